Context: an optimization exercise on an open-source flow, tuned for small area and a short achievable clock period. The choices shown serve that exercise and are no tape-out recipe. Where RTL was checked, it was by simulation tests only, not by an equivalence proof against the original. Runs are listed by start time; runs that overlapped did not see each other's results, and the first one shown may already differ from the original design. The series may have gaps, and a smaller design here may also do less where the tests do not look. For runs 1, 2 and 5, only the layout was checked, not whether the RTL still works.

File: flow/design.v
module div_steps #(parameter int JHI = 15, parameter int JLO = 0) (
	input  logic [15:0]      r_in,
	input  logic [JHI:JLO]   a,
	input  logic [15:0]      b,
	output logic [15:0]      r_out,
	output logic [JHI:JLO]   q
);
	logic [15:0] rr [JLO:JHI+1];
	assign rr[JHI+1] = r_in;
	for (genvar j = JHI; j >= JLO; j--) begin : st
		localparam int W = 16 - j;
		logic [W-1:0] t, d;
		logic         bo, hz;
		if (W == 1) begin : w1
			assign t = a[j];
		end else begin : wn
			assign t = {rr[j+1][W-2:0], a[j]};
		end
		assign {bo, d} = {1'b0, t} - {1'b0, b[W-1:0]};
		if (W == 16) begin : hz16
			assign hz = 1'b1;
		end else begin : hzn
			assign hz = ~|b[15:W];
		end
		assign q[j] = hz & ~bo;
		if (W == 16) begin : o16
			assign rr[j] = q[j] ? d : t;
		end else begin : on
			assign rr[j] = {{(16-W){1'b0}}, q[j] ? d : t};
		end
	end
	assign r_out = rr[JLO];
endmodule
module pr2_cpu(
	input  logic        clk,
	input  logic        rst,
	output logic [5:0]  pc,
	input  logic [17:0] instr,
	output logic [4:0]  dmem_addr,
	output logic [15:0] dmem_wdata,
	output logic        dmem_we,
	input  logic [15:0] dmem_rdata,
	input  logic        init_en,
	input  logic [3:0]  init_addr,
	input  logic [3:0]  init_data,
	input  logic [3:0]  dbg_addr,
	output logic [15:0] dbg_data
	);
	localparam int DK = 6;    
	logic [5:0] op;
	logic [3:0] rs, rt, rd;
	assign op = instr[17:12];
	assign rs = instr[11:8];
	assign rt = instr[7:4];
	assign rd = instr[3:0];
	logic cJ, cB1, cB2, cM, cI, cR, jump;
	assign cJ  = (op[5:1] == 5'b00000);    
	assign cB1 = (op[5:1] == 5'b00001);    
	assign cB2 = (op[5:2] == 4'b0001);     
	assign cM  = (op[5:3] == 3'b001);      
	assign cI  = (op[5:4] == 2'b01);       
	assign cR  = op[5];                    
	assign jump = cJ | (op[5:2] == 4'b1000);
	logic [15:0] regs [16];
	logic [15:0] RD1, RD2, WD;
	logic [3:0]  WA;
	assign RD1 = regs[rs];
	assign RD2 = regs[rt];
	assign dbg_data = regs[dbg_addr];
	for (genvar k = 0; k < 16; k++) begin : rf
		always_ff @(posedge clk)
			if (WA == k) regs[k] <= WD;
	end
	logic [15:0] SignImm, ZeroImm, CompImm, opb;
	assign SignImm = {{12{rd[3]}}, rd};
	assign ZeroImm = {12'b0, rd};
	assign CompImm = op[1] ? (op[0] ? {~rd, 12'hFFF} : {8'b0, rd, 4'b0}) : {4'b0, rd, 8'b0};
	assign opb = cR ? RD2 : ((op[2] & cI) ? ((op[3] | (op[0] & op[1])) ? CompImm : ZeroImm) : SignImm);
	logic [3:0]  F;
	logic [15:0] g, sum, lg, alu_out;
	logic        cout, ovs, slt;
	assign F = (op[3] & op[2]) ? 4'b0101 : op[3:0];
	assign g = F[1] ? ~opb : opb;
	assign {cout, sum} = {1'b0, RD1} + {1'b0, g} + {16'b0, F[1]};
	assign ovs = (sum[15] ^ RD1[15]) & ~(RD1[15] ^ g[15]);
	assign slt = F[0] ? ~cout : (ovs ? cout : sum[15]);
	always_comb
		case (F[1:0])
			2'b00: lg = RD1 & opb;
			2'b01: lg = RD1 | opb;
			2'b10: lg = RD1 ^ opb;
			default: lg = ~(RD1 | opb);
		endcase
	assign alu_out = F[2] ? lg : (F[3] ? {15'b0, slt} : sum);
	logic [15:0] sh_out;
	always_comb
		case (op[1:0])
			2'b00: sh_out = RD2 << RD1[3:0];
			2'b01: sh_out = RD2 >> RD1[3:0];
			default: sh_out = $signed(RD2) >>> RD1[3:0];
		endcase
	localparam logic [1:0] MD_RES = 2'd0, MD_MUL = 2'd1, MD_DIV = 2'd2;
	logic [1:0]  mode;
	logic [15:0] hr, lr, xr;
	logic [15:0] fH, fL, mH, mL, dR, dQl;
	logic [31:0] prod;
	assign prod = hr * lr;
	div_steps #(.JHI(15-DK), .JLO(0)) div2 (
		.r_in(hr), .a(lr[15:DK]), .b(xr), .r_out(dR), .q(dQl[15-DK:0]));
	assign dQl[15:16-DK] = lr[DK-1:0];
	always_comb
		case (mode)
			MD_MUL: begin fH = prod[31:16]; fL = prod[15:0]; end
			MD_DIV: begin fH = dR; fL = dQl; end
			default: begin fH = hr; fL = lr; end
		endcase
	logic [15:0] d1R;
	logic [15:16-DK] d1Q;
	div_steps #(.JHI(15), .JLO(16-DK)) div1 (
		.r_in(16'b0), .a(RD1[15:16-DK]), .b(RD2), .r_out(d1R), .q(d1Q));
	always_ff @(posedge clk) begin
		if (op[2]) begin
			if (op[0]) begin
				mode <= MD_RES; hr <= RD1; lr <= RD1;
			end else if (op[1]) begin
				mode <= MD_DIV; hr <= d1R; lr <= {RD1[15-DK:0], d1Q}; xr <= RD2;
			end else begin
				mode <= MD_MUL; hr <= RD1; lr <= RD2;
			end
		end else if (op[0]) begin
			mode <= MD_RES;
			if (op[1]) begin hr <= fH; lr <= RD1; end
			else       begin hr <= RD1; lr <= fL; end
		end
	end
	logic [15:0] mul_out;
	assign mul_out = op[1] ? fL : fH;
	logic [15:0] R_out;
	always_comb
		if (cI | (cR & op[4]))       R_out = alu_out;
		else if (cR & ~op[3])        R_out = sh_out;
		else if (cR)                 R_out = mul_out;
		else                         R_out = 16'b0;
	logic [5:0]  addr6;
	logic [15:0] MOut, ld, bsel;
	assign addr6 = RD1[5:0] + SignImm[5:0];
	assign MOut = dmem_rdata;
	assign dmem_addr = addr6[5:1];
	assign dmem_we = op[2] & cM;
	assign dmem_wdata = op[0] ? RD2 : (addr6[0] ? {RD2[7:0], MOut[15:8]} : {MOut[15:8], RD2[7:0]});
	assign bsel = addr6[0] ? {8'b0, MOut[15:8]} : {8'b0, MOut[7:0]};
	assign ld = op[0] ? MOut : {{8{bsel[7] & ~op[1]}}, bsel[7:0]};
	logic [5:0] pc1, pc_next;
	logic       taken, eq, lez;
	assign pc1 = pc + 6'd1;
	assign eq  = (RD1 == RD2);
	assign lez = RD1[15] | (RD1 == 16'b0);
	assign taken = (cB1 & (op[0] ^ RD1[15])) |
	               (cB2 & (op[0] ^ (op[1] ? lez : eq)));
	assign pc_next = taken ? (pc1 + SignImm[5:0]) : (jump ? (cR ? RD1[5:0] : instr[5:0]) : pc1);
	always_ff @(posedge clk)
		if (rst) pc <= 6'd0;
		else if (!init_en) pc <= pc_next;
	always_comb begin
		if (init_en) begin
			WA = init_addr;
			WD = {12'b0, init_data};
		end else begin
			WA = jump ? 4'd15 : (cR ? rd : rt);
			WD = cM ? ld : ((jump & op[0]) ? {10'b0, pc1} : R_out);
		end
	end
endmodule
File: flow/run.sh
#!/bin/bash
# synth_recipe.tcl (not shown) runs the flow's synth.tcl, then flattens the netlist and writes it again
# the make line also repeats each setting of config.mk as NAME=value (left out here)
make -C /OpenROAD-flow-scripts/flow DESIGN_CONFIG=/design/flow/config.mk WORK_HOME=/design/flow/orfs CLKGATE_MAP_FILE= SYNTH_SCRIPT=/design/flow/synth_recipe.tcl finish
File: flow/config.mk
export PLATFORM = sky130hd
export DESIGN_NAME = pr2_cpu
export DESIGN_NICKNAME = pr2_cpu
export VERILOG_FILES = /design/flow/design.v
export SDC_FILE = /design/flow/constraint.sdc
export NUM_CORES = 4
export LEC_CHECK = 0
export CAP_MARGIN = 20
export CORE_MARGIN = 2
export CORE_UTILIZATION = 40
export SLEW_MARGIN = 20
File: flow/constraint.sdc
create_clock -name core_clock -period 42.0 [get_ports {clk}]
set_input_delay 8.4000 -clock core_clock [delete_from_list [all_inputs] [get_ports {clk}]]
set_output_delay 8.4000 -clock core_clock [all_outputs]
set_load 0.01 [all_outputs]
==> impl_metrics.tcl, run 1 <==
set metrics [dict create \
    ant_nets 0 \
    cts_buffers 36 \
    synth_edf_count 306 \
    synthAdderAreaFrac 0.1991 \
    min_to "pc[5]" \
    htree_levels 2 \
    period_share 0.6200 \
    cts-resized-gates 0 \
    min_from "pc[5]" \
    worstSkewPairLatency_ns 0.58 \
    worstRegToRegCells 78 \
    hpwlAfterDp_um 123700 \
    synth_warnings 6 \
    hold_depth 2 \
    grt_overflow 0 \
    yosysSeqAreaShare 0.2317 \
    io_buffers 92 \
    finClkSkew_ns 0.04977 \
    async_reset_ff_frac 0 \
    die_w_um 320.9 \
    holdBufCountCts 0 \
    cp_max_fo 20 \
    area_delta_synth_final_pct 9.322 \
    vias 39890 \
    hold_violations 0 \
    worstPathArrival_ns 26.24 \
    nNetsFinal 5187 \
    tns_ns 0 \
    r2r_start "xr[1]" \
    maxCapViolations 0 \
    post-route-min-period_ns 26.04 \
    gp_congestion 1.025 \
    crit_path_end_kind "register" \
    rows 116 \
    worstPathRequired_ns 42.20 \
    wl_per_cell_um 29.53 \
    die_area_um2 103000 \
    synth_top_family_by_area "compound AO/OA/AOI/OAI gates" \
    drv_slew 0 \
    post_cts_buffers 0 \
    tightestPinTransition_ns 1.336 \
    die_h_um 320.9 \
    cpMostUsedCell "ha_1" \
    initial_core_util 0.4023 \
    final-setup-viol-count 0 \
    synth_nets 5199 \
    grt_pass1_wl_um 254800 \
    core_area_um2 99860 \
    synth_compound_area_frac 0.2499 \
    viasPerCell 6.702 \
    synthDistinctLibCells 117 \
    rsz0062_at_grt "no" \
    fmax_ghz 0.03840 \
    start_kind "register" \
    ys.flop_type "edfxtp_1" \
    synthMuxAreaShare 0.04544 \
    layout-drive-gt1-share 0.08276 \
    cts_root_buf "clkbuf_16" \
    hp-class "register to register" \
    drc_errors 0 \
    final_area_um2 43920 \
    antenna_found_initial 4 \
    clk_pin_slew_ns 0.07 \
    cts_tree "done" \
    worst-setup-path-type "register to register" \
    outcome "finished clean" \
    synthCells 4638 \
    synth-simple-area-share 0.1708 \
    wl_um 175700 \
    track_usage 0.3314 \
    cts_sinks 312 \
    syn_area_per_cell_um2 8.662 \
    syn_area_um2 40170 \
    place_area_um2 42650 \
    num_io_pins 93 \
    cp_slowest_cell "a221oi_2" \
    grt_max_degree 67 \
    synth_seq_cells 312 \
    timing.rr.end "regs[3][5]" \
    drt-initial-drc-count 5592 \
    dr.pass1.iters 9 \
    grt_pass1_vias 37750 \
    cts_buffer_depth 3 \
    cpPeakStageDelay_ns 0.89 \
    synth_xor_area_frac 0.03336 \
    reg2reg_slack_ns 15.96 \
    maxSlewHeadroom 0.1078 \
]
state kept, by name, summed over array words and instances (netlist names):
signal	cells
lr	16
regs	256
xr	16
hr	16
mode	2
pc	6
cells in the mapped netlist, drive strengths merged (50+ instances only):
cell type | n | share of area
nor2 | 319 | 0.030
nor3 | 97 | 0.012
buf | 96 | 0.015
xor2 | 61 | 0.013
xnor2 | 92 | 0.020
mux2i | 104 | 0.026
a22oi | 139 | 0.026
o21a | 58 | 0.011
inv | 395 | 0.037
a21oi | 263 | 0.033
edfxtp | 306 | 0.23
ha | 300 | 0.093
o22ai | 56 | 0.0087
fa | 212 | 0.11
mux2 | 65 | 0.018
a21o | 76 | 0.014
a31oi | 72 | 0.013
clkbuf | 186 | 0.017
nand2b | 50 | 0.0078
a221oi | 59 | 0.013
nand2 | 423 | 0.040
nor2b | 67 | 0.010
o21ai | 224 | 0.028
nand3 | 104 | 0.013
a211oi | 59 | 0.011
and2 | 96 | 0.015
per-stage QoR:
step,instances,util,hold WS (ns),worst slack [ns]
after global placement,5884,0.4269,0.5103,17.03
final,5952,0.4398,0.5248,15.96
after detailed placement,5886,0.4271,0.5154,16.52
after global routing,5950,0.4398,0.5499,14.04
after floorplan,4638,-,0.5225,21.06
after CTS,5950,0.4396,0.5274,16.30
cell type report:
| class | count | area, um^2 |
|---|---|---|
| repair buffers | 232 | 1919 |
| diodes | 2 | 5.005 |
| clock inverters | 22 | 305.3 |
| inverters | 403 | 1513 |
| multi-input cells | 3641 | 28300 |
| flip-flops and latches | 312 | 9309 |
| clock buffers | 42 | 944.7 |
| well taps | 1298 | 1624 |
| fillers | 9800 | 55940 |
worst max-delay path by stage:
stage | startpoint | to | slack, ns | depth (start not counted)
6_report | xr[1] | regs[3][5] | 15.96 | 78
5_1_grt | xr[1] | regs[0][5] | 14.04 | 78
4_1_cts | xr[1] | regs[0][5] | 16.30 | 78
3_5_place_dp | xr[1] | regs[0][5] | 16.52 | 78
3_3_place_gp | xr[1] | regs[1][5] | 17.03 | 78
2_1_floorplan | xr[1] | regs[0][5] | 21.06 | 84
critical path: cells and delay by family (launching register included):
family	cells	cell delay [ns]
DFF	1	0.60
adders and majority gates	10	3.11
and+or+nand+nor	17	4.99
buffers and inverters	5	0.98
AOI/OAI and AO/OA	43	14.78
muxes	3	1.17
logic make-up (layout without fill, tap and decap cells):
kind of cell / Yosys count / in the layout
compound gates: 1421 / 1421
simple gates: 1384 / 1384
buf+inv: 685 / 699
fa+ha+maj: 512 / 512
flops: 312 / 312
mux: 171 / 171
xor+xnor: 153 / 153
other cells: 0 / 2
metal layers:
layer | wire length (um) | vias up | global-route usage | share of wire
li1 | - | 17100 | - | -
met1 | 68740 | 19290 | 0.4377 | 0.39
met2 | 74620 | 2807 | 0.5008 | 0.42
met3 | 20770 | 691 | 0.07826 | 0.12
met4 | 11610 | 0 | 0.1790 | 0.066
met5 | 0 | - | 0 | 0
layout by cell type, fill, tap and decap left out, types with 76 or more instances in the layout:
cell type | netlist | final
nand3_1 | 103 | 103
buf_4 | 9 | 141
a22oi_1 | 138 | 138
edfxtp_1 | 306 | 306
xnor2_1 | 92 | 92
and2_1 | 93 | 93
nand2_1 | 423 | 423
ha_1 | 300 | 300
o21ai_0 | 216 | 215
a21o_1 | 76 | 76
nor3_1 | 95 | 88
fa_1 | 212 | 212
a21oi_1 | 261 | 260
mux2i_1 | 104 | 104
clkdlybuf4s50_1 | 0 | 79
nor2_1 | 317 | 301
inv_1 | 395 | 395
Power of run 1 is not shown: the default activity estimate is doubtful for this run.
==> run 2, diff against run 1 <==
--- a/flow/config.mk
+++ b/flow/config.mk
@@ -5,6 +5,7 @@
 export SDC_FILE = /design/flow/constraint.sdc
 export NUM_CORES = 4
 export LEC_CHECK = 0
+export ABC_AREA = 1
 export CAP_MARGIN = 20
 export CORE_MARGIN = 2
 export CORE_UTILIZATION = 40
==> run 2 against run 1 <==
  * Worst setup slack better by 3.0 ns
  * Count of clock-buffer cells in the layout down 1
  * Critical path type unchanged
  * Cell count up 12%
  * Register-to-register slack better by 3.0 ns
  * Sequential share of layout area up 0.78 points
  * Critical path depth up 31
==> impl_metrics.tcl, run 2 <==
set metrics [dict create \
    use_met1 0.4729 \
    period_share 0.5490 \
    worstRegToRegCells 109 \
    track_usage 0.3341 \
    initial_core_util 0.4034 \
    syn_area_per_cell_um2 7.242 \
    hold_depth 4 \
    cpMostUsedCell "nand2_1" \
    maxSlewHeadroom 0.1301 \
    tns_ns 0 \
    nNetsFinal 5910 \
    post-route-min-period_ns 23.06 \
    core_area_um2 95010 \
    hpwlAfterDp_um 123600 \
    yosysSeqAreaShare 0.2429 \
    worstPathArrival_ns 23.33 \
    async_reset_ff_frac 0 \
    synth_nets 5853 \
    grt_overflow 0 \
    clk_pin_slew_ns 0.07 \
    crit_cells 109 \
    final-setup-viol-count 0 \
    drc_errors 0 \
    cts_root_buf "clkbuf_16" \
    die_w_um 313.5 \
    cts_buffers 38 \
    yosysTopAreaCell "edfxtp_1" \
    cts_tree "done" \
    holdBufCountCts 0 \
    outcome "finished clean" \
    worst-setup-path-type "register to register" \
    cts-resized-gates 0 \
    synthCells 5292 \
    hold_violations 0 \
    postLayoutCoreUtil 0.4458 \
    die_h_um 313.5 \
    dr.pass1.iters 10 \
    drv_slew 0 \
    cpPeakStageDelay_ns 0.71 \
    gp_congestion 1.075 \
    cp_slowest_cell "nor2_1" \
    wl_um 167800 \
    io_buffers 92 \
    viasPerCell 6.011 \
    drt-initial-drc-count 5829 \
    crit_family "simple AND/OR/NAND/NOR gates" \
    yosysTopAreaCellShare 0.2397 \
    synth_area_leaders "edfxtp_1 24%, nand2_1 13%, fa_1 11%" \
    ys.flop_type "edfxtp_1" \
    hp-class "register to register" \
    crit_path_end_kind "register" \
    finClkSkew_ns 0.02444 \
    grt_pass1_wl_um 246400 \
    worstPathRequired_ns 42.27 \
    maxCapViolations 0 \
    rows 113 \
    cp_max_fo 22 \
    num_io_pins 93 \
    syn_area_um2 38330 \
    synth_edf_count 306 \
    rsz0062_at_grt "no" \
    synth_seq_cells 312 \
    fmax_ghz 0.04337 \
    antenna_found_initial 5 \
    yosysMostFrequentCell "nand2_1" \
    layout_commonest_cell "nand2_1" \
    synth_warnings 6 \
    largest_register_ffs 256 \
    layout-drive-gt1-share 0.06193 \
    wl_per_cell_um 25.24 \
    cts_buffer_depth 3 \
    busiest_layer "met2" \
    post_cts_buffers 0 \
    tightestPinTransition_ns 1.295 \
    htree_levels 2 \
    yosys-top-cells-count "1,352 x nand2_1, 866 x inv_1, 317 x o21ai_0, 306 x edfxtp_1, 302 x a21oi_1" \
    vias 39960 \
    use_met3 0.08675 \
    final_cell_mix "1,352 x nand2_1, 866 x inv_1, 315 x o21ai_0" \
    die_area_um2 98310 \
    cts_sinks 312 \
    grt_max_degree 48 \
    ant_nets 0 \
    area_delta_synth_final_pct 10.51 \
    crit_buf_inv 14 \
    worstSkewPairLatency_ns 0.59 \
    synthDistinctLibCells 66 \
    use_met2 0.4810 \
    regMostFlops "regs" \
    start_kind "register" \
    grt_pass1_vias 37720 \
]
run 2: worst min-delay path, cell delays in order, from the launching register on:
cell and delay [ns]:
dfxtp_1 0.31, inv_1 0.08, a21oi_1 0.06, nand2_1 0.06, inv_1 0.03
run 2: area by class of cell:
| type | instances | area (um^2) |
|---|---|---|
| clock buffers | 41 | 962.2 |
| fillers | 9825 | 52660 |
| inverters | 916 | 3446 |
| repair buffers | 207 | 1784 |
| well taps | 1265 | 1583 |
| flip-flops and latches | 312 | 9309 |
| multi-input cells | 3874 | 24870 |
| diodes | 5 | 12.51 |
| clock inverters | 27 | 386.6 |
run 2: per-layer routing:
metal / wire, um / up-vias
met5: 13 / -
li1: - / 17800
met1: 69970 / 18820
met4: 8603 / 2
met3: 21300 / 593
met2: 67900 / 2735
run 2: cell families after synthesis:
logic type                 synth area share
buffers and inverters                0.1107
adders and majority gates            0.2087
DFF                                  0.2429
xor gates and xnor gates            0.02559
AOI/OAI and AO/OA                    0.1812
and+or+nand+nor                      0.2309
run 2: per-stage QoR:
stage	cell area, um^2	std cells	worst slack [ns]	hold WS [ns]
floorplan	38330	5292	22.32	0.5781
global placement	40980	6574	19.77	0.5752
detailed placement	40990	6574	19.30	0.5801
CTS	42330	6642	19.23	0.5933
global route	42340	6642	16.65	0.6333
finish	42350	6647	18.94	0.5793
run 2: path summary, 6_finish.rpt:
check                           slack [ns]  start         end
worst min-delay path                  0.58  pc[5]       pc[5]
worst max register to register       18.94  xr[1]  regs[2][1]
worst max-delay path                 18.94  xr[1]  regs[2][1]
worst min register to register        0.58  pc[5]       pc[5]
Power of run 2 is not shown: the default activity estimate is doubtful for this run.
==> run 3, diff against run 2 <==
--- a/flow/design.v
+++ b/flow/design.v
@@ -31,6 +31,37 @@
 	end
 	assign r_out = rr[JLO];
 endmodule
+module mul16 (
+	input  logic [15:0] a, b,
+	output logic [31:0] p
+);
+	logic [16:0] s [0:15];
+	logic [15:0] c [0:15];
+	assign s[0] = {1'b0, a & {16{b[0]}}};
+	assign c[0] = 16'b0;
+	assign p[0] = s[0][0];
+	for (genvar i = 1; i < 16; i++) begin : row
+		for (genvar j = 0; j < 16; j++) begin : col
+			logic x, y, z;
+			assign x = a[j] & b[i];
+			assign y = s[i-1][j+1];
+			assign z = c[i-1][j];
+			assign s[i][j] = x ^ y ^ z;
+			assign c[i][j] = (x & y) | (x & z) | (y & z);
+		end
+		assign s[i][16] = 1'b0;
+		assign p[i] = s[i][0];
+	end
+	logic [16:0] fc;
+	assign fc[0] = 1'b0;
+	for (genvar j = 0; j < 16; j++) begin : fin
+		logic x, y;
+		assign x = s[15][j+1];
+		assign y = c[15][j];
+		assign p[16+j] = x ^ y ^ fc[j];
+		assign fc[j+1] = (x & y) | (x & fc[j]) | (y & fc[j]);
+	end
+endmodule
 module pr2_cpu(
 	input  logic        clk,
 	input  logic        rst,
@@ -46,7 +77,7 @@
 	input  logic [3:0]  dbg_addr,
 	output logic [15:0] dbg_data
 	);
-	localparam int DK = 6;    
+	localparam int DK = 7;    
 	logic [5:0] op;
 	logic [3:0] rs, rt, rd;
 	assign op = instr[17:12];
@@ -104,7 +135,7 @@
 	logic [15:0] hr, lr, xr;
 	logic [15:0] fH, fL, mH, mL, dR, dQl;
 	logic [31:0] prod;
-	assign prod = hr * lr;
+	mul16 mul (.a(hr), .b(lr), .p(prod));
 	div_steps #(.JHI(15-DK), .JLO(0)) div2 (
 		.r_in(hr), .a(lr[15:DK]), .b(xr), .r_out(dR), .q(dQl[15-DK:0]));
 	assign dQl[15:16-DK] = lr[DK-1:0];
==> flow/flow/run.sh (new file) <==
#!/bin/bash
# Standard layout, with timing repair asked to leave extra setup slack so that
# the resizer keeps improving paths beyond what the 42 ns clock requires.
set -euo pipefail
bash standard.sh SETUP_SLACK_MARGIN=20 finish > orfs_flow.log 2>&1
==> flow/standard.sh (new file) <==
#!/bin/bash
# synth_recipe.tcl (not shown) runs the flow's synth.tcl, then flattens the netlist and writes it again
# the make line also repeats each setting of config.mk as NAME=value (left out here)
make -C /OpenROAD-flow-scripts/flow DESIGN_CONFIG=/design/flow/config.mk WORK_HOME=/design/flow/orfs CLKGATE_MAP_FILE= SYNTH_SCRIPT=/design/flow/synth_recipe.tcl "${@:-finish}"
removed: flow/run.sh
==> run 3 against run 2 <==
  * Still clean on timing, DRC and antenna
  * Core utilization is 0.35 points lower
  * Die area shrank 3.8%
  * Synthesized area is 3.8% lower
  * Synthesized cell count down 3.6%
  * Via count decreased by 6.0%
  * Flip-flop and latch count did not move
  * Count of clock-buffer cells in the layout increased by 5
  * Non-clock buffer count is 27 lower
  * Critical path type is now input pin to output port
==> impl_metrics.tcl, run 3 <==
set metrics [dict create \
    outcome "finished clean" \
    post-route-min-period_ns 21.78 \
    syn_area_um2 36860 \
    timing.rr.end "regs[14][0]" \
    die_area_um2 94600 \
    cp_slowest_cell "clkdlybuf4s50_1" \
    maxSlewHeadroom 0.1467 \
    synthDistinctLibCells 63 \
    die_w_um 307.6 \
    yosys-top-cells-count "1,421 x nand2_1, 867 x inv_1, 315 x nor2_1, 306 x edfxtp_1, 281 x o21ai_0" \
    grt_overflow 0 \
    tns_ns 0 \
    hold_violations 0 \
    synth_area_leaders "edfxtp_1 25%, nand2_1 14%, fa_1 13%" \
    yosysSeqAreaShare 0.2525 \
    clk_pin_slew_ns 0.05 \
    nNetsFinal 5645 \
    yosysMostFrequentCell "nand2_1" \
    fin_ws_ns 20.22 \
    layout_commonest_cell "nand2_1" \
    num_io_pins 93 \
    crit_path_end_kind "output port" \
    cts_root_buf "clkbuf_16" \
    core_area_um2 91520 \
    synth_edf_count 306 \
    cts_buffers 36 \
    io_buffers 92 \
    grt_pass1_wl_um 243100 \
    grt_pass1_vias 35920 \
    initial_core_util 0.4028 \
    min_to "pc[2]" \
    worstPathRequired_ns 33.60 \
    wl_um 168000 \
    start_kind "input pin" \
    reg2reg_slack_ns 22.22 \
    fmax_ghz 0.04592 \
    hpwlAfterDp_um 125400 \
    synth_seq_cells 312 \
    dr.pass1.iters 8 \
    gp_congestion 1.021 \
    ys.flop_type "edfxtp_1" \
    synth_nets 5605 \
    track_usage 0.3496 \
    worstPathArrival_ns 13.38 \
    finClkSkew_ns 0.02933 \
    antenna_found_initial 4 \
    worstRegToRegCells 98 \
    cts_buffer_depth 3 \
    cts_sinks 312 \
    crit_path_cell_trace "clkdlybuf4s50_1, nand2_1, nor2_2, inv_1, o22ai_1, nor2_1, nand4_1, o21ai_2, buf_4, inv_2, ha_1, a21oi_1, inv_1, a31oi_1, nor2_1, o21ai_0, nand2_1, xor2_1, xnor2_1, inv_1, clkdlybuf4s50_1" \
    drt-initial-drc-count 4933 \
    cpMostUsedCell "inv_1" \
    ant_nets 0 \
    synth_warnings 9 \
    regMostFlops "regs" \
    dp_slack_ns 20.04 \
    holdBufCountCts 0 \
    worst-setup-path-type "input pin to output port" \
    cp_max_fo 35 \
    wl_per_cell_um 26.45 \
    final-setup-viol-count 0 \
    area_delta_synth_final_pct 9.816 \
    rsz0062_at_grt "no" \
    viasPerCell 5.915 \
    final_cells 6351 \
    period_share 0.5185 \
    cpPeakStageDelay_ns 0.55 \
    hold_depth 2 \
    synthCells 5102 \
    largest_register_ffs 256 \
    maxCapViolations 0 \
    syn_area_per_cell_um2 7.225 \
    min_from "pc[2]" \
    vias 37570 \
    htree_levels 2 \
    drv_slew 0 \
    final.hold.worst_slack_ns 0.6349 \
    r2r_start "hr[0]" \
    async_reset_ff_frac 0 \
    drc_errors 0 \
    layout-drive-gt1-share 0.05383 \
    tightestPinTransition_ns 1.279 \
    yosysTopAreaCell "edfxtp_1" \
    yosysTopAreaCellShare 0.2493 \
    grt_max_degree 36 \
    worstSkewPairLatency_ns 0.58 \
    hp-class "register to register" \
    dp_cells 6288 \
    cts_tree "done" \
    rows 111 \
    die_h_um 307.6 \
    final_cell_mix "1,418 x nand2_1, 866 x inv_1, 306 x edfxtp_1" \
]
[run 3: cells by family (layout without fill, tap and decap cells)]
group / count (synthesis) / in the layout / synth area share
AND/OR/NAND/NOR: 2120 / 2120 / 0.2347
buffers and inverters: 1085 / 1147 / 0.1130
AO/OA/AOI/OAI: 1012 / 1012 / 0.1681
adder cells (fa/ha/maj): 454 / 454 / 0.2034
flip-flops: 312 / 312 / 0.2525
XOR/XNOR: 118 / 118 / 0.02804
multiplexers: 1 / 1 / 0.0002715
other: 0 / 1 / 0
[run 3: worst max-delay path, delay by kind of cell]
family / cells / cell delay (ns)
buffers and inverters: 7 / 2.40
and+or+nand+nor: 6 / 0.97
AOI/OAI and AO/OA: 5 / 0.86
adders and majority gates: 1 / 0.36
xor gates and xnor gates: 2 / 0.30
[run 3: worst max-delay path by stage]
| stage | startpoint | endpoint | slack (ns) |
|---|---|---|---|
| CTS | instr[8] | dmem_wdata[1] | 20.02 |
| global route | hr[0] | regs[0][3] | 20.00 |
| finish | instr[11] | dmem_addr[4] | 20.22 |
| global placement | instr[8] | dmem_wdata[1] | 20.19 |
| floorplan | instr[8] | dmem_addr[4] | 22.54 |
| detailed placement | instr[8] | dmem_wdata[1] | 20.04 |
[run 3: layout make-up]
cell class	count	area, um^2
Clock inverter	14	147.6
Fill cell	9444	51040
Multi-Input combinational cell	3705	23570
Sequential cell	312	9309
Timing Repair Buffer	180	1582
Antenna cell	1	2.502
Inverter	907	3405
Clock buffer	46	980.9
Tap cell	1186	1484
[run 3: timing repair]
item,CTS,global route
setup buffers,0,0
endpoints found under the setup margin,0,261
gates resized for setup,0,10
[run 3: metal layers]
metal,wire length [um],up-vias,share of wire,track usage
li1,-,16850,-,-
met2,70910,2313,0.42,0.5256
met5,24,-,0.00014,0
met3,18460,559,0.11,0.07673
met4,10080,4,0.060,0.1706
met1,68530,17840,0.41,0.4753
[run 3: metrics by stage]
stage,area [um^2],util
after global routing,40480,0.4423
after CTS,40440,0.4418
after floorplan,36860,-
final,40480,0.4423
after detailed placement,39310,0.4295
after global placement,39310,0.4295
Power of run 3 is not shown: the default activity estimate is doubtful for this run.
==> run 4, diff against run 3 <==
==> flow/run.sh (new file) <==
#!/bin/bash
# synth_recipe.tcl (not shown) runs the flow's synth.tcl, then flattens the netlist and writes it again
# the make line also repeats each setting of config.mk as NAME=value (left out here)
make -C /OpenROAD-flow-scripts/flow DESIGN_CONFIG=/design/flow/config.mk WORK_HOME=/design/flow/orfs CLKGATE_MAP_FILE= SYNTH_SCRIPT=/design/flow/synth_recipe.tcl finish
removed: flow/flow/run.sh
removed: flow/standard.sh
==> run 4 against run 3 <==
  * Still clean on timing, DRC and antenna
  * Fmax fell by 1.4%
  * Worst setup slack got worse by 0.31 ns
  * Synthesized area did not move
  * Count of clock-buffer cells in the layout did not move
  * Worst hold slack got worse by 0.027 ns
  * First-iteration DRC count rose by 1.8%
  * Sequential share of layout area barely moved
  * Cell count barely moved
  * Global-route usage did not move
  * Flip-flop and latch count did not move
==> impl_metrics.tcl, run 4 <==
set metrics [dict create \
    async_reset_ff_frac 0 \
    drv_slew 0 \
    synth_nets 5605 \
    cts_tree "done" \
    vias 37610 \
    grt_pass1_wl_um 243100 \
    grt_pass1_vias 35920 \
    layout-drive-gt1-share 0.05287 \
    die_area_um2 94600 \
    wl_met3_um 18510 \
    hold_depth 2 \
    cp_max_fo 23 \
    holdBufCountCts 0 \
    cts_buffers 36 \
    hpwlAfterDp_um 125400 \
    synth_seq_cells 312 \
    dr_wl_met2_um 71230 \
    rows 111 \
    die_w_um 307.6 \
    gp_congestion 1.021 \
    post_cts_buffers 0 \
    synth_area_leaders "edfxtp_1 25%, nand2_1 14%, fa_1 13%" \
    syn_area_per_cell_um2 7.225 \
    num_io_pins 93 \
    final-setup-viol-count 0 \
    viasPerCell 5.921 \
    io_buffers 92 \
    cts_sinks 312 \
    dr.pass1.iters 8 \
    maxCapViolations 0 \
    clk_pin_slew_ns 0.05 \
    fmax_ghz 0.04526 \
    period_share 0.5260 \
    grt_max_degree 36 \
    grt_overflow 0 \
    ys.flop_type "edfxtp_1" \
    tns_ns 0 \
    wl_um 167900 \
    post-route-min-period_ns 22.09 \
    worstPathRequired_ns 33.60 \
    synthCells 5102 \
    worstSkewPairLatency_ns 0.58 \
    rsz0062_at_grt "no" \
    synthDistinctLibCells 63 \
    topRoutingLayerUsed "met5" \
    yosysMostFrequentCell "nand2_1" \
    core_area_um2 91520 \
    worst-setup-path-type "input pin to output port" \
    worstRegToRegCells 100 \
    synth_edf_count 306 \
    worstPathArrival_ns 13.69 \
    yosysSeqAreaShare 0.2525 \
    final_cell_mix "1,421 x nand2_1, 866 x inv_1, 306 x edfxtp_1" \
    hold_violations 0 \
    outcome "finished clean" \
    area_delta_synth_final_pct 9.755 \
    htree_levels 2 \
    syn_area_um2 36860 \
    cts-resized-gates 0 \
    yosysTopAreaCellShare 0.2493 \
    nNetsFinal 5645 \
    wl_per_cell_um 26.44 \
    drc_errors 0 \
    track_usage 0.3496 \
    cts_buffer_depth 3 \
    maxSlewHeadroom 0.1291 \
    cts_root_buf "clkbuf_16" \
    finClkSkew_ns 0.02558 \
    wl_met1_um 68490 \
    largest_register_ffs 256 \
    yosysTopAreaCell "edfxtp_1" \
    hp-class "register to register" \
    drt-initial-drc-count 5024 \
    synth_warnings 9 \
    initial_core_util 0.4028 \
    start_kind "input pin" \
    yosys-top-cells-count "1,421 x nand2_1, 867 x inv_1, 315 x nor2_1, 306 x edfxtp_1, 281 x o21ai_0" \
    die_h_um 307.6 \
    antenna_found_initial 5 \
    crit_path_end_kind "output port" \
    regMostFlops "regs" \
    tightestPinTransition_ns 1.302 \
    layout_commonest_cell "nand2_1" \
    ant_nets 0 \
]
run 4: layout make-up:
class	instances	area, um^2
clock buffer	46	980.9
antenna	2	5.005
sequential	312	9309
timing repair buffer	180	1582
inverter	907	3405
clock inverter	14	147.6
multi-input combinational	3705	23550
fill	9443	51070
tap	1186	1484
run 4: per-stage QoR:
stage | worst slack [ns] | instances | area (um^2) | hold slack (ns) | util
2_1_floorplan | 22.54 | 5102 | 36860 | 0.5798 | -
3_3_place_gp | 20.19 | 6288 | 39310 | 0.5663 | 0.4295
3_5_place_dp | 20.04 | 6288 | 39310 | 0.5844 | 0.4295
4_1_cts | 20.02 | 6348 | 40440 | 0.6008 | 0.4418
5_1_grt | 19.14 | 6350 | 40450 | 0.6099 | 0.4420
6_report | 19.91 | 6352 | 40460 | 0.6082 | 0.4421
run 4: layer usage:
layer,vias up,global-route usage
met5,-,0
met4,4,0.1706
met3,530,0.07673
met2,2337,0.5256
met1,17890,0.4753
li1,16850,-
run 4: path summary, 6_finish.rpt:
kind / startpoint / end / slack, ns
setup reg to reg: hr[0] / regs[0][1] / 21.28
hold / removal: pc[5] / pc[5] / 0.61
setup / recovery: instr[9] / dmem_wdata[1] / 19.91
hold reg to reg: pc[5] / pc[5] / 0.61
run 4: cells by family (layout without fill, tap and decap cells):
group,Yosys count,after routing,share of synthesized area
AND/OR/NAND/NOR,2120,2120,0.2347
buffers and inverters,1085,1147,0.1130
AO/OA/AOI/OAI,1012,1012,0.1681
adder cells (fa/ha/maj),454,454,0.2034
flip-flops,312,312,0.2525
XOR/XNOR,118,118,0.02804
multiplexers,1,1,0.0002715
other,0,2,0
run 4: worst max-delay path, stage by stage:
cell             delay (ns)
clkdlybuf4s50_1        0.51
nand2_1                0.21
inv_1                  0.09
nand2_1                0.58
inv_1                  0.40
nand2_1                0.15
nand2_1                0.05
nor2_1                 0.11
nand4_1                0.09
nand2_1                0.07
buf_4                  0.31
inv_2                  0.29
ha_1                   0.39
clkinv_1               0.34
nor2_1                 0.77
nand2_1                0.14
o21ai_0                0.15
clkdlybuf4s50_1        0.58
Power of run 4 is not shown: the default activity estimate is doubtful for this run.
==> run 5, diff against run 4 <==
--- a/flow/design.v
+++ b/flow/design.v
@@ -1,3 +1,1056 @@
+module mul16 (
+	input  logic [15:0] a, b,
+	output logic [31:0] p
+);
+	logic one0, two0, neg0;
+	logic e1;
+	logic e2;
+	logic e3;
+	logic e4;
+	logic e5;
+	logic e6;
+	logic e7;
+	logic e8;
+	logic e9;
+	logic e10;
+	logic e11;
+	logic e12;
+	logic e13;
+	logic e14;
+	logic e15;
+	logic e16;
+	logic e17;
+	logic ns18;
+	logic one1, two1, neg1;
+	logic e19;
+	logic e20;
+	logic e21;
+	logic e22;
+	logic e23;
+	logic e24;
+	logic e25;
+	logic e26;
+	logic e27;
+	logic e28;
+	logic e29;
+	logic e30;
+	logic e31;
+	logic e32;
+	logic e33;
+	logic e34;
+	logic e35;
+	logic ns36;
+	logic one2, two2, neg2;
+	logic e37;
+	logic e38;
+	logic e39;
+	logic e40;
+	logic e41;
+	logic e42;
+	logic e43;
+	logic e44;
+	logic e45;
+	logic e46;
+	logic e47;
+	logic e48;
+	logic e49;
+	logic e50;
+	logic e51;
+	logic e52;
+	logic e53;
+	logic ns54;
+	logic one3, two3, neg3;
+	logic e55;
+	logic e56;
+	logic e57;
+	logic e58;
+	logic e59;
+	logic e60;
+	logic e61;
+	logic e62;
+	logic e63;
+	logic e64;
+	logic e65;
+	logic e66;
+	logic e67;
+	logic e68;
+	logic e69;
+	logic e70;
+	logic e71;
+	logic ns72;
+	logic one4, two4, neg4;
+	logic e73;
+	logic e74;
+	logic e75;
+	logic e76;
+	logic e77;
+	logic e78;
+	logic e79;
+	logic e80;
+	logic e81;
+	logic e82;
+	logic e83;
+	logic e84;
+	logic e85;
+	logic e86;
+	logic e87;
+	logic e88;
+	logic e89;
+	logic ns90;
+	logic one5, two5, neg5;
+	logic e91;
+	logic e92;
+	logic e93;
+	logic e94;
+	logic e95;
+	logic e96;
+	logic e97;
+	logic e98;
+	logic e99;
+	logic e100;
+	logic e101;
+	logic e102;
+	logic e103;
+	logic e104;
+	logic e105;
+	logic e106;
+	logic e107;
+	logic ns108;
+	logic one6, two6, neg6;
+	logic e109;
+	logic e110;
+	logic e111;
+	logic e112;
+	logic e113;
+	logic e114;
+	logic e115;
+	logic e116;
+	logic e117;
+	logic e118;
+	logic e119;
+	logic e120;
+	logic e121;
+	logic e122;
+	logic e123;
+	logic e124;
+	logic e125;
+	logic ns126;
+	logic one7, two7, neg7;
+	logic e127;
+	logic e128;
+	logic e129;
+	logic e130;
+	logic e131;
+	logic e132;
+	logic e133;
+	logic e134;
+	logic e135;
+	logic e136;
+	logic e137;
+	logic e138;
+	logic e139;
+	logic e140;
+	logic e141;
+	logic e142;
+	logic e143;
+	logic ns144;
+	logic e145;
+	logic e146;
+	logic e147;
+	logic e148;
+	logic e149;
+	logic e150;
+	logic e151;
+	logic e152;
+	logic e153;
+	logic e154;
+	logic e155;
+	logic e156;
+	logic e157;
+	logic e158;
+	logic e159;
+	logic e160;
+	logic s161;
+	logic c162;
+	logic s163;
+	logic c164;
+	logic s165;
+	logic c166;
+	logic s167;
+	logic c168;
+	logic s169;
+	logic c170;
+	logic s171;
+	logic c172;
+	logic s173;
+	logic c174;
+	logic s175;
+	logic c176;
+	logic s177;
+	logic c178;
+	logic s179;
+	logic c180;
+	logic s181;
+	logic c182;
+	logic s183;
+	logic c184;
+	logic s185;
+	logic c186;
+	logic s187;
+	logic c188;
+	logic s189;
+	logic c190;
+	logic s191;
+	logic c192;
+	logic s193;
+	logic c194;
+	logic s195;
+	logic c196;
+	logic s197;
+	logic c198;
+	logic s199;
+	logic c200;
+	logic s201;
+	logic c202;
+	logic s203;
+	logic c204;
+	logic s205;
+	logic c206;
+	logic s207;
+	logic c208;
+	logic s209;
+	logic c210;
+	logic s211;
+	logic c212;
+	logic s213;
+	logic c214;
+	logic s215;
+	logic c216;
+	logic s217;
+	logic c218;
+	logic s219;
+	logic c220;
+	logic s221;
+	logic c222;
+	logic s223;
+	logic c224;
+	logic s225;
+	logic c226;
+	logic s227;
+	logic c228;
+	logic s229;
+	logic c230;
+	logic s231;
+	logic c232;
+	logic s233;
+	logic c234;
+	logic s235;
+	logic c236;
+	logic s237;
+	logic c238;
+	logic s239;
+	logic c240;
+	logic s241;
+	logic c242;
+	logic s243;
+	logic c244;
+	logic s245;
+	logic c246;
+	logic s247;
+	logic c248;
+	logic s249;
+	logic c250;
+	logic s251;
+	logic c252;
+	logic s253;
+	logic c254;
+	logic s255;
+	logic c256;
+	logic s257;
+	logic c258;
+	logic s259;
+	logic c260;
+	logic s261;
+	logic c262;
+	logic s263;
+	logic c264;
+	logic s265;
+	logic c266;
+	logic s267;
+	logic c268;
+	logic s269;
+	logic c270;
+	logic s271;
+	logic c272;
+	logic s273;
+	logic c274;
+	logic s275;
+	logic c276;
+	logic s277;
+	logic c278;
+	logic s279;
+	logic c280;
+	logic s281;
+	logic c282;
+	logic s283;
+	logic c284;
+	logic s285;
+	logic c286;
+	logic s287;
+	logic c288;
+	logic s289;
+	logic c290;
+	logic s291;
+	logic c292;
+	logic s293;
+	logic c294;
+	logic s295;
+	logic c296;
+	logic s297;
+	logic c298;
+	logic s299;
+	logic c300;
+	logic s301;
+	logic c302;
+	logic s303;
+	logic c304;
+	logic s305;
+	logic c306;
+	logic s307;
+	logic c308;
+	logic s309;
+	logic c310;
+	logic s311;
+	logic c312;
+	logic s313;
+	logic c314;
+	logic s315;
+	logic c316;
+	logic s317;
+	logic c318;
+	logic s319;
+	logic c320;
+	logic s321;
+	logic c322;
+	logic s323;
+	logic c324;
+	logic s325;
+	logic c326;
+	logic s327;
+	logic c328;
+	logic s329;
+	logic c330;
+	logic s331;
+	logic c332;
+	logic s333;
+	logic c334;
+	logic s335;
+	logic c336;
+	logic s337;
+	logic c338;
+	logic s339;
+	logic c340;
+	logic s341;
+	logic c342;
+	logic s343;
+	logic c344;
+	logic s345;
+	logic c346;
+	logic s347;
+	logic c348;
+	logic s349;
+	logic c350;
+	logic s351;
+	logic c352;
+	logic s353;
+	logic c354;
+	logic s355;
+	logic c356;
+	logic s357;
+	logic c358;
+	logic s359;
+	logic c360;
+	logic s361;
+	logic c362;
+	logic s363;
+	logic c364;
+	logic s365;
+	logic c366;
+	logic s367;
+	logic c368;
+	logic s369;
+	logic c370;
+	logic s371;
+	logic c372;
+	logic s373;
+	logic c374;
+	logic s375;
+	logic c376;
+	logic s377;
+	logic c378;
+	logic s379;
+	logic c380;
+	logic s381;
+	logic c382;
+	logic s383;
+	logic c384;
+	logic s385;
+	logic c386;
+	logic s387;
+	logic c388;
+	logic s389;
+	logic c390;
+	logic s391;
+	logic c392;
+	logic s393;
+	logic c394;
+	logic s395;
+	logic c396;
+	logic s397;
+	logic c398;
+	logic s399;
+	logic c400;
+	logic s401;
+	logic c402;
+	logic s403;
+	logic c404;
+	logic s405;
+	logic c406;
+	logic s407;
+	logic c408;
+	logic s409;
+	logic c410;
+	logic s411;
+	logic c412;
+	logic s413;
+	logic c414;
+	logic s415;
+	logic c416;
+	logic s417;
+	logic c418;
+	logic s419;
+	logic c420;
+	logic s421;
+	logic c422;
+	logic s423;
+	logic c424;
+	logic s425;
+	logic c426;
+	logic s427;
+	logic c428;
+	logic s429;
+	logic c430;
+	logic s431;
+	logic c432;
+	logic s433;
+	logic c434;
+	logic s435;
+	logic c436;
+	logic s437;
+	logic c438;
+	logic s439;
+	logic c440;
+	logic s441;
+	logic c442;
+	logic s443;
+	logic c444;
+	logic s445;
+	logic c446;
+	logic s447;
+	logic c448;
+	logic s449;
+	logic c450;
+	logic s451;
+	logic c452;
+	logic s453;
+	logic c454;
+	logic s455;
+	logic c456;
+	logic s457;
+	logic c458;
+	logic s459;
+	logic c460;
+	logic s461;
+	logic c462;
+	logic s463;
+	logic c464;
+	logic s465;
+	logic c466;
+	logic s467;
+	logic c468;
+	logic s469;
+	logic c470;
+	logic s471;
+	logic c472;
+	logic s473;
+	logic c474;
+	logic s475;
+	logic c476;
+	logic s477;
+	logic c478;
+	logic s479;
+	logic c480;
+	logic s481;
+	logic c482;
+	logic s483;
+	logic c484;
+	logic s485;
+	logic c486;
+	logic s487;
+	logic c488;
+	logic s489;
+	logic c490;
+	logic s491;
+	logic c492;
+	assign one0 = b[0] ^ 1'b0;
+	assign two0 = (b[1] & ~b[0] & ~1'b0) | (~b[1] & b[0] & 1'b0);
+	assign neg0 = b[1];
+	assign e1 = ((one0 & a[0])) ^ neg0;
+	assign e2 = ((one0 & a[1]) | (two0 & a[0])) ^ neg0;
+	assign e3 = ((one0 & a[2]) | (two0 & a[1])) ^ neg0;
+	assign e4 = ((one0 & a[3]) | (two0 & a[2])) ^ neg0;
+	assign e5 = ((one0 & a[4]) | (two0 & a[3])) ^ neg0;
+	assign e6 = ((one0 & a[5]) | (two0 & a[4])) ^ neg0;
+	assign e7 = ((one0 & a[6]) | (two0 & a[5])) ^ neg0;
+	assign e8 = ((one0 & a[7]) | (two0 & a[6])) ^ neg0;
+	assign e9 = ((one0 & a[8]) | (two0 & a[7])) ^ neg0;
+	assign e10 = ((one0 & a[9]) | (two0 & a[8])) ^ neg0;
+	assign e11 = ((one0 & a[10]) | (two0 & a[9])) ^ neg0;
+	assign e12 = ((one0 & a[11]) | (two0 & a[10])) ^ neg0;
+	assign e13 = ((one0 & a[12]) | (two0 & a[11])) ^ neg0;
+	assign e14 = ((one0 & a[13]) | (two0 & a[12])) ^ neg0;
+	assign e15 = ((one0 & a[14]) | (two0 & a[13])) ^ neg0;
+	assign e16 = ((one0 & a[15]) | (two0 & a[14])) ^ neg0;
+	assign e17 = ((two0 & a[15])) ^ neg0;
+	assign ns18 = ~neg0;
+	assign one1 = b[2] ^ b[1];
+	assign two1 = (b[3] & ~b[2] & ~b[1]) | (~b[3] & b[2] & b[1]);
+	assign neg1 = b[3];
+	assign e19 = ((one1 & a[0])) ^ neg1;
+	assign e20 = ((one1 & a[1]) | (two1 & a[0])) ^ neg1;
+	assign e21 = ((one1 & a[2]) | (two1 & a[1])) ^ neg1;
+	assign e22 = ((one1 & a[3]) | (two1 & a[2])) ^ neg1;
+	assign e23 = ((one1 & a[4]) | (two1 & a[3])) ^ neg1;
+	assign e24 = ((one1 & a[5]) | (two1 & a[4])) ^ neg1;
+	assign e25 = ((one1 & a[6]) | (two1 & a[5])) ^ neg1;
+	assign e26 = ((one1 & a[7]) | (two1 & a[6])) ^ neg1;
+	assign e27 = ((one1 & a[8]) | (two1 & a[7])) ^ neg1;
+	assign e28 = ((one1 & a[9]) | (two1 & a[8])) ^ neg1;
+	assign e29 = ((one1 & a[10]) | (two1 & a[9])) ^ neg1;
+	assign e30 = ((one1 & a[11]) | (two1 & a[10])) ^ neg1;
+	assign e31 = ((one1 & a[12]) | (two1 & a[11])) ^ neg1;
+	assign e32 = ((one1 & a[13]) | (two1 & a[12])) ^ neg1;
+	assign e33 = ((one1 & a[14]) | (two1 & a[13])) ^ neg1;
+	assign e34 = ((one1 & a[15]) | (two1 & a[14])) ^ neg1;
+	assign e35 = ((two1 & a[15])) ^ neg1;
+	assign ns36 = ~neg1;
+	assign one2 = b[4] ^ b[3];
+	assign two2 = (b[5] & ~b[4] & ~b[3]) | (~b[5] & b[4] & b[3]);
+	assign neg2 = b[5];
+	assign e37 = ((one2 & a[0])) ^ neg2;
+	assign e38 = ((one2 & a[1]) | (two2 & a[0])) ^ neg2;
+	assign e39 = ((one2 & a[2]) | (two2 & a[1])) ^ neg2;
+	assign e40 = ((one2 & a[3]) | (two2 & a[2])) ^ neg2;
+	assign e41 = ((one2 & a[4]) | (two2 & a[3])) ^ neg2;
+	assign e42 = ((one2 & a[5]) | (two2 & a[4])) ^ neg2;
+	assign e43 = ((one2 & a[6]) | (two2 & a[5])) ^ neg2;
+	assign e44 = ((one2 & a[7]) | (two2 & a[6])) ^ neg2;
+	assign e45 = ((one2 & a[8]) | (two2 & a[7])) ^ neg2;
+	assign e46 = ((one2 & a[9]) | (two2 & a[8])) ^ neg2;
+	assign e47 = ((one2 & a[10]) | (two2 & a[9])) ^ neg2;
+	assign e48 = ((one2 & a[11]) | (two2 & a[10])) ^ neg2;
+	assign e49 = ((one2 & a[12]) | (two2 & a[11])) ^ neg2;
+	assign e50 = ((one2 & a[13]) | (two2 & a[12])) ^ neg2;
+	assign e51 = ((one2 & a[14]) | (two2 & a[13])) ^ neg2;
+	assign e52 = ((one2 & a[15]) | (two2 & a[14])) ^ neg2;
+	assign e53 = ((two2 & a[15])) ^ neg2;
+	assign ns54 = ~neg2;
+	assign one3 = b[6] ^ b[5];
+	assign two3 = (b[7] & ~b[6] & ~b[5]) | (~b[7] & b[6] & b[5]);
+	assign neg3 = b[7];
+	assign e55 = ((one3 & a[0])) ^ neg3;
+	assign e56 = ((one3 & a[1]) | (two3 & a[0])) ^ neg3;
+	assign e57 = ((one3 & a[2]) | (two3 & a[1])) ^ neg3;
+	assign e58 = ((one3 & a[3]) | (two3 & a[2])) ^ neg3;
+	assign e59 = ((one3 & a[4]) | (two3 & a[3])) ^ neg3;
+	assign e60 = ((one3 & a[5]) | (two3 & a[4])) ^ neg3;
+	assign e61 = ((one3 & a[6]) | (two3 & a[5])) ^ neg3;
+	assign e62 = ((one3 & a[7]) | (two3 & a[6])) ^ neg3;
+	assign e63 = ((one3 & a[8]) | (two3 & a[7])) ^ neg3;
+	assign e64 = ((one3 & a[9]) | (two3 & a[8])) ^ neg3;
+	assign e65 = ((one3 & a[10]) | (two3 & a[9])) ^ neg3;
+	assign e66 = ((one3 & a[11]) | (two3 & a[10])) ^ neg3;
+	assign e67 = ((one3 & a[12]) | (two3 & a[11])) ^ neg3;
+	assign e68 = ((one3 & a[13]) | (two3 & a[12])) ^ neg3;
+	assign e69 = ((one3 & a[14]) | (two3 & a[13])) ^ neg3;
+	assign e70 = ((one3 & a[15]) | (two3 & a[14])) ^ neg3;
+	assign e71 = ((two3 & a[15])) ^ neg3;
+	assign ns72 = ~neg3;
+	assign one4 = b[8] ^ b[7];
+	assign two4 = (b[9] & ~b[8] & ~b[7]) | (~b[9] & b[8] & b[7]);
+	assign neg4 = b[9];
+	assign e73 = ((one4 & a[0])) ^ neg4;
+	assign e74 = ((one4 & a[1]) | (two4 & a[0])) ^ neg4;
+	assign e75 = ((one4 & a[2]) | (two4 & a[1])) ^ neg4;
+	assign e76 = ((one4 & a[3]) | (two4 & a[2])) ^ neg4;
+	assign e77 = ((one4 & a[4]) | (two4 & a[3])) ^ neg4;
+	assign e78 = ((one4 & a[5]) | (two4 & a[4])) ^ neg4;
+	assign e79 = ((one4 & a[6]) | (two4 & a[5])) ^ neg4;
+	assign e80 = ((one4 & a[7]) | (two4 & a[6])) ^ neg4;
+	assign e81 = ((one4 & a[8]) | (two4 & a[7])) ^ neg4;
+	assign e82 = ((one4 & a[9]) | (two4 & a[8])) ^ neg4;
+	assign e83 = ((one4 & a[10]) | (two4 & a[9])) ^ neg4;
+	assign e84 = ((one4 & a[11]) | (two4 & a[10])) ^ neg4;
+	assign e85 = ((one4 & a[12]) | (two4 & a[11])) ^ neg4;
+	assign e86 = ((one4 & a[13]) | (two4 & a[12])) ^ neg4;
+	assign e87 = ((one4 & a[14]) | (two4 & a[13])) ^ neg4;
+	assign e88 = ((one4 & a[15]) | (two4 & a[14])) ^ neg4;
+	assign e89 = ((two4 & a[15])) ^ neg4;
+	assign ns90 = ~neg4;
+	assign one5 = b[10] ^ b[9];
+	assign two5 = (b[11] & ~b[10] & ~b[9]) | (~b[11] & b[10] & b[9]);
+	assign neg5 = b[11];
+	assign e91 = ((one5 & a[0])) ^ neg5;
+	assign e92 = ((one5 & a[1]) | (two5 & a[0])) ^ neg5;
+	assign e93 = ((one5 & a[2]) | (two5 & a[1])) ^ neg5;
+	assign e94 = ((one5 & a[3]) | (two5 & a[2])) ^ neg5;
+	assign e95 = ((one5 & a[4]) | (two5 & a[3])) ^ neg5;
+	assign e96 = ((one5 & a[5]) | (two5 & a[4])) ^ neg5;
+	assign e97 = ((one5 & a[6]) | (two5 & a[5])) ^ neg5;
+	assign e98 = ((one5 & a[7]) | (two5 & a[6])) ^ neg5;
+	assign e99 = ((one5 & a[8]) | (two5 & a[7])) ^ neg5;
+	assign e100 = ((one5 & a[9]) | (two5 & a[8])) ^ neg5;
+	assign e101 = ((one5 & a[10]) | (two5 & a[9])) ^ neg5;
+	assign e102 = ((one5 & a[11]) | (two5 & a[10])) ^ neg5;
+	assign e103 = ((one5 & a[12]) | (two5 & a[11])) ^ neg5;
+	assign e104 = ((one5 & a[13]) | (two5 & a[12])) ^ neg5;
+	assign e105 = ((one5 & a[14]) | (two5 & a[13])) ^ neg5;
+	assign e106 = ((one5 & a[15]) | (two5 & a[14])) ^ neg5;
+	assign e107 = ((two5 & a[15])) ^ neg5;
+	assign ns108 = ~neg5;
+	assign one6 = b[12] ^ b[11];
+	assign two6 = (b[13] & ~b[12] & ~b[11]) | (~b[13] & b[12] & b[11]);
+	assign neg6 = b[13];
+	assign e109 = ((one6 & a[0])) ^ neg6;
+	assign e110 = ((one6 & a[1]) | (two6 & a[0])) ^ neg6;
+	assign e111 = ((one6 & a[2]) | (two6 & a[1])) ^ neg6;
+	assign e112 = ((one6 & a[3]) | (two6 & a[2])) ^ neg6;
+	assign e113 = ((one6 & a[4]) | (two6 & a[3])) ^ neg6;
+	assign e114 = ((one6 & a[5]) | (two6 & a[4])) ^ neg6;
+	assign e115 = ((one6 & a[6]) | (two6 & a[5])) ^ neg6;
+	assign e116 = ((one6 & a[7]) | (two6 & a[6])) ^ neg6;
+	assign e117 = ((one6 & a[8]) | (two6 & a[7])) ^ neg6;
+	assign e118 = ((one6 & a[9]) | (two6 & a[8])) ^ neg6;
+	assign e119 = ((one6 & a[10]) | (two6 & a[9])) ^ neg6;
+	assign e120 = ((one6 & a[11]) | (two6 & a[10])) ^ neg6;
+	assign e121 = ((one6 & a[12]) | (two6 & a[11])) ^ neg6;
+	assign e122 = ((one6 & a[13]) | (two6 & a[12])) ^ neg6;
+	assign e123 = ((one6 & a[14]) | (two6 & a[13])) ^ neg6;
+	assign e124 = ((one6 & a[15]) | (two6 & a[14])) ^ neg6;
+	assign e125 = ((two6 & a[15])) ^ neg6;
+	assign ns126 = ~neg6;
+	assign one7 = b[14] ^ b[13];
+	assign two7 = (b[15] & ~b[14] & ~b[13]) | (~b[15] & b[14] & b[13]);
+	assign neg7 = b[15];
+	assign e127 = ((one7 & a[0])) ^ neg7;
+	assign e128 = ((one7 & a[1]) | (two7 & a[0])) ^ neg7;
+	assign e129 = ((one7 & a[2]) | (two7 & a[1])) ^ neg7;
+	assign e130 = ((one7 & a[3]) | (two7 & a[2])) ^ neg7;
+	assign e131 = ((one7 & a[4]) | (two7 & a[3])) ^ neg7;
+	assign e132 = ((one7 & a[5]) | (two7 & a[4])) ^ neg7;
+	assign e133 = ((one7 & a[6]) | (two7 & a[5])) ^ neg7;
+	assign e134 = ((one7 & a[7]) | (two7 & a[6])) ^ neg7;
+	assign e135 = ((one7 & a[8]) | (two7 & a[7])) ^ neg7;
+	assign e136 = ((one7 & a[9]) | (two7 & a[8])) ^ neg7;
+	assign e137 = ((one7 & a[10]) | (two7 & a[9])) ^ neg7;
+	assign e138 = ((one7 & a[11]) | (two7 & a[10])) ^ neg7;
+	assign e139 = ((one7 & a[12]) | (two7 & a[11])) ^ neg7;
+	assign e140 = ((one7 & a[13]) | (two7 & a[12])) ^ neg7;
+	assign e141 = ((one7 & a[14]) | (two7 & a[13])) ^ neg7;
+	assign e142 = ((one7 & a[15]) | (two7 & a[14])) ^ neg7;
+	assign e143 = ((two7 & a[15])) ^ neg7;
+	assign ns144 = ~neg7;
+	assign e145 = a[0] & b[15];
+	assign e146 = a[1] & b[15];
+	assign e147 = a[2] & b[15];
+	assign e148 = a[3] & b[15];
+	assign e149 = a[4] & b[15];
+	assign e150 = a[5] & b[15];
+	assign e151 = a[6] & b[15];
+	assign e152 = a[7] & b[15];
+	assign e153 = a[8] & b[15];
+	assign e154 = a[9] & b[15];
+	assign e155 = a[10] & b[15];
+	assign e156 = a[11] & b[15];
+	assign e157 = a[12] & b[15];
+	assign e158 = a[13] & b[15];
+	assign e159 = a[14] & b[15];
+	assign e160 = a[15] & b[15];
+	assign s161 = ns18 ^ e34;
+	assign c162 = ns18 & e34;
+	assign s163 = e35 ^ e51;
+	assign c164 = e35 & e51;
+	assign s165 = e11 ^ e27;
+	assign c166 = e11 & e27;
+	assign s167 = e12 ^ e28;
+	assign c168 = e12 & e28;
+	assign s169 = e13 ^ e29 ^ e45;
+	assign c170 = (e13 & e29) | (e13 & e45) | (e29 & e45);
+	assign s171 = e61 ^ e77;
+	assign c172 = e61 & e77;
+	assign s173 = e14 ^ e30 ^ e46;
+	assign c174 = (e14 & e30) | (e14 & e46) | (e30 & e46);
+	assign s175 = e62 ^ e78;
+	assign c176 = e62 & e78;
+	assign s177 = e15 ^ e31 ^ e47;
+	assign c178 = (e15 & e31) | (e15 & e47) | (e31 & e47);
+	assign s179 = e63 ^ e79 ^ e95;
+	assign c180 = (e63 & e79) | (e63 & e95) | (e79 & e95);
+	assign s181 = e111 ^ e127;
+	assign c182 = e111 & e127;
+	assign s183 = e16 ^ e32 ^ e48;
+	assign c184 = (e16 & e32) | (e16 & e48) | (e32 & e48);
+	assign s185 = e64 ^ e80 ^ e96;
+	assign c186 = (e64 & e80) | (e64 & e96) | (e80 & e96);
+	assign s187 = e112 ^ e128;
+	assign c188 = e112 & e128;
+	assign s189 = e17 ^ e33 ^ e49;
+	assign c190 = (e17 & e33) | (e17 & e49) | (e33 & e49);
+	assign s191 = e65 ^ e81 ^ e97;
+	assign c192 = (e65 & e81) | (e65 & e97) | (e81 & e97);
+	assign s193 = e113 ^ e129 ^ e145;
+	assign c194 = (e113 & e129) | (e113 & e145) | (e129 & e145);
+	assign s195 = s161 ^ e50 ^ e66;
+	assign c196 = (s161 & e50) | (s161 & e66) | (e50 & e66);
+	assign s197 = e82 ^ e98 ^ e114;
+	assign c198 = (e82 & e98) | (e82 & e114) | (e98 & e114);
+	assign s199 = e130 ^ e146 ^ 1'b1;
+	assign c200 = (e130 & e146) | (e130 & 1'b1) | (e146 & 1'b1);
+	assign s201 = c162 ^ s163 ^ e67;
+	assign c202 = (c162 & s163) | (c162 & e67) | (s163 & e67);
+	assign s203 = e83 ^ e99 ^ e115;
+	assign c204 = (e83 & e99) | (e83 & e115) | (e99 & e115);
+	assign s205 = e131 ^ e147 ^ 1'b1;
+	assign c206 = (e131 & e147) | (e131 & 1'b1) | (e147 & 1'b1);
+	assign s207 = c164 ^ ns36 ^ e52;
+	assign c208 = (c164 & ns36) | (c164 & e52) | (ns36 & e52);
+	assign s209 = e68 ^ e84 ^ e100;
+	assign c210 = (e68 & e84) | (e68 & e100) | (e84 & e100);
+	assign s211 = e116 ^ e132 ^ e148;
+	assign c212 = (e116 & e132) | (e116 & e148) | (e132 & e148);
+	assign s213 = e53 ^ e69 ^ e85;
+	assign c214 = (e53 & e69) | (e53 & e85) | (e69 & e85);
+	assign s215 = e101 ^ e117 ^ e133;
+	assign c216 = (e101 & e117) | (e101 & e133) | (e117 & e133);
+	assign s217 = e149 ^ 1'b1;
+	assign c218 = e149 & 1'b1;
+	assign s219 = ns54 ^ e70 ^ e86;
+	assign c220 = (ns54 & e70) | (ns54 & e86) | (e70 & e86);
+	assign s221 = e102 ^ e118 ^ e134;
+	assign c222 = (e102 & e118) | (e102 & e134) | (e118 & e134);
+	assign s223 = e71 ^ e87 ^ e103;
+	assign c224 = (e71 & e87) | (e71 & e103) | (e87 & e103);
+	assign s225 = e119 ^ e135;
+	assign c226 = e119 & e135;
+	assign s227 = ns72 ^ e88 ^ e104;
+	assign c228 = (ns72 & e88) | (ns72 & e104) | (e88 & e104);
+	assign s229 = e89 ^ e105;
+	assign c230 = e89 & e105;
+	assign s231 = e7 ^ e23;
+	assign c232 = e7 & e23;
+	assign s233 = e8 ^ e24;
+	assign c234 = e8 & e24;
+	assign s235 = e9 ^ e25 ^ e41;
+	assign c236 = (e9 & e25) | (e9 & e41) | (e25 & e41);
+	assign s237 = e57 ^ e73;
+	assign c238 = e57 & e73;
+	assign s239 = e10 ^ e26 ^ e42;
+	assign c240 = (e10 & e26) | (e10 & e42) | (e26 & e42);
+	assign s241 = e58 ^ e74;
+	assign c242 = e58 & e74;
+	assign s243 = s165 ^ e43 ^ e59;
+	assign c244 = (s165 & e43) | (s165 & e59) | (e43 & e59);
+	assign s245 = e75 ^ e91 ^ neg5;
+	assign c246 = (e75 & e91) | (e75 & neg5) | (e91 & neg5);
+	assign s247 = c166 ^ s167 ^ e44;
+	assign c248 = (c166 & s167) | (c166 & e44) | (s167 & e44);
+	assign s249 = e60 ^ e76 ^ e92;
+	assign c250 = (e60 & e76) | (e60 & e92) | (e76 & e92);
+	assign s251 = c168 ^ s169 ^ s171;
+	assign c252 = (c168 & s169) | (c168 & s171) | (s169 & s171);
+	assign s253 = e93 ^ e109 ^ neg6;
+	assign c254 = (e93 & e109) | (e93 & neg6) | (e109 & neg6);
+	assign s255 = c170 ^ c172 ^ s173;
+	assign c256 = (c170 & c172) | (c170 & s173) | (c172 & s173);
+	assign s257 = s175 ^ e94 ^ e110;
+	assign c258 = (s175 & e94) | (s175 & e110) | (e94 & e110);
+	assign s259 = c174 ^ c176 ^ s177;
+	assign c260 = (c174 & c176) | (c174 & s177) | (c176 & s177);
+	assign s261 = s179 ^ s181 ^ neg7;
+	assign c262 = (s179 & s181) | (s179 & neg7) | (s181 & neg7);
+	assign s263 = c178 ^ c180 ^ c182;
+	assign c264 = (c178 & c180) | (c178 & c182) | (c180 & c182);
+	assign s265 = s183 ^ s185 ^ s187;
+	assign c266 = (s183 & s185) | (s183 & s187) | (s185 & s187);
+	assign s267 = c184 ^ c186 ^ c188;
+	assign c268 = (c184 & c186) | (c184 & c188) | (c186 & c188);
+	assign s269 = s189 ^ s191 ^ s193;
+	assign c270 = (s189 & s191) | (s189 & s193) | (s191 & s193);
+	assign s271 = c190 ^ c192 ^ c194;
+	assign c272 = (c190 & c192) | (c190 & c194) | (c192 & c194);
+	assign s273 = s195 ^ s197 ^ s199;
+	assign c274 = (s195 & s197) | (s195 & s199) | (s197 & s199);
+	assign s275 = c196 ^ c198 ^ c200;
+	assign c276 = (c196 & c198) | (c196 & c200) | (c198 & c200);
+	assign s277 = s201 ^ s203 ^ s205;
+	assign c278 = (s201 & s203) | (s201 & s205) | (s203 & s205);
+	assign s279 = c202 ^ c204 ^ c206;
+	assign c280 = (c202 & c204) | (c202 & c206) | (c204 & c206);
+	assign s281 = s207 ^ s209 ^ s211;
+	assign c282 = (s207 & s209) | (s207 & s211) | (s209 & s211);
+	assign s283 = c208 ^ c210 ^ c212;
+	assign c284 = (c208 & c210) | (c208 & c212) | (c210 & c212);
+	assign s285 = s213 ^ s215 ^ s217;
+	assign c286 = (s213 & s215) | (s213 & s217) | (s215 & s217);
+	assign s287 = c214 ^ c216 ^ c218;
+	assign c288 = (c214 & c216) | (c214 & c218) | (c216 & c218);
+	assign s289 = s219 ^ s221 ^ e150;
+	assign c290 = (s219 & s221) | (s219 & e150) | (s221 & e150);
+	assign s291 = c220 ^ c222 ^ s223;
+	assign c292 = (c220 & c222) | (c220 & s223) | (c222 & s223);
+	assign s293 = s225 ^ e151 ^ 1'b1;
+	assign c294 = (s225 & e151) | (s225 & 1'b1) | (e151 & 1'b1);
+	assign s295 = c224 ^ c226 ^ s227;
+	assign c296 = (c224 & c226) | (c224 & s227) | (c226 & s227);
+	assign s297 = e120 ^ e136 ^ e152;
+	assign c298 = (e120 & e136) | (e120 & e152) | (e136 & e152);
+	assign s299 = c228 ^ s229 ^ e121;
+	assign c300 = (c228 & s229) | (c228 & e121) | (s229 & e121);
+	assign s301 = e137 ^ e153 ^ 1'b1;
+	assign c302 = (e137 & e153) | (e137 & 1'b1) | (e153 & 1'b1);
+	assign s303 = c230 ^ ns90 ^ e106;
+	assign c304 = (c230 & ns90) | (c230 & e106) | (ns90 & e106);
+	assign s305 = e122 ^ e138 ^ e154;
+	assign c306 = (e122 & e138) | (e122 & e154) | (e138 & e154);
+	assign s307 = e107 ^ e123 ^ e139;
+	assign c308 = (e107 & e123) | (e107 & e139) | (e123 & e139);
+	assign s309 = e155 ^ 1'b1;
+	assign c310 = e155 & 1'b1;
+	assign s311 = ns108 ^ e124 ^ e140;
+	assign c312 = (ns108 & e124) | (ns108 & e140) | (e124 & e140);
+	assign s313 = e125 ^ e141;
+	assign c314 = e125 & e141;
+	assign s315 = e5 ^ e21;
+	assign c316 = e5 & e21;
+	assign s317 = e6 ^ e22;
+	assign c318 = e6 & e22;
+	assign s319 = s231 ^ e39 ^ e55;
+	assign c320 = (s231 & e39) | (s231 & e55) | (e39 & e55);
+	assign s321 = c232 ^ s233 ^ e40;
+	assign c322 = (c232 & s233) | (c232 & e40) | (s233 & e40);
+	assign s323 = c234 ^ s235 ^ s237;
+	assign c324 = (c234 & s235) | (c234 & s237) | (s235 & s237);
+	assign s325 = c236 ^ c238 ^ s239;
+	assign c326 = (c236 & c238) | (c236 & s239) | (c238 & s239);
+	assign s327 = c240 ^ c242 ^ s243;
+	assign c328 = (c240 & c242) | (c240 & s243) | (c242 & s243);
+	assign s329 = c244 ^ c246 ^ s247;
+	assign c330 = (c244 & c246) | (c244 & s247) | (c246 & s247);
+	assign s331 = c248 ^ c250 ^ s251;
+	assign c332 = (c248 & c250) | (c248 & s251) | (c250 & s251);
+	assign s333 = c252 ^ c254 ^ s255;
+	assign c334 = (c252 & c254) | (c252 & s255) | (c254 & s255);
+	assign s335 = c256 ^ c258 ^ s259;
+	assign c336 = (c256 & c258) | (c256 & s259) | (c258 & s259);
+	assign s337 = c260 ^ c262 ^ s263;
+	assign c338 = (c260 & c262) | (c260 & s263) | (c262 & s263);
+	assign s339 = c264 ^ c266 ^ s267;
+	assign c340 = (c264 & c266) | (c264 & s267) | (c266 & s267);
+	assign s341 = c268 ^ c270 ^ s271;
+	assign c342 = (c268 & c270) | (c268 & s271) | (c270 & s271);
+	assign s343 = c272 ^ c274 ^ s275;
+	assign c344 = (c272 & c274) | (c272 & s275) | (c274 & s275);
+	assign s345 = c276 ^ c278 ^ s279;
+	assign c346 = (c276 & c278) | (c276 & s279) | (c278 & s279);
+	assign s347 = c280 ^ c282 ^ s283;
+	assign c348 = (c280 & c282) | (c280 & s283) | (c282 & s283);
+	assign s349 = c284 ^ c286 ^ s287;
+	assign c350 = (c284 & c286) | (c284 & s287) | (c286 & s287);
+	assign s351 = c288 ^ c290 ^ s291;
+	assign c352 = (c288 & c290) | (c288 & s291) | (c290 & s291);
+	assign s353 = c292 ^ c294 ^ s295;
+	assign c354 = (c292 & c294) | (c292 & s295) | (c294 & s295);
+	assign s355 = c296 ^ c298 ^ s299;
+	assign c356 = (c296 & c298) | (c296 & s299) | (c298 & s299);
+	assign s357 = c300 ^ c302 ^ s303;
+	assign c358 = (c300 & c302) | (c300 & s303) | (c302 & s303);
+	assign s359 = c304 ^ c306 ^ s307;
+	assign c360 = (c304 & c306) | (c304 & s307) | (c306 & s307);
+	assign s361 = c308 ^ c310 ^ s311;
+	assign c362 = (c308 & c310) | (c308 & s311) | (c310 & s311);
+	assign s363 = c312 ^ s313 ^ e157;
+	assign c364 = (c312 & s313) | (c312 & e157) | (s313 & e157);
+	assign s365 = c314 ^ ns126 ^ e142;
+	assign c366 = (c314 & ns126) | (c314 & e142) | (ns126 & e142);
+	assign s367 = e143 ^ e159;
+	assign c368 = e143 & e159;
+	assign s369 = e3 ^ e19;
+	assign c370 = e3 & e19;
+	assign s371 = e4 ^ e20;
+	assign c372 = e4 & e20;
+	assign s373 = s315 ^ e37 ^ neg2;
+	assign c374 = (s315 & e37) | (s315 & neg2) | (e37 & neg2);
+	assign s375 = c316 ^ s317 ^ e38;
+	assign c376 = (c316 & s317) | (c316 & e38) | (s317 & e38);
+	assign s377 = c318 ^ s319 ^ neg3;
+	assign c378 = (c318 & s319) | (c318 & neg3) | (s319 & neg3);
+	assign s379 = c320 ^ s321 ^ e56;
+	assign c380 = (c320 & s321) | (c320 & e56) | (s321 & e56);
+	assign s381 = c322 ^ s323 ^ neg4;
+	assign c382 = (c322 & s323) | (c322 & neg4) | (s323 & neg4);
+	assign s383 = c324 ^ s325 ^ s241;
+	assign c384 = (c324 & s325) | (c324 & s241) | (s325 & s241);
+	assign s385 = c326 ^ s327 ^ s245;
+	assign c386 = (c326 & s327) | (c326 & s245) | (s327 & s245);
+	assign s387 = c328 ^ s329 ^ s249;
+	assign c388 = (c328 & s329) | (c328 & s249) | (s329 & s249);
+	assign s389 = c330 ^ s331 ^ s253;
+	assign c390 = (c330 & s331) | (c330 & s253) | (s331 & s253);
+	assign s391 = c332 ^ s333 ^ s257;
+	assign c392 = (c332 & s333) | (c332 & s257) | (s333 & s257);
+	assign s393 = c334 ^ s335 ^ s261;
+	assign c394 = (c334 & s335) | (c334 & s261) | (s335 & s261);
+	assign s395 = c336 ^ s337 ^ s265;
+	assign c396 = (c336 & s337) | (c336 & s265) | (s337 & s265);
+	assign s397 = c338 ^ s339 ^ s269;
+	assign c398 = (c338 & s339) | (c338 & s269) | (s339 & s269);
+	assign s399 = c340 ^ s341 ^ s273;
+	assign c400 = (c340 & s341) | (c340 & s273) | (s341 & s273);
+	assign s401 = c342 ^ s343 ^ s277;
+	assign c402 = (c342 & s343) | (c342 & s277) | (s343 & s277);
+	assign s403 = c344 ^ s345 ^ s281;
+	assign c404 = (c344 & s345) | (c344 & s281) | (s345 & s281);
+	assign s405 = c346 ^ s347 ^ s285;
+	assign c406 = (c346 & s347) | (c346 & s285) | (s347 & s285);
+	assign s407 = c348 ^ s349 ^ s289;
+	assign c408 = (c348 & s349) | (c348 & s289) | (s349 & s289);
+	assign s409 = c350 ^ s351 ^ s293;
+	assign c410 = (c350 & s351) | (c350 & s293) | (s351 & s293);
+	assign s411 = c352 ^ s353 ^ s297;
+	assign c412 = (c352 & s353) | (c352 & s297) | (s353 & s297);
+	assign s413 = c354 ^ s355 ^ s301;
+	assign c414 = (c354 & s355) | (c354 & s301) | (s355 & s301);
+	assign s415 = c356 ^ s357 ^ s305;
+	assign c416 = (c356 & s357) | (c356 & s305) | (s357 & s305);
+	assign s417 = c358 ^ s359 ^ s309;
+	assign c418 = (c358 & s359) | (c358 & s309) | (s359 & s309);
+	assign s419 = c360 ^ s361 ^ e156;
+	assign c420 = (c360 & s361) | (c360 & e156) | (s361 & e156);
+	assign s421 = c362 ^ s363 ^ 1'b1;
+	assign c422 = (c362 & s363) | (c362 & 1'b1) | (s363 & 1'b1);
+	assign s423 = c364 ^ s365 ^ e158;
+	assign c424 = (c364 & s365) | (c364 & e158) | (s365 & e158);
+	assign s425 = c366 ^ s367 ^ 1'b1;
+	assign c426 = (c366 & s367) | (c366 & 1'b1) | (s367 & 1'b1);
+	assign s427 = c368 ^ ns144 ^ e160;
+	assign c428 = (c368 & ns144) | (c368 & e160) | (ns144 & e160);
+	assign s429 = e1 ^ neg0;
+	assign c430 = e1 & neg0;
+	assign s431 = e2 ^ c430;
+	assign c432 = e2 & c430;
+	assign s433 = s369 ^ neg1 ^ c432;
+	assign c434 = (s369 & neg1) | (s369 & c432) | (neg1 & c432);
+	assign s435 = c370 ^ s371 ^ c434;
+	assign c436 = (c370 & s371) | (c370 & c434) | (s371 & c434);
+	assign s437 = c372 ^ s373 ^ c436;
+	assign c438 = (c372 & s373) | (c372 & c436) | (s373 & c436);
+	assign s439 = c374 ^ s375 ^ c438;
+	assign c440 = (c374 & s375) | (c374 & c438) | (s375 & c438);
+	assign s441 = c376 ^ s377 ^ c440;
+	assign c442 = (c376 & s377) | (c376 & c440) | (s377 & c440);
+	assign s443 = c378 ^ s379 ^ c442;
+	assign c444 = (c378 & s379) | (c378 & c442) | (s379 & c442);
+	assign s445 = c380 ^ s381 ^ c444;
+	assign c446 = (c380 & s381) | (c380 & c444) | (s381 & c444);
+	assign s447 = c382 ^ s383 ^ c446;
+	assign c448 = (c382 & s383) | (c382 & c446) | (s383 & c446);
+	assign s449 = c384 ^ s385 ^ c448;
+	assign c450 = (c384 & s385) | (c384 & c448) | (s385 & c448);
+	assign s451 = c386 ^ s387 ^ c450;
+	assign c452 = (c386 & s387) | (c386 & c450) | (s387 & c450);
+	assign s453 = c388 ^ s389 ^ c452;
+	assign c454 = (c388 & s389) | (c388 & c452) | (s389 & c452);
+	assign s455 = c390 ^ s391 ^ c454;
+	assign c456 = (c390 & s391) | (c390 & c454) | (s391 & c454);
+	assign s457 = c392 ^ s393 ^ c456;
+	assign c458 = (c392 & s393) | (c392 & c456) | (s393 & c456);
+	assign s459 = c394 ^ s395 ^ c458;
+	assign c460 = (c394 & s395) | (c394 & c458) | (s395 & c458);
+	assign s461 = c396 ^ s397 ^ c460;
+	assign c462 = (c396 & s397) | (c396 & c460) | (s397 & c460);
+	assign s463 = c398 ^ s399 ^ c462;
+	assign c464 = (c398 & s399) | (c398 & c462) | (s399 & c462);
+	assign s465 = c400 ^ s401 ^ c464;
+	assign c466 = (c400 & s401) | (c400 & c464) | (s401 & c464);
+	assign s467 = c402 ^ s403 ^ c466;
+	assign c468 = (c402 & s403) | (c402 & c466) | (s403 & c466);
+	assign s469 = c404 ^ s405 ^ c468;
+	assign c470 = (c404 & s405) | (c404 & c468) | (s405 & c468);
+	assign s471 = c406 ^ s407 ^ c470;
+	assign c472 = (c406 & s407) | (c406 & c470) | (s407 & c470);
+	assign s473 = c408 ^ s409 ^ c472;
+	assign c474 = (c408 & s409) | (c408 & c472) | (s409 & c472);
+	assign s475 = c410 ^ s411 ^ c474;
+	assign c476 = (c410 & s411) | (c410 & c474) | (s411 & c474);
+	assign s477 = c412 ^ s413 ^ c476;
+	assign c478 = (c412 & s413) | (c412 & c476) | (s413 & c476);
+	assign s479 = c414 ^ s415 ^ c478;
+	assign c480 = (c414 & s415) | (c414 & c478) | (s415 & c478);
+	assign s481 = c416 ^ s417 ^ c480;
+	assign c482 = (c416 & s417) | (c416 & c480) | (s417 & c480);
+	assign s483 = c418 ^ s419 ^ c482;
+	assign c484 = (c418 & s419) | (c418 & c482) | (s419 & c482);
+	assign s485 = c420 ^ s421 ^ c484;
+	assign c486 = (c420 & s421) | (c420 & c484) | (s421 & c484);
+	assign s487 = c422 ^ s423 ^ c486;
+	assign c488 = (c422 & s423) | (c422 & c486) | (s423 & c486);
+	assign s489 = c424 ^ s425 ^ c488;
+	assign c490 = (c424 & s425) | (c424 & c488) | (s425 & c488);
+	assign s491 = c426 ^ s427 ^ c490;
+	assign c492 = (c426 & s427) | (c426 & c490) | (s427 & c490);
+	assign p[0] = s429;
+	assign p[1] = s431;
+	assign p[2] = s433;
+	assign p[3] = s435;
+	assign p[4] = s437;
+	assign p[5] = s439;
+	assign p[6] = s441;
+	assign p[7] = s443;
+	assign p[8] = s445;
+	assign p[9] = s447;
+	assign p[10] = s449;
+	assign p[11] = s451;
+	assign p[12] = s453;
+	assign p[13] = s455;
+	assign p[14] = s457;
+	assign p[15] = s459;
+	assign p[16] = s461;
+	assign p[17] = s463;
+	assign p[18] = s465;
+	assign p[19] = s467;
+	assign p[20] = s469;
+	assign p[21] = s471;
+	assign p[22] = s473;
+	assign p[23] = s475;
+	assign p[24] = s477;
+	assign p[25] = s479;
+	assign p[26] = s481;
+	assign p[27] = s483;
+	assign p[28] = s485;
+	assign p[29] = s487;
+	assign p[30] = s489;
+	assign p[31] = s491;
+endmodule
 module div_steps #(parameter int JHI = 15, parameter int JLO = 0) (
 	input  logic [15:0]      r_in,
 	input  logic [JHI:JLO]   a,
@@ -31,37 +1084,6 @@
 	end
 	assign r_out = rr[JLO];
 endmodule
-module mul16 (
-	input  logic [15:0] a, b,
-	output logic [31:0] p
-);
-	logic [16:0] s [0:15];
-	logic [15:0] c [0:15];
-	assign s[0] = {1'b0, a & {16{b[0]}}};
-	assign c[0] = 16'b0;
-	assign p[0] = s[0][0];
-	for (genvar i = 1; i < 16; i++) begin : row
-		for (genvar j = 0; j < 16; j++) begin : col
-			logic x, y, z;
-			assign x = a[j] & b[i];
-			assign y = s[i-1][j+1];
-			assign z = c[i-1][j];
-			assign s[i][j] = x ^ y ^ z;
-			assign c[i][j] = (x & y) | (x & z) | (y & z);
-		end
-		assign s[i][16] = 1'b0;
-		assign p[i] = s[i][0];
-	end
-	logic [16:0] fc;
-	assign fc[0] = 1'b0;
-	for (genvar j = 0; j < 16; j++) begin : fin
-		logic x, y;
-		assign x = s[15][j+1];
-		assign y = c[15][j];
-		assign p[16+j] = x ^ y ^ fc[j];
-		assign fc[j+1] = (x & y) | (x & fc[j]) | (y & fc[j]);
-	end
-endmodule
 module pr2_cpu(
 	input  logic        clk,
 	input  logic        rst,
==> flow/flow/run.sh (new file) <==
#!/bin/bash
# Standard layout with two changes to how the layout is optimised (the clock,
# constraints and synthesis are the standard flow's own):
#  - timing repair is asked to leave extra setup slack, so the resizer keeps
#    improving paths beyond what the 42 ns clock requires;
#  - the input/output port buffers are buf_4 instead of the default choice.
set -euo pipefail
bash standard.sh SETUP_SLACK_MARGIN=24 "BUFFER_PORTS_ARGS=-buffer_cell sky130_fd_sc_hd__buf_4" finish > orfs_flow.log 2>&1
==> flow/standard.sh (new file) <==
#!/bin/bash
# synth_recipe.tcl (not shown) runs the flow's synth.tcl, then flattens the netlist and writes it again
# the make line also repeats each setting of config.mk as NAME=value (left out here)
make -C /OpenROAD-flow-scripts/flow DESIGN_CONFIG=/design/flow/config.mk WORK_HOME=/design/flow/orfs CLKGATE_MAP_FILE= SYNTH_SCRIPT=/design/flow/synth_recipe.tcl "${@:-finish}"
removed: flow/run.sh
==> run 5 against run 4 <==
  * Die area decreased by 2.6%
  * Fmax increased by 13%
  * Wire length increased by 6.3%
  * Core utilization increased by 5.8 points
  * Critical endpoint is now dmem_addr[4]
  * Worst hold slack got worse by 0.0068 ns
  * Cell count increased by 2.1%
  * Via count increased by 8.1%
  * Synthesized area decreased by 2.6%
  * Worst setup slack improved by 2.5 ns
  * Synthesized cell count decreased by 2.2%
  * Highest routed layer unchanged
  * Critical path type unchanged
==> impl_metrics.tcl, run 5 <==
set metrics [dict create \
    outcome "finished clean" \
    final-setup-viol-count 0 \
    hold_violations 0 \
    worstSkewPairLatency_ns 0.58 \
    vias 40650 \
    crit_path_cell_trace "buf_6, nand2_4, inv_4, nand2_8, buf_4, o22ai_1, a211oi_1, nand2_2, nor2_1, nor2_1, buf_4, ha_1, a21oi_1, xor2_1, xor2_1, inv_1, buf_6" \
    cp_slowest_cell "buf_4" \
    cpPeakStageDelay_ns 0.32 \
    regMostFlops "regs" \
    layout-drive-gt1-share 0.1692 \
    tightestPinTransition_ns 1.128 \
    gp_congestion 1.038 \
    synthCells 4989 \
    yosys-top-cells-count "1,226 x nand2_1, 704 x inv_1, 338 x nor2_1, 312 x o21ai_0, 306 x edfxtp_1" \
    yosysTopAreaCellShare 0.2559 \
    dp_cells 6158 \
    syn_area_um2 35910 \
    htree_levels 2 \
    grt_pass1_vias 37580 \
    synth_seq_cells 312 \
    worstPathArrival_ns 11.22 \
    dr.pass1.iters 9 \
    grt_overflow 0 \
    ys.flop_type "edfxtp_1" \
    track_usage 0.3676 \
    die_w_um 303.6 \
    yosysTopAreaCell "edfxtp_1" \
    die_area_um2 92180 \
    synth_edf_count 306 \
    crit_path_end_kind "output port" \
    initial_core_util 0.4051 \
    core_area_um2 88650 \
    wl_per_cell_um 27.53 \
    grt_max_degree 36 \
    synth_area_leaders "edfxtp_1 26%, nand2_1 13%, fa_1 8.1%" \
    syn_area_per_cell_um2 7.197 \
    maxSlewHeadroom 0.2473 \
    cts_buffers 34 \
    cts_sinks 312 \
    drv_slew 0 \
    hp-class "register to register" \
    fmax_ghz 0.05098 \
    cts_buffer_depth 3 \
    layout_commonest_cell "nand2_1" \
    rows 109 \
    finClkSkew_ns 0.03829 \
    nNetsFinal 5707 \
    start_kind "input pin" \
    drc_errors 0 \
    final_cell_mix "1,154 x nand2_1, 654 x inv_1, 320 x buf_4" \
    yosysSeqAreaShare 0.2593 \
    synth_warnings 6 \
    largest_register_ffs 256 \
    drt-initial-drc-count 6243 \
    holdBufCountCts 0 \
    worst-setup-path-type "input pin to output port" \
    maxCapViolations 0 \
    post-route-min-period_ns 19.62 \
    ant_nets 0 \
    area_delta_synth_final_pct 23.48 \
    num_io_pins 93 \
    viasPerCell 6.270 \
    yosysMostFrequentCell "nand2_1" \
    tns_ns 0 \
    worstPathRequired_ns 33.60 \
    antenna_found_initial 5 \
    cts_tree "done" \
    period_share 0.4671 \
    io_buffers 92 \
    clk_pin_slew_ns 0.06 \
    die_h_um 303.6 \
    wl_um 178500 \
    final_cells 6483 \
    grt_pass1_wl_um 252200 \
    cts_root_buf "clkbuf_16" \
    cp_max_fo 10 \
    rsz0062_at_grt "yes" \
    synth_nets 5407 \
    hpwlAfterDp_um 121600 \
    synthDistinctLibCells 58 \
    async_reset_ff_frac 0 \
]
[run 5: per-layer routing]
metal | wire length (um) | GRT usage | up-vias
met5 | 46 | 0 | -
met2 | 72920 | 0.5417 | 3143
li1 | - | - | 17550
met1 | 68130 | 0.4878 | 19130
met4 | 13200 | 0.2059 | 6
met3 | 24190 | 0.09778 | 822
[run 5: final timing paths]
path	depth (start not counted)	end	slack, ns	from
worst max-delay path	17	dmem_addr[4]	22.38	instr[9]
worst min-delay path	2	pc[5]	0.60	pc[5]
worst max register to register	52	regs[13][15]	25.12	lr[0]
worst min register to register	2	pc[5]	0.60	pc[5]
[run 5: through the flow]
step / utilization / setup WS (ns) / hold slack (ns) / area [um^2]
global route: 0.5000 / 22.29 / 0.6485 / 44330
detailed placement: 0.4330 / 21.11 / 0.5834 / 38380
CTS: 0.4810 / 22.50 / 0.5935 / 42640
global placement: 0.4330 / 21.09 / 0.5618 / 38380
floorplan: - / 22.98 / 0.5798 / 36210
finish: 0.5002 / 22.38 / 0.6014 / 44340
[run 5: timing repair]
item,CTS,global route
pin swaps,87,97
cloned,9,1
endpoints found under the setup margin,310,310
resized for setup,343,254
setup buffers,175,75
[run 5: area by class of cell]
| class | count | area [um^2] |
|---|---|---|
| Timing Repair Buffer | 433 | 4198 |
| Antenna cell | 4 | 10.01 |
| Fill cell | 8618 | 44310 |
| Sequential cell | 312 | 9309 |
| Tap cell | 1165 | 1458 |
| Timing Repair inverter | 1 | 5.005 |
| Clock buffer | 37 | 883.3 |
| Inverter | 753 | 3065 |
| Clock inverter | 24 | 244.0 |
| Multi-Input combinational cell | 3754 | 25170 |
[run 5: cell families (layout without fill, tap and decap cells)]
logic type / Yosys count / after routing / synth area share
compound gates: 1177 / 1177 / 0.2000
xor+xnor: 244 / 244 / 0.05952
fa+ha+maj: 370 / 370 / 0.1594
buf+inv: 926 / 1248 / 0.09833
flops: 312 / 312 / 0.2593
other cells: 0 / 4 / 0
simple gates: 1960 / 1963 / 0.2235
[run 5: critical path, delay by kind of cell]
kind	cells	cell delay [ns]
AO/OA/AOI/OAI	3	0.63
XOR/XNOR	2	0.36
adder cells (fa/ha/maj)	1	0.32
buffers and inverters	6	0.92
AND/OR/NAND/NOR	5	0.57
Power of run 5 is not shown: the default activity estimate is doubtful for this run.
==> run 6, diff against run 5 <==
--- a/flow/design.v
+++ b/flow/design.v
@@ -1145,13 +1145,18 @@
 			default: lg = ~(RD1 | opb);
 		endcase
 	assign alu_out = F[2] ? lg : (F[3] ? {15'b0, slt} : sum);
-	logic [15:0] sh_out;
-	always_comb
-		case (op[1:0])
-			2'b00: sh_out = RD2 << RD1[3:0];
-			2'b01: sh_out = RD2 >> RD1[3:0];
-			default: sh_out = $signed(RD2) >>> RD1[3:0];
-		endcase
+	logic [15:0] sh_in, sh_r, sh_out, sh_s0, sh_s1, sh_s2;
+	logic        sh_left, sh_fill;
+	assign sh_left = (op[1:0] == 2'b00);
+	assign sh_fill = op[1] & RD2[15];
+	for (genvar i = 0; i < 16; i++) begin : rv
+		assign sh_in[i] = sh_left ? RD2[15-i] : RD2[i];
+		assign sh_out[i] = sh_left ? sh_r[15-i] : sh_r[i];
+	end
+	assign sh_s0 = RD1[0] ? {sh_fill, sh_in[15:1]} : sh_in;
+	assign sh_s1 = RD1[1] ? {{2{sh_fill}}, sh_s0[15:2]} : sh_s0;
+	assign sh_s2 = RD1[2] ? {{4{sh_fill}}, sh_s1[15:4]} : sh_s1;
+	assign sh_r  = RD1[3] ? {{8{sh_fill}}, sh_s2[15:8]} : sh_s2;
 	localparam logic [1:0] MD_RES = 2'd0, MD_MUL = 2'd1, MD_DIV = 2'd2;
 	logic [1:0]  mode;
 	logic [15:0] hr, lr, xr;
==> flow/run.sh (new file) <==
#!/bin/bash
# synth_recipe.tcl (not shown) runs the flow's synth.tcl, then flattens the netlist and writes it again
# the make line also repeats each setting of config.mk as NAME=value (left out here)
make -C /OpenROAD-flow-scripts/flow DESIGN_CONFIG=/design/flow/config.mk WORK_HOME=/design/flow/orfs CLKGATE_MAP_FILE= SYNTH_SCRIPT=/design/flow/synth_recipe.tcl finish
removed: flow/flow/run.sh
removed: flow/standard.sh
==> run 6 against run 5 <==
  * Via count shrank 11%
  * Worst hold slack improved by 0.014 ns
  * Count of clock-buffer cells in the layout down 1
  * Flip-flop and latch count unchanged
  * Still clean on timing, DRC and antenna
  * Register-to-register slack lost 3.7 ns
  * Clock skew up 0.012 ns
  * Synthesized cell count decreased by 5.3%
  * Worst setup slack worse by 2.6 ns
  * Largest cell class unchanged
  * Core utilization down 5.4 points
==> impl_metrics.tcl, run 6 <==
set metrics [dict create \
    antenna_found_initial 2 \
    synthMuxAreaShare 0 \
    outcome "finished clean" \
    die_area_um2 89790 \
    viasPerCell 6.078 \
    ant_nets 0 \
    maxCapViolations 0 \
    hp-class "register to register" \
    largest_register_ffs 256 \
    num_io_pins 93 \
    synthCells 4723 \
    final_cell_mix "1,086 x nand2_1, 645 x inv_1, 306 x edfxtp_1" \
    io_buffers 92 \
    clk_pin_slew_ns 0.06 \
    start_kind "input pin" \
    synthDistinctLibCells 55 \
    grt_pass1_vias 34270 \
    use_met2 0.5029 \
    grt_pass1_wl_um 225300 \
    cts_buffers 35 \
    cts_sinks 312 \
    worst-setup-path-type "input pin to output port" \
    area_delta_synth_final_pct 10.64 \
    finClkSkew_ns 0.05032 \
    drc_errors 0 \
    hold_violations 0 \
    die_w_um 299.7 \
    tightestPinTransition_ns 1.181 \
    syn_area_um2 34960 \
    dr.pass1.iters 8 \
    synth_seq_cells 312 \
    holdBufCountCts 0 \
    cts_buffer_depth 3 \
    synth_xor_area_frac 0.06638 \
    yosysMostFrequentCell "nand2_1" \
    cts-resized-gates 0 \
    wl_um 154500 \
    initial_core_util 0.4030 \
    rsz0062_at_grt "no" \
    worstPathArrival_ns 13.82 \
    synth_area_leaders "edfxtp_1 26%, nand2_1 12%, fa_1 8.4%" \
    drv_slew 0 \
    fin_ws_ns 19.78 \
    period_share 0.5291 \
    cp_max_fo 23 \
    yosysTopAreaCellShare 0.2628 \
    gp_congestion 1.023 \
    track_usage 0.3353 \
    final.hold.worst_slack_ns 0.6156 \
    layout_commonest_cell "nand2_1" \
    use_met1 0.4670 \
    post-route-min-period_ns 22.22 \
    syn_area_per_cell_um2 7.403 \
    cts_root_buf "clkbuf_16" \
    yosysSeqAreaShare 0.2662 \
    layout-drive-gt1-share 0.05500 \
    rows 108 \
    yosys-top-cells-count "1,086 x nand2_1, 645 x inv_1, 306 x edfxtp_1, 299 x o21ai_0, 284 x nand3_1" \
    synth-simple-area-share 0.2141 \
    final-setup-viol-count 0 \
    synth_warnings 6 \
    synthAdderAreaFrac 0.1633 \
    worstSkewPairLatency_ns 0.58 \
    crit_path_end_kind "output port" \
    regMostFlops "regs" \
    grt_max_degree 41 \
    drt-initial-drc-count 4650 \
    post_cts_buffers 0 \
    cts_tree "done" \
    wl_per_cell_um 25.86 \
    fmax_ghz 0.04500 \
    core_area_um2 86750 \
    nNetsFinal 5210 \
    grt_overflow 0 \
    use_met3 0.06320 \
    die_h_um 299.7 \
    htree_levels 2 \
    busiest_layer "met2" \
    yosysTopAreaCell "edfxtp_1" \
    worstPathRequired_ns 33.60 \
    tns_ns 0 \
    ys.flop_type "edfxtp_1" \
    synth_compound_area_frac 0.1951 \
    async_reset_ff_frac 0 \
    synth_top_family_by_area "simple AND/OR/NAND/NOR gates" \
    hpwlAfterDp_um 118000 \
    synth_edf_count 306 \
    synth_nets 5140 \
    vias 36310 \
    dp_slack_ns 19.90 \
    fill_cells 8988 \
    maxSlewHeadroom 0.1924 \
]
[run 6: cell types whose count changed after synthesis, sizes merged, moves of 18 or more]
cell and change:
nand2 -136, nor2 -79, inv -58, nand3 +45, a21oi -38, a221oi +29
o211ai -29, o22ai -28, nor4 +18
[run 6: area by class of cell]
| type | count | area [um^2] | share of cell area |
|---|---|---|---|
| antenna | 1 | 2.502 | 0.00006469 |
| clock buffer | 36 | 879.6 | 0.02274 |
| clock inverter | 26 | 292.8 | 0.007569 |
| inverter | 699 | 2624 | 0.06783 |
| multi-input combinational | 3542 | 22380 | 0.5785 |
| sequential | 312 | 9309 | 0.2406 |
| tap | 1155 | 1445 | 0.03736 |
| timing repair buffer | 203 | 1754 | 0.04535 |
[run 6: per-layer routing]
metal  share of wire  up-vias
li1                -    16350
met1            0.42    17350
met2            0.42     2187
met3            0.10      430
met4           0.054        4
met5         0.00017        -
[run 6: worst paths after layout]
check / start / end / slack, ns / depth (start not counted)
max: instr[8] / dmem_wdata[3] / 19.78 / 16
min: pc[5] / pc[5] / 0.62 / 4
max reg2reg: lr[15] / regs[6][1] / 21.44 / 101
min reg2reg: pc[5] / pc[5] / 0.62 / 4
[run 6: through the flow]
stage / cell area [um^2] / utilization / std cells
floorplan: 34960 / - / 4723
global placement: 37500 / 0.4322 / 5910
detailed placement: 37510 / 0.4324 / 5911
CTS: 38680 / 0.4459 / 5973
global route: 38680 / 0.4459 / 5973
finish: 38680 / 0.4459 / 5974
[run 6: critical path: stages]
cell and delay, ns:
clkdlybuf4s50_1 0.60, nand2_1 0.17, nor2_1 0.45, inv_1 0.42, o22ai_1 0.27, nor2_1 0.07, nand4_1 0.10, nand2_1 0.16
buf_4 0.28, inv_1 0.61, ha_1 0.26, clkinv_1 0.33, nor2_1 0.79, nand2_1 0.14, o21ai_0 0.14, clkdlybuf4s50_1 0.59
[run 6: logic make-up (layout without fill, tap and decap cells)]
| kind of cell | count (synthesis) | in the layout |
|---|---|---|
| xor+xnor | 265 | 265 |
| simple gates | 1794 | 1794 |
| fa+ha+maj | 369 | 369 |
| flops | 312 | 312 |
| other cells | 0 | 1 |
| compound gates | 1114 | 1114 |
| buf+inv | 869 | 964 |
Power of run 6 is not shown: default switching activity piles up to over one toggle a cycle in this logic, so the estimate is an artifact.
==> run 7, diff against run 6 <==
==> flow/flow/run.sh (new file) <==
#!/bin/bash
# Standard layout (the standard flow's synthesis, clock and constraints) with two changes
# to how the layout is optimised:
#  - timing repair is asked to leave extra setup slack, so the resizer keeps
#    improving paths beyond what the 42 ns clock requires;
#  - the input/output port buffers are buf_2 instead of the default choice.
set -euo pipefail
bash standard.sh SETUP_SLACK_MARGIN=20 "BUFFER_PORTS_ARGS=-buffer_cell sky130_fd_sc_hd__buf_2" finish > orfs_flow.log 2>&1
==> flow/standard.sh (new file) <==
#!/bin/bash
# synth_recipe.tcl (not shown) runs the flow's synth.tcl, then flattens the netlist and writes it again
# the make line also repeats each setting of config.mk as NAME=value (left out here)
make -C /OpenROAD-flow-scripts/flow DESIGN_CONFIG=/design/flow/config.mk WORK_HOME=/design/flow/orfs CLKGATE_MAP_FILE= SYNTH_SCRIPT=/design/flow/synth_recipe.tcl "${@:-finish}"
--- a/flow/config.mk
+++ b/flow/config.mk
@@ -9,4 +9,5 @@
 export CAP_MARGIN = 20
 export CORE_MARGIN = 2
 export CORE_UTILIZATION = 40
+export CTS_BUF_LIST = sky130_fd_sc_hd__clkbuf_8
 export SLEW_MARGIN = 20
removed: flow/run.sh
==> run 7 against run 6 <==
  * Still clean
  * Synthesized area unchanged
  * Non-clock buffer count increased by 4
  * First-iteration DRC count increased by 8.8%
  * Flip-flop and latch count unchanged
  * Via count decreased by 0.14%
  * Global-route usage increased by 0.086 points
  * Synthesized cell count unchanged
  * Worst setup slack improved by 0.76 ns
  * Die area unchanged
  * Sequential share of layout area increased by 0.29 points
==> impl_metrics.tcl, run 7 <==
set metrics [dict create \
    drt-initial-drc-count 5057 \
    cts_buffer_depth 3 \
    largest_register_ffs 256 \
    outcome "finished clean" \
    layout-drive-gt1-share 0.08049 \
    synthMuxAreaShare 0 \
    layout_commonest_cell "nand2_1" \
    synthCells 4723 \
    worstPathArrival_ns 13.07 \
    crit_path_end_kind "output port" \
    area_delta_synth_final_pct 9.304 \
    cts_tree "done" \
    crit_family "simple AND/OR/NAND/NOR gates" \
    synth_compound_area_frac 0.1951 \
    core_area_um2 86750 \
    tns_ns 0 \
    ys.flop_type "edfxtp_1" \
    synth_area_leaders "edfxtp_1 26%, nand2_1 12%, fa_1 8.4%" \
    grt_pass1_wl_um 226300 \
    yosysTopAreaCellShare 0.2628 \
    multi_input_area_um2 22400 \
    synthAdderAreaFrac 0.1633 \
    die_w_um 299.7 \
    reg2reg_slack_ns 21.77 \
    crit_buf_inv 6 \
    cp_max_fo 23 \
    yosysTopAreaCell "edfxtp_1" \
    gp_congestion 0.9963 \
    ant_nets 0 \
    yosysMostFrequentCell "nand2_1" \
    dp_slack_ns 20.44 \
    hpwlAfterDp_um 117800 \
    fill_cells 9073 \
    regArea_um2 9309 \
    grt_overflow 0 \
    nNetsFinal 5231 \
    maxSlewHeadroom 0.2207 \
    worst-setup-path-type "input pin to output port" \
    drc_errors 0 \
    post-route-min-period_ns 21.47 \
    synth_nets 5140 \
    regMostFlops "regs" \
    final_cell_mix "1,078 x nand2_1, 653 x inv_1, 306 x edfxtp_1" \
    wl_um 154600 \
    final-setup-viol-count 0 \
    start_kind "input pin" \
    wl_per_cell_um 25.71 \
    worstPathRequired_ns 33.60 \
    hp-class "register to register" \
    track_usage 0.3361 \
    drv_slew 0 \
    rsz0062_at_grt "no" \
    cts_root_buf "clkbuf_8" \
    syn_area_per_cell_um2 7.403 \
    yosys-top-cells-count "1,086 x nand2_1, 645 x inv_1, 306 x edfxtp_1, 299 x o21ai_0, 284 x nand3_1" \
    crit_path_cell_trace "buf_2, nor2_1, inv_1, nor2_1, a221oi_1, nand4_1, nand2_1, buf_4, inv_1, ha_1, clkinv_1, nor2_1, nand2_1, o21ai_0, buf_2" \
    synth_top_family_by_area "simple AND/OR/NAND/NOR gates" \
    grt_max_degree 41 \
    dr.pass1.iters 8 \
    fmax_ghz 0.04658 \
    worstSkewPairLatency_ns 0.71 \
    synthDistinctLibCells 55 \
    synth-simple-area-share 0.2141 \
    cpPeakStageDelay_ns 0.82 \
    cp_slowest_cell "nor2_1" \
    period_share 0.5111 \
    initial_core_util 0.4030 \
    num_io_pins 93 \
    synth_edf_count 306 \
    grt_pass1_vias 34210 \
    antenna_cells 0 \
    async_reset_ff_frac 0 \
    io_buffers 92 \
    viasPerCell 6.031 \
    antenna_found_initial 6 \
    cts_buffers 52 \
    fin_ws_ns 20.53 \
    syn_area_um2 34960 \
    maxCapViolations 0 \
    synth_seq_cells 312 \
    holdBufCountCts 0 \
    die_area_um2 89790 \
    cts_sinks 312 \
    rows 108 \
    tightestPinTransition_ns 1.140 \
    hold_violations 0 \
    synth_xor_area_frac 0.06638 \
    htree_levels 2 \
    cpMostUsedCell "nor2_1" \
    synth_warnings 6 \
    yosysSeqAreaShare 0.2662 \
    finClkSkew_ns 0.08385 \
    clk_pin_slew_ns 0.07 \
    vias 36260 \
    die_h_um 299.7 \
]
## run 7: final timing paths
kind              cells after the start             to  startpoint
setup reg to reg                     98     regs[0][0]       xr[1]
setup / recovery                     15  dmem_wdata[3]    instr[9]
hold reg to reg                       2          pc[2]       pc[2]
hold / removal                        2          pc[2]       pc[2]
## run 7: repair_timing
action	in CTS	in global routing
endpoints found under the setup margin	0	271
resized for setup	0	11
setup buffers	0	5
## run 7: layout make-up
cell class                 count  share of cell area
multi-input combinational   3542              0.5861
sequential                   312              0.2436
inverter                     699             0.06875
tap                         1155             0.03781
timing repair buffer         207             0.03464
clock buffer                  52             0.01873
clock inverter                46             0.01041
## run 7: metrics by stage
stage,hold WS [ns],cells,instance area (um^2),utilization
finish,0.6228,6013,38220,0.4405
global route,0.6341,6013,38220,0.4405
CTS,0.6139,6008,38140,0.4397
detailed placement,0.6022,5910,37030,0.4268
global placement,0.5830,5910,37030,0.4268
floorplan,0.5841,4723,34960,-
## run 7: tightest hold or removal path: cells and delay by family (launching register included)
kind	cells	cell delay [ns]
AND/OR/NAND/NOR	1	0.04
AO/OA/AOI/OAI	1	0.16
flip-flops	1	0.38
## run 7: cells by family after synthesis
family | count (synthesis)
AOI/OAI and AO/OA | 1114
buffers and inverters | 869
xor gates and xnor gates | 265
and+or+nand+nor | 1794
DFF | 312
adders and majority gates | 369
## run 7: routing by layer
layer  vias up  routed length, um  track usage
met5         -                 36            0
met4         6               7345       0.1445
met3       376              15760      0.05392
met2      2201              66680       0.5119
met1     17300              64760       0.4716
li1      16380                  -            -
Power of run 7 is not shown: the default activity estimate is doubtful for this run.
==> run 8, diff against run 7 <==
--- a/flow/flow/run.sh
+++ b/flow/flow/run.sh
@@ -5,4 +5,4 @@
 #    improving paths beyond what the 42 ns clock requires;
 #  - the input/output port buffers are buf_2 instead of the default choice.
 set -euo pipefail
-bash standard.sh SETUP_SLACK_MARGIN=20 "BUFFER_PORTS_ARGS=-buffer_cell sky130_fd_sc_hd__buf_2" finish > orfs_flow.log 2>&1
+bash standard.sh SETUP_SLACK_MARGIN=22 "BUFFER_PORTS_ARGS=-buffer_cell sky130_fd_sc_hd__buf_2" finish > orfs_flow.log 2>&1
==> run 8 against run 7 <==
  * Flip-flop and latch count did not move
  * Clock skew is 0.011 ns higher
  * Still clean on timing, DRC and antenna
  * Worst setup slack better by 1.5 ns
  * Largest cell class unchanged
  * Synthesized cell count unchanged
  * First-iteration DRC count down 3.2%
  * Sequential share of layout area shrank 0.62 points
  * Register-to-register slack improved by 1.7 ns
  * Wire length is 0.74% higher
  * Fmax grew 7.5%
==> impl_metrics.tcl, run 8 <==
set metrics [dict create \
    holdBufCountCts 0 \
    grt_overflow 0 \
    vias 36660 \
    maxSlewHeadroom 0.2292 \
    use_met2 0.5164 \
    synth_xor_area_frac 0.06638 \
    async_reset_ff_frac 0 \
    grt_max_degree 41 \
    clk_pin_slew_ns 0.07 \
    use_met1 0.4717 \
    fmax_ghz 0.05007 \
    hpwlAfterDp_um 117800 \
    ant_nets 0 \
    synthMuxAreaShare 0 \
    synth-simple-area-share 0.2141 \
    layout_commonest_cell "nand2_1" \
    nNetsFinal 5284 \
    cts_tree "done" \
    synth_area_leaders "edfxtp_1 26%, nand2_1 12%, fa_1 8.4%" \
    cp_max_fo 10 \
    worstPathArrival_ns 11.57 \
    gp_congestion 0.9963 \
    finClkSkew_ns 0.09441 \
    cts_buffer_depth 3 \
    yosys-top-cells-count "1,086 x nand2_1, 645 x inv_1, 306 x edfxtp_1, 299 x o21ai_0, 284 x nand3_1" \
    cts_buffers 52 \
    crit_path_end_kind "output port" \
    start_kind "input pin" \
    synthAdderAreaFrac 0.1633 \
    period_share 0.4755 \
    maxCapViolations 0 \
    viasPerCell 6.044 \
    die_w_um 299.7 \
    yosysMostFrequentCell "nand2_1" \
    wl_um 155700 \
    synth_compound_area_frac 0.1951 \
    grt_pass1_vias 34470 \
    synth_warnings 6 \
    synth_nets 5140 \
    rsz0062_at_grt "no" \
    worstPathRequired_ns 33.60 \
    ys.flop_type "edfxtp_1" \
    yosysTopAreaCell "edfxtp_1" \
    drt-initial-drc-count 4893 \
    tns_ns 0 \
    use_met3 0.05516 \
    synth_edf_count 306 \
    io_buffers 92 \
    core_area_um2 86750 \
    yosysTopAreaCellShare 0.2628 \
    htree_levels 2 \
    fill_cells 9034 \
    cts_root_buf "clkbuf_8" \
    syn_area_per_cell_um2 7.403 \
    grt_pass1_wl_um 227500 \
    initial_core_util 0.4030 \
    worst-setup-path-type "input pin to output port" \
    area_delta_synth_final_pct 12.15 \
    syn_area_um2 34960 \
    synth_seq_cells 312 \
    tightestPinTransition_ns 1.127 \
    worstSkewPairLatency_ns 0.72 \
    hp-class "register to register" \
    yosysSeqAreaShare 0.2662 \
    num_io_pins 93 \
    die_h_um 299.7 \
    track_usage 0.3377 \
    regMostFlops "regs" \
    drc_errors 0 \
    dr.pass1.iters 8 \
    hold_violations 0 \
    die_area_um2 89790 \
    synthCells 4723 \
    cts_sinks 312 \
    drv_slew 0 \
    final_cell_mix "1,056 x nand2_1, 641 x inv_1, 306 x edfxtp_1" \
    synth_top_family_by_area "simple AND/OR/NAND/NOR gates" \
    wl_per_cell_um 25.67 \
    antenna_found_initial 4 \
    synthDistinctLibCells 55 \
    busiest_layer "met2" \
    rows 108 \
    post-route-min-period_ns 19.97 \
    antenna_cells 0 \
    final-setup-viol-count 0 \
    layout-drive-gt1-share 0.1041 \
    largest_register_ffs 256 \
    outcome "finished clean" \
]
[run 8: changes by cell type in the layout (fill, tap and decap cells not counted), sizes merged]
cell,previous run,this run
bufbuf,0,1
clkbuf,52,54
inv,683,678
clkinv,52,49
buf,207,255
nor2,268,269
clkinvlp,4,13
[run 8: stage by stage]
step | hold WS, ns | instances | util | setup WS, ns | cell area [um^2]
CTS | 0.6139 | 6033 | 0.4451 | 21.98 | 38610
detailed placement | 0.6022 | 5910 | 0.4268 | 20.44 | 37030
floorplan | 0.5841 | 4723 | - | 22.51 | 34960
finish | 0.6269 | 6066 | 0.4520 | 22.03 | 39210
global placement | 0.5830 | 5910 | 0.4268 | 20.45 | 37030
global route | 0.6341 | 6066 | 0.4520 | 22.01 | 39210
[run 8: metal layers]
metal,routed length [um],vias to the layer above
met2,66890,2288
li1,-,16490
met5,13,-
met1,64720,17470
met3,16340,410
met4,7770,2
[run 8: path summary, 6_finish.rpt]
path                            depth (start not counted)  slack (ns)         from      endpoint
worst max register to register                        103       23.50       lr[15]    regs[0][0]
worst max-delay path                                    9       22.03  dbg_addr[3]  dbg_data[14]
worst min-delay path                                    2        0.63        pc[2]         pc[2]
worst min register to register                          2        0.63        pc[2]         pc[2]
[run 8: critical path: stages]
cell and delay (ns):
buf_2 0.14, nor2_1 0.59, inv_1 0.16, nor2_1 0.73
clkinvlp_4 0.57, o221ai_1 0.31, a2111oi_0 0.09, o211ai_1 0.32
buf_2 0.25
[run 8: cells by family (layout without fill, tap and decap cells)]
family	Yosys count	after routing
compound gates	1114	1114
simple gates	1794	1795
fa+ha+maj	369	369
buf+inv	869	1056
flops	312	312
xor+xnor	265	265
[run 8: cell type report]
cell class	instances	area [um^2]	area share
flip-flops and latches	312	9309	0.2374
clock buffers	52	715.7	0.01825
multi-input cells	3543	22820	0.5821
repair buffers	258	1831	0.04668
clock inverters	46	397.9	0.01015
well taps	1155	1445	0.03686
inverters	699	2684	0.06844
repair inverters	1	5.005	0.0001276
[run 8: repair_timing]
item                                    in CTS  in global routing
buffers inserted                            23                 32
endpoints found under the setup margin     290                287
gates cloned                                 2                  1
endpoints found under the hold margin        0                  0
gates resized for setup                     66                 90
pin swaps                                   10                 15
Power of run 8 is not shown: the default activity estimate is doubtful for this run.
==> run 9, diff against run 8 <==
--- a/flow/flow/run.sh
+++ b/flow/flow/run.sh
@@ -5,4 +5,4 @@
 #    improving paths beyond what the 42 ns clock requires;
 #  - the input/output port buffers are buf_2 instead of the default choice.
 set -euo pipefail
-bash standard.sh SETUP_SLACK_MARGIN=22 "BUFFER_PORTS_ARGS=-buffer_cell sky130_fd_sc_hd__buf_2" finish > orfs_flow.log 2>&1
+bash standard.sh SETUP_SLACK_MARGIN=23 "BUFFER_PORTS_ARGS=-buffer_cell sky130_fd_sc_hd__buf_2" finish > orfs_flow.log 2>&1
--- a/flow/config.mk
+++ b/flow/config.mk
@@ -11,3 +11,4 @@
 export CORE_UTILIZATION = 40
 export CTS_BUF_LIST = sky130_fd_sc_hd__clkbuf_8
 export SLEW_MARGIN = 20
+export TNS_END_PERCENT = 20
==> run 9 against run 8 <==
  * Critical path depth unchanged
  * Worst hold slack got worse by 0.037 ns
  * Flip-flop and latch count unchanged
  * Fmax increased by 1.8%
  * Critical endpoint unchanged
  * Worst setup slack improved by 0.36 ns
==> impl_metrics.tcl, run 9 <==
set metrics [dict create \
    post-route-min-period_ns 19.61 \
    synth_top_family_by_area "simple AND/OR/NAND/NOR gates" \
    synthMuxAreaShare 0 \
    core_area_um2 86750 \
    vias 37300 \
    finClkSkew_ns 0.1093 \
    hold_violations 0 \
    synth_warnings 6 \
    worstPathArrival_ns 11.21 \
    synthCells 4723 \
    rsz0062_at_grt "yes" \
    syn_area_per_cell_um2 7.403 \
    ys.flop_type "edfxtp_1" \
    largest_register_ffs 256 \
    synth_nets 5140 \
    ant_nets 0 \
    hp-class "register to register" \
    synth_edf_count 306 \
    drt-initial-drc-count 5188 \
    die_h_um 299.7 \
    grt_max_degree 41 \
    syn_area_um2 34960 \
    antenna_found_initial 4 \
    cts_tree "done" \
    holdBufCountCts 0 \
    synth_area_leaders "edfxtp_1 26%, nand2_1 12%, fa_1 8.4%" \
    outcome "finished clean" \
    grt_overflow 0 \
    async_reset_ff_frac 0 \
    track_usage 0.3368 \
    synth_seq_cells 312 \
    start_kind "input pin" \
    yosysTopAreaCell "edfxtp_1" \
    crit_path_cell_trace "buf_2, nor2_1, inv_1, nor2_2, clkinv_1, o221ai_1, a2111oi_0, o211ai_1, buf_2" \
    final.hold.worst_slack_ns 0.5895 \
    reg2reg_slack_ns 24.38 \
    tightestPinTransition_ns 1.088 \
    io_buffers 92 \
    gp_congestion 1.036 \
    final_cell_mix "1,048 x nand2_1, 634 x inv_1, 306 x edfxtp_1" \
    worst-setup-path-type "input pin to output port" \
    synth_xor_area_frac 0.06638 \
    grt_pass1_vias 35100 \
    synthDistinctLibCells 55 \
    worstRegToRegCells 104 \
    synth_compound_area_frac 0.1951 \
    period_share 0.4669 \
    layout_commonest_cell "nand2_1" \
    yosysSeqAreaShare 0.2662 \
    cts_root_buf "clkbuf_8" \
    synthAdderAreaFrac 0.1633 \
    hpwlAfterDp_um 112800 \
    viasPerCell 6.122 \
    maxSlewHeadroom 0.2703 \
    layout-drive-gt1-share 0.1161 \
    yosysTopAreaCellShare 0.2628 \
    nNetsFinal 5313 \
    htree_levels 2 \
    wl_um 155100 \
    hold_depth 4 \
    tns_ns 0 \
    die_area_um2 89790 \
    yosysMostFrequentCell "nand2_1" \
    cpMostUsedCell "buf_2" \
    cpPeakStageDelay_ns 0.56 \
    wl_per_cell_um 25.45 \
    drv_slew 0 \
    clk_pin_slew_ns 0.05 \
    yosys-top-cells-count "1,086 x nand2_1, 645 x inv_1, 306 x edfxtp_1, 299 x o21ai_0, 284 x nand3_1" \
    fmax_ghz 0.05100 \
    worstPathRequired_ns 33.60 \
    grt_pass1_wl_um 226700 \
    rows 108 \
    cts_buffer_depth 3 \
    initial_core_util 0.4030 \
    num_io_pins 93 \
    maxCapViolations 0 \
    area_delta_synth_final_pct 13.77 \
    dr.pass1.iters 6 \
    worstSkewPairLatency_ns 0.70 \
    regMostFlops "regs" \
    cp_slowest_cell "nor2_1" \
    cts_sinks 312 \
    cp_max_fo 10 \
    die_w_um 299.7 \
    cts_buffers 51 \
    final-setup-viol-count 0 \
    synth-simple-area-share 0.2141 \
    crit_path_end_kind "output port" \
    drc_errors 0 \
]
## run 9: per-stage QoR
stage | util | instances | area (um^2) | setup WS (ns)
CTS | 0.4544 | 6077 | 39420 | 22.59
global placement | 0.4276 | 5900 | 37090 | 19.87
detailed placement | 0.4277 | 5900 | 37110 | 20.37
global route | 0.4585 | 6091 | 39780 | 22.37
floorplan | - | 4723 | 35170 | 22.90
finish | 0.4586 | 6093 | 39780 | 22.39
## run 9: worst paths after layout
path	from	endpoint
max reg2reg	lr[15]	regs[5][8]
max	dbg_addr[3]	dbg_data[14]
min reg2reg	pc[3]	pc[3]
min	pc[3]	pc[3]
## run 9: layout make-up
| class | count | area [um^2] |
|---|---|---|
| Fill cell | 8886 | 46970 |
| Multi-Input combinational cell | 3543 | 23120 |
| Sequential cell | 312 | 9309 |
| Inverter | 699 | 2751 |
| Timing Repair Buffer | 287 | 2102 |
| Tap cell | 1155 | 1445 |
| Clock buffer | 51 | 701.9 |
| Clock inverter | 41 | 334.1 |
| Timing Repair inverter | 2 | 8.758 |
| Antenna cell | 3 | 7.507 |
## run 9: repair_timing
| action | CTS | global route |
|---|---|---|
| resized for setup | 146 | 63 |
| gates cloned | 5 | 0 |
| setup endpoints to repair | 308 | 310 |
| pin swaps | 30 | 6 |
| buffers inserted | 80 | 13 |
| endpoints found under the hold margin | 0 | 0 |
## run 9: cell families (layout without fill, tap and decap cells)
kind of cell,after synthesis,count (layout)
AND/OR/NAND/NOR,1794,1794
AO/OA/AOI/OAI,1114,1115
XOR/XNOR,265,265
buffers and inverters,869,1080
other,0,3
flip-flops,312,312
adder cells (fa/ha/maj),369,369
## run 9: critical path: cells and delay by family
family / cells / cell delay (ns)
buf+inv: 4 / 1.04
simple gates: 2 / 0.95
compound gates: 3 / 0.81
## run 9: per-layer routing
layer  track usage  share of wire  up-vias
li1              -              -    16550
met1        0.4635           0.41    17610
met2        0.4955           0.41     2613
met3       0.07197           0.12      532
met4        0.1762          0.063        0
met5             0              0        -
Power of run 9 is left out: the tool's default activity adds up to more than one toggle a clock period on the data nets, which glitch-free logic cannot reach.
==> run 10, diff against run 9 <==
--- a/flow/flow/run.sh
+++ b/flow/flow/run.sh
@@ -5,4 +5,4 @@
 #    improving paths beyond what the 42 ns clock requires;
 #  - the input/output port buffers are buf_2 instead of the default choice.
 set -euo pipefail
-bash standard.sh SETUP_SLACK_MARGIN=23 "BUFFER_PORTS_ARGS=-buffer_cell sky130_fd_sc_hd__buf_2" finish > orfs_flow.log 2>&1
+bash standard.sh SETUP_SLACK_MARGIN=24 "BUFFER_PORTS_ARGS=-buffer_cell sky130_fd_sc_hd__buf_2" finish > orfs_flow.log 2>&1
--- a/flow/config.mk
+++ b/flow/config.mk
@@ -10,5 +10,6 @@
 export CORE_MARGIN = 2
 export CORE_UTILIZATION = 40
 export CTS_BUF_LIST = sky130_fd_sc_hd__clkbuf_8
+export CTS_CLUSTER_SIZE = 30
 export SLEW_MARGIN = 20
-export TNS_END_PERCENT = 20
+export TNS_END_PERCENT = 10
==> run 10 against run 9 <==
  * Non-clock buffer count rose by 54
  * Cell area grew 2.7%
  * Register-to-register slack improved by 0.34 ns
  * Count of clock-buffer cells in the layout shrank 1
  * Cell count increased by 0.79%
  * First-iteration DRC count down 6.1%
  * Critical path depth up 1
  * Critical endpoint unchanged
==> impl_metrics.tcl, run 10 <==
set metrics [dict create \
    outcome "finished clean" \
    crit_path_cell_trace "buf_2, nor2_1, buf_4, inv_1, nor2_1, clkinv_1, o221ai_1, a2111oi_0, o211ai_1, buf_2" \
    synthMuxAreaShare 0 \
    synth_warnings 6 \
    gp_congestion 1.033 \
    htree_levels 2 \
    layout_commonest_cell "nand2_1" \
    drt-initial-drc-count 4872 \
    synth_area_leaders "edfxtp_1 26%, nand2_1 12%, fa_1 8.4%" \
    rsz0062_at_grt "yes" \
    async_reset_ff_frac 0 \
    maxSlewHeadroom 0.3043 \
    yosysMostFrequentCell "nand2_1" \
    core_area_um2 86750 \
    synthDistinctLibCells 55 \
    grt_overflow 0 \
    nNetsFinal 5365 \
    cp_slowest_cell "clkinv_1" \
    holdBufCountCts 0 \
    synthAdderAreaFrac 0.1633 \
    worst-setup-path-type "input pin to output port" \
    synth_seq_cells 312 \
    die_area_um2 89790 \
    area_delta_synth_final_pct 16.83 \
    track_usage 0.3367 \
    fill_cells 8719 \
    syn_area_per_cell_um2 7.403 \
    cts_buffer_depth 3 \
    synth-simple-area-share 0.2141 \
    num_io_pins 93 \
    synth_edf_count 306 \
    clk_pin_slew_ns 0.05 \
    synth_compound_area_frac 0.1951 \
    post-route-min-period_ns 19.64 \
    grt_pass1_wl_um 226100 \
    regMostFlops "regs" \
    yosysTopAreaCell "edfxtp_1" \
    final_cell_mix "1,028 x nand2_1, 628 x inv_1, 306 x edfxtp_1" \
    start_kind "input pin" \
    yosys-top-cells-count "1,086 x nand2_1, 645 x inv_1, 306 x edfxtp_1, 299 x o21ai_0, 284 x nand3_1" \
    antenna_found_initial 2 \
    hp-class "register to register" \
    reg2reg_slack_ns 24.72 \
    worstPathArrival_ns 11.24 \
    cp_max_fo 10 \
    synth_nets 5140 \
    wl_um 157000 \
    ant_nets 0 \
    cpPeakStageDelay_ns 0.61 \
    die_w_um 299.7 \
    vias 37440 \
    tightestPinTransition_ns 1.042 \
    synthCells 4723 \
    io_buffers 92 \
    yosysTopAreaCellShare 0.2628 \
    syn_area_um2 34960 \
    period_share 0.4676 \
    synth_top_family_by_area "simple AND/OR/NAND/NOR gates" \
    dp_slack_ns 20.91 \
    cts_root_buf "clkbuf_8" \
    worstSkewPairLatency_ns 0.69 \
    cts_tree "done" \
    cts_sinks 312 \
    die_h_um 299.7 \
    synth_xor_area_frac 0.06638 \
    initial_core_util 0.4030 \
    rows 108 \
    final-setup-viol-count 0 \
    hpwlAfterDp_um 114300 \
    layout-drive-gt1-share 0.1398 \
    drc_errors 0 \
    dr.pass1.iters 7 \
    viasPerCell 6.097 \
    worstPathRequired_ns 33.60 \
    grt_max_degree 41 \
    grt_pass1_vias 34530 \
    yosysSeqAreaShare 0.2662 \
    tns_ns 0 \
    drv_slew 0 \
    fmax_ghz 0.05092 \
    ys.flop_type "edfxtp_1" \
    cts_buffers 50 \
    fin_ws_ns 22.36 \
    hold_violations 0 \
    wl_per_cell_um 25.56 \
    finClkSkew_ns 0.09020 \
    largest_register_ffs 256 \
    crit_path_end_kind "output port" \
    maxCapViolations 0 \
]
[run 10: layout make-up]
| type | instances | area, um^2 | area share |
|---|---|---|---|
| clock inverters | 38 | 284.0 | 0.006953 |
| flip-flops and latches | 312 | 9309 | 0.2279 |
| well taps | 1155 | 1445 | 0.03538 |
| clock buffers | 50 | 688.2 | 0.01685 |
| repair inverters | 1 | 5.005 | 0.0001225 |
| repair buffers | 341 | 2628 | 0.06432 |
| inverters | 699 | 2795 | 0.06843 |
| multi-input cells | 3543 | 23690 | 0.5799 |
| diodes | 2 | 5.005 | 0.0001225 |
[run 10: kinds of logic after synthesis]
kind of cell,count (synthesis)
AO/OA/AOI/OAI,1114
XOR/XNOR,265
adder cells (fa/ha/maj),369
buffers and inverters,869
flip-flops,312
AND/OR/NAND/NOR,1794
[run 10: layer usage]
| layer | part of all wire | vias to the layer above | track usage |
|---|---|---|---|
| met3 | 0.11 | 513 | 0.06364 |
| met1 | 0.41 | 17720 | 0.4661 |
| li1 | - | 16670 | - |
| met5 | 0 | - | 0 |
| met4 | 0.062 | 0 | 0.1761 |
| met2 | 0.42 | 2538 | 0.4984 |
[run 10: final timing paths]
check / startpoint / cells past startpoint / end
max: dbg_addr[3] / 10 / dbg_data[14]
min: pc[3] / 4 / pc[3]
max reg2reg: lr[0] / 54 / regs[0][15]
min reg2reg: pc[3] / 4 / pc[3]
[run 10: per-stage QoR]
| step | utilization | hold slack, ns | std cells | cell area [um^2] |
|---|---|---|---|---|
| 6_report | 0.4709 | 0.6055 | 6141 | 40850 |
| 5_1_grt | 0.4708 | 0.6407 | 6140 | 40850 |
| 4_1_cts | 0.4518 | 0.6006 | 6058 | 39200 |
| 3_5_place_dp | 0.4287 | 0.5896 | 5910 | 37190 |
| 3_3_place_gp | 0.4286 | 0.5834 | 5910 | 37180 |
| 2_1_floorplan | - | 0.5841 | 4723 | 35190 |
[run 10: critical path, delay by kind of cell]
| family | cells | cell delay, ns |
|---|---|---|
| compound gates | 3 | 0.81 |
| buf+inv | 5 | 1.32 |
| simple gates | 2 | 0.70 |
[run 10: what timing repair did]
action / CTS / global route
cloned: 4 / 1
pin swaps: 28 / 64
gates resized for setup: 137 / 242
setup buffers: 56 / 80
endpoints found under the setup margin: 310 / 311
Power of run 10 is left out for the same reason.
==> run 11, diff against run 10 <==
--- a/flow/flow/run.sh
+++ b/flow/flow/run.sh
@@ -5,4 +5,4 @@
 #    improving paths beyond what the 42 ns clock requires;
 #  - the input/output port buffers are buf_2 instead of the default choice.
 set -euo pipefail
-bash standard.sh SETUP_SLACK_MARGIN=24 "BUFFER_PORTS_ARGS=-buffer_cell sky130_fd_sc_hd__buf_2" finish > orfs_flow.log 2>&1
+bash standard.sh SETUP_SLACK_MARGIN=22 "BUFFER_PORTS_ARGS=-buffer_cell sky130_fd_sc_hd__buf_2" finish > orfs_flow.log 2>&1
--- a/flow/config.mk
+++ b/flow/config.mk
@@ -6,10 +6,9 @@
 export NUM_CORES = 4
 export LEC_CHECK = 0
 export ABC_AREA = 1
-export CAP_MARGIN = 20
+export CAP_MARGIN = 5
 export CORE_MARGIN = 2
 export CORE_UTILIZATION = 40
 export CTS_BUF_LIST = sky130_fd_sc_hd__clkbuf_8
 export CTS_CLUSTER_SIZE = 30
-export SLEW_MARGIN = 20
-export TNS_END_PERCENT = 10
+export SLEW_MARGIN = 5
==> run 11 against run 10 <==
  * Still clean
  * First-iteration DRC count rose by 0.43%
  * Core utilization fell by 1.9 points
  * Worst hold slack improved by 0.021 ns
  * Cell count fell by 1.2%
  * Register-to-register slack got worse by 1.2 ns
  * Via count fell by 2.1%
  * Critical path type unchanged
==> impl_metrics.tcl, run 11 <==
set metrics [dict create \
    cts_buffers 52 \
    async_reset_ff_frac 0 \
    outcome "finished clean" \
    layout_commonest_cell "nand2_1" \
    crit_path_end_kind "output port" \
    fmax_ghz 0.05007 \
    largest_register_ffs 256 \
    wl_um 155700 \
    viasPerCell 6.044 \
    hold_violations 0 \
    htree_levels 2 \
    worst-setup-path-type "input pin to output port" \
    yosys-top-cells-count "1,086 x nand2_1, 645 x inv_1, 306 x edfxtp_1, 299 x o21ai_0, 284 x nand3_1" \
    post-route-min-period_ns 19.97 \
    cp_max_fo 10 \
    synth_nets 5140 \
    die_area_um2 89790 \
    tightestPinTransition_ns 1.127 \
    syn_area_per_cell_um2 7.403 \
    grt_max_degree 41 \
    final-setup-viol-count 0 \
    synth_area_leaders "edfxtp_1 26%, nand2_1 12%, fa_1 8.4%" \
    dr.pass1.iters 8 \
    grt_pass1_wl_um 227500 \
    final_area_um2 39210 \
    maxCapViolations 0 \
    drt-initial-drc-count 4893 \
    gp_congestion 0.9963 \
    rows 108 \
    dp_slack_ns 20.44 \
    period_share 0.4755 \
    yosysMostFrequentCell "nand2_1" \
    yosysTopAreaCellShare 0.2628 \
    cts_sinks 312 \
    cts_buffer_depth 3 \
    grt_pass1_vias 34470 \
    yosysSeqAreaShare 0.2662 \
    grt_overflow 0 \
    synthDistinctLibCells 55 \
    rsz0062_at_grt "no" \
    final.hold.worst_slack_ns 0.6269 \
    fin_ws_ns 22.03 \
    hpwlAfterDp_um 117800 \
    drc_errors 0 \
    area_delta_synth_final_pct 12.15 \
    vias 36660 \
    cts_tree "done" \
    tns_ns 0 \
    synth_edf_count 306 \
    die_w_um 299.7 \
    ant_nets 0 \
    maxSlewHeadroom 0.2292 \
    antenna_cells 0 \
    synth_warnings 6 \
    fill_cells 9034 \
    cts_root_buf "clkbuf_8" \
    antenna_found_initial 4 \
    track_usage 0.3377 \
    synth_seq_cells 312 \
    yosysTopAreaCell "edfxtp_1" \
    start_kind "input pin" \
    worstPathRequired_ns 33.60 \
    nNetsFinal 5284 \
    die_h_um 299.7 \
    finClkSkew_ns 0.09441 \
    worstSkewPairLatency_ns 0.72 \
    drv_slew 0 \
    initial_core_util 0.4030 \
    regMostFlops "regs" \
    hp-class "register to register" \
    io_buffers 92 \
    wl_per_cell_um 25.67 \
    core_area_um2 86750 \
    place_area_um2 37030 \
    ys.flop_type "edfxtp_1" \
    num_io_pins 93 \
    synthCells 4723 \
    layout-drive-gt1-share 0.1041 \
    clk_pin_slew_ns 0.07 \
    syn_area_um2 34960 \
    worstPathArrival_ns 11.57 \
    final_cell_mix "1,056 x nand2_1, 641 x inv_1, 306 x edfxtp_1" \
]
[run 11: worst paths after layout]
kind / startpoint / endpoint / slack, ns / cells after the start
hold / removal: pc[2] / pc[2] / 0.63 / 2
setup reg to reg: lr[15] / regs[0][0] / 23.50 / 103
hold reg to reg: pc[2] / pc[2] / 0.63 / 2
setup / recovery: dbg_addr[3] / dbg_data[14] / 22.03 / 9
[run 11: routing by layer]
layer / wire (um) / global-route usage / part of all wire
met3: 16340 / 0.05516 / 0.10
met2: 66890 / 0.5164 / 0.43
met5: 13 / 0 / 0.000083
met4: 7770 / 0.1450 / 0.050
met1: 64720 / 0.4717 / 0.42
[run 11: cell type report]
cell class | count | area [um^2] | area share
timing repair inverter | 1 | 5.005 | 0.0001276
timing repair buffer | 258 | 1831 | 0.04668
tap | 1155 | 1445 | 0.03686
sequential | 312 | 9309 | 0.2374
multi-input combinational | 3543 | 22820 | 0.5821
clock inverter | 46 | 397.9 | 0.01015
inverter | 699 | 2684 | 0.06844
clock buffer | 52 | 715.7 | 0.01825
[run 11: timing repair]
| item | 4_1_cts | 5_1_grt |
|---|---|---|
| setup buffers | 23 | 32 |
| pin swaps | 10 | 15 |
| setup endpoints to repair | 290 | 287 |
| resized for setup | 66 | 90 |
| cloned | 2 | 1 |
| hold buffers | 0 | 0 |
[run 11: metrics by stage]
step	util	std cells
final	0.4520	6066
after global placement	0.4268	5910
after CTS	0.4451	6033
after global routing	0.4520	6066
after detailed placement	0.4268	5910
after floorplan	-	4723
[run 11: logic make-up (layout without fill, tap and decap cells)]
kind of cell,Yosys count,count (layout),share of synthesized area
XOR/XNOR,265,265,0.06638
AO/OA/AOI/OAI,1114,1114,0.1951
buffers and inverters,869,1056,0.09490
AND/OR/NAND/NOR,1794,1795,0.2141
adder cells (fa/ha/maj),369,369,0.1633
flip-flops,312,312,0.2662
[run 11: worst max-delay path, cell delays in order]
cell	delay, ns
buf_2	0.14
nor2_1	0.59
inv_1	0.16
nor2_1	0.73
clkinvlp_4	0.57
o221ai_1	0.31
a2111oi_0	0.09
o211ai_1	0.32
buf_2	0.25
Power of run 11 is not shown: the default activity estimate is doubtful for this run.
==> run 12, diff against run 11 <==
--- a/flow/config.mk
+++ b/flow/config.mk
@@ -6,9 +6,9 @@
 export NUM_CORES = 4
 export LEC_CHECK = 0
 export ABC_AREA = 1
-export CAP_MARGIN = 5
+export CAP_MARGIN = 20
 export CORE_MARGIN = 2
-export CORE_UTILIZATION = 40
+export CORE_UTILIZATION = 55
 export CTS_BUF_LIST = sky130_fd_sc_hd__clkbuf_8
-export CTS_CLUSTER_SIZE = 30
-export SLEW_MARGIN = 5
+export PLACE_DENSITY = 0.7
+export SLEW_MARGIN = 20
==> run 12 against run 11 <==
  * Non-clock buffer count down 6
  * Synthesized cell count stayed put
  * Die area decreased by 27%
  * Wire length decreased by 4.6%
  * Critical path type unchanged
==> impl_metrics.tcl, run 12 <==
set metrics [dict create \
    final-setup-viol-count 0 \
    area_delta_synth_final_pct 10.69 \
    cts_buffers 48 \
    worstPathArrival_ns 11.58 \
    dr.pass1.iters 9 \
    yosysMostFrequentCell "nand2_1" \
    grt_max_degree 41 \
    worstSkewPairLatency_ns 0.68 \
    syn_area_per_cell_um2 7.403 \
    synth_edf_count 306 \
    hpwlAfterDp_um 111300 \
    syn_area_um2 34960 \
    async_reset_ff_frac 0 \
    wl_um 148600 \
    outcome "finished clean" \
    tightestPinTransition_ns 1.103 \
    synth_warnings 6 \
    wl_per_cell_um 25.89 \
    synth_area_leaders "edfxtp_1 26%, nand2_1 12%, fa_1 8.4%" \
    synthDistinctLibCells 55 \
    synth_seq_cells 312 \
    cts_buffer_depth 3 \
    r2r_start "lr[15]" \
    regArea_um2 9309 \
    drt-initial-drc-count 5806 \
    vias 37190 \
    io_buffers 92 \
    worstRegToRegCells 102 \
    die_w_um 256.1 \
    yosysTopAreaCell "edfxtp_1" \
    grt_pass1_wl_um 218700 \
    core_area_um2 62970 \
    post-route-min-period_ns 19.98 \
    synthCells 4723 \
    die_h_um 256.1 \
    cts_sinks 312 \
    drv_slew 0 \
    final_cell_mix "1,057 x nand2_1, 631 x inv_1, 306 x edfxtp_1" \
    crit_start "instr[11]" \
    grt_pass1_vias 34730 \
    tns_ns 0 \
    reg2reg_slack_ns 23.90 \
    yosysSeqAreaShare 0.2662 \
    min_from "pc[3]" \
    cp_max_fo 6 \
    fill_cells 5937 \
    gp_congestion 1.114 \
    hp-class "register to register" \
    htree_levels 2 \
    timing.rr.end "regs[4][11]" \
    ant_nets 0 \
    worst-setup-path-type "input pin to output port" \
    nNetsFinal 5273 \
    layout_commonest_cell "nand2_1" \
    drc_errors 0 \
    cts_tree "done" \
    clk_pin_slew_ns 0.06 \
    largest_register_ffs 256 \
    synth_nets 5140 \
    initial_core_util 0.5553 \
    rows 92 \
    track_usage 0.4416 \
    critical_path.endpoint "dmem_addr[4]" \
    start_kind "input pin" \
    die_area_um2 65610 \
    ys.flop_type "edfxtp_1" \
    antenna_found_initial 5 \
    finClkSkew_ns 0.07599 \
    yosys-top-cells-count "1,086 x nand2_1, 645 x inv_1, 306 x edfxtp_1, 299 x o21ai_0, 284 x nand3_1" \
    grt_overflow 0 \
    layout-drive-gt1-share 0.1031 \
    viasPerCell 6.482 \
    hold_violations 0 \
    worstPathRequired_ns 33.60 \
    maxSlewHeadroom 0.2456 \
    crit_path_end_kind "output port" \
    fmax_ghz 0.05004 \
    rsz0062_at_grt "yes" \
    cts_root_buf "clkbuf_8" \
    period_share 0.4758 \
    maxCapViolations 0 \
    regMostFlops "regs" \
    yosysTopAreaCellShare 0.2628 \
    multi_input_area_um2 22890 \
    num_io_pins 93 \
]
==> run 12: cell counts after synthesis <==
No cell type changed its count.
==> run 12: area by class of cell <==
| type | count | area share |
|---|---|---|
| sequential | 312 | 0.2405 |
| clock inverter | 35 | 0.007985 |
| inverter | 699 | 0.06951 |
| timing repair buffer | 252 | 0.04558 |
| multi-input combinational | 3542 | 0.5914 |
| clock buffer | 49 | 0.01743 |
| tap | 846 | 0.02735 |
| antenna | 2 | 0.0001293 |
| timing repair inverter | 1 | 0.0001293 |
==> run 12: layer usage <==
layer | wire (um) | vias up | track usage | part of all wire
met5 | 64 | - | 0 | 0.00043
met4 | 12180 | 8 | 0.2846 | 0.082
met3 | 18780 | 668 | 0.1029 | 0.13
met2 | 62860 | 2805 | 0.6699 | 0.42
met1 | 54690 | 17230 | 0.5666 | 0.37
li1 | - | 16480 | - | -
==> run 12: worst min-delay path by stage <==
stage          slack (ns)  endpoint  cells past startpoint
3_5_place_dp         0.59     pc[2]                      2
4_1_cts              0.59     pc[2]                      2
3_3_place_gp         0.57     pc[4]                      4
2_1_floorplan        0.58     pc[4]                      4
5_1_grt              0.65     pc[3]                      4
6_report             0.60     pc[3]                      4
==> run 12: what timing repair did <==
action | 4_1_cts | 5_1_grt
setup endpoints to repair | 29 | 292
gates resized for setup | 53 | 113
buffers inserted | 25 | 27
cloned | 2 | 0
hold buffers | 0 | 0
pin swaps | 6 | 16
==> run 12: cells by family after synthesis <==
kind of cell             share of synthesized area
flip-flops                                  0.2662
buffers and inverters                      0.09490
AND/OR/NAND/NOR                             0.2141
XOR/XNOR                                   0.06638
AO/OA/AOI/OAI                               0.1951
adder cells (fa/ha/maj)                     0.1633
==> run 12: critical path: stages <==
cell	delay (ns)
clkbuf_4	0.16
inv_2	0.08
nor2_2	0.07
nand2_4	0.09
buf_4	0.17
o21ai_0	0.24
a221oi_1	0.46
nand4_1	0.34
o21ai_4	0.26
clkinvlp_4	0.26
ha_1	0.36
a21oi_2	0.15
xor2_1	0.20
xnor2_1	0.14
inv_1	0.05
buf_2	0.13
==> run 12: metrics by stage <==
stage	cell area [um^2]	hold WS, ns	setup slack, ns	std cells	utilization
3_3_place_gp	36600	0.5743	20.64	5596	0.5813
3_5_place_dp	36620	0.5855	20.60	5598	0.5816
6_report	38700	0.5972	22.02	5738	0.6147
2_1_floorplan	34960	0.5841	22.51	4723	-
5_1_grt	38700	0.6480	21.86	5737	0.6146
4_1_cts	38010	0.5936	21.94	5709	0.6037
Power of run 12 is not shown: the default activity estimate is doubtful for this run.
==> run 13, diff against run 12 <==
--- a/flow/flow/run.sh
+++ b/flow/flow/run.sh
@@ -5,4 +5,4 @@
 #    improving paths beyond what the 42 ns clock requires;
 #  - the input/output port buffers are buf_2 instead of the default choice.
 set -euo pipefail
-bash standard.sh SETUP_SLACK_MARGIN=22 "BUFFER_PORTS_ARGS=-buffer_cell sky130_fd_sc_hd__buf_2" finish > orfs_flow.log 2>&1
+bash standard.sh SETUP_SLACK_MARGIN=23 "BUFFER_PORTS_ARGS=-buffer_cell sky130_fd_sc_hd__buf_2" finish > orfs_flow.log 2>&1
--- a/flow/config.mk
+++ b/flow/config.mk
@@ -8,7 +8,6 @@
 export ABC_AREA = 1
 export CAP_MARGIN = 20
 export CORE_MARGIN = 2
-export CORE_UTILIZATION = 55
+export CORE_UTILIZATION = 40
 export CTS_BUF_LIST = sky130_fd_sc_hd__clkbuf_8
-export PLACE_DENSITY = 0.7
 export SLEW_MARGIN = 20
==> run 13 against run 12 <==
  * Wire length grew 7.1%
  * Cell count grew 6.7%
  * Still clean
  * Register-to-register slack gained 0.53 ns
  * Via count grew 1.3%
  * Highest routed layer is now met4
==> impl_metrics.tcl, run 13 <==
set metrics [dict create \
    outcome "finished clean" \
    yosysTopAreaCell "edfxtp_1" \
    die_h_um 299.7 \
    cts_buffers 50 \
    drc_errors 0 \
    grt_max_degree 41 \
    wl_per_cell_um 25.98 \
    synthMuxAreaShare 0 \
    tns_ns 0 \
    layout_commonest_cell "nand2_1" \
    synth_area_leaders "edfxtp_1 26%, nand2_1 12%, fa_1 8.4%" \
    postLayoutCoreUtil 0.4684 \
    hp-class "register to register" \
    crit_path_cell_trace "buf_12, inv_8, nand4_1, buf_6, buf_4, o22ai_2, nor3_4, nand4_1, o21ai_4, buf_12, inv_8, buf_12, ha_4, a21oi_2, inv_2, a31oi_4, o21ai_2, a21oi_2, xor2_1, xnor2_1, inv_1, buf_2" \
    cp_max_fo 5 \
    syn_area_per_cell_um2 7.403 \
    htree_levels 2 \
    cts_tree "done" \
    drv_slew 0 \
    regMostFlops "regs" \
    cts_buffer_depth 3 \
    layout-drive-gt1-share 0.1337 \
    rsz0062_at_grt "yes" \
    nNetsFinal 5344 \
    post-route-min-period_ns 19.70 \
    finClkSkew_ns 0.08080 \
    crit_path_end_kind "output port" \
    grt_pass1_vias 35270 \
    synthAdderAreaFrac 0.1633 \
    hpwlAfterDp_um 114800 \
    use_met3 0.06755 \
    crit_buf_inv 10 \
    worst-setup-path-type "input pin to output port" \
    start_kind "input pin" \
    hold_violations 0 \
    num_io_pins 93 \
    synth-simple-area-share 0.2141 \
    grt_pass1_wl_um 231400 \
    final-setup-viol-count 0 \
    track_usage 0.3432 \
    ant_nets 0 \
    dr.pass1.iters 6 \
    synth_top_family_by_area "simple AND/OR/NAND/NOR gates" \
    area_delta_synth_final_pct 16.21 \
    yosysSeqAreaShare 0.2662 \
    synth_compound_area_frac 0.1951 \
    synth_seq_cells 312 \
    syn_area_um2 34960 \
    io_buffers 92 \
    initial_core_util 0.4030 \
    synthDistinctLibCells 55 \
    vias 37670 \
    worstPathArrival_ns 11.30 \
    grt_overflow 0 \
    busiest_layer "met2" \
    async_reset_ff_frac 0 \
    clk_pin_slew_ns 0.06 \
    use_met1 0.4779 \
    cts_sinks 312 \
    cpMostUsedCell "buf_12" \
    period_share 0.4689 \
    synth_warnings 6 \
    gp_congestion 1.045 \
    wl_um 159100 \
    cpPeakStageDelay_ns 0.38 \
    crit_family "buffers and inverters" \
    cts_root_buf "clkbuf_8" \
    rows 108 \
    largest_register_ffs 256 \
    yosysTopAreaCellShare 0.2628 \
    worstPathRequired_ns 33.60 \
    core_area_um2 86750 \
    synthCells 4723 \
    final_cell_mix "1,045 x nand2_1, 618 x inv_1, 306 x edfxtp_1" \
    synth_edf_count 306 \
    cp_slowest_cell "nor3_4" \
    maxCapViolations 0 \
    die_w_um 299.7 \
    yosysMostFrequentCell "nand2_1" \
    maxSlewHeadroom 0.2118 \
    drt-initial-drc-count 5218 \
    synth_xor_area_frac 0.06638 \
    tightestPinTransition_ns 1.181 \
    use_met2 0.5068 \
    ys.flop_type "edfxtp_1" \
    fmax_ghz 0.05077 \
    viasPerCell 6.151 \
    worstSkewPairLatency_ns 0.70 \
    antenna_found_initial 4 \
    die_area_um2 89790 \
    yosys-top-cells-count "1,086 x nand2_1, 645 x inv_1, 306 x edfxtp_1, 299 x o21ai_0, 284 x nand3_1" \
    synth_nets 5140 \
]
[run 13: routing by layer]
metal	up-vias	part of all wire
li1	16650	-
met1	17900	0.41
met2	2613	0.42
met3	505	0.12
met4	0	0.060
met5	-	0
[run 13: cell type report]
class                           instances  area [um^2]
Fill cell                            8810        46120
Multi-Input combinational cell       3544        23410
Sequential cell                       312         9309
Inverter                              699         2825
Timing Repair Buffer                  317         2561
Tap cell                             1155         1445
Clock buffer                           54        743.2
Clock inverter                         39        309.0
Timing Repair inverter                  3        22.52
Antenna cell                            2        5.005
[run 13: through the flow]
stage | hold slack, ns | setup WS, ns | cells | cell area, um^2
after floorplan | 0.5841 | 22.90 | 4723 | 35170
after CTS | 0.5865 | 22.37 | 6087 | 39870
after global placement | 0.5817 | 20.49 | 5903 | 37120
final | 0.5875 | 22.30 | 6125 | 40630
after global routing | 0.6230 | 22.21 | 6124 | 40630
after detailed placement | 0.5759 | 20.48 | 5903 | 37120
[run 13: path summary, 6_finish.rpt]
kind                  end  cells past startpoint      from  slack, ns
max          dmem_addr[4]                     22  instr[8]      22.30
min reg2reg         pc[2]                      2     pc[2]       0.59
min                 pc[2]                      2     pc[2]       0.59
max reg2reg    regs[6][3]                     97    lr[15]      24.43
[run 13: cells by family after synthesis]
group	count (synthesis)
AND/OR/NAND/NOR	1794
XOR/XNOR	265
buffers and inverters	869
adder cells (fa/ha/maj)	369
flip-flops	312
AO/OA/AOI/OAI	1114
[run 13: repair_timing]
action	4_1_cts	5_1_grt
setup buffers	84	33
gates cloned	7	3
hold buffers	0	0
pin swaps	40	34
gates resized for setup	222	125
endpoints found under the setup margin	310	304
[run 13: tightest hold or removal path, delay by kind of cell, from the launching register on]
kind            cells  cell delay (ns)
compound gates      1             0.15
flops               1             0.36
simple gates        1             0.04
Power of run 13 is not shown: the default activity estimate is doubtful for this run.
==> run 14, diff against run 13 <==
--- a/flow/flow/run.sh
+++ b/flow/flow/run.sh
@@ -5,4 +5,4 @@
 #    improving paths beyond what the 42 ns clock requires;
 #  - the input/output port buffers are buf_2 instead of the default choice.
 set -euo pipefail
-bash standard.sh SETUP_SLACK_MARGIN=23 "BUFFER_PORTS_ARGS=-buffer_cell sky130_fd_sc_hd__buf_2" finish > orfs_flow.log 2>&1
+bash standard.sh SETUP_SLACK_MARGIN=22 "BUFFER_PORTS_ARGS=-buffer_cell sky130_fd_sc_hd__buf_2" finish > orfs_flow.log 2>&1
--- a/flow/config.mk
+++ b/flow/config.mk
@@ -8,6 +8,7 @@
 export ABC_AREA = 1
 export CAP_MARGIN = 20
 export CORE_MARGIN = 2
-export CORE_UTILIZATION = 40
-export CTS_BUF_LIST = sky130_fd_sc_hd__clkbuf_8
+export CORE_UTILIZATION = 55
+export CTS_BUF_LIST = sky130_fd_sc_hd__clkbuf_4
+export PLACE_DENSITY = 0.7
 export SLEW_MARGIN = 20
==> run 14 against run 13 <==
  * Worst hold slack gained 0.012 ns
  * Die area shrank 27%
  * Cell area shrank 4.6%
  * Clock skew grew 0.013 ns
  * Count of clock-buffer cells in the layout grew 43
  * Largest cell class unchanged
==> impl_metrics.tcl, run 14 <==
set metrics [dict create \
    outcome "finished clean" \
    post-route-min-period_ns 19.97 \
    ys.flop_type "edfxtp_1" \
    grt_pass1_wl_um 218700 \
    track_usage 0.4421 \
    drc_errors 0 \
    postLayoutCoreUtil 0.6157 \
    synth_nets 5140 \
    cts_root_buf "clkbuf_4" \
    wl_um 149100 \
    ant_nets 0 \
    cts_buffer_depth 3 \
    worstPathRequired_ns 33.60 \
    yosysTopAreaCell "edfxtp_1" \
    clk_pin_slew_ns 0.07 \
    die_w_um 256.1 \
    regArea_um2 9309 \
    rows 92 \
    maxSlewHeadroom 0.2375 \
    cts_sinks 312 \
    synthMuxAreaShare 0 \
    cp_slowest_cell "a221oi_1" \
    grt_overflow 0 \
    worstPathArrival_ns 11.57 \
    synth_compound_area_frac 0.1951 \
    initial_core_util 0.5553 \
    hpwlAfterDp_um 111300 \
    die_h_um 256.1 \
    holdBufCountCts 0 \
    layout_commonest_cell "nand2_1" \
    viasPerCell 6.440 \
    cts_tree "done" \
    synth-simple-area-share 0.2141 \
    fmax_ghz 0.05007 \
    core_area_um2 62970 \
    final.hold.worst_slack_ns 0.5995 \
    synth_area_leaders "edfxtp_1 26%, nand2_1 12%, fa_1 8.4%" \
    nNetsFinal 5308 \
    start_kind "input pin" \
    cts_buffers 77 \
    htree_levels 3 \
    cpMostUsedCell "inv_1" \
    worstSkewPairLatency_ns 0.88 \
    async_reset_ff_frac 0 \
    die_area_um2 65610 \
    area_delta_synth_final_pct 10.88 \
    largest_register_ffs 256 \
    synthAdderAreaFrac 0.1633 \
    gp_congestion 1.114 \
    tns_ns 0 \
    synth_edf_count 306 \
    yosysSeqAreaShare 0.2662 \
    final_cell_mix "1,057 x nand2_1, 626 x inv_1, 306 x edfxtp_1" \
    syn_area_um2 34960 \
    yosysTopAreaCellShare 0.2628 \
    period_share 0.4755 \
    hold_violations 0 \
    synth_xor_area_frac 0.06638 \
    num_io_pins 93 \
    maxCapViolations 0 \
    yosysMostFrequentCell "nand2_1" \
    grt_max_degree 41 \
    multi_input_area_um2 22890 \
    fill_cells 5948 \
    syn_area_per_cell_um2 7.403 \
    regMostFlops "regs" \
    crit_path_cell_trace "buf_8, inv_2, nor2_1, nand2_2, inv_1, a221oi_1, nand4_1, o21ai_4, clkinvlp_4, ha_1, a21oi_2, xor2_1, xnor2_1, inv_1, buf_2" \
    layout-drive-gt1-share 0.1117 \
    yosys-top-cells-count "1,086 x nand2_1, 645 x inv_1, 306 x edfxtp_1, 299 x o21ai_0, 284 x nand3_1" \
    grt_pass1_vias 35100 \
    rsz0062_at_grt "yes" \
    worstRegToRegCells 101 \
    synth_seq_cells 312 \
    hold_depth 4 \
    final-setup-viol-count 0 \
    synthCells 4723 \
    dr.pass1.iters 10 \
    tightestPinTransition_ns 1.133 \
    io_buffers 92 \
    antenna_found_initial 5 \
    hp-class "register to register" \
    cpPeakStageDelay_ns 0.50 \
    cp_max_fo 9 \
    drv_slew 0 \
    finClkSkew_ns 0.09339 \
    crit_path_end_kind "output port" \
    vias 37350 \
    worst-setup-path-type "input pin to output port" \
    synthDistinctLibCells 55 \
    wl_per_cell_um 25.72 \
    drt-initial-drc-count 5664 \
    synth_warnings 6 \
    synth_top_family_by_area "simple AND/OR/NAND/NOR gates" \
]
run 14: cell counts after synthesis:
Identical to the previous run, type by type.
run 14: cell type report:
class                           count  area share
Clock inverter                     40    0.006745
Multi-Input combinational cell   3542      0.5904
Antenna cell                        4   0.0002582
Inverter                          699     0.06955
Tap cell                          846     0.02730
Timing Repair Buffer              258     0.04670
Clock buffer                       97     0.01878
Timing Repair inverter              1   0.0001291
Sequential cell                   312      0.2401
run 14: logic make-up (layout without fill, tap and decap cells):
| logic type | after synthesis | after routing |
|---|---|---|
| compound gates | 1114 | 1114 |
| xor+xnor | 265 | 265 |
| fa+ha+maj | 369 | 369 |
| buf+inv | 869 | 1095 |
| flops | 312 | 312 |
| other cells | 0 | 4 |
| simple gates | 1794 | 1794 |
run 14: worst paths after layout:
kind | from | to | slack [ns]
max | instr[9] | dmem_addr[4] | 22.03
max reg2reg | lr[15] | regs[2][1] | 23.77
min reg2reg | pc[3] | pc[3] | 0.60
min | pc[3] | pc[3] | 0.60
run 14: through the flow:
stage / area [um^2] / std cells / worst slack [ns]
2_1_floorplan: 34960 / 4723 / 22.51
3_3_place_gp: 36600 / 5596 / 20.64
3_5_place_dp: 36620 / 5598 / 20.60
4_1_cts: 37910 / 5755 / 21.85
5_1_grt: 38770 / 5799 / 21.98
6_report: 38770 / 5799 / 22.03
run 14: layer usage:
| metal | global-route usage | vias up | part of all wire |
|---|---|---|---|
| li1 | - | 16610 | - |
| met1 | 0.5655 | 17240 | 0.37 |
| met2 | 0.6617 | 2821 | 0.42 |
| met3 | 0.1064 | 679 | 0.12 |
| met4 | 0.3030 | 2 | 0.081 |
| met5 | 0 | - | 0.00012 |
run 14: worst max-delay path: cells and delay by family:
| family | cells | cell delay [ns] |
|---|---|---|
| AO/OA/AOI/OAI | 3 | 0.92 |
| buffers and inverters | 6 | 0.89 |
| adder cells (fa/ha/maj) | 1 | 0.36 |
| AND/OR/NAND/NOR | 3 | 0.63 |
| XOR/XNOR | 2 | 0.34 |
run 14: what timing repair did:
| action | in CTS | in global routing |
|---|---|---|
| resized for setup | 45 | 128 |
| buffers inserted | 19 | 39 |
| setup endpoints to repair | 24 | 292 |
| hold endpoints to repair | 0 | 0 |
| pin swaps | 4 | 18 |
| gates cloned | 1 | 1 |
Power of run 14 is not shown: the default activity estimate is doubtful for this run.
==> run 15, diff against run 14 <==
--- a/flow/flow/run.sh
+++ b/flow/flow/run.sh
@@ -5,4 +5,4 @@
 #    improving paths beyond what the 42 ns clock requires;
 #  - the input/output port buffers are buf_2 instead of the default choice.
 set -euo pipefail
-bash standard.sh SETUP_SLACK_MARGIN=22 "BUFFER_PORTS_ARGS=-buffer_cell sky130_fd_sc_hd__buf_2" finish > orfs_flow.log 2>&1
+bash standard.sh SETUP_SLACK_MARGIN=22.5 "BUFFER_PORTS_ARGS=-buffer_cell sky130_fd_sc_hd__buf_2" finish > orfs_flow.log 2>&1
--- a/flow/config.mk
+++ b/flow/config.mk
@@ -8,7 +8,7 @@
 export ABC_AREA = 1
 export CAP_MARGIN = 20
 export CORE_MARGIN = 2
-export CORE_UTILIZATION = 55
-export CTS_BUF_LIST = sky130_fd_sc_hd__clkbuf_4
-export PLACE_DENSITY = 0.7
+export CORE_UTILIZATION = 40
+export CTS_BUF_LIST = sky130_fd_sc_hd__clkbuf_8
 export SLEW_MARGIN = 20
+export TNS_END_PERCENT = 30
==> run 15 against run 14 <==
  * Largest cell class unchanged
  * Register-to-register slack improved by 0.09 ns
  * Fmax is 1.5% higher
  * Worst setup slack improved by 0.29 ns
  * Critical path depth grew 5
  * Critical endpoint unchanged
  * Synthesized cell count did not move
  * Worst hold slack better by 0.026 ns
  * Critical path type unchanged
  * Flip-flop and latch count is the same
  * Non-clock buffer count up 40
  * Synthesized area unchanged
  * Core utilization is 15 points lower
==> impl_metrics.tcl, run 15 <==
set metrics [dict create \
    outcome "finished clean" \
    cts_sinks 312 \
    initial_core_util 0.4030 \
    synth_compound_area_frac 0.1951 \
    largest_register_ffs 256 \
    synthMuxAreaShare 0 \
    finClkSkew_ns 0.09248 \
    worstRegToRegCells 102 \
    worstSkewPairLatency_ns 0.72 \
    synth_area_leaders "edfxtp_1 26%, nand2_1 12%, fa_1 8.4%" \
    antenna_found_initial 9 \
    cts_buffer_depth 3 \
    regMostFlops "regs" \
    synth-simple-area-share 0.2141 \
    fmax_ghz 0.05081 \
    die_h_um 299.7 \
    htree_levels 2 \
    grt_max_degree 41 \
    ys.flop_type "edfxtp_1" \
    vias 36940 \
    hp-class "register to register" \
    hold_depth 4 \
    synth_top_family_by_area "simple AND/OR/NAND/NOR gates" \
    yosysMostFrequentCell "nand2_1" \
    gp_congestion 0.9963 \
    synth_nets 5140 \
    wl_per_cell_um 25.84 \
    worst-setup-path-type "input pin to output port" \
    ant_nets 0 \
    syn_area_um2 34960 \
    final_area_um2 40060 \
    place_area_um2 37030 \
    synth_seq_cells 312 \
    syn_area_per_cell_um2 7.403 \
    maxCapViolations 0 \
    synth_edf_count 306 \
    postLayoutCoreUtil 0.4618 \
    hpwlAfterDp_um 117800 \
    start_kind "input pin" \
    period_share 0.4686 \
    fin_ws_ns 22.32 \
    synthCells 4723 \
    clk_pin_slew_ns 0.06 \
    synthDistinctLibCells 55 \
    worstPathArrival_ns 11.28 \
    area_delta_synth_final_pct 14.58 \
    grt_overflow 0 \
    worstPathRequired_ns 33.60 \
    post-route-min-period_ns 19.68 \
    num_io_pins 93 \
    yosys-top-cells-count "1,086 x nand2_1, 645 x inv_1, 306 x edfxtp_1, 299 x o21ai_0, 284 x nand3_1" \
    async_reset_ff_frac 0 \
    synthAdderAreaFrac 0.1633 \
    dp_slack_ns 20.44 \
    tightestPinTransition_ns 1.127 \
    grt_pass1_vias 34640 \
    dr.pass1.iters 7 \
    layout-drive-gt1-share 0.1206 \
    synth_warnings 6 \
    cts_buffers 52 \
    viasPerCell 6.047 \
    hold_violations 0 \
    yosysSeqAreaShare 0.2662 \
    core_area_um2 86750 \
    final_cell_mix "1,048 x nand2_1, 629 x inv_1, 306 x edfxtp_1" \
    rows 108 \
    cts_tree "done" \
    die_w_um 299.7 \
    yosysTopAreaCellShare 0.2628 \
    crit_path_end_kind "output port" \
    maxSlewHeadroom 0.2293 \
    drc_errors 0 \
    nNetsFinal 5325 \
    wl_um 157800 \
    drv_slew 0 \
    tns_ns 0 \
    drt-initial-drc-count 5195 \
    final-setup-viol-count 0 \
    track_usage 0.3393 \
    cts_root_buf "clkbuf_8" \
    synth_xor_area_frac 0.06638 \
    cp_max_fo 6 \
    yosysTopAreaCell "edfxtp_1" \
    rsz0062_at_grt "yes" \
    grt_pass1_wl_um 228500 \
    layout_commonest_cell "nand2_1" \
    io_buffers 92 \
    die_area_um2 89790 \
]
==> run 15: path summary, 6_finish.rpt <==
kind                                 from      endpoint  slack (ns)
worst min register to register      pc[5]         pc[5]        0.63
worst max register to register     lr[15]    regs[5][3]       23.86
worst min-delay path                pc[5]         pc[5]        0.63
worst max-delay path            instr[10]  dmem_addr[4]       22.32
==> run 15: worst max-delay path, cell delays in order <==
cell	delay [ns]
buf_12	0.12
nand4_1	0.16
buf_6	0.15
buf_12	0.10
o22ai_2	0.07
nor3_2	0.30
nand4_1	0.26
o21ai_4	0.15
buf_12	0.17
clkinv_16	0.07
ha_4	0.15
a21oi_2	0.12
inv_1	0.05
a31oi_2	0.19
o21ai_1	0.10
a21oi_1	0.16
xor2_1	0.19
xnor2_1	0.14
inv_1	0.08
buf_6	0.12
==> run 15: cells by family (layout without fill, tap and decap cells) <==
family          after synthesis  in the layout
xor+xnor                    265            265
compound gates             1114           1114
other cells                   0              2
fa+ha+maj                   369            369
buf+inv                     869           1097
simple gates               1794           1795
flops                       312            312
==> run 15: layer usage <==
| layer | global-route usage | wire, um | part of all wire | up-vias |
|---|---|---|---|---|
| met4 | 0.1504 | 8007 | 0.051 | 12 |
| met1 | 0.4724 | 64720 | 0.41 | 17560 |
| li1 | - | - | - | 16590 |
| met5 | 0 | 80 | 0.00051 | - |
| met3 | 0.05922 | 17350 | 0.11 | 440 |
| met2 | 0.5154 | 67680 | 0.43 | 2348 |
==> run 15: through the flow <==
stage,cells,hold slack (ns)
2_1_floorplan,4723,0.5841
3_3_place_gp,5910,0.5830
3_5_place_dp,5910,0.6022
4_1_cts,6057,0.6139
5_1_grt,6107,0.6341
6_report,6109,0.6252
==> run 15: timing repair <==
| action | in CTS | in global routing |
|---|---|---|
| pin swaps | 18 | 29 |
| buffers inserted | 47 | 46 |
| hold buffers | 0 | 0 |
| resized for setup | 137 | 121 |
| setup endpoints to repair | 303 | 304 |
| cloned | 2 | 4 |
==> run 15: layout make-up <==
type,count,area [um^2]
fill,8964,46690
clock inverter,46,397.9
sequential,312,9309
tap,1155,1445
timing repair buffer,298,2312
inverter,699,2751
multi-input combinational,3543,23110
timing repair inverter,2,16.27
antenna,2,5.005
clock buffer,52,715.7
Power of run 15 is not shown: the default activity estimate is doubtful for this run.

-- static timing again, ports no longer ideal --
Ports are ideal in the flow. The routed layouts listed here were re-timed in OpenROAD.
Step 1, drivers: a clkbuf_16 drives clk and a buf_2 each remaining input, both assumed.
Step 2 times the ports against the registers' clock, not the clock port: input delays grow and output delays shrink by t, the midpoint of the rising clock arrivals with the driver on.
Slacks: no drivers / after step 1 / after step 2; pairs: no drivers / after step 1.
run | shift t [ns] | setup WS [ns] | worst setup path at the end | latest minus earliest clock arrival (ns)
run 1 | 0.619 | 15.961 / 15.961 / 15.961 | register to register | 0.050 / 0.050
run 2 | 0.632 | 18.940 / 18.940 / 18.940 | register to register | 0.025 / 0.024
run 3 | 0.631 | 20.222 / 20.162 / 20.162 | input to output | 0.029 / 0.029
run 4 | 0.631 | 19.908 / 19.866 / 19.866 | input to output | 0.025 / 0.025
run 5 | 0.632 | 22.383 / 22.316 / 22.316 | input to output | 0.038 / 0.038
run 6 | 0.620 | 19.778 / 19.755 / 19.755 | input to output | 0.050 / 0.050
run 7 | 0.729 | 20.533 / 20.506 / 20.506 | input to output | 0.084 / 0.084
run 8 | 0.729 | 22.028 / 22.006 / 22.006 | input to output | 0.094 / 0.094
run 9 | 0.707 | 22.391 / 22.373 / 22.373 | input to output | 0.109 / 0.110
run 10 | 0.706 | 22.360 / 22.341 / 22.341 | input to output | 0.090 / 0.090
run 11 | 0.729 | 22.028 / 22.006 / 22.006 | input to output | 0.094 / 0.094
run 12 | 0.699 | 22.016 / 21.980 / 21.875 | input to register | 0.076 / 0.076
run 13 | 0.728 | 22.305 / 22.240 / 22.240 | input to output | 0.081 / 0.081
run 14 | 0.894 | 22.029 / 21.979 / 21.850 | input to register | 0.093 / 0.094
run 15 | 0.740 | 22.321 / 22.272 / 22.272 | input to output | 0.092 / 0.093
After both steps setup and hold are still met in every run listed. For run 14, which loses most, drivers alone change the setup slack by -0.050 ns; drivers and shift together by -0.179 ns.
